From an optimization exercise on the open Yosys and OpenROAD flow, aimed at small area and a short achievable clock period; shortcuts taken in it are not production practice. At most, simulation tests tie the RTL to the original design; equivalence was not proved. The runs stand in the order in which they began. Some may have run side by side, so a run need not build on the results above it, and the first need not be the original design. The series may have gaps, and a smaller design here may also do less where the tests do not look. Only the layout flow was run in runs 1 to 5 and 18; the RTL was not checked for function there. In runs 15 to 21 the design's own scripts or RTL, not TritonCTS, make the clock network. The clock input has no modelled driver; a real chip could not lean on it and would need a root buffer or a full tree. No activity file was given, so power comes from the tool's default toggle rates.

**flow/config.mk**
```make
export PLATFORM = sky130hd
export DESIGN_NAME = spi_master_top
export DESIGN_NICKNAME = spi_master_top
export VERILOG_FILES = /design/flow/design.v
export SDC_FILE = /design/flow/constraint.sdc
export NUM_CORES = 4
export LEC_CHECK = 0
export CAP_MARGIN = 20
export CORE_MARGIN = 2
export CORE_UTILIZATION = 40
export SLEW_MARGIN = 20
```
**flow/constraint.sdc**
```tcl
create_clock -name core_clock -period 5.0 [get_ports {clk_i}]
set_input_delay 1.0000 -clock core_clock [delete_from_list [all_inputs] [get_ports {clk_i}]]
set_output_delay 1.0000 -clock core_clock [all_outputs]
set_load 0.01 [all_outputs]
```
**flow/design.v**
```verilog
module spi_master_top (
    input                    clk_i          ,
    input                    rstn_i         ,
    input                    miso_i         ,
    output reg               sck_o          ,
    output                   mosi_o         ,
    output                   spi_oe_o       ,               
    output      [7:0]        ssn_o          ,
    input                    stb_i          ,
    input       [1:0]        addr_i         ,
    input                    we_i           ,
    input       [7:0]        data_i         ,
    output reg  [7:0]        data_o         ,
    output reg               ack_o          ,
    output reg               int_o
);
reg              rstn_sync         ;
reg              rstn_temp         ;
always @(posedge clk_i or negedge rstn_i) begin
    if (!rstn_i) begin
        rstn_sync <= 1'b0;
        rstn_temp <= 1'b0;
    end
    else begin
        rstn_temp <= 1'b1;
        rstn_sync <= rstn_temp;
    end
end
wire             srst   = ~rstn_sync ;              
wire             wb_wr      = stb_i & we_i ;
wire             wr_con     = wb_wr & (addr_i == 2'b00);
wire             wr_sta     = wb_wr & (addr_i == 2'b01);
wire             wr_ext     = wb_wr & (addr_i == 2'b11);
reg              con5      ;                        
reg    [7:0]     con_r     ;                        
wire   [7:0]     spi_con   = {con_r[7:6], con5, con_r[4:0]};
always @(posedge clk_i or negedge rstn_sync) begin
    if (!rstn_sync)
        con5 <= 1'b1;
    else if (wr_con)
        con5 <= data_i[5];
end
always @(posedge clk_i) begin
    if (srst)
        con_r <= 8'h00;
    else if (wr_con)
        con_r <= data_i;
end
wire             spi_en     = spi_con[7];
wire             spi_int_en = spi_con[6];
wire             cpol       = spi_con[4];
wire             cpha       = spi_con[3];
wire   [2:0]     sck_sel    = spi_con[2:0];
wire             me         = spi_con[7] & con5;    
assign           spi_oe_o   = con5;
reg    [7:0]     spi_ext   ;
always @(posedge clk_i) begin
    if (srst)
        spi_ext <= 8'h08;
    else if (me && wr_ext)
        spi_ext <= data_i;
end
wire   [1:0]     intcnt_sel = spi_ext[7:6];
wire   [2:0]     sck_mode   = spi_ext[5:3];
wire   [2:0]     slave_sel  = spi_ext[2:0];
reg              wfifo_ren ;
reg              rfifo_wen ;
reg              db7       ;                        
reg    [6:0]     db_lo     ;                        
wire   [7:0]     data_buf  = {db7, db_lo};
wire             fclr       = srst | ~spi_en;
wire             wfifo_wen  = stb_i & (addr_i == 2'b10) & ack_o &  we_i;
wire             rfifo_ren  = stb_i & (addr_i == 2'b10) & ack_o & ~we_i;
reg    [7:0]     wmem [0:3];
reg    [2:0]     wwp, wrp;
always @(posedge clk_i) begin
    if (fclr) begin
        wwp <= 3'd0;
        wrp <= 3'd0;
    end
    else begin
        wwp <= wwp + {2'b00, wfifo_wen};
        wrp <= wrp + {2'b00, wfifo_ren};
    end
end
integer i;
wire   [7:0]     wdin = data_i & {8{rstn_sync}};
always @(posedge clk_i) begin
    for (i = 0; i < 4; i = i + 1)
        if (srst || (wfifo_wen && wwp[1:0] == i))
            wmem[i] <= wdin;
end
wire   [7:0]     wfifo_dout = wmem[wrp[1:0]];
wire             wfifo_emp  = (wwp == wrp);
wire             wfifo_ful  = (wwp[2] != wrp[2]) && (wwp[1:0] == wrp[1:0]);
reg    [7:0]     rmem [0:3];
reg    [2:0]     rwp, rrp;
always @(posedge clk_i) begin
    if (fclr) begin
        rwp <= 3'd0;
        rrp <= 3'd0;
    end
    else begin
        rwp <= rwp + {2'b00, rfifo_wen};
        rrp <= rrp + {2'b00, rfifo_ren};
    end
end
wire   [7:0]     rdin = data_buf & {8{rstn_sync}};
always @(posedge clk_i) begin
    for (i = 0; i < 4; i = i + 1)
        if (srst || (rfifo_wen && rwp[1:0] == i))
            rmem[i] <= rdin;
end
wire   [7:0]     rfifo_dout = rmem[rrp[1:0]];
wire             rfifo_emp  = (rwp == rrp);
wire             rfifo_ful  = (rwp[2] != rrp[2]) && (rwp[1:0] == rrp[1:0]);
reg    [1:0]     trans_cnt ;
reg              spi_int_f ;
reg              wr_col_f  ;
always @(posedge clk_i) begin
    if (srst)
        trans_cnt <= 2'd0;
    else if (me) begin
        if (wr_ext)
            trans_cnt <= intcnt_sel;
        else if (rfifo_wen)
            trans_cnt <= (|trans_cnt) ? trans_cnt - 2'd1 : intcnt_sel;
    end
end
always @(posedge clk_i) begin
    if (srst)
        spi_int_f <= 1'b0;
    else if (me)
        spi_int_f <= (wr_sta & data_i[7]) ? 1'b0 : (spi_int_f | (~|trans_cnt & rfifo_wen));
end
always @(posedge clk_i) begin
    if (srst)
        wr_col_f <= 1'b0;
    else if (me)
        wr_col_f <= (wr_sta & data_i[6]) ? 1'b0 : (wr_col_f | (wfifo_wen & wfifo_ful));
end
wire   [7:0]     spi_sta = {spi_int_f, wr_col_f, 2'b00, wfifo_ful, wfifo_emp, rfifo_ful, rfifo_emp};
always @(posedge clk_i or negedge rstn_sync) begin
    if (!rstn_sync)
        data_o <= 8'h00;
    else if (me) begin
        case (addr_i)
            2'b00 : data_o <= spi_con    ;
            2'b01 : data_o <= spi_sta    ;
            2'b10 : data_o <= rfifo_dout ;
            2'b11 : data_o <= spi_ext    ;
        endcase
    end
end
always @(posedge clk_i or negedge rstn_sync) begin
    if (!rstn_sync)
        ack_o <= 1'b0;
    else if (me)
        ack_o <= stb_i & ~ack_o;
end
always @(posedge clk_i or negedge rstn_sync) begin
    if (!rstn_sync)
        int_o <= 1'b0;
    else if (me)
        int_o <= spi_int_en & spi_int_f;
end
localparam [2:0] IDLE = 3'b000,
                 ST   = 3'b001,
                 P2   = 3'b011,
                 P1   = 3'b010,
                 CT   = 3'b110;
reg    [2:0]     state     ;
reg    [12:0]    clk_cnt   ;
reg    [12:0]    reload    ;
always @(*) begin
    case (sck_mode)
        3'b010 : case (sck_sel)
            3'd0 : reload = 13'd4;
            3'd1 : reload = 13'd9;
            3'd2 : reload = 13'd19;
            3'd3 : reload = 13'd79;
            3'd4 : reload = 13'd159;
            3'd5 : reload = 13'd319;
            3'd6 : reload = 13'd1279;
            default : reload = 13'd2559;
        endcase
        3'b100 : case (sck_sel)
            3'd0 : reload = 13'd4;
            3'd1 : reload = 13'd24;
            3'd2 : reload = 13'd49;
            3'd3 : reload = 13'd99;
            3'd4 : reload = 13'd249;
            3'd5 : reload = 13'd499;
            3'd6 : reload = 13'd2499;
            default : reload = 13'd4999;
        endcase
        default : case (sck_sel)
            3'd0 : reload = 13'h1;
            3'd1 : reload = 13'h3;
            3'd2 : reload = 13'h7;
            3'd3 : reload = 13'h1f;
            3'd4 : reload = 13'h7f;
            3'd5 : reload = 13'h1ff;
            3'd6 : reload = 13'h7ff;
            default : reload = 13'h1fff;
        endcase
    endcase
end
wire             trans_en = (clk_cnt == 13'd0);
always @(posedge clk_i) begin
    if (me) begin
        if (!trans_en && state != IDLE)
            clk_cnt <= clk_cnt - 13'd1;
        else
            clk_cnt <= reload;
    end
end
reg    [2:0]     bit_cnt   ;
reg              ssn       ;
always @(posedge clk_i or negedge rstn_sync) begin
    if (!rstn_sync) begin
        sck_o       <= 1'b0;
        db7         <= 1'b0;
        ssn         <= 1'b1;
    end
    else if (me) begin
        case (state)
            IDLE: begin
                db7 <= wfifo_dout[7];
                sck_o       <= cpol;
                ssn         <= wfifo_emp;
            end
            ST: begin
                if (trans_en && cpha)
                    sck_o <= ~sck_o;
            end
            P2: begin
                if (trans_en)
                    sck_o <= ~sck_o;
            end
            P1: begin
                if (trans_en) begin
                    db7 <= db_lo[6];
                    if (bit_cnt != 3'd0)
                        sck_o <= ~sck_o;
                end
            end
            CT: begin
                if (wfifo_emp)
                    sck_o <= cpol;
                else begin
                    db7 <= wfifo_dout[7];
                    sck_o       <= ~sck_o;
                end
            end
            default: ;
        endcase
    end
end
always @(posedge clk_i) begin
    if (me) begin
        case (state)
            IDLE: begin
                bit_cnt       <= 3'd7;
                db_lo <= wfifo_dout[6:0];
            end
            P1: begin
                if (trans_en) begin
                    db_lo <= {db_lo[5:0], miso_i};
                    bit_cnt       <= bit_cnt - 3'd1;
                end
            end
            CT: begin
                if (!wfifo_emp) begin
                    bit_cnt       <= 3'd7;
                    db_lo <= wfifo_dout[6:0];
                end
            end
            default: ;
        endcase
    end
end
always @(posedge clk_i) begin
    if (srst) begin
        state     <= IDLE;
        wfifo_ren <= 1'b0;
        rfifo_wen <= 1'b0;
    end
    else if (me) begin
        wfifo_ren <= 1'b0;
        rfifo_wen <= 1'b0;
        case (state)
            IDLE: begin
                if (!wfifo_emp)
                    state <= ST;
            end
            ST: begin
                if (trans_en) begin
                    wfifo_ren <= 1'b1;
                    state     <= P2;
                end
            end
            P2: begin
                if (trans_en)
                    state <= P1;
            end
            P1: begin
                if (trans_en) begin
                    if (bit_cnt == 3'd0) begin
                        rfifo_wen <= 1'b1;
                        state     <= CT;
                    end
                    else
                        state <= P2;
                end
            end
            CT: begin
                if (wfifo_emp)
                    state <= IDLE;
                else begin
                    wfifo_ren <= 1'b1;
                    state     <= P2;
                end
            end
            default: state <= IDLE;
        endcase
    end
end
assign mosi_o = db7;
genvar g;
generate
    for (g = 0; g < 8; g = g + 1) begin : g_ssn
        assign ssn_o[g] = ssn | (slave_sel != g);
    end
endgenerate
endmodule
```
**flow/run.sh**
```bash
#!/bin/bash
# synth_recipe.tcl (not shown) runs the flow's synth.tcl, then flattens the netlist and writes it again
# the make line also repeats each setting of config.mk as NAME=value (left out here)
make -C /OpenROAD-flow-scripts/flow DESIGN_CONFIG=/design/flow/config.mk WORK_HOME=/design/flow/orfs CLKGATE_MAP_FILE= SYNTH_SCRIPT=/design/flow/synth_recipe.tcl finish
```
==> metrics.md, run 1 <==
| Metric | Value |
|---|---|
| Run status | finished clean |
| Period minus WS final | 2.76 ns |
| Slew Limit Fails | 0 |
| Leading area contributor after synthesis | edfxtp_1 |
| Setup TNS | 0 ns |
| Starting density of the core | 41.0% |
| Vias in the first global route | roughly 4100 |
| EDFF count, synth | 87 |
| Nets | approximately 600 |
| Die Span X | 132 um |
| Total Power | 2810 uW |
| Routed length per instance | 17.8 um |
| Crit-path cells | clkdlybuf4s50_1 -> buf_4 -> nor2b_1 -> nand4_1 -> inv_1 -> nand2_1 -> o21ai_0 -> buf_4 |
| GRT Residual Overflow | 0 |
| Worst path max stage delay | 0.46 ns |
| CTS max path bufs | 2 |
| Area Growth Syn to Fin | 18.3% |
| CTS buffer count | 17 |
| Post-synthesis average cell area | 12.1 um^2 |
| Final ANT Viol Nets | 0 |
| Worst setup EP type | flip-flop |
| Worst Hold Class | reg2async |
| RSZ-0062 raised after global routing | false |
| Sw Share | a little under a quarter |
| Worst setup SP type | input pin |
| Setup Fix Bufs, Post-CTS | 0 |
| Overall routing resource usage | 17.2% |
| # rows | 46 |
| Final Instance Count excl. Fillers | between 800 and 900 |
| Post-route DRC | 0 |
| Core area | approximately 16000 um^2 |
| Clock sink count | between 100 and 150 |
| Maximum vdd drop | ~0.00024 V |
| Max frequency | ~360 MHz |
| Port Buffers | 35 |
| CTS root buffer | clkbuf_16 |
| Yosys reg bits | 139 |
| I/O pins | 36 |
| CTS tree | built |
| Reg-to-reg startpoint | wrp[0]$_SDFF_PP0_ |
| Routability cong. | 0.867 |
| Final critical-path share of the clock period | 55.2% |
| Vias per cell | 5.37 |
| Post-DP HPWL | 10.3 mm |
| WS Path Type | in2reg |
| Clk pwr share | between 40% and 50% |
| Routed wire length | 14.3 mm |
| LEAKAGE | 0.00280 uW |
| Full die area | approximately 17000 um^2 |
| Pwr dens | 365 nW/um^2 |
| Synth async-reset ratio | 11.5% |
| # placed instances | 773 |
| Initial antenna violation count | 0 |
| Top FF cell, synth | edfxtp_1 |
| Count of final hold-check violations | 0 |
| Synth warnings | 3 |
| CP most frequent cell | buf_4 |
| Layout Skew | just over 0.008 ns |
| P_int | 2160 uW |
| Die Ht | 132 um |
| Share of layout cells above drive strength 1 | 14.9% |
| Resize count post-CTS | 0 |
| Cell Area, Synth | 6510 um^2 |
| Cell count after synthesis | 539 |
| Largest cells by area after synthesis | edfxtp_1, dfxtp_1, mux4_2, dfrtp_1, mux2i_1 |
| Sequential area share after synthesis | between 50% and 60% |
| Total number of vias | 4321 |
| Worst r2r path cells | 4 |
| Reg2reg end | bit_cnt[2]$_SDFFCE_PN1P_ |
| R2R Setup Slk | 2.64 ns |
| Crit path max-delay cell type | clkdlybuf4s50_1 |
| Req. time, crit path | 5.13 ns |
| Worst-Skew Late Latency | around 0.42 ns |
| Post-Place Worst Slack | 1.82 ns |
| Crit-path max FO | 23 |
| Synth top area share | 40.1% |
| CTS Hold Bufs | 0 |
| Final worst setup slack | 2.24 ns |
| Htree depth | 4 |
| Inserted Diodes | 0 |
| Final setup vio count | 0 |
| Sequential Power Share | 48.0% |
| Syn Nets | approximately 570 |
| Combinational share of power | 8.5% |
| Worst-path clk slew | 0.06 ns |
| Initial DRC count | 352 |
| Netlist cell types | 60 |
| Worst Path Arrival | 2.89 ns |
| Max Cap Viol | 0 |
| Worst-Margin Slew | around 0.81 ns |
| Largest net degree at the start of global routing | 53 |
| Psw | 650 uW |
| Worst rel slew slack | 45.5% |
| First-pass GRT wire length | ~23 mm |
| Drt first pass iters | 5 |
==> logic make-up (layout without fill, tap and decap cells) <==
family                   Yosys count  count (layout)  synth area share (%)
AO/OA/AOI/OAI                     96              96                  9.39
AND/OR/NAND/NOR                  168             168                  13.2
XOR/XNOR                          23              23                  3.09
flip-flops                       139             139                  57.4
multiplexers                      53              53                  11.6
adder cells (fa/ha/maj)           12              12                  2.30
buffers and inverters             47              97                  2.94
other                              1               1                0.0576
==> synth_stat cells, types with 8 or more instances <==
master	n
a21oi_1	35
and2_1	16
and3_1	8
buf_2	9
clkbuf_1	21
dfrtp_1	14
dfxtp_1	36
edfxtp_1	87
ha_1	12
inv_1	14
mux2_2	12
mux2i_1	24
mux4_2	17
nand2_1	38
nand2b_1	8
nor2_1	47
nor3_1	11
o21ai_0	19
xnor2_1	11
xor2_1	12
==> layer usage <==
| layer | GRT usage [%] | share of wire, % | vias up | wire (um) |
|---|---|---|---|---|
| met5 | 0 | 0 | - | 0 |
| met4 | 5.92 | 1.8 | 0 | 257 |
| met3 | 3.74 | 4.7 | 18 | 668 |
| met2 | 26.4 | 47 | 113 | 6680 |
| met1 | 24.2 | 47 | 2127 | 6680 |
| li1 | - | - | 2063 | - |
==> power by group through the flow <==
stage | registers (uW) | clock network [uW] | logic [uW]
6_report | 1350 | 1220 | 239
5_1_grt | 1360 | 1290 | 258
4_1_cts | 1350 | 1250 | 242
3_5_place_dp | 1370 | 0 | 242
3_3_place_gp | 1370 | 0 | 237
2_1_floorplan | 1370 | 0 | 99.9
==> worst max path at each step <==
stage | end | slack (ns) | depth (start not counted) | from
after CTS | bit_cnt[2]$_SDFFCE_PN1P_ | 2.22 | 4 | wrp[0]$_SDFF_PP0_
after detailed placement | wmem[1][3]$_DFFE_PP_ | 1.82 | 8 | addr_i[1]
after floorplan | wmem[1][0]$_DFFE_PP_ | 2.48 | 5 | addr_i[1]
final | wmem[3][5]$_DFFE_PP_ | 2.24 | 8 | addr_i[1]
after global placement | wmem[3][5]$_DFFE_PP_ | 1.86 | 8 | addr_i[1]
after global routing | wmem[3][2]$_DFFE_PP_ | 2.08 | 8 | addr_i[1]
==> flip-flops by register name, summed over array words and instances, names as in the netlist, 2 cells and up <==
name / flops
rmem: 32
wmem: 32
clk_cnt: 13
data_o: 8
spi_ext: 8
con_r: 7
db_lo: 7
bit_cnt: 3
rrp: 3
rwp: 3
state: 3
wrp: 3
wwp: 3
trans_cnt: 2
==> through the flow <==
stage | util, % | instance area (um^2) | hold WS (ns)
floorplan | - | 6510 | 0.189
global placement | 44.8 | 7120 | 0.313
detailed placement | 44.8 | 7120 | 0.319
CTS | 48.5 | 7700 | 0.329
global route | 48.5 | 7700 | 0.366
finish | 48.5 | 7700 | 0.300
==> critical path, delay by kind of cell <==
family                 cells  cell delay [ns]
buffers and inverters      4             1.08
and+or+nand+nor            3             0.65
AOI/OAI and AO/OA          1             0.16
==> cell usage in the layout (no fill, tap or decap), drive strengths merged, types with 5 or more instances in the layout <==
cell            n
a21o            5
a21oi          35
and2           17
and3            8
buf            15
clkbuf         20
clkdlybuf4s50  35
dfrtp          14
dfxtp          36
edfxtp         87
ha             12
inv            21
mux2           12
mux2i          24
mux4           17
nand2          39
nand2b          8
nand3           7
nor2           47
nor2b           7
nor3           13
o21ai          19
xnor2          11
xor2           12
==> cell type report <==
class	count	area, um^2
fill	1419	8180
sequential	139	3740
multi-input combinational	353	2590
timing repair buffer	50	463
clock buffer	20	458
tap	216	270
clock inverter	12	125
inverter	15	56.3
==> inputs of run 2 (changes only) <==
==> flow/flow/run.sh (new file) <==
#!/bin/bash
# Standard layout, with plain buf_1 cells as the port buffers.
set -euo pipefail
bash standard.sh "BUFFER_PORTS_ARGS=-buffer_cell sky130_fd_sc_hd__buf_1" finish > flow_standard.log 2>&1
==> flow/standard.sh (new file) <==
#!/bin/bash
# synth_recipe.tcl (not shown) runs the flow's synth.tcl, then flattens the netlist and writes it again
# the make line also repeats each setting of config.mk as NAME=value (left out here)
make -C /OpenROAD-flow-scripts/flow DESIGN_CONFIG=/design/flow/config.mk WORK_HOME=/design/flow/orfs CLKGATE_MAP_FILE= SYNTH_SCRIPT=/design/flow/synth_recipe.tcl "${@:-finish}"
--- a/flow/config.mk
+++ b/flow/config.mk
@@ -9,3 +9,4 @@
 export CORE_MARGIN = 2
 export CORE_UTILIZATION = 40
+export CTS_BUF_LIST = sky130_fd_sc_hd__clkbuf_4 sky130_fd_sc_hd__clkbuf_8
 export SLEW_MARGIN = 20
removed: flow/run.sh
==> run 2 against run 1 <==
Against the previous run: global-route usage is 0.069 points higher; total power is 10% lower; non-clock buffer count is 2 lower; synthesized cell count stayed put; flip-flop and latch count stayed put; cell area is 5.0% lower; still clean on timing, DRC and antenna; die area stayed put; final cell count is 0.25% lower; sequential share of layout area is 2.6 points higher.
==> metrics.md, run 2 <==
| Metric | Value |
|---|---|
| Run status | finished clean |
| Max Cap Viol | 0 (unchanged) |
| First-pass GRT wire length | 23.0 mm (about the same) |
| Routed length per instance | 17.8 um (about the same) |
| Pwr dens | 345 nW/um^2 (-5.3%) |
| Htree depth | 4 (unchanged) |
| Post-DP HPWL | 10.3 mm (+0.26%) |
| Synth cell count leaders | edfxtp_1, nor2_1, nand2_1, dfxtp_1, a21oi_1 |
| Worst Path Arrival | 3.01 ns (+0.12 ns) |
| GRT Residual Overflow | 0 (unchanged) |
| Worst path max stage delay | 0.76 ns (+0.30 ns) |
| Final worst setup slack | 2.15 ns (-0.0845 ns) |
| Most common cell in the netlist | edfxtp_1 |
| R2R Setup Slk | 2.39 ns (-0.25 ns) |
| Nets | 601 (-0.33%) |
| Crit-path cells | buf_1 -> nor2b_1 -> nand4_1 -> inv_1 -> nand2_1 -> o21ai_0 -> buf_4 |
| Full die area | 17300 um^2 (unchanged) |
| Initial DRC count | 361 (+2.6%) |
| Yosys reg bits | 139 (unchanged) |
| Setup Fix Bufs, Post-CTS | 0 (unchanged) |
| Worst rel slew slack | 29.8% (-16 points) |
| Inserted Diodes | 0 (unchanged) |
| Area Growth Syn to Fin | 12.3% |
| # placed instances | 771 (-0.26%) |
| Post-Place Worst Slack | 1.75 ns (-0.0746 ns) |
| Die Span X | 132 um (unchanged) |
| Worst Hold Class | reg2async |
| Worst setup EP type | flip-flop |
| Worst-path clk slew | 0.08 ns (+0.02 ns) |
| Maximum vdd drop | 0.000287 V (+21%) |
| Resize count post-CTS | 0 (unchanged) |
| Final setup vio count | 0 (unchanged) |
| Drt first pass iters | 5 (unchanged) |
| Largest net degree at the start of global routing | 36 (-32%) |
| Commonest non-fill, non-tap cell in the layout | edfxtp_1 |
| CTS buffer count | 17 (unchanged) |
| Sequential area share after synthesis | 57.4% (unchanged) |
| Cell Area, Synth | 6510 um^2 (unchanged) |
| Routed wire length | 14.3 mm (-0.19%) |
| Clock sink count | 139 (unchanged) |
| Synth async-reset ratio | 11.5% (unchanged) |
| Layout fillers | 1472 (+3.7%) |
| Overall routing resource usage | 17.3% (+0.069 points) |
| Netlist cell types | 60 (unchanged) |
| Setup TNS | 0 ns (unchanged) |
| Layout Skew | 0.0125 ns (+0.00442 ns) |
| Share of layout cells above drive strength 1 | 14.7% (-0.29 points) |
| Top Registers | rmem (32), wmem (32), clk_cnt (13) |
| I/O pins | 36 (unchanged) |
| Routability cong. | 0.868 (+0.10%) |
| Cell count after synthesis | 539 (unchanged) |
| Req. time, crit path | 5.16 ns (+0.03 ns) |
| Crit-path max FO | 23 (unchanged) |
| Die Ht | 132 um (unchanged) |
| Crit path max-delay cell type | buf_1 |
| Top FF cell, synth | edfxtp_1 |
| Post-synthesis average cell area | 12.1 um^2 (unchanged) |
| Starting density of the core | 41.0% (unchanged) |
| Initial antenna violation count | 0 (unchanged) |
| LEAKAGE | 0.00263 uW (-6.2%) |
| Port Buffers | 35 (unchanged) |
| CTS Hold Bufs | 0 (unchanged) |
| Worst setup SP type | input pin |
| Area of the multi-input gates | 2590 um^2 (-0.14%) |
| CTS max path bufs | 2 (unchanged) |
| Worst-Margin Slew | 1.05 ns (+0.240 ns) |
| Vias in the first global route | 4196 (+1.7%) |
| Post-route DRC | 0 (unchanged) |
| Final critical-path share of the clock period | 56.9% (+1.7 points) |
| Max frequency | 351 MHz (-3.0%) |
| WS Path Type | in2reg |
| CTS root buffer | clkbuf_8 |
| Synth warnings | 3 (unchanged) |
| Largest cells by area after synthesis | edfxtp_1, dfxtp_1, mux4_2, dfrtp_1, mux2i_1 |
| RSZ-0062 raised after global routing | false |
| Period minus WS final | 2.85 ns (+0.0845 ns) |
| Core area | 15900 um^2 (unchanged) |
| Count of final hold-check violations | 0 (unchanged) |
| # rows | 46 (unchanged) |
| CTS tree | built |
| Syn Nets | 566 (unchanged) |
| Vias per cell | 5.29 (-1.4%) |
| FF/Latch Area | 3740 um^2 (unchanged) |
| Final Instance Count excl. Fillers | 803 (-0.25%) |
| Synth top area share | 40.1% (unchanged) |
| EDFF count, synth | 87 (unchanged) |
| Total number of vias | 4251 (-1.6%) |
| Worst-Skew Late Latency | 0.45 ns (+0.03 ns) |
| Final ANT Viol Nets | 0 (unchanged) |
| Slew Limit Fails | 0 (unchanged) |
| Commonest non-fill, non-tap cells in the layout | edfxtp_1, nor2_1, nand2_1 |
| Leading area contributor after synthesis | edfxtp_1 |
## run 2: path summary, 6_finish.rpt
kind                       cells after the start                start                    to
setup / recovery                               7            addr_i[1]  wmem[3][6]$_DFFE_PP_
hold / removal                                 0  rstn_sync$_DFF_PN0_     ack_o$_DFFE_PN0P_
hold reg to reg                                0  rstn_sync$_DFF_PN0_     ack_o$_DFFE_PN0P_
min in group core_clock                        0  rstn_temp$_DFF_PN0_   rstn_sync$_DFF_PN0_
setup reg to reg                               4    wrp[0]$_SDFF_PP0_    db_lo[5]$_DFFE_PP_
max in group asynchronous                      1  rstn_sync$_DFF_PN0_       ssn$_DFFE_PN1P_
## run 2: critical path: cells and delay by family
| kind | cells | cell delay (ns) |
|---|---|---|
| and+or+nand+nor | 3 | 0.69 |
| AOI/OAI and AO/OA | 1 | 0.18 |
| buffers and inverters | 3 | 1.13 |
## run 2: per-layer routing
| metal | GRT usage, % | wire length [um] |
|---|---|---|
| met5 | 0 | 0 |
| met4 | 5.13 | 116 |
| met3 | 4.67 | 640 |
| met2 | 26.5 | 6720 |
| met1 | 24.1 | 6780 |
## run 2: cell type report
| type | count | share of cell area [%] |
|---|---|---|
| Multi-Input combinational cell | 353 | 35.4 |
| Clock buffer | 21 | 3.61 |
| Clock inverter | 11 | 2.31 |
| Inverter | 15 | 0.770 |
| Sequential cell | 139 | 51.1 |
| Tap cell | 216 | 3.69 |
| Timing Repair Buffer | 48 | 3.13 |
## run 2: logic make-up (layout without fill, tap and decap cells)
group,count (synthesis),count (layout),share of synthesized area [%]
AOI/OAI and AO/OA,96,96,9.39
xor gates and xnor gates,23,23,3.09
adders and majority gates,12,12,2.30
buffers and inverters,47,95,2.94
DFF,139,139,57.4
muxes,53,53,11.6
other,1,1,0.0576
and+or+nand+nor,168,168,13.2
## run 2: stage by stage
step | utilization, % | power, uW | area, um^2 | hold slack [ns]
3_3_place_gp | 43.3 | 1550 | 6880 | 0.293
5_1_grt | 46.1 | 2630 | 7320 | 0.282
2_1_floorplan | - | 1470 | 6510 | 0.189
6_report | 46.1 | 2530 | 7320 | 0.283
4_1_cts | 46.1 | 2560 | 7320 | 0.281
3_5_place_dp | 43.3 | 1560 | 6880 | 0.283
## run 2: power by group
part	switching (uW)	internal (uW)
registers	47.2	1300
logic	109	73.2
clock network	428	566
==> inputs of run 3 (changes only) <==
==> flow/run.sh (new file) <==
#!/bin/bash
# synth_recipe.tcl (not shown) runs the flow's synth.tcl, then flattens the netlist and writes it again
# the make line also repeats each setting of config.mk as NAME=value (left out here)
make -C /OpenROAD-flow-scripts/flow DESIGN_CONFIG=/design/flow/config.mk WORK_HOME=/design/flow/orfs CLKGATE_MAP_FILE= SYNTH_SCRIPT=/design/flow/synth_recipe.tcl finish
removed: flow/flow/run.sh
removed: flow/standard.sh
==> run 3 against run 2 <==
Against the previous run: global-route usage is 0.20 points lower; die area stayed put; critical path depth is 1 higher; total power is 0.81% lower; non-clock buffer count is 2 higher; area after synthesis stayed put; hold slack better by 0.023 ns; register-to-register slack better by 0.28 ns; first-iteration DRC count is 12% lower.
==> metrics.md, run 3 <==
| Metric | Value |
|---|---|
| Crit-path cells | clkdlybuf4s50_1 -> buf_4 -> nor2b_1 -> nand4_1 -> inv_1 -> nand2_1 -> o21ai_0 -> buf_4 |
| Initial DRC count | 316 (-12%) |
| Final setup vio count | 0 (unchanged) |
| WS Path Type | in2reg |
| Area of the multi-input gates | 2590 um^2 (+0.14%) |
| Post-synthesis average cell area | 12.1 um^2 (unchanged) |
| Top FF cell, synth | edfxtp_1 |
| Synth cell count leaders | edfxtp_1, nor2_1, nand2_1, dfxtp_1, a21oi_1 |
| Die Span X | 132 um (unchanged) |
| Nets | 603 (+0.33%) |
| Initial antenna violation count | 0 (unchanged) |
| Final ANT Viol Nets | 0 (unchanged) |
| Starting density of the core | 41.0% (unchanged) |
| Core area | 15900 um^2 (unchanged) |
| Period minus WS final | 2.75 ns (-0.0947 ns) |
| Port Buffers | 35 (unchanged) |
| Routed wire length | 14.2 mm (-0.78%) |
| Pwr dens | 333 nW/um^2 (-3.6%) |
| First-pass GRT wire length | 22.8 mm (-0.96%) |
| CTS Hold Bufs | 0 (unchanged) |
| Most common cell in the netlist | edfxtp_1 |
| Worst Path Arrival | 2.91 ns (-0.10 ns) |
| Routability cong. | 0.867 (-0.10%) |
| CTS root buffer | clkbuf_8 |
| Worst Hold Class | reg2async |
| Synth async-reset ratio | 11.5% (unchanged) |
| Maximum vdd drop | 0.000217 V (-24%) |
| Largest cells by area after synthesis | edfxtp_1, dfxtp_1, mux4_2, dfrtp_1, mux2i_1 |
| Crit-path max FO | 23 (unchanged) |
| Worst-Skew Late Latency | 0.45 ns (about the same) |
| Commonest non-fill, non-tap cells in the layout | edfxtp_1, nor2_1, nand2_1 |
| Share of layout cells above drive strength 1 | 15.3% (+0.63 points) |
| Worst setup SP type | input pin |
| Largest net degree at the start of global routing | 53 (+47%) |
| Max frequency | 364 MHz (+3.4%) |
| Drt first pass iters | 5 (unchanged) |
| Synth warnings | 3 (unchanged) |
| Area Growth Syn to Fin | 15.5% |
| CTS buffer count | 17 (unchanged) |
| Final critical-path share of the clock period | 55.0% (-1.9 points) |
| Vias in the first global route | 4131 (-1.5%) |
| Htree depth | 4 (unchanged) |
| Commonest non-fill, non-tap cell in the layout | edfxtp_1 |
| FF/Latch Area | 3740 um^2 (unchanged) |
| Worst setup EP type | flip-flop |
| Setup TNS | 0 ns (unchanged) |
| Cell count after synthesis | 539 (unchanged) |
| RSZ-0062 raised after global routing | false |
| CTS max path bufs | 2 (unchanged) |
| Clock sink count | 139 (unchanged) |
| Req. time, crit path | 5.16 ns (about the same) |
| Cell Area, Synth | 6510 um^2 (unchanged) |
| Max Cap Viol | 0 (unchanged) |
| Layout Skew | 0.0127 ns (+0.000195 ns) |
| Worst-Margin Slew | 0.818 ns (-0.234 ns) |
| Vias per cell | 5.33 (+0.60%) |
| Synth top area share | 40.1% (unchanged) |
| Full die area | 17300 um^2 (unchanged) |
| Netlist cell types | 60 (unchanged) |
| Post-DP HPWL | 10.3 mm (-0.26%) |
| Run status | finished clean |
| Setup Fix Bufs, Post-CTS | 0 (unchanged) |
| LEAKAGE | 0.00272 uW (+3.6%) |
| Crit path max-delay cell type | clkdlybuf4s50_1 |
| Overall routing resource usage | 17.1% (-0.20 points) |
| Routed length per instance | 17.6 um (-1.0%) |
| Syn Nets | 566 (unchanged) |
| # rows | 46 (unchanged) |
| Layout fillers | 1442 (-2.0%) |
| Worst r2r path cells | 4 (unchanged) |
| Sequential area share after synthesis | 57.4% (unchanged) |
| Worst path max stage delay | 0.46 ns (-0.30 ns) |
| Top Registers | rmem (32), wmem (32), clk_cnt (13) |
| Inserted Diodes | 0 (unchanged) |
| CP most frequent cell | buf_4 |
| Count of final hold-check violations | 0 (unchanged) |
| Total number of vias | 4287 (+0.85%) |
| R2R Setup Slk | 2.67 ns (+0.28 ns) |
| Slew Limit Fails | 0 (unchanged) |
| Core occupancy in the finished layout | 47.4% (+1.3 points) |
| EDFF count, synth | 87 (unchanged) |
| I/O pins | 36 (unchanged) |
| Worst rel slew slack | 45.1% (+15 points) |
| Yosys reg bits | 139 (unchanged) |
| Worst-path clk slew | 0.08 ns (about the same) |
| GRT Residual Overflow | 0 (unchanged) |
| Post-route DRC | 0 (unchanged) |
| CTS tree | built |
| Die Ht | 132 um (unchanged) |
| Resize count post-CTS | 0 (unchanged) |
| Leading area contributor after synthesis | edfxtp_1 |
## run 3: worst paths after layout
check	startpoint	to
max reg2reg	wrp[0]$_SDFF_PP0_	bit_cnt[2]$_SDFFCE_PN1P_
min reg2reg	rstn_sync$_DFF_PN0_	data_o[7]$_DFFE_PN0P_
max	addr_i[1]	wmem[3][5]$_DFFE_PP_
min in group core_clock	rstn_temp$_DFF_PN0_	rstn_sync$_DFF_PN0_
max in group asynchronous	rstn_i	rstn_sync$_DFF_PN0_
min	rstn_sync$_DFF_PN0_	data_o[7]$_DFFE_PN0P_
## run 3: where the power goes
| part | total, uW | internal [uW] | switching [uW] |
|---|---|---|---|
| clock network | 921 | 467 | 454 |
| registers | 1350 | 1300 | 43.6 |
| logic | 239 | 129 | 111 |
| total | 2510 | 1900 | 608 |
## run 3: kinds of logic (layout without fill, tap and decap cells)
kind of cell,Yosys count,count (layout),share of synthesized area (%)
AO/OA/AOI/OAI,96,96,9.39
AND/OR/NAND/NOR,168,168,13.2
buffers and inverters,47,97,2.94
other,1,1,0.0576
flip-flops,139,139,57.4
multiplexers,53,53,11.6
XOR/XNOR,23,23,3.09
adder cells (fa/ha/maj),12,12,2.30
## run 3: final cells by class
class	instances	share of cell area, %
clock buffers	19	3.31
flip-flops and latches	139	49.7
inverters	15	0.748
repair buffers	50	6.15
well taps	216	3.59
multi-input cells	353	34.5
clock inverters	13	2.06
## run 3: metrics by stage
stage | instances | hold slack (ns) | total power [uW] | worst slack (ns) | cell area, um^2
2_1_floorplan | 539 | 0.189 | 1470 | 2.48 | 6510
3_3_place_gp | 773 | 0.313 | 1610 | 1.86 | 7120
3_5_place_dp | 773 | 0.319 | 1620 | 1.82 | 7120
4_1_cts | 805 | 0.332 | 2540 | 2.22 | 7520
5_1_grt | 805 | 0.372 | 2610 | 2.12 | 7520
6_report | 805 | 0.306 | 2510 | 2.25 | 7520
## run 3: worst max-delay path: cells and delay by family
| kind | cells | cell delay, ns |
|---|---|---|
| AND/OR/NAND/NOR | 3 | 0.65 |
| AO/OA/AOI/OAI | 1 | 0.16 |
| buffers and inverters | 4 | 1.09 |
## run 3: layer usage
metal	track usage (%)	wire (um)	part of all wire, %
met1	23.8	6750	48
met2	26.4	6610	47
met3	3.51	543	3.8
met4	6.64	253	1.8
met5	0	0	0
==> inputs of run 4 (changes only) <==
==> flow/flow/run.sh (new file) <==
#!/bin/bash
# Standard layout with buf_2 port buffers and a lighter clock tree (no dummy loads,
# clkbuf_4/clkbuf_8 only, larger sink clusters).
set -euo pipefail
bash standard.sh \
  "BUFFER_PORTS_ARGS=-buffer_cell sky130_fd_sc_hd__buf_2" \
  "CTS_ARGS=-sink_clustering_enable -repair_clock_nets -dont_use_dummy_load -buf_list {sky130_fd_sc_hd__clkbuf_4 sky130_fd_sc_hd__clkbuf_8} -sink_clustering_size 20" \
  finish > flow_standard.log 2>&1
==> flow/standard.sh (new file) <==
#!/bin/bash
# synth_recipe.tcl (not shown) runs the flow's synth.tcl, then flattens the netlist and writes it again
# the make line also repeats each setting of config.mk as NAME=value (left out here)
make -C /OpenROAD-flow-scripts/flow DESIGN_CONFIG=/design/flow/config.mk WORK_HOME=/design/flow/orfs CLKGATE_MAP_FILE= SYNTH_SCRIPT=/design/flow/synth_recipe.tcl "${@:-finish}"
--- a/flow/config.mk
+++ b/flow/config.mk
@@ -9,4 +9,4 @@
 export CORE_MARGIN = 2
 export CORE_UTILIZATION = 40
-export CTS_BUF_LIST = sky130_fd_sc_hd__clkbuf_4 sky130_fd_sc_hd__clkbuf_8
+export SETUP_SLACK_MARGIN = 2.6
 export SLEW_MARGIN = 20
removed: flow/run.sh
==> run 4 against run 3 <==
Against the previous run: still clean on timing, DRC and antenna; critical path depth decreased by 5; synthesized cell count unchanged; clock power decreased by 29%; count of clock-buffer cells in the layout decreased by 2; hold slack improved by 0.0065 ns; largest cell class unchanged.
==> metrics.md, run 4 <==
| Metric | Value |
|---|---|
| Die Ht | 132 um (unchanged) |
| Worst setup SP type | flip-flop |
| Layout fillers | 1464 (+1.5%) |
| Worst r2r path cells | 5 (+1) |
| Crit-path max FO | 4 (-83%) |
| EDFF count, synth | 87 (unchanged) |
| # rows | 46 (unchanged) |
| Nets | 599 (-0.66%) |
| Slew Limit Fails | 0 (unchanged) |
| Pwr dens | 304 nW/um^2 (-8.6%) |
| Count of final hold-check violations | 0 (unchanged) |
| Initial antenna violation count | 0 (unchanged) |
| LEAKAGE | 0.00264 uW (-3.0%) |
| Routability cong. | 0.853 (-1.6%) |
| CTS root buffer | clkbuf_8 |
| Synth top area share | 40.1% (unchanged) |
| Area Growth Syn to Fin | 11.0% |
| Final setup vio count | 0 (unchanged) |
| Post-synthesis average cell area | 12.1 um^2 (unchanged) |
| Post-route DRC | 0 (unchanged) |
| Routed length per instance | 17.8 um (+1.4%) |
| Largest cells by area after synthesis | edfxtp_1, dfxtp_1, mux4_2, dfrtp_1, mux2i_1 |
| Starting density of the core | 41.0% (unchanged) |
| Htree depth | 4 (unchanged) |
| WS Path Type | reg2out |
| First-pass GRT wire length | 22.5 mm (-1.2%) |
| Req. time, crit path | 4.00 ns (-1.16 ns) |
| Full die area | 17300 um^2 (unchanged) |
| Most common cell in the netlist | edfxtp_1 |
| Drt first pass iters | 5 (unchanged) |
| GRT Residual Overflow | 0 (unchanged) |
| Post-DP HPWL | 10.3 mm (+0.69%) |
| Worst-Margin Slew | 0.966 ns (+0.147 ns) |
| Run status | finished clean |
| RSZ-0062 raised after global routing | false |
| Final ANT Viol Nets | 0 (unchanged) |
| Max Cap Viol | 0 (unchanged) |
| FF/Latch Area | 3740 um^2 (+0.10%) |
| Cell count after synthesis | 539 (unchanged) |
| Largest net degree at the start of global routing | 26 (-51%) |
| Port Buffers | 35 (unchanged) |
| Routed wire length | 14.0 mm (-1.0%) |
| CTS max path bufs | 2 (unchanged) |
| Synth async-reset ratio | 11.5% (unchanged) |
| Clk pwr share | 29.7% (-7.1 points) |
| Inserted Diodes | 0 (unchanged) |
| Total number of vias | 4214 (-1.7%) |
| Synth cell count leaders | edfxtp_1, nor2_1, nand2_1, dfxtp_1, a21oi_1 |
| I/O pins | 36 (unchanged) |
| Final critical-path share of the clock period | 46.6% (-8.4 points) |
| Top FF cell, synth | edfxtp_1 |
| Initial DRC count | 350 (+11%) |
| Worst Hold Class | in2async |
| Commonest non-fill, non-tap cell in the layout | edfxtp_1 |
| CTS tree | built |
| Maximum vdd drop | 0.000205 V (-5.8%) |
| Top Registers | rmem (32), wmem (32), clk_cnt (13) |
| Vias per cell | 5.36 (+0.67%) |
| Sequential area share after synthesis | 57.4% (unchanged) |
| Setup TNS | 0 ns (unchanged) |
| Max frequency | 429 MHz (+18%) |
| P_int | 1690 uW (-11%) |
| Yosys reg bits | 139 (unchanged) |
| Period minus WS final | 2.33 ns (-0.419 ns) |
| CTS buffer count | 17 (unchanged) |
| Combinational share of power | 8.9% (-0.6 points) |
| Worst-Skew Late Latency | 0.45 ns (about the same) |
| Worst Path Arrival | 1.33 ns (-1.58 ns) |
| Fin Hold WS | 0.313 ns (+0.00650 ns) |
| Worst-path clk slew | 0.09 ns (about the same) |
| Area of the multi-input gates | 2670 um^2 (+2.8%) |
| Vias in the first global route | 4085 (-1.1%) |
| Syn Nets | 566 (unchanged) |
| Layout Skew | 0.0336 ns (+0.0209 ns) |
| Netlist cell types | 60 (unchanged) |
| Worst setup EP type | output port |
| Synth warnings | 3 (unchanged) |
| Cell Area, Synth | 6510 um^2 (unchanged) |
| Share of layout cells above drive strength 1 | 20.4% (+5.1 points) |
| Worst rel slew slack | 35.3% (-9.8 points) |
| Leading area contributor after synthesis | edfxtp_1 |
| Commonest non-fill, non-tap cells in the layout | edfxtp_1, nor2_1, nand2_1 |
| Core area | 15900 um^2 (unchanged) |
| Psw | 512 uW (-16%) |
| Sequential Power Share | 61.4% (+7.7 points) |
| Die Span X | 132 um (unchanged) |
| Sw Share | 23.3% (-0.98 points) |
| Overall routing resource usage | 16.9% (-0.19 points) |
| Clock sink count | 139 (unchanged) |
-- run 4: cell types whose count changed in the layout (fill, tap and decap cells not counted), sizes merged --
| cell | delta |
|---|---|
| clkbuf | -2 |
| clkinvlp | -1 |
| buf | +31 |
| clkinv | -3 |
| inv | -7 |
| clkdlybuf4s50 | -35 |
| bufinv | -2 |
-- run 4: area by class of cell --
class	count	area share [%]
Multi-Input combinational cell	353	36.9
Sequential cell	139	51.7
Clock buffer	17	3.24
Timing Repair Buffer	46	3.60
Tap cell	216	3.74
Inverter	15	0.796
-- run 4: timing repair --
| action | in CTS | in global routing |
|---|---|---|
| gates cloned | 0 | 0 |
| endpoints found under the setup margin | 54 | 47 |
| hold buffers | 0 | 0 |
| buffers inserted | 0 | 2 |
| pin swaps | 0 | 1 |
| gates resized for setup | 14 | 7 |
-- run 4: metal layers --
metal  share of wire (%)  track usage [%]  vias to the layer above
met1                  47             23.4                     2045
met4                 1.5             5.37                        0
met5                   0                0                        -
li1                    -                -                     2033
met2                  46             26.2                      118
met3                 5.3             4.24                       18
-- run 4: logic make-up after synthesis --
family / synth area share, %
compound gates: 9.39
fa+ha+maj: 2.30
simple gates: 13.2
mux: 11.6
buf+inv: 2.94
flops: 57.4
xor+xnor: 3.09
other cells: 0.0576
-- run 4: path summary, 6_finish.rpt --
path / startpoint / endpoint / slack [ns]
max in group asynchronous: rstn_sync$_DFF_PN0_ / data_o[0]$_DFFE_PN0P_ / 3.95
max: spi_ext[2]$_SDFFE_PN0P_ / ssn_o[7] / 2.67
min reg2reg: rstn_temp$_DFF_PN0_ / rstn_sync$_DFF_PN0_ / 0.36
min: rstn_i / rstn_sync$_DFF_PN0_ / 0.31
min in group core_clock: rstn_temp$_DFF_PN0_ / rstn_sync$_DFF_PN0_ / 0.36
max reg2reg: clk_cnt[2]$_DFFE_PP_ / clk_cnt[6]$_DFFE_PP_ / 2.79
-- run 4: metrics by stage --
stage          instance area, um^2  util [%]  setup WS [ns]  instances  power [uW]
2_1_floorplan                 6510         -           2.48        539        1470
3_3_place_gp                  6900      43.4           1.61        767        1560
3_5_place_dp                  6900      43.4           1.53        767        1570
4_1_cts                       7170      45.1           2.47        784        2220
5_1_grt                       7230      45.5           2.61        786        2300
6_report                      7230      45.5           2.67        786        2200
-- run 4: critical path: stages (launching register included) --
cell	delay (ns)
dfxtp_1	0.45
nor2b_4	0.22
nand3_1	0.08
buf_2	0.15
-- run 4: power groups by stage --
stage	clock network (uW)	registers [uW]	logic (uW)
2_1_floorplan	0	1370	99.9
3_3_place_gp	0	1370	191
3_5_place_dp	0	1380	195
4_1_cts	676	1350	197
5_1_grt	723	1360	215
6_report	653	1350	196
==> inputs of run 5 (changes only) <==
--- a/flow/config.mk
+++ b/flow/config.mk
@@ -9,4 +9,4 @@
 export CORE_MARGIN = 2
 export CORE_UTILIZATION = 40
-export SETUP_SLACK_MARGIN = 2.6
+export SETUP_SLACK_MARGIN = 2.9
 export SLEW_MARGIN = 20
==> run 5 against run 4 <==
Against the previous run: still clean on timing, DRC and antenna; total power is 0.46% higher; core utilization rose by 1.2 points; non-clock buffer count increased by 3; global-route usage up 0.45 points; clock skew is 0.016 ns lower; sequential power hardly changed; cell area rose by 2.6%; hold slack improved by 0.0062 ns; largest cell class unchanged; setup slack gained 0.055 ns; highest routed layer unchanged.
==> metrics.md, run 5 <==
| Metric | Value |
|---|---|
| Run status | finished clean |
| Cell Area, Synth | 6510 um^2 (unchanged) |
| Max Cap Viol | 0 (unchanged) |
| Clock sink count | 139 (unchanged) |
| Final setup vio count | 0 (unchanged) |
| Routed wire length | 14.4 mm (+3.1%) |
| Sequential area share after synthesis | 57.4% (unchanged) |
| Reg-to-reg startpoint | clk_cnt[5]$_DFFE_PP_ |
| Die Ht | 132 um (unchanged) |
| Vias in the first global route | 4233 (+3.6%) |
| Worst Path Arrival | 1.28 ns (-0.05 ns) |
| Period minus WS final | 2.28 ns (-0.0553 ns) |
| Routability cong. | 0.833 (-2.3%) |
| Fin Hold WS | 0.319 ns (+0.00625 ns) |
| Post-synthesis simple-gate area fraction | 13.2% (unchanged) |
| Synth warnings | 3 (unchanged) |
| Top Registers | rmem (32), wmem (32), clk_cnt (13) |
| CTS max path bufs | 2 (unchanged) |
| Nets | 603 (+0.67%) |
| Synth top area share | 40.1% (unchanged) |
| EDFF count, synth | 87 (unchanged) |
| Worst-Skew Late Latency | 0.44 ns (about the same) |
| Crit-path max FO | 4 (unchanged) |
| Count of final hold-check violations | 0 (unchanged) |
| Crit-path leading delay family | flip-flops |
| Maximum vdd drop | 0.000215 V (+4.9%) |
| Drt first pass iters | 4 (-1) |
| Commonest non-fill, non-tap cells in the layout | edfxtp_1, nor2_1, nand2_1 |
| Final critical-path share of the clock period | 45.5% (-1.1 points) |
| WS Path Type | reg2out |
| RSZ-0062 raised after global routing | true |
| Commonest non-fill, non-tap cell in the layout | edfxtp_1 |
| Synth Area in Compound Gates | 9.39% (unchanged) |
| Worst-path clk slew | 0.08 ns (about the same) |
| WP buf/inv | 1 (unchanged) |
| Yosys reg bits | 139 (unchanged) |
| Htree depth | 4 (unchanged) |
| I/O pins | 36 (unchanged) |
| Reg2reg end | clk_cnt[11]$_DFFE_PP_ |
| Worst rel slew slack | 39.9% (+4.6 points) |
| Slew Limit Fails | 0 (unchanged) |
| Final ANT Viol Nets | 0 (unchanged) |
| Worst path max stage delay | 0.59 ns (+0.14 ns) |
| Area Growth Syn to Fin | 13.9% |
| R2R Setup Slk | 3.00 ns (+0.21 ns) |
| Worst-Margin Slew | 0.891 ns (-0.0743 ns) |
| Post-synthesis adder-cell area fraction | 2.31% (unchanged) |
| Final worst setup slack | 2.72 ns (+0.0553 ns) |
| Port Buffers | 35 (unchanged) |
| Core area | 15900 um^2 (unchanged) |
| Routed length per instance | 18.3 um (+2.5%) |
| Worst r2r path cells | 6 (+1) |
| Overall routing resource usage | 17.3% (+0.45 points) |
| Pwr dens | 298 nW/um^2 (-2.1%) |
| Synth async-reset ratio | 11.5% (unchanged) |
| Top FF cell, synth | edfxtp_1 |
| Mux contribution to synthesized area | 11.6% (unchanged) |
| Final instance area | 7420 um^2 (+2.6%) |
| CTS root buffer | clkbuf_8 |
| Xor/xnor share of the synthesized area | 3.09% (unchanged) |
| Max frequency | 439 MHz (+2.4%) |
| Total Power | 2210 uW (+0.46%) |
| Setup TNS | 0 ns (unchanged) |
| GRT Residual Overflow | 0 (unchanged) |
| Post-route DRC | 0 (unchanged) |
| CTS buffer count | 17 (unchanged) |
| Worst setup SP type | flip-flop |
| Initial DRC count | 419 (+20%) |
| Starting density of the core | 41.0% (unchanged) |
| # rows | 46 (unchanged) |
| Cell count after synthesis | 539 (unchanged) |
| Crit path max-delay cell type | dfstp_2 |
| Post-Place Worst Slack | 2.03 ns (+0.505 ns) |
| Vias per cell | 5.39 (+0.46%) |
| Netlist cell types | 60 (unchanged) |
| Synth cell count leaders | edfxtp_1, nor2_1, nand2_1, dfxtp_1, a21oi_1 |
| Total number of vias | 4255 (+0.97%) |
| Dpl cell area | 6950 um^2 (+0.82%) |
| Worst Hold Class | in2async |
| Inserted Diodes | 0 (unchanged) |
| Post-synthesis average cell area | 12.1 um^2 (unchanged) |
| Main combinational cell family by area after synthesis | simple AND/OR/NAND/NOR gates |
| Share of layout cells above drive strength 1 | 24.2% (+3.9 points) |
| Most common cell in the netlist | edfxtp_1 |
| Worst setup EP type | output port |
| CTS Hold Bufs | 0 (unchanged) |
| Largest cells by area after synthesis | edfxtp_1, dfxtp_1, mux4_2, dfrtp_1, mux2i_1 |
| Post-DP HPWL | 10.3 mm (-0.84%) |
| First-pass GRT wire length | 23.0 mm (+2.2%) |
| Initial antenna violation count | 0 (unchanged) |
| CTS tree | built |
| Leading area contributor after synthesis | edfxtp_1 |
| Full die area | 17300 um^2 (unchanged) |
| LEAKAGE | 0.00270 uW (+2.3%) |
| Req. time, crit path | 4.00 ns (about the same) |
| Layout Skew | 0.0173 ns (-0.0163 ns) |
| Crit-path cells | nor2_4 -> nand3_1 -> buf_2 |
| Syn Nets | 566 (unchanged) |
| Die Span X | 132 um (unchanged) |
| Largest net degree at the start of global routing | 53 (+100%) |
run 5: routing by layer:
metal / global-route usage, % / wire length [um]
met1: 23.7 / 6630
met2: 26.2 / 6900
met3: 4.98 / 639
met4: 6.52 / 265
met5: 0 / 0
run 5: stage by stage:
step	utilization [%]	cells
after floorplan	-	539
after global placement	43.8	765
after detailed placement	43.8	765
after CTS	45.8	786
after global routing	46.7	790
final	46.7	790
run 5: logic make-up (layout without fill, tap and decap cells):
family	after synthesis	in the layout
compound gates	96	96
fa+ha+maj	12	12
mux	53	53
buf+inv	47	82
simple gates	168	168
flops	139	139
xor+xnor	23	23
other cells	1	1
run 5: worst max path at each step:
stage                           end  cells after the start            start
6_report                   ssn_o[3]                      3  ssn$_DFFE_PN1P_
5_1_grt                    ssn_o[0]                      3  ssn$_DFFE_PN1P_
4_1_cts                    ssn_o[3]                      3  ssn$_DFFE_PN1P_
3_5_place_dp   wmem[3][0]$_DFFE_PP_                      6        addr_i[1]
3_3_place_gp   wmem[1][0]$_DFFE_PP_                      6        addr_i[1]
2_1_floorplan  wmem[1][0]$_DFFE_PP_                      5        addr_i[1]
run 5: power breakdown:
group | internal (uW) | total, uW | switching [uW]
Combinational | 93.8 | 211 | 117
Clock | 299 | 653 | 354
Sequential | 1300 | 1350 | 44.7
run 5: cell type report:
cell class                 instances  area (um^2)
tap                              216          270
clock buffer                      17          234
timing repair buffer              49          337
sequential                       139         3760
fill                            1474         8470
timing repair inverter             1         5.00
multi-input combinational        353         2750
inverter                          15         65.1
run 5: timing repair:
item / 4_1_cts / 5_1_grt
pin swaps: 3 / 5
endpoints found under the setup margin: 98 / 64
setup buffers: 4 / 3
cloned: 0 / 1
gates resized for setup: 19 / 22
==> inputs of run 6 (changes only) <==
--- a/flow/design.v
+++ b/flow/design.v
@@ -32,12 +32,13 @@
 wire             wr_sta     = wb_wr & (addr_i == 2'b01);
 wire             wr_ext     = wb_wr & (addr_i == 2'b11);
-reg              con5      ;                        
+reg              con5_n    ;                        
+wire             con5      = ~con5_n;
 reg    [7:0]     con_r     ;                        
 wire   [7:0]     spi_con   = {con_r[7:6], con5, con_r[4:0]};
 always @(posedge clk_i or negedge rstn_sync) begin
     if (!rstn_sync)
-        con5 <= 1'b1;
+        con5_n <= 1'b0;
     else if (wr_con)
-        con5 <= data_i[5];
+        con5_n <= ~data_i[5];
 end
 always @(posedge clk_i) begin
@@ -217,10 +218,10 @@
 end
 reg    [2:0]     bit_cnt   ;
-reg              ssn       ;
+reg              ssn_n     ;                        
 always @(posedge clk_i or negedge rstn_sync) begin
     if (!rstn_sync) begin
         sck_o       <= 1'b0;
         db7         <= 1'b0;
-        ssn         <= 1'b1;
+        ssn_n       <= 1'b0;
     end
     else if (me) begin
@@ -229,5 +230,5 @@
                 db7 <= wfifo_dout[7];
                 sck_o       <= cpol;
-                ssn         <= wfifo_emp;
+                ssn_n       <= ~wfifo_emp;
             end
             ST: begin
@@ -331,5 +332,5 @@
 generate
     for (g = 0; g < 8; g = g + 1) begin : g_ssn
-        assign ssn_o[g] = ssn | (slave_sel != g);
+        assign ssn_o[g] = ~(ssn_n & (slave_sel == g));
     end
 endgenerate
==> run 6 against run 5 <==
Against the previous run: still clean; critical endpoint is now ssn_o[7]; clock power is 2% higher; count of clock-buffer cells in the layout stayed put; clock skew is 0.021 ns higher; core utilization is 0.81 points higher; critical path depth stayed put.
==> metrics.md, run 6 <==
| Metric | Value |
|---|---|
| Leading area contributor after synthesis | edfxtp_1 |
| GRT Residual Overflow | 0 (unchanged) |
| I/O pins | 36 (unchanged) |
| Core area | 16000 um^2 (+0.72%) |
| Met1 usage | 25.1% (+1.4 points) |
| Post-DP HPWL | 10.5 mm (+2.2%) |
| Crit path max-delay cell type | dfxtp_4 |
| Final ANT Viol Nets | 0 (unchanged) |
| Worst Hold Class | reg2async |
| Worst setup SP type | flip-flop |
| Initial antenna violation count | 0 (unchanged) |
| Yosys reg bits | 139 (unchanged) |
| Starting density of the core | 41.2% (+0.18 points) |
| Overall routing resource usage | 18.0% (+0.63 points) |
| Max frequency | 453 MHz (+3.2%) |
| Die Span X | 132 um (+0.57%) |
| Clock sink count | 139 (unchanged) |
| Share of layout cells above drive strength 1 | 24.5% (+0.24 points) |
| Post-synthesis average cell area | 11.7 um^2 (-2.8%) |
| Final critical-path share of the clock period | 44.1% (-1.4 points) |
| Worst r2r path cells | 5 (-1) |
| Inserted Diodes | 0 (unchanged) |
| CTS Hold Bufs | 0 (unchanged) |
| Vias in the first global route | 4279 (+1.1%) |
| Slew Limit Fails | 0 (unchanged) |
| EDFF count, synth | 87 (unchanged) |
| Post-route DRC | 0 (unchanged) |
| Drt first pass iters | 5 (+1) |
| # rows | 46 (unchanged) |
| Met2 Use GR | 28.0% (+1.7 points) |
| Worst setup EP type | output port |
| Port Buffers | 35 (unchanged) |
| Synth warnings | 3 (unchanged) |
| Crit-path leading delay family | flip-flops |
| Commonest non-fill, non-tap cells in the layout | edfxtp_1, nand2_1, buf_2 |
| Synth cell count leaders | edfxtp_1, nand2_1, dfxtp_1, a21oi_1, nor2_1 |
| Synth async-reset ratio | 11.5% (unchanged) |
| Netlist cell types | 61 (+1.7%) |
| RSZ-0062 raised after global routing | true |
| Commonest non-fill, non-tap cell in the layout | edfxtp_1 |
| Run status | finished clean |
| WP buf/inv | 2 (+1) |
| Crit-path cells | buf_4 -> nand4_1 -> buf_2 |
| Top Registers | rmem (32), wmem (32), clk_cnt (13) |
| Setup TNS | 0 ns (unchanged) |
| Die Ht | 132 um (+0.57%) |
| Sequential area share after synthesis | 56.7% (-0.70 points) |
| Worst-Margin Slew | 0.823 ns (-0.0682 ns) |
| Cell count after synthesis | 561 (+4.1%) |
| Initial DRC count | 393 (-6.2%) |
| Req. time, crit path | 4.00 ns (about the same) |
| Total number of vias | 4474 (+5.1%) |
| Worst rel slew slack | 44.7% (+4.8 points) |
| Largest net degree at the start of global routing | 44 (-17%) |
| Most common cell in the netlist | edfxtp_1 |
| WS Path Type | reg2out |
| CTS root buffer | clkbuf_8 |
| Nets | 630 (+4.5%) |
| Reg-to-reg startpoint | wwp[1]$_SDFF_PP0_ |
| Worst-Skew Late Latency | 0.46 ns (+0.02 ns) |
| Largest cells by area after synthesis | edfxtp_1, dfxtp_1, dfrtp_1, mux4_2, nand2_1 |
| Total Power | 2240 uW (+1.4%) |
| GR peak layer | met2 |
| R2R Setup Slk | 2.95 ns (-0.05 ns) |
| Full die area | 17500 um^2 (+1.1%) |
| Worst Path Arrival | 1.21 ns (-0.07 ns) |
| LEAKAGE | 0.00277 uW (+2.7%) |
| Worst path max stage delay | 0.39 ns (-0.20 ns) |
| Max Cap Viol | 0 (unchanged) |
| Worst-path clk slew | 0.08 ns (about the same) |
| Routability cong. | 0.805 (-3.5%) |
| Met3 GRT Util | 3.69% (-1.3 points) |
| Reg2reg end | db_lo[5]$_DFFE_PP_ |
| Count of final hold-check violations | 0 (unchanged) |
| Syn Nets | 588 (+3.9%) |
| Final setup vio count | 0 (unchanged) |
| Layout Skew | 0.0383 ns (+0.0210 ns) |
| Crit-path max FO | 5 (+1) |
| Period minus WS final | 2.21 ns (-0.0710 ns) |
| CTS tree | built |
| Pwr dens | 295 nW/um^2 (-1.1%) |
| Htree depth | 4 (unchanged) |
| Area Growth Syn to Fin | 15.3% |
| Top FF cell, synth | edfxtp_1 |
| CTS max path bufs | 2 (unchanged) |
| Maximum vdd drop | 0.000162 V (-24%) |
| First-pass GRT wire length | 24.2 mm (+5.2%) |
| Routed length per instance | 18.6 um (+1.7%) |
| Cell Area, Synth | 6590 um^2 (+1.2%) |
| Vias per cell | 5.48 (+1.7%) |
| CTS buffer count | 17 (unchanged) |
| Routed wire length | 15.2 mm (+5.1%) |
| Synth top area share | 39.6% (-0.46 points) |
## run 6: cells by family (layout without fill, tap and decap cells)
group	Yosys count	count (layout)	synth area share [%]
multiplexers	41	41	9.59
XOR/XNOR	23	23	3.06
buffers and inverters	54	94	3.59
adder cells (fa/ha/maj)	12	12	2.28
other	1	1	0.0569
AO/OA/AOI/OAI	106	106	10.0
AND/OR/NAND/NOR	185	185	14.8
flip-flops	139	139	56.7
## run 6: metrics by stage
step / hold slack (ns) / cell area, um^2 / cells / util (%) / setup slack [ns]
after CTS: 0.249 / 7450 / 811 / 46.6 / 2.79
after detailed placement: 0.262 / 6980 / 782 / 43.6 / 2.14
final: 0.239 / 7600 / 817 / 47.5 / 2.79
after floorplan: 0.205 / 6680 / 561 / - / 2.84
after global placement: 0.260 / 6980 / 782 / 43.6 / 2.19
after global routing: 0.278 / 7600 / 817 / 47.5 / 2.74
## run 6: how the worst max path moves through the flow
| stage | cells after the start | startpoint | to | slack, ns |
|---|---|---|---|---|
| 2_1_floorplan | 6 | addr_i[0] | rrp[1]$_SDFF_PP0_ | 2.84 |
| 3_3_place_gp | 5 | addr_i[1] | wmem[1][0]$_DFFE_PP_ | 2.19 |
| 3_5_place_dp | 5 | addr_i[1] | wmem[1][3]$_DFFE_PP_ | 2.14 |
| 4_1_cts | 3 | spi_ext[0]$_SDFFE_PN0P_ | ssn_o[5] | 2.79 |
| 5_1_grt | 3 | spi_ext[1]$_SDFFE_PN0P_ | ssn_o[7] | 2.74 |
| 6_report | 3 | spi_ext[1]$_SDFFE_PN0P_ | ssn_o[7] | 2.79 |
## run 6: layer usage
metal	vias up	share of wire [%]
met2	119	47
met5	-	0
met3	18	3.9
met1	2208	47
met4	0	1.3
li1	2129	-
## run 6: cell type report
type | count | area (um^2)
fillers | 1480 | 8400
flip-flops and latches | 139 | 3750
multi-input cells | 368 | 2850
repair buffers | 58 | 420
well taps | 216 | 270
clock buffers | 17 | 234
inverters | 18 | 71.3
repair inverters | 1 | 7.51
## run 6: worst register-to-register path: cells and delay by family (launching register included)
| family | cells | cell delay, ns |
|---|---|---|
| xor+xnor | 1 | 0.34 |
| compound gates | 3 | 0.73 |
| buf+inv | 1 | 0.16 |
| flops | 1 | 0.54 |
## run 6: where the power goes
group | internal [uW] | total, uW | leakage [uW] | switching, uW
combinational | 103 | 230 | 0.00134 | 126
sequential | 1300 | 1350 | 0.00131 | 47.8
clock | 299 | 663 | 0.000122 | 364
total | 1700 | 2240 | 0.00277 | 539
## run 6: what timing repair did
action / CTS / global route
hold endpoints to repair: 0 / 0
pin swaps: 6 / 5
setup endpoints to repair: 112 / 61
cloned: 1 / 0
gates resized for setup: 36 / 18
buffers inserted: 11 / 6
==> inputs of run 7 (changes only) <==
--- a/flow/config.mk
+++ b/flow/config.mk
@@ -9,4 +9,4 @@
 export CORE_MARGIN = 2
 export CORE_UTILIZATION = 40
-export SETUP_SLACK_MARGIN = 2.9
+export SETUP_SLACK_MARGIN = 3.1
 export SLEW_MARGIN = 20
==> run 7 against run 6 <==
Against the previous run: sequential power about the same; register-to-register slack better by 0.09 ns; non-clock buffer count up 23; first-iteration DRC count down 24%; critical path type unchanged; largest power group unchanged; core utilization up 2.3 points; final cell count up 2.9%.
==> metrics.md, run 7 <==
| Metric | Value |
|---|---|
| Metal3 WL | 791 um (+33%) |
| P_int | 1750 uW (+2.8%) |
| Reg2reg end | clk_cnt[0]$_DFFE_PP_ |
| Dpl cell area | 7010 um^2 (+0.48%) |
| Vias per cell | 5.42 (-0.94%) |
| Yosys reg bits | 139 (unchanged) |
| Netlist cell types | 61 (unchanged) |
| Worst Setup EP | ssn_o[3] |
| Core area | 16000 um^2 (unchanged) |
| Combinational share of power | 13.0% (+2.7 points) |
| Die Span X | 132 um (unchanged) |
| Count of final hold-check violations | 0 (unchanged) |
| Nets | 654 (+3.8%) |
| Starting density of the core | 41.2% (unchanged) |
| CTS tree | built |
| Full die area | 17500 um^2 (unchanged) |
| I/O pins | 36 (unchanged) |
| Final ANT Viol Nets | 0 (unchanged) |
| Worst Hold Class | reg2async |
| Cell count after synthesis | 561 (unchanged) |
| Core occupancy in the finished layout | 49.8% (+2.3 points) |
| EDFF count, synth | 87 (unchanged) |
| Syn Nets | 588 (unchanged) |
| Worst setup EP type | output port |
| Psw | 541 uW (+0.52%) |
| Most common cell in the netlist | edfxtp_1 |
| Worst-path clk slew | 0.06 ns (-0.02 ns) |
| Crit path max-delay cell type | dfrtp_1 |
| Die Ht | 132 um (unchanged) |
| Req. time, crit path | 4.00 ns (about the same) |
| WP buf/inv | 1 (-1) |
| Worst r2r path cells | 6 (+1) |
| Max frequency | 455 MHz (+0.44%) |
| RSZ-0062 raised after global routing | true |
| Worst-Margin Slew | 0.836 ns (+0.0124 ns) |
| Top FF cell, synth | edfxtp_1 |
| Highest metal used | met4 |
| Crit-path cells | nor2b_4 -> nand3_2 -> buf_6 |
| Initial DRC count | 297 (-24%) |
| Post-DP HPWL | 10.2 mm (-2.9%) |
| Crit-path leading delay family | flip-flops |
| LEAKAGE | 0.00295 uW (+6.5%) |
| Maximum vdd drop | 0.000164 V (+1.2%) |
| Synth warnings | 3 (unchanged) |
| Run status | finished clean |
| Total number of vias | 4562 (+2.0%) |
| CTS max path bufs | 2 (unchanged) |
| Top Registers | rmem (32), wmem (32), clk_cnt (13) |
| CP startpoint | ssn_n$_DFFE_PN0P_ |
| Drt first pass iters | 5 (unchanged) |
| Commonest non-fill, non-tap cell in the layout | edfxtp_1 |
| Worst Path Arrival | 1.20 ns (about the same) |
| Met2 wire length | 7.61 mm (+5.5%) |
| Pwr dens | 287 nW/um^2 (-2.5%) |
| Synth top area share | 39.6% (unchanged) |
| Sw Share | 23.6% (-0.41 points) |
| # rows | 46 (unchanged) |
| Synth cell count leaders | edfxtp_1, nand2_1, dfxtp_1, a21oi_1, nor2_1 |
| CTS buffer count | 17 (unchanged) |
| Setup TNS | 0 ns (unchanged) |
| Logic depth of the worst path, buffers included | 3 (unchanged) |
| Worst rel slew slack | 43.9% (-0.78 points) |
| Wire length on met1 | 6.60 mm (-8.0%) |
| Slew Limit Fails | 0 (unchanged) |
| Inserted Diodes | 0 (unchanged) |
| Commonest non-fill, non-tap cells in the layout | edfxtp_1, nand2_1, buf_4 |
| Crit-path max FO | 4 (-1) |
| Vias in the first global route | 4470 (+4.5%) |
| Period minus WS final | 2.20 ns (-0.00974 ns) |
| Final instance area | 7970 um^2 (+4.9%) |
| Post-route DRC | 0 (unchanged) |
| Worst path max stage delay | 0.35 ns (-0.04 ns) |
| CTS root buffer | clkbuf_8 |
| Sequential area share after synthesis | 56.7% (unchanged) |
| Htree depth | 4 (unchanged) |
| Worst setup SP type | flip-flop |
| WS Path Type | reg2out |
| Layout Skew | 0.0300 ns (-0.00834 ns) |
| Synth async-reset ratio | 11.5% (unchanged) |
| Port Buffers | 35 (unchanged) |
| Leading area contributor after synthesis | edfxtp_1 |
| Post-synthesis average cell area | 11.7 um^2 (unchanged) |
| Final setup vio count | 0 (unchanged) |
| Max Cap Viol | 0 (unchanged) |
| Initial antenna violation count | 0 (unchanged) |
| GRT Residual Overflow | 0 (unchanged) |
| Sequential Power Share | 58.3% (-1.8 points) |
| Cell Area, Synth | 6590 um^2 (unchanged) |
| Routability cong. | 0.785 (-2.5%) |
| Clock sink count | 139 (unchanged) |
| Final critical-path share of the clock period | 43.9% (-0.19 points) |
| Routed wire length | 15.2 mm (-0.20%) |
| Reg-to-reg startpoint | clk_cnt[5]$_DFFE_PP_ |
| Worst-Skew Late Latency | 0.44 ns (-0.02 ns) |
| Routed length per instance | 18.0 um (-3.1%) |
| Clk pwr share | 28.7% (-0.9 points) |
| First-pass GRT wire length | 24.1 mm (-0.48%) |
| Share of layout cells above drive strength 1 | 30.2% (+5.8 points) |
| Layout fillers | 1437 (-2.9%) |
| Area Growth Syn to Fin | 21.0% |
| Largest net degree at the start of global routing | 73 (+66%) |
| Overall routing resource usage | 17.8% (-0.15 points) |
| Largest cells by area after synthesis | edfxtp_1, dfxtp_1, dfrtp_1, mux4_2, nand2_1 |
| R2R Setup Slk | 3.04 ns (+0.09 ns) |
==> run 7: what timing repair did <==
action | CTS | global route
gates resized for setup | 42 | 37
hold buffers | 0 | 0
setup buffers | 36 | 8
gates cloned | 2 | 0
endpoints found under the setup margin | 135 | 148
pin swaps | 9 | 7
==> run 7: worst min-delay path by stage <==
stage | start | end | slack (ns)
global route | rstn_i | rstn_temp$_DFF_PN0_ | 0.33
detailed placement | rstn_temp$_DFF_PN0_ | rstn_sync$_DFF_PN0_ | 0.34
finish | rstn_sync$_DFF_PN0_ | data_o[6]$_DFFE_PN0P_ | 0.32
CTS | rstn_i | rstn_temp$_DFF_PN0_ | 0.33
global placement | rstn_temp$_DFF_PN0_ | rstn_sync$_DFF_PN0_ | 0.34
floorplan | rstn_sync$_DFF_PN0_ | ack_o$_DFFE_PN0P_ | 0.21
==> run 7: area by class of cell <==
type / count / area [um^2] / area share, %
Sequential cell: 139 / 3760 / 47.2
Multi-Input combinational cell: 369 / 2940 / 36.8
Timing Repair Buffer: 81 / 688 / 8.63
Tap cell: 216 / 270 / 3.39
Clock buffer: 17 / 234 / 2.93
Inverter: 18 / 71.3 / 0.895
Timing Repair inverter: 1 / 7.51 / 0.0942
==> run 7: cells by family after synthesis <==
family	after synthesis	share of synthesized area, %
other	1	0.0569
DFF	139	56.7
adders and majority gates	12	2.28
buffers and inverters	54	3.59
AOI/OAI and AO/OA	106	10.0
muxes	41	9.59
and+or+nand+nor	185	14.8
xor gates and xnor gates	23	3.06
==> run 7: through the flow <==
step	setup slack, ns	std cells	total power [uW]	hold slack (ns)
after floorplan	2.84	561	1490	0.205
after global placement	2.29	778	1570	0.342
after CTS	2.79	833	2280	0.328
after global routing	2.74	841	2390	0.329
after detailed placement	2.20	778	1580	0.335
final	2.80	841	2290	0.321
==> run 7: routing by layer <==
metal / up-vias / track usage, %
li1: 2181 / -
met1: 2235 / 23.6
met2: 130 / 29.2
met3: 16 / 4.46
met4: 0 / 4.96
met5: - / 0
==> run 7: power groups by stage <==
stage	logic, uW	registers [uW]	clock network (uW)
after CTS	272	1340	675
after global routing	324	1340	724
after global placement	206	1370	0
after floorplan	118	1370	0
after detailed placement	210	1370	0
final	299	1340	656
==> inputs of run 8 (changes only) <==
--- a/flow/config.mk
+++ b/flow/config.mk
@@ -6,7 +6,8 @@
 export NUM_CORES = 4
 export LEC_CHECK = 0
+export ABC_AREA = 1
 export CAP_MARGIN = 20
 export CORE_MARGIN = 2
-export CORE_UTILIZATION = 40
-export SETUP_SLACK_MARGIN = 3.1
+export CORE_UTILIZATION = 65
+export SETUP_SLACK_MARGIN = 2.9
 export SLEW_MARGIN = 20
==> run 8 against run 7 <==
Against the previous run: synthesized cell count rose by 28%; count of clock-buffer cells in the layout did not move; non-clock buffer count fell by 41; routed wire length fell by 0.83%; critical endpoint unchanged; largest cell class unchanged.
==> metrics.md, run 8 <==
| Metric | Value |
|---|---|
| Met3 GRT Util | 7.21% (+2.7 points) |
| I/O pins | 36 (unchanged) |
| Synth async-reset ratio | 11.5% (unchanged) |
| Worst Path Arrival | 1.18 ns (-0.02 ns) |
| Setup TNS | 0 ns (unchanged) |
| Clock sink count | 139 (unchanged) |
| Maximum vdd drop | 0.000235 V (+43%) |
| Largest net degree at the start of global routing | 56 (-23%) |
| Vias per cell | 5.71 (+5.3%) |
| Final Instance Count excl. Fillers | 894 (+6.3%) |
| Yosys reg bits | 139 (unchanged) |
| Combinational share of power | 9.1% (-3.9 points) |
| Core area | 9770 um^2 (-39%) |
| Commonest non-fill, non-tap cell in the layout | nand2_1 |
| CTS tree | built |
| RSZ-0062 raised after global routing | true |
| Worst-path clk slew | 0.06 ns (about the same) |
| Met2 Use GR | 44.4% (+15 points) |
| Count of final hold-check violations | 0 (unchanged) |
| Sw Share | 23.8% (+0.19 points) |
| Die Ht | 104 um (-21%) |
| Post-synthesis average cell area | 9.13 um^2 (-22%) |
| Routed wire length | 15.0 mm (-0.83%) |
| CTS root buffer | clkbuf_8 |
| Leading area contributor after synthesis | edfxtp_1 |
| Slew Limit Fails | 0 (unchanged) |
| # placed instances | 872 (+12%) |
| Worst setup SP type | flip-flop |
| Sequential Power Share | 61.3% (+3.0 points) |
| Psw | 521 uW (-3.8%) |
| CTS buffer count | 17 (unchanged) |
| LEAKAGE | 0.00297 uW (+0.55%) |
| Max frequency | 459 MHz (+0.83%) |
| Commonest non-fill, non-tap cells in the layout | nand2_1, edfxtp_1, inv_1 |
| CTS max path bufs | 2 (unchanged) |
| GR peak layer | met2 |
| Top Registers | rmem (32), wmem (32), clk_cnt (13) |
| WS Path Type | reg2out |
| Routability cong. | 0.885 (+13%) |
| Overall routing resource usage | 28.8% (+11 points) |
| Full die area | 10900 um^2 (-38%) |
| Total Power | 2190 uW (-4.5%) |
| Crit-path max FO | 4 (unchanged) |
| Post-route DRC | 0 (unchanged) |
| Run status | finished clean |
| Worst rel slew slack | 43.4% (-0.56 points) |
| Worst Hold Class | in2async |
| Clk pwr share | 29.7% (+1.0 points) |
| Max Cap Viol | 0 (unchanged) |
| GRT Residual Overflow | 0 (unchanged) |
| Final setup vio count | 0 (unchanged) |
| First-pass GRT wire length | 23.9 mm (-0.97%) |
| Largest cells by area after synthesis | edfxtp_1, dfxtp_1, nand2_1, dfrtp_1, inv_1 |
| Pwr dens | 302 nW/um^2 (+5.2%) |
| Dpl cell area | 6920 um^2 (-1.3%) |
| Share of layout cells above drive strength 1 | 15.6% (-15 points) |
| Synth top area share | 39.9% (+0.28 points) |
| Cell Area, Synth | 6540 um^2 (-0.70%) |
| Htree depth | 4 (unchanged) |
| Final critical-path share of the clock period | 43.5% (-0.36 points) |
| Post-DP HPWL | 11.0 mm (+8.2%) |
| Vias in the first global route | 4780 (+6.9%) |
| Fin Hold WS | 0.342 ns (+0.0209 ns) |
| Layout Skew | 0.0297 ns (-0.000218 ns) |
| Starting density of the core | 66.9% (+26 points) |
| P_int | 1670 uW (-4.8%) |
| Syn Nets | 744 (+27%) |
| Cell count after synthesis | 717 (+28%) |
| CTS Hold Bufs | 0 (unchanged) |
| Top FF cell, synth | edfxtp_1 |
| Port Buffers | 35 (unchanged) |
| Period minus WS final | 2.18 ns (-0.0181 ns) |
| Drt first pass iters | 5 (unchanged) |
| Area Growth Syn to Fin | 10.6% |
| Req. time, crit path | 4.00 ns (about the same) |
| Sequential area share after synthesis | 57.1% (+0.40 points) |
| Inserted Diodes | 0 (unchanged) |
| Total number of vias | 5108 (+12%) |
| Layout fillers | 743 (-48%) |
| # rows | 36 (-22%) |
| Worst-Skew Late Latency | 0.45 ns (about the same) |
| Initial DRC count | 425 (+43%) |
| EDFF count, synth | 87 (unchanged) |
| Final ANT Viol Nets | 0 (unchanged) |
| Routed length per instance | 16.8 um (-6.7%) |
| Most common cell in the netlist | nand2_1 |
| Final instance area | 7240 um^2 (-9.2%) |
| Worst setup EP type | output port |
| Initial antenna violation count | 0 (unchanged) |
| Nets | 790 (+21%) |
| Netlist cell types | 43 (-30%) |
| Worst-Margin Slew | 0.849 ns (+0.0131 ns) |
| Die Span X | 104 um (-21%) |
| Met1 usage | 39.4% (+16 points) |
| Synth cell count leaders | nand2_1, edfxtp_1, inv_1, nor2_1, o21ai_0 |
| Synth warnings | 3 (unchanged) |
-- run 8: cell types whose count changed after synthesis, moves of 36 or more --
| cell | before | now |
|---|---|---|
| nor2_1 | 28 | 68 |
| inv_1 | 18 | 80 |
| o21ai_0 | 22 | 58 |
| nand2_1 | 56 | 177 |
-- run 8: logic make-up (layout without fill, tap and decap cells) --
family                     after synthesis  count (layout)  synth area share (%)
xor gates and xnor gates                15              15                  2.01
and+or+nand+nor                        313             314                  20.7
AOI/OAI and AO/OA                      132             132                  11.6
adders and majority gates               12              12                  2.29
other                                    1               1                0.0573
buffers and inverters                  105             148                  6.35
DFF                                    139             139                  57.1
-- run 8: path summary, 6_finish.rpt --
path	slack (ns)	startpoint	depth (start not counted)	end
max	2.82	ssn_n$_DFFE_PN0P_	4	ssn_o[3]
min	0.34	rstn_i	1	rstn_sync$_DFF_PN0_
max reg2reg	3.09	con5_n$_DFFE_PN0P_	5	data_o[4]$_DFFE_PN0P_
min reg2reg	0.35	rstn_temp$_DFF_PN0_	0	rstn_sync$_DFF_PN0_
max in group asynchronous	4.01	rstn_sync$_DFF_PN0_	1	con5_n$_DFFE_PN0P_
min in group core_clock	0.35	rstn_temp$_DFF_PN0_	0	rstn_sync$_DFF_PN0_
-- run 8: layer usage --
layer | share of wire [%] | wire length, um
met1 | 43 | 6520
met2 | 47 | 7080
met3 | 6.9 | 1040
met4 | 2.6 | 391
met5 | 0 | 0
-- run 8: per-stage QoR --
| stage | utilization (%) | worst slack, ns |
|---|---|---|
| final | 74.0 | 2.82 |
| after global routing | 74.0 | 2.77 |
| after CTS | 73.7 | 2.83 |
| after detailed placement | 70.8 | 2.49 |
| after global placement | 70.8 | 2.56 |
| after floorplan | - | 2.82 |
-- run 8: power groups by stage --
stage	Combinational (uW)	Sequential, uW	Clock [uW]
2_1_floorplan	97.6	1370	0
3_3_place_gp	182	1360	0
3_5_place_dp	187	1370	0
4_1_cts	193	1340	656
5_1_grt	219	1350	703
6_report	198	1340	649
-- run 8: cell type report --
cell class,count,area (um^2),area share [%]
clock buffer,17,234,3.23
multi-input combinational,474,2510,34.7
tap,133,166,2.30
timing repair buffer,40,213,2.94
inverter,91,365,5.05
sequential,139,3750,51.8
-- run 8: worst max-delay path, cell delays in order (launching register included) --
cell     delay [ns]
dfrtp_1        0.37
inv_2          0.06
nor2_4         0.11
nand2_1        0.06
buf_2          0.14
-- run 8: timing repair --
item,in CTS,in global routing
cloned,1,0
resized for setup,13,8
setup endpoints to repair,19,20
pin swaps,4,5
buffers inserted,3,1
==> inputs of run 9 (changes only) <==
--- a/flow/config.mk
+++ b/flow/config.mk
@@ -6,5 +6,4 @@
 export NUM_CORES = 4
 export LEC_CHECK = 0
-export ABC_AREA = 1
 export CAP_MARGIN = 20
 export CORE_MARGIN = 2
==> run 9 against run 8 <==
Against the previous run: still clean; critical path depth shrank 1; routed wire length shrank 2.5%; register-to-register slack lost 0.12 ns; total power grew 1.9%; cell area grew 3.0%; flip-flop and latch count is the same; global-route usage shrank 0.59 points; sequential share of layout area shrank 1.5 points; die area grew 0.68%; clock power is essentially flat; final cell count shrank 17%; critical path type unchanged; critical endpoint is now ssn_o[6]; largest cell class unchanged.
==> metrics.md, run 9 <==
| Metric | Value |
|---|---|
| Full die area | 11000 um^2 (+0.68%) |
| Worst Hold Class | reg2async |
| # placed instances | 700 (-20%) |
| Drt first pass iters | 6 (+1) |
| Routability cong. | 0.828 (-6.4%) |
| Setup TNS | 0 ns (unchanged) |
| Commonest non-fill, non-tap cells in the layout | edfxtp_1, nand2_1, buf_2 |
| Post-synthesis adder-cell area fraction | 2.28% (-0.016 points) |
| Synth top area share | 39.6% (-0.28 points) |
| Initial antenna violation count | 0 (unchanged) |
| Vias in the first global route | 4424 (-7.4%) |
| Final setup vio count | 0 (unchanged) |
| Worst-path clk slew | 0.07 ns (about the same) |
| Overall routing resource usage | 28.2% (-0.59 points) |
| Maximum vdd drop | 0.000243 V (+3.7%) |
| Post-Place Worst Slack | 2.08 ns (-0.414 ns) |
| Cell Area, Synth | 6590 um^2 (+0.71%) |
| Netlist cell types | 61 (+42%) |
| Top FF cell, synth | edfxtp_1 |
| Pwr dens | 299 nW/um^2 (-1.1%) |
| Initial DRC count | 341 (-20%) |
| Area Growth Syn to Fin | 13.1% |
| I/O pins | 36 (unchanged) |
| Final worst setup slack | 2.74 ns (-0.0842 ns) |
| Largest cells by area after synthesis | edfxtp_1, dfxtp_1, dfrtp_1, mux4_2, nand2_1 |
| Synth warnings | 3 (unchanged) |
| Worst setup EP type | output port |
| Fin Hold WS | 0.122 ns (-0.221 ns) |
| Nets | 634 (-20%) |
| Syn Nets | 588 (-21%) |
| Inserted Diodes | 0 (unchanged) |
| EDFF count, synth | 87 (unchanged) |
| Crit-path max FO | 7 (+3) |
| Routed length per instance | 19.9 um (+18%) |
| Post-synthesis simple-gate area fraction | 14.8% (-5.9 points) |
| Main combinational cell family by area after synthesis | simple AND/OR/NAND/NOR gates |
| CTS tree | built |
| Routed wire length | 14.7 mm (-2.5%) |
| Most common cell in the netlist | edfxtp_1 |
| Post-route DRC | 0 (unchanged) |
| First-pass GRT wire length | 23.7 mm (-0.87%) |
| Run status | finished clean |
| Top Registers | rmem (32), wmem (32), clk_cnt (13) |
| Final critical-path share of the clock period | 45.2% (+1.7 points) |
| Worst Path Arrival | 1.26 ns (+0.08 ns) |
| WS Path Type | reg2out |
| CTS root buffer | clkbuf_8 |
| Worst-Margin Slew | 0.694 ns (-0.155 ns) |
| Synth cell count leaders | edfxtp_1, nand2_1, dfxtp_1, a21oi_1, nor2_1 |
| Synth async-reset ratio | 11.5% (unchanged) |
| Post-synthesis average cell area | 11.7 um^2 (+29%) |
| RSZ-0062 raised after global routing | true |
| Worst-Skew Late Latency | 0.45 ns (about the same) |
| Worst setup SP type | flip-flop |
| # rows | 36 (unchanged) |
| Req. time, crit path | 4.00 ns (about the same) |
| Port Buffers | 35 (unchanged) |
| Core occupancy in the finished layout | 75.9% (+1.9 points) |
| Largest net degree at the start of global routing | 63 (+13%) |
| Count of final hold-check violations | 0 (unchanged) |
| Die Ht | 105 um (+0.34%) |
| Xor/xnor share of the synthesized area | 3.06% (+1.0 points) |
| Max frequency | 442 MHz (-3.7%) |
| Yosys reg bits | 139 (unchanged) |
| GRT Residual Overflow | 0 (unchanged) |
| Final Instance Count excl. Fillers | 738 (-17%) |
| LEAKAGE | 0.00277 uW (-6.7%) |
| Final ANT Viol Nets | 0 (unchanged) |
| Worst rel slew slack | 53.3% (+9.9 points) |
| Htree depth | 4 (unchanged) |
| Starting density of the core | 67.1% (+0.16 points) |
| Synth Area in Compound Gates | 10.0% (-1.6 points) |
| Period minus WS final | 2.26 ns (+0.0842 ns) |
| Post-DP HPWL | 9.79 mm (-11%) |
| Slew Limit Fails | 0 (unchanged) |
| Mux contribution to synthesized area | 9.59% (+9.6 points) |
| CTS max path bufs | 2 (unchanged) |
| Total number of vias | 4571 (-11%) |
| Die Span X | 105 um (+0.34%) |
| Layout Skew | 0.0237 ns (-0.00604 ns) |
| Max Cap Viol | 0 (unchanged) |
| Core area | 9820 um^2 (+0.46%) |
| Share of layout cells above drive strength 1 | 24.6% (+9.0 points) |
| Leading area contributor after synthesis | edfxtp_1 |
| Commonest non-fill, non-tap cell in the layout | edfxtp_1 |
| CTS buffer count | 17 (unchanged) |
| Clock sink count | 139 (unchanged) |
| Cell count after synthesis | 561 (-22%) |
| Vias per cell | 6.19 (+8.4%) |
| Sequential area share after synthesis | 56.7% (-0.40 points) |
-- run 9: cell types whose count changed in the layout (fill, tap and decap cells not counted), moves of 11 or more --
cell      previous run  this run
inv_1               74        15
and2_1               0        18
nor2_1              65        28
mux2i_1              0        17
o21ai_0             54        18
inv_2               15         2
and3_1               0        11
a21boi_0             0        11
nand2_1            176        54
mux4_2               0        17
buf_4                5        22
nand3_1             27         9
-- run 9: where the power goes --
group | internal, uW | total, uW | switching, uW
registers | 1300 | 1340 | 45.1
logic | 106 | 233 | 127
clock network | 299 | 650 | 352
-- run 9: area by class of cell --
class                      instances  area, um^2
multi-input combinational        368        2800
timing repair buffer              63         425
sequential                       139        3750
tap                              133         166
inverter                          18        71.3
fill                             692        2360
clock buffer                      17         234
-- run 9: per-layer routing --
metal	track usage [%]	up-vias	share of wire, %
li1	-	2131	-
met1	40.5	2258	44
met2	43.7	156	49
met3	5.80	26	5.4
met4	9.05	0	2.0
met5	0	-	0
-- run 9: stage by stage --
stage / instance area (um^2) / power (uW)
floorplan: 6680 / 1480
global placement: 6880 / 1570
detailed placement: 6880 / 1580
CTS: 7320 / 2230
global route: 7460 / 2310
finish: 7460 / 2230
-- run 9: worst max-delay path: stages, from the launching register on --
cell     delay (ns)
dfxtp_4        0.41
nor2b_2        0.19
nand3_1        0.08
buf_2          0.14
-- run 9: path summary, 6_finish.rpt --
path / start / to / slack, ns / cells after the start
min reg2reg: rstn_sync$_DFF_PN0_ / data_o[6]$_DFFE_PN0P_ / 0.12 / 0
min: rstn_sync$_DFF_PN0_ / data_o[6]$_DFFE_PN0P_ / 0.12 / 0
max in group asynchronous: rstn_sync$_DFF_PN0_ / sck_o$_DFFE_PN0P_ / 4.14 / 1
max: spi_ext[1]$_SDFFE_PN0P_ / ssn_o[6] / 2.74 / 3
max reg2reg: rrp[1]$_SDFF_PP0_ / data_o[1]$_DFFE_PN0P_ / 2.97 / 5
min in group core_clock: rstn_temp$_DFF_PN0_ / rstn_sync$_DFF_PN0_ / 0.35 / 0
-- run 9: cells by family (layout without fill, tap and decap cells) --
family,after synthesis,in the layout
XOR/XNOR,23,23
AO/OA/AOI/OAI,106,106
other,1,1
adder cells (fa/ha/maj),12,12
buffers and inverters,54,98
multiplexers,41,41
flip-flops,139,139
AND/OR/NAND/NOR,185,185
-- run 9: repair_timing --
action | 4_1_cts | 5_1_grt
hold buffers | 0 | 0
setup buffers | 11 | 9
cloned | 0 | 1
setup endpoints to repair | 90 | 68
pin swaps | 5 | 4
gates resized for setup | 26 | 18
==> inputs of run 10 (changes only) <==
--- a/flow/design.v
+++ b/flow/design.v
@@ -208,11 +208,16 @@
     endcase
 end
-wire             trans_en = (clk_cnt == 13'd0);
+reg              trans_en  ;
+wire             cnt_run  = !trans_en && state != IDLE;
 always @(posedge clk_i) begin
     if (me) begin
-        if (!trans_en && state != IDLE)
-            clk_cnt <= clk_cnt - 13'd1;
-        else
-            clk_cnt <= reload;
+        if (cnt_run) begin
+            clk_cnt  <= clk_cnt - 13'd1;
+            trans_en <= (clk_cnt == 13'd1);
+        end
+        else begin
+            clk_cnt  <= reload;
+            trans_en <= 1'b0;
+        end
     end
 end
--- a/flow/config.mk
+++ b/flow/config.mk
@@ -8,5 +8,5 @@
 export CAP_MARGIN = 20
 export CORE_MARGIN = 2
-export CORE_UTILIZATION = 65
+export CORE_UTILIZATION = 40
 export SETUP_SLACK_MARGIN = 2.9
 export SLEW_MARGIN = 20
==> run 10 against run 9 <==
Against the previous run: synthesized cell count unchanged; final cell count increased by 11%; cell area increased by 1.6%; non-clock buffer count decreased by 4; die area increased by 58%; clock skew increased by 0.012 ns; critical path depth unchanged; via count decreased by 1.6%; total power about the same; routed wire length increased by 1.3%; critical path type unchanged.
==> metrics.md, run 10 <==
| Metric | Value |
|---|---|
| Nets | 632 (-0.32%) |
| Final instance area | 7580 um^2 (+1.6%) |
| Final ANT Viol Nets | 0 (unchanged) |
| Max frequency | 447 MHz (+1.1%) |
| Synth warnings | 3 (unchanged) |
| Max Cap Viol | 0 (unchanged) |
| Overall routing resource usage | 17.6% (-11 points) |
| Req. time, crit path | 4.00 ns (about the same) |
| I/O pins | 36 (unchanged) |
| Share of layout cells above drive strength 1 | 26.0% (+1.4 points) |
| Slew Limit Fails | 0 (unchanged) |
| Vias per cell | 5.49 (-11%) |
| Worst-Skew Late Latency | 0.45 ns (about the same) |
| Largest cells by area after synthesis | edfxtp_1, dfxtp_1, dfrtp_1, mux4_2, nand2_1 |
| Syn Nets | 588 (unchanged) |
| Post-route DRC | 0 (unchanged) |
| Commonest non-fill, non-tap cells in the layout | edfxtp_1, nand2_1, nor2_1 |
| Worst rel slew slack | 41.2% (-12 points) |
| Leading area contributor after synthesis | edfxtp_1 |
| Total Power | 2230 uW (about the same) |
| Worst-path clk slew | 0.07 ns (about the same) |
| Pwr dens | 294 nW/um^2 (-1.6%) |
| Post-synthesis average cell area | 11.6 um^2 (-1.0%) |
| Area Growth Syn to Fin | 16.1% |
| Period minus WS final | 2.24 ns (-0.0249 ns) |
| # rows | 46 (+28%) |
| Initial antenna violation count | 0 (unchanged) |
| Final critical-path share of the clock period | 44.7% (-0.50 points) |
| Worst Path Arrival | 1.24 ns (-0.02 ns) |
| Post-DP HPWL | 10.3 mm (+5.2%) |
| Fin Hold WS | 0.348 ns (+0.227 ns) |
| Worst Hold Class | reg2reg |
| Layout Skew | 0.0356 ns (+0.0119 ns) |
| Die Span X | 132 um (+26%) |
| Netlist cell types | 56 (-8.2%) |
| Most common cell in the netlist | edfxtp_1 |
| Initial DRC count | 369 (+8.2%) |
| Routability cong. | 0.835 (+0.76%) |
| Routed length per instance | 18.1 um (-8.7%) |
| Port Buffers | 35 (unchanged) |
| Worst setup EP type | output port |
| Full die area | 17300 um^2 (+58%) |
| Die Ht | 132 um (+26%) |
| CTS buffer count | 17 (unchanged) |
| Setup TNS | 0 ns (unchanged) |
| Synth top area share | 40.5% (+0.86 points) |
| Post-Place Worst Slack | 2.21 ns (+0.131 ns) |
| Inserted Diodes | 0 (unchanged) |
| Maximum vdd drop | 0.000219 V (-10%) |
| Count of final hold-check violations | 0 (unchanged) |
| Cell count after synthesis | 561 (unchanged) |
| Final setup vio count | 0 (unchanged) |
| CTS max path bufs | 2 (unchanged) |
| EDFF count, synth | 88 (+1.1%) |
| Core area | 15900 um^2 (+62%) |
| Synth async-reset ratio | 11.4% (-0.082 points) |
| Worst-Margin Slew | 0.875 ns (+0.181 ns) |
| Top FF cell, synth | edfxtp_1 |
| WS Path Type | reg2out |
| Run status | finished clean |
| Routed wire length | 14.8 mm (+1.3%) |
| Vias in the first global route | 4318 (-2.4%) |
| Starting density of the core | 41.1% (-26 points) |
| Clock sink count | 140 (+0.72%) |
| Drt first pass iters | 6 (unchanged) |
| Yosys reg bits | 140 (+0.72%) |
| GRT Residual Overflow | 0 (unchanged) |
| Cell Area, Synth | 6520 um^2 (-1.0%) |
| RSZ-0062 raised after global routing | true |
| CTS Hold Bufs | 0 (unchanged) |
| Total number of vias | 4498 (-1.6%) |
| Crit-path max FO | 6 (-1) |
| LEAKAGE | 0.00277 uW (about the same) |
| Synth cell count leaders | edfxtp_1, nand2_1, nor2_1, a21oi_1, dfxtp_1 |
| CTS tree | built |
| CTS root buffer | clkbuf_8 |
| Largest net degree at the start of global routing | 53 (-16%) |
| First-pass GRT wire length | 23.6 mm (-0.35%) |
| Top Registers | rmem (32), wmem (32), clk_cnt (13) |
| Dpl cell area | 6990 um^2 (+1.6%) |
| Htree depth | 4 (unchanged) |
| Final worst setup slack | 2.76 ns (+0.0249 ns) |
| Commonest non-fill, non-tap cell in the layout | edfxtp_1 |
| Worst setup SP type | flip-flop |
| Sequential area share after synthesis | 57.7% (+1.0 points) |
[run 10: changes by cell type after synthesis, sizes merged, moves of 4 or more]
cell / delta
a31oi: -4
buf: -7
nor2: +13
o211ai: +8
mux2i: -6
nor2b: -5
a21oi: +8
a21boi: -10
clkbuf: +6
[run 10: logic make-up (layout without fill, tap and decap cells)]
logic type      count (synthesis)  after routing  synth area share (%)
fa+ha+maj                      12             12                  2.30
simple gates                  185            185                  14.4
other cells                     1              1                0.0575
buf+inv                        56             98                  3.30
flops                         140            140                  57.7
compound gates                107            107                  10.1
xor+xnor                       23             23                  3.09
mux                            37             37                  9.11
[run 10: final timing paths]
kind / from / endpoint / slack, ns / cells past startpoint
max: spi_ext[1]$_SDFFE_PN0P_ / ssn_o[6] / 2.76 / 3
min: rstn_temp$_DFF_PN0_ / rstn_sync$_DFF_PN0_ / 0.35 / 0
max reg2reg: clk_cnt[3]$_DFFE_PP_ / clk_cnt[9]$_DFFE_PP_ / 2.77 / 5
min reg2reg: rstn_temp$_DFF_PN0_ / rstn_sync$_DFF_PN0_ / 0.35 / 0
max in group asynchronous: rstn_sync$_DFF_PN0_ / ack_o$_DFFE_PN0P_ / 4.19 / 1
min in group asynchronous: rstn_sync$_DFF_PN0_ / sck_o$_DFFE_PN0P_ / 0.36 / 1
[run 10: per-stage QoR]
stage	instances	util, %
final	819	47.7
after global placement	783	44.0
after CTS	812	46.6
after global routing	819	47.7
after floorplan	561	-
after detailed placement	783	44.0
[run 10: critical path, cell delays in order, from the launching register on]
cell,delay [ns]
dfxtp_4,0.42
nor2b_4,0.18
nand3_2,0.08
buf_6,0.12
[run 10: where the power goes]
| group | switching [uW] | total, uW | internal (uW) |
|---|---|---|---|
| registers | 43.3 | 1350 | 1310 |
| clock network | 355 | 653 | 299 |
| logic | 123 | 224 | 102 |
| total | 521 | 2230 | 1710 |
[run 10: layout make-up]
cell class	instances	area, um^2
Clock buffer	17	234
Fill cell	1458	8310
Inverter	21	97.6
Multi-Input combinational cell	365	2770
Sequential cell	140	3790
Tap cell	216	270
Timing Repair Buffer	59	408
Timing Repair inverter	1	5.00
[run 10: repair_timing]
action / CTS / global route
pin swaps: 7 / 7
setup buffers: 12 / 6
gates cloned: 0 / 1
hold endpoints to repair: 0 / 0
gates resized for setup: 30 / 19
setup endpoints to repair: 77 / 70
[run 10: routing by layer]
layer | up-vias | wire length, um | GRT usage (%)
li1 | 2127 | - | -
met1 | 2222 | 7170 | 25.7
met2 | 134 | 6660 | 25.9
met3 | 15 | 756 | 3.63
met4 | 0 | 256 | 6.28
met5 | - | 0 | 0
==> inputs of run 11 (changes only) <==
--- a/flow/config.mk
+++ b/flow/config.mk
@@ -9,4 +9,4 @@
 export CORE_MARGIN = 2
 export CORE_UTILIZATION = 40
-export SETUP_SLACK_MARGIN = 2.9
+export SETUP_SLACK_MARGIN = 2.7
 export SLEW_MARGIN = 20
==> run 11 against run 10 <==
Against the previous run: still clean; synthesized cell count is the same; sequential share of layout area grew 1.2 points; register-to-register slack got worse by 0.05 ns; routed wire length is 0.67% lower; critical path type is now reg2reg.
==> metrics.md, run 11 <==
| Metric | Value |
|---|---|
| Worst-path clk slew | 0.08 ns (about the same) |
| Overall routing resource usage | 17.8% (+0.22 points) |
| Worst-Skew Late Latency | 0.45 ns (about the same) |
| Routed length per instance | 18.3 um (+0.69%) |
| Maximum vdd drop | 0.000141 V (-35%) |
| Worst-Margin Slew | 0.869 ns (-0.00592 ns) |
| RSZ-0062 raised after global routing | true |
| Setup TNS | 0 ns (unchanged) |
| Core area | 15900 um^2 (unchanged) |
| Final setup vio count | 0 (unchanged) |
| Routability cong. | 0.804 (-3.7%) |
| Commonest non-fill, non-tap cell in the layout | edfxtp_1 |
| Crit-path max FO | 4 (-2) |
| Sequential area share after synthesis | 57.7% (unchanged) |
| Synth warnings | 3 (unchanged) |
| Die Ht | 132 um (unchanged) |
| Synth async-reset ratio | 11.4% (unchanged) |
| CTS Hold Bufs | 0 (unchanged) |
| CTS max path bufs | 2 (unchanged) |
| Post-DP HPWL | 10.3 mm (about the same) |
| Leading area contributor after synthesis | edfxtp_1 |
| Run status | finished clean |
| LEAKAGE | 0.00270 uW (-2.5%) |
| I/O pins | 36 (unchanged) |
| Req. time, crit path | 5.18 ns (+1.18 ns) |
| GRT Residual Overflow | 0 (unchanged) |
| Most common cell in the netlist | edfxtp_1 |
| Area Growth Syn to Fin | 13.2% |
| # rows | 46 (unchanged) |
| Initial DRC count | 286 (-22%) |
| Cell count after synthesis | 561 (unchanged) |
| Full die area | 17300 um^2 (unchanged) |
| Largest cells by area after synthesis | edfxtp_1, dfxtp_1, dfrtp_1, mux4_2, nand2_1 |
| Worst Hold Class | reg2async |
| Synth top area share | 40.5% (unchanged) |
| Share of layout cells above drive strength 1 | 22.5% (-3.6 points) |
| Crit-path cells | or4_4 -> or3_4 -> or4_4 -> xor2_4 -> o21ai_2 |
| Vias in the first global route | 4311 (-0.16%) |
| CTS root buffer | clkbuf_8 |
| Top FF cell, synth | edfxtp_1 |
| Commonest non-fill, non-tap cells in the layout | edfxtp_1, nand2_1, nor2_1 |
| Synth cell count leaders | edfxtp_1, nand2_1, nor2_1, a21oi_1, dfxtp_1 |
| Final critical-path share of the clock period | 45.6% (+0.91 points) |
| Largest net degree at the start of global routing | 53 (unchanged) |
| Worst setup SP type | flip-flop |
| Total number of vias | 4475 (-0.51%) |
| Reg-to-reg startpoint | clk_cnt[3]$_DFFE_PP_ |
| CTS buffer count | 17 (unchanged) |
| WS Path Type | reg2reg |
| Final ANT Viol Nets | 0 (unchanged) |
| Htree depth | 4 (unchanged) |
| Clock sink count | 140 (unchanged) |
| Layout Skew | 0.0377 ns (+0.00217 ns) |
| Cell Area, Synth | 6520 um^2 (unchanged) |
| CP startpoint | clk_cnt[3]$_DFFE_PP_ |
| First-pass GRT wire length | 23.7 mm (+0.61%) |
| Core occupancy in the finished layout | 46.5% (-1.2 points) |
| Yosys reg bits | 140 (unchanged) |
| Worst setup EP type | flip-flop |
| Starting density of the core | 41.1% (unchanged) |
| Vias per cell | 5.54 (+0.84%) |
| Crit path max-delay cell type | or4_4 |
| Slew Limit Fails | 0 (unchanged) |
| Pwr dens | 301 nW/um^2 (+2.4%) |
| Inserted Diodes | 0 (unchanged) |
| Period minus WS final | 2.28 ns (+0.0453 ns) |
| Worst rel slew slack | 41.6% (+0.40 points) |
| Drt first pass iters | 7 (+1) |
| Max Cap Viol | 0 (unchanged) |
| Top Registers | rmem (32), wmem (32), clk_cnt (13) |
| Routed wire length | 14.7 mm (-0.67%) |
| Worst Path Arrival | 2.46 ns (+1.22 ns) |
| Worst path max stage delay | 0.56 ns (+0.14 ns) |
| Max frequency | 438 MHz (-2.0%) |
| Post-route DRC | 0 (unchanged) |
| Port Buffers | 35 (unchanged) |
| Post-synthesis average cell area | 11.6 um^2 (unchanged) |
| Netlist cell types | 56 (unchanged) |
| Nets | 621 (-1.7%) |
| CP most frequent cell | or4_4 |
| EDFF count, synth | 88 (unchanged) |
| CTS tree | built |
| Syn Nets | 588 (unchanged) |
| Die Span X | 132 um (unchanged) |
| Count of final hold-check violations | 0 (unchanged) |
| Initial antenna violation count | 0 (unchanged) |
run 11: cell counts after synthesis:
Identical to the previous run, type by type.
run 11: path summary, 6_finish.rpt:
path                                        end  slack (ns)  cells after the start
setup / recovery           clk_cnt[9]$_DFFE_PP_        2.72                      5
hold / removal               con5_n$_DFFE_PN0P_        0.33                      1
setup reg to reg           clk_cnt[9]$_DFFE_PP_        2.72                      5
hold reg to reg              con5_n$_DFFE_PN0P_        0.33                      1
max in group asynchronous     ssn_n$_DFFE_PN0P_        4.25                      1
min in group core_clock     rstn_sync$_DFF_PN0_        0.35                      0
run 11: cell families after synthesis:
logic type	synth area share (%)
AO/OA/AOI/OAI	10.1
XOR/XNOR	3.09
adder cells (fa/ha/maj)	2.30
buffers and inverters	3.30
flip-flops	57.7
multiplexers	9.11
other	0.0575
AND/OR/NAND/NOR	14.4
run 11: critical path: cells and delay by family, from the launching register on:
family                    cells  cell delay [ns]
xor gates and xnor gates      1             0.17
AOI/OAI and AO/OA             1             0.06
and+or+nand+nor               3             1.39
DFF                           1             0.40
run 11: through the flow:
step	setup WS [ns]	hold WS [ns]	area (um^2)	instances	total power, uW
5_1_grt	2.67	0.321	7380	808	2320
3_5_place_dp	1.94	0.342	6960	782	1580
3_3_place_gp	2.06	0.339	6960	782	1570
2_1_floorplan	2.68	0.189	6630	561	1490
4_1_cts	2.67	0.325	7310	806	2250
6_report	2.72	0.330	7380	808	2220
run 11: layout make-up:
class,instances,area (um^2)
multi-input cells,365,2720
fillers,1478,8500
flip-flops and latches,140,3780
repair buffers,49,295
clock buffers,17,234
well taps,216,270
inverters,21,88.8
run 11: routing by layer:
| layer | vias to the layer above | track usage [%] | share of wire (%) |
|---|---|---|---|
| li1 | 2108 | - | - |
| met1 | 2222 | 26.4 | 50 |
| met2 | 125 | 25.8 | 44 |
| met3 | 20 | 4.36 | 4.7 |
| met4 | 0 | 5.43 | 1.5 |
| met5 | - | 0 | 0 |
run 11: repair_timing:
| action | CTS | global route |
|---|---|---|
| buffers inserted | 7 | 2 |
| hold endpoints to repair | 0 | 0 |
| setup endpoints to repair | 85 | 20 |
| pin swaps | 2 | 0 |
| resized for setup | 16 | 15 |
run 11: power breakdown:
group,switching [uW],internal [uW],leakage (uW),total [uW]
Clock,359,298,0.000122,657
Combinational,124,95.9,0.00124,220
Sequential,40.6,1310,0.00133,1350
==> inputs of run 12 (changes only) <==
--- a/flow/config.mk
+++ b/flow/config.mk
@@ -6,7 +6,8 @@
 export NUM_CORES = 4
 export LEC_CHECK = 0
+export ABC_AREA = 1
 export CAP_MARGIN = 20
 export CORE_MARGIN = 2
 export CORE_UTILIZATION = 40
-export SETUP_SLACK_MARGIN = 2.7
+export SETUP_SLACK_MARGIN = 2.9
 export SLEW_MARGIN = 20
==> run 12 against run 11 <==
Against the previous run: cell area decreased by 0.49%; sequential power about the same; critical path depth down 1; area after synthesis about the same; final cell count is 23% higher; register-to-register slack improved by 0.33 ns; core utilization decreased by 0.23 points; non-clock buffer count decreased by 4; count of clock-buffer cells in the layout did not move; combinational power down 7%.
==> metrics.md, run 12 <==
| Metric | Value |
|---|---|
| Run status | finished clean |
| Post-synthesis average cell area | 8.94 um^2 (-23%) |
| Initial antenna violation count | 0 (unchanged) |
| Sequential area share after synthesis | 57.7% (about the same) |
| Layout fillers | 1543 (+4.4%) |
| Slew Limit Fails | 0 (unchanged) |
| # rows | 46 (unchanged) |
| Core area | 15900 um^2 (unchanged) |
| Final instance area | 7350 um^2 (-0.49%) |
| Pwr dens | 300 nW/um^2 (-0.33%) |
| Synth async-reset ratio | 11.4% (unchanged) |
| First-pass GRT wire length | 25.0 mm (+5.2%) |
| Largest net degree at the start of global routing | 38 (-28%) |
| Inserted Diodes | 0 (unchanged) |
| Period minus WS final | 2.16 ns (-0.122 ns) |
| Final critical-path share of the clock period | 43.2% (-2.4 points) |
| Area of the multi-input gates | 2420 um^2 (-11%) |
| Fin Hold WS | 0.164 ns (-0.166 ns) |
| Vias per cell | 5.15 (-7.0%) |
| Setup TNS | 0 ns (unchanged) |
| Worst-Margin Slew | 0.670 ns (-0.199 ns) |
| CTS root buffer | clkbuf_8 |
| Die Ht | 132 um (about the same) |
| Post-synthesis simple-gate area fraction | 21.0% (+6.7 points) |
| Drt first pass iters | 7 (unchanged) |
| Port Buffers | 35 (unchanged) |
| FF/Latch Area | 3770 um^2 (-0.17%) |
| Cell Area, Synth | 6520 um^2 (about the same) |
| Commonest non-fill, non-tap cell in the layout | nand2_1 |
| I/O pins | 36 (unchanged) |
| EDFF count, synth | 88 (unchanged) |
| Die Span X | 132 um (about the same) |
| Reg-to-reg startpoint | wwp[1]$_SDFF_PP0_ |
| R2R Setup Slk | 3.05 ns (+0.33 ns) |
| Area Growth Syn to Fin | 12.7% |
| Nets | 804 (+29%) |
| Worst rel slew slack | 55.3% (+14 points) |
| Synth warnings | 3 (unchanged) |
| Cell count after synthesis | 729 (+30%) |
| Routed length per instance | 15.6 um (-15%) |
| Netlist cell types | 42 (-25%) |
| GRT Residual Overflow | 0 (unchanged) |
| Max frequency | 463 MHz (+5.7%) |
| CTS tree | built |
| Worst-path clk slew | 0.06 ns (-0.02 ns) |
| Final ANT Viol Nets | 0 (unchanged) |
| Top Registers | rmem (32), wmem (32), clk_cnt (13) |
| Total number of vias | 5106 (+14%) |
| Full die area | 17300 um^2 (about the same) |
| Crit-path max FO | 4 (unchanged) |
| RSZ-0062 raised after global routing | true |
| Worst r2r path cells | 7 (+2) |
| Clock sink count | 140 (unchanged) |
| Yosys reg bits | 140 (unchanged) |
| Htree depth | 4 (unchanged) |
| Overall routing resource usage | 18.5% (+0.66 points) |
| CP startpoint | ssn_n$_DFFE_PN0P_ |
| Routability cong. | 0.947 (+18%) |
| Worst Hold Class | reg2async |
| Leading area contributor after synthesis | edfxtp_1 |
| Maximum vdd drop | 0.000234 V (+66%) |
| Main combinational cell family by area after synthesis | simple AND/OR/NAND/NOR gates |
| Layout Skew | 0.0235 ns (-0.0143 ns) |
| Mux contribution to synthesized area | 0% (-9.1 points) |
| Synth top area share | 40.5% (about the same) |
| Post-synthesis adder-cell area fraction | 2.30% (about the same) |
| LEAKAGE | 0.00301 uW (+12%) |
| Starting density of the core | 41.0% (about the same) |
| Synth cell count leaders | nand2_1, edfxtp_1, inv_1, nor2_1, o21ai_0 |
| Worst Path Arrival | 1.16 ns (-1.30 ns) |
| CTS buffer count | 17 (unchanged) |
| Count of final hold-check violations | 0 (unchanged) |
| Synth Area in Compound Gates | 10.7% (+0.60 points) |
| Largest cells by area after synthesis | edfxtp_1, nand2_1, dfxtp_1, dfrtp_1, inv_1 |
| Share of layout cells above drive strength 1 | 13.0% (-9.4 points) |
| CTS max path bufs | 2 (unchanged) |
| Reg2reg end | bit_cnt[0]$_SDFFCE_PN1P_ |
| Xor/xnor share of the synthesized area | 1.46% (-1.6 points) |
| Initial DRC count | 307 (+7.3%) |
| Worst setup SP type | flip-flop |
| Post-route DRC | 0 (unchanged) |
| Vias in the first global route | 4831 (+12%) |
| Post-DP HPWL | 11.4 mm (+10%) |
| WS Path Type | reg2out |
| Commonest non-fill, non-tap cells in the layout | nand2_1, edfxtp_1, inv_1 |
| Req. time, crit path | 4.00 ns (-1.18 ns) |
| CTS Hold Bufs | 0 (unchanged) |
| Max Cap Viol | 0 (unchanged) |
| Worst Setup EP | ssn_o[2] |
| Dpl cell area | 7000 um^2 (+0.63%) |
| Final setup vio count | 0 (unchanged) |
| Most common cell in the netlist | nand2_1 |
| Routed wire length | 15.4 mm (+4.6%) |
| Worst setup EP type | output port |
| Top FF cell, synth | edfxtp_1 |
| Worst-Skew Late Latency | 0.45 ns (about the same) |
| Syn Nets | 756 (+29%) |
## run 12: area by class of cell
| type | count | area share (%) |
|---|---|---|
| timing repair buffer | 45 | 3.78 |
| tap | 216 | 3.68 |
| inverter | 94 | 5.07 |
| clock buffer | 17 | 3.18 |
| multi-input combinational | 479 | 32.9 |
| sequential | 140 | 51.4 |
## run 12: cells by family after synthesis
group / after synthesis
and+or+nand+nor: 330
DFF: 140
AOI/OAI and AO/OA: 126
buffers and inverters: 110
adders and majority gates: 12
xor gates and xnor gates: 10
other: 1
## run 12: report_power, final
group | internal, uW | leakage (uW) | total, uW | switching, uW
Sequential | 1310 | 0.00133 | 1350 | 38.9
Clock | 299 | 0.000122 | 656 | 357
Combinational | 74.1 | 0.00156 | 204 | 130
Total | 1680 | 0.00301 | 2210 | 526
## run 12: what timing repair did
| item | in CTS | in global routing |
|---|---|---|
| pin swaps | 7 | 3 |
| resized for setup | 21 | 5 |
| setup endpoints to repair | 57 | 20 |
| buffers inserted | 4 | 0 |
| gates cloned | 0 | 0 |
## run 12: worst max-delay path: stages (launching register included)
cell and delay (ns):
dfrtp_1 0.36, inv_2 0.06, nor2_4 0.11, nand2_1 0.06, buf_2 0.13
## run 12: how the worst min path moves through the flow
| stage | end | slack (ns) |
|---|---|---|
| 3_3_place_gp | sck_o$_DFFE_PN0P_ | 0.16 |
| 5_1_grt | ssn_n$_DFFE_PN0P_ | 0.20 |
| 4_1_cts | sck_o$_DFFE_PN0P_ | 0.17 |
| 3_5_place_dp | sck_o$_DFFE_PN0P_ | 0.17 |
| 2_1_floorplan | ack_o$_DFFE_PN0P_ | 0.18 |
| 6_report | sck_o$_DFFE_PN0P_ | 0.16 |
## run 12: metrics by stage
step / instances / total power (uW) / util, % / setup slack [ns]
3_3_place_gp: 970 / 1560 / 44.1 / 2.10
6_report: 991 / 2210 / 46.3 / 2.84
5_1_grt: 991 / 2310 / 46.3 / 2.75
2_1_floorplan: 729 / 1470 / - / 2.65
3_5_place_dp: 970 / 1570 / 44.1 / 2.02
4_1_cts: 991 / 2230 / 46.1 / 2.81
## run 12: routing by layer
layer | vias to the layer above | part of all wire (%) | track usage [%]
li1 | 2522 | - | -
met1 | 2407 | 46 | 24.3
met2 | 157 | 47 | 30.1
met3 | 20 | 4.9 | 3.82
met4 | 0 | 1.7 | 6.76
met5 | - | 0 | 0
==> inputs of run 13 (changes only) <==
--- a/flow/flow/run.sh
+++ b/flow/flow/run.sh
@@ -6,3 +6,4 @@
   "BUFFER_PORTS_ARGS=-buffer_cell sky130_fd_sc_hd__buf_2" \
   "CTS_ARGS=-sink_clustering_enable -repair_clock_nets -dont_use_dummy_load -buf_list {sky130_fd_sc_hd__clkbuf_4 sky130_fd_sc_hd__clkbuf_8} -sink_clustering_size 20" \
+  RECOVER_POWER=100 \
   finish > flow_standard.log 2>&1
==> run 13 against run 12 <==
Against the previous run: the layout now fails its checks (max-capacitance violations, max-slew violations); clock skew barely moved; area after synthesis did not move; synthesized cell count did not move; setup slack got worse by 1.1 ns; sequential share of layout area rose by 0.78 points; flip-flop and latch count did not move; sequential power barely moved; total power fell by 0.76%; critical path type is now reg2reg; highest routed layer unchanged.
==> metrics.md, run 13 <==
| Metric | Value |
|---|---|
| Run status | failed layout checks |
| Layout check faults | max-capacitance violations, max-slew violations |
| Total number of vias | 5076 (-0.59%) |
| LEAKAGE | 0.00292 uW (-3.2%) |
| Worst Path Arrival | 3.44 ns (+2.28 ns) |
| FF/Latch Area | 3770 um^2 (about the same) |
| Most common cell in the netlist | nand2_1 |
| Max frequency | 303 MHz (-35%) |
| Pwr dens | 303 nW/um^2 (+0.79%) |
| CTS root buffer | clkbuf_8 |
| Post-DP HPWL | 11.4 mm (unchanged) |
| Slew Limit Fails | 67 (+67) |
| Die Ht | 132 um (unchanged) |
| Sequential area share after synthesis | 57.7% (unchanged) |
| Setup TNS | 0 ns (unchanged) |
| Maximum vdd drop | 0.000234 V (-0.12%) |
| Period minus WS final | 3.30 ns (+1.14 ns) |
| Clock sink count | 140 (unchanged) |
| Count of final hold-check violations | 0 (unchanged) |
| Fin Hold WS | 0.252 ns (+0.0886 ns) |
| Layout fillers | 1566 (+1.5%) |
| Netlist cell types | 42 (unchanged) |
| Full die area | 17300 um^2 (unchanged) |
| Worst setup SP type | flip-flop |
| Post-route DRC | 0 (unchanged) |
| Area of the multi-input gates | 2370 um^2 (-2.1%) |
| Worst setup EP type | flip-flop |
| Largest net degree at the start of global routing | 38 (unchanged) |
| Max Cap Viol | 2 (+2) |
| Synth cell count leaders | nand2_1, edfxtp_1, inv_1, nor2_1, o21ai_0 |
| Yosys reg bits | 140 (unchanged) |
| Routability cong. | 0.947 (unchanged) |
| Post-synthesis average cell area | 8.94 um^2 (unchanged) |
| Syn Nets | 756 (unchanged) |
| Htree depth | 4 (unchanged) |
| I/O pins | 36 (unchanged) |
| Worst-path clk slew | 0.06 ns (about the same) |
| Vias per cell | 5.12 (-0.59%) |
| Worst-Margin Slew | 2.07 ns (+1.40 ns) |
| Final critical-path share of the clock period | 66.0% (+23 points) |
| Leading area contributor after synthesis | edfxtp_1 |
| Synth top area share | 40.5% (unchanged) |
| CTS max path bufs | 2 (unchanged) |
| # rows | 46 (unchanged) |
| Commonest non-fill, non-tap cells in the layout | nand2_1, edfxtp_1, inv_1 |
| Vias in the first global route | 4831 (unchanged) |
| Worst rel slew slack | -37.8% (-93 points) |
| Routed length per instance | 15.5 um (-0.14%) |
| Commonest non-fill, non-tap cell in the layout | nand2_1 |
| First-pass GRT wire length | 25.0 mm (unchanged) |
| Share of layout cells above drive strength 1 | 8.00% (-5.0 points) |
| Top Registers | rmem (32), wmem (32), clk_cnt (13) |
| Core area | 15900 um^2 (unchanged) |
| Final ANT Viol Nets | 0 (unchanged) |
| Layout Skew | 0.0231 ns (-0.000351 ns) |
| GRT Residual Overflow | 0 (unchanged) |
| CTS Hold Bufs | 0 (unchanged) |
| Port Buffers | 35 (unchanged) |
| Initial DRC count | 313 (+2.0%) |
| Top FF cell, synth | edfxtp_1 |
| Synth async-reset ratio | 11.4% (unchanged) |
| Nets | 804 (unchanged) |
| Routed wire length | 15.4 mm (-0.14%) |
| Starting density of the core | 41.0% (unchanged) |
| Worst Hold Class | reg2async |
| Overall routing resource usage | 18.5% (unchanged) |
| Area Growth Syn to Fin | 11.0% |
| Final setup vio count | 0 (unchanged) |
| Worst-Skew Late Latency | 0.45 ns (about the same) |
| Synth warnings | 3 (unchanged) |
| Drt first pass iters | 5 (-2) |
| Initial antenna violation count | 0 (unchanged) |
| WS Path Type | reg2reg |
| Cell count after synthesis | 729 (unchanged) |
| Req. time, crit path | 5.15 ns (+1.15 ns) |
| Die Span X | 132 um (unchanged) |
| Largest cells by area after synthesis | edfxtp_1, nand2_1, dfxtp_1, dfrtp_1, inv_1 |
| CTS tree | built |
| Inserted Diodes | 0 (unchanged) |
| Cell Area, Synth | 6520 um^2 (unchanged) |
| CTS buffer count | 17 (unchanged) |
| Crit-path max FO | 28 (+24) |
| EDFF count, synth | 88 (unchanged) |
| RSZ-0062 raised after global routing | true |
[run 13: report_power, final]
| part | leakage, uW | switching [uW] | internal, uW |
|---|---|---|---|
| sequential | 0.00133 | 39.8 | 1310 |
| clock | 0.000122 | 356 | 299 |
| combinational | 0.00146 | 126 | 60.9 |
[run 13: logic make-up after synthesis]
kind of cell,count (synthesis),share of synthesized area [%]
AO/OA/AOI/OAI,126,10.7
adder cells (fa/ha/maj),12,2.30
buffers and inverters,110,6.70
other,1,0.0575
flip-flops,140,57.7
XOR/XNOR,10,1.46
AND/OR/NAND/NOR,330,21.0
[run 13: layout make-up]
type                            count  share of cell area, %
Clock buffer                       17                   3.23
Inverter                           94                   5.14
Multi-Input combinational cell    479                   32.8
Sequential cell                   140                   52.1
Tap cell                          216                   3.74
Timing Repair Buffer               45                   3.01
[run 13: final timing paths]
| check | startpoint | endpoint | slack (ns) | cells past startpoint |
|---|---|---|---|---|
| max | con5_n$_DFFE_PN0P_ | bit_cnt[0]$_SDFFCE_PN1P_ | 1.70 | 9 |
| min | rstn_sync$_DFF_PN0_ | sck_o$_DFFE_PN0P_ | 0.25 | 0 |
| max reg2reg | con5_n$_DFFE_PN0P_ | bit_cnt[0]$_SDFFCE_PN1P_ | 1.70 | 9 |
| min reg2reg | rstn_sync$_DFF_PN0_ | sck_o$_DFFE_PN0P_ | 0.25 | 0 |
| max in group asynchronous | rstn_sync$_DFF_PN0_ | db7$_DFFE_PN0P_ | 2.41 | 1 |
| min in group core_clock | rstn_temp$_DFF_PN0_ | rstn_sync$_DFF_PN0_ | 0.35 | 0 |
[run 13: worst max-delay path, cell delays in order (launching register included)]
cell	delay (ns)
dfrtp_1	0.37
inv_1	0.08
nand2_1	0.38
inv_1	0.15
clkbuf_1	1.18
o21ai_1	0.23
inv_1	0.11
o21ai_0	0.19
nor2_4	0.18
buf_12	0.14
[run 13: metal layers]
layer,GRT usage (%),share of wire (%)
met4,6.76,1.9
met1,24.3,46
met2,30.1,47
met3,3.82,4.3
met5,0,0
[run 13: stage by stage]
step	worst slack (ns)	area, um^2	total power, uW	util, %	cells
2_1_floorplan	2.65	6600	1470	-	729
3_3_place_gp	2.10	7000	1560	44.1	970
3_5_place_dp	2.02	7000	1570	44.1	970
4_1_cts	2.81	7330	2230	46.1	991
5_1_grt	1.39	7240	2290	45.5	991
6_report	1.70	7240	2190	45.5	991
[run 13: repair_timing]
item / CTS / global route
resized for setup: 21 / 5
endpoints found under the setup margin: 57 / 20
pin swaps: 7 / 3
endpoints found under the hold margin: 0 / 0
buffers inserted: 4 / 0
==> inputs of run 14 (changes only) <==
==> flow/flow/run.sh (replaced) <==
#!/bin/bash
# Standard layout with buf_1 port buffers and a lighter clock tree (no dummy loads,
# clkbuf_4/clkbuf_8 only, larger sink clusters).
set -euo pipefail
bash standard.sh \
  "BUFFER_PORTS_ARGS=-buffer_cell sky130_fd_sc_hd__buf_1" \
  "CTS_ARGS=-sink_clustering_enable -repair_clock_nets -dont_use_dummy_load -buf_list {sky130_fd_sc_hd__clkbuf_4 sky130_fd_sc_hd__clkbuf_8} -sink_clustering_size 20" \
  finish > flow_standard.log 2>&1
==> run 14 against run 13 <==
Against the previous run: now clean on timing, DRC and antenna; count of clock-buffer cells in the layout is the same; first-iteration DRC count grew 33%; sequential power is essentially flat; total power is essentially flat; combinational power is essentially flat; critical path type is now reg2out; largest cell class unchanged.
==> metrics.md, run 14 <==
| Metric | Value |
|---|---|
| Mux contribution to synthesized area | 0% (unchanged) |
| Worst Path Arrival | 1.19 ns (-2.25 ns) |
| Commonest non-fill, non-tap cell in the layout | nand2_1 |
| # rows | 46 (unchanged) |
| Final critical-path share of the clock period | 43.9% (-22 points) |
| Synth cell count leaders | nand2_1, edfxtp_1, inv_1, nor2_1, o21ai_0 |
| Routability cong. | 0.937 (-1.1%) |
| Inserted Diodes | 0 (unchanged) |
| Share of layout cells above drive strength 1 | 10.7% (+2.7 points) |
| Reg-to-reg startpoint | con5_n$_DFFE_PN0P_ |
| Post-DP HPWL | 11.5 mm (+0.66%) |
| Synth Area in Compound Gates | 10.7% (unchanged) |
| Main combinational cell family by area after synthesis | simple AND/OR/NAND/NOR gates |
| Sw Share | 23.7% (-0.17 points) |
| Die Span X | 132 um (unchanged) |
| LEAKAGE | 0.00296 uW (+1.5%) |
| Netlist cell types | 42 (unchanged) |
| Post-Place Worst Slack | 1.95 ns (-0.0778 ns) |
| Full die area | 17300 um^2 (unchanged) |
| P_int | 1670 uW (+0.17%) |
| Layout Skew | 0.0244 ns (+0.00129 ns) |
| Drt first pass iters | 5 (unchanged) |
| Layout fillers | 1592 (+1.7%) |
| Initial DRC count | 415 (+33%) |
| Max frequency | 456 MHz (+50%) |
| Worst path max stage delay | 0.37 ns (-0.81 ns) |
| Final worst setup slack | 2.81 ns (+1.11 ns) |
| Worst Hold Class | reg2async |
| First-pass GRT wire length | 24.9 mm (-0.25%) |
| Synth async-reset ratio | 11.4% (unchanged) |
| Post-synthesis average cell area | 8.94 um^2 (unchanged) |
| Req. time, crit path | 4.00 ns (-1.15 ns) |
| Leading area contributor after synthesis | edfxtp_1 |
| Final setup vio count | 0 (unchanged) |
| Worst-path clk slew | 0.06 ns (about the same) |
| R2R Setup Slk | 3.09 ns (+1.39 ns) |
| Core area | 15900 um^2 (unchanged) |
| Clk pwr share | 29.6% (-0.3 points) |
| Top Registers | rmem (32), wmem (32), clk_cnt (13) |
| Vias in the first global route | 4857 (+0.54%) |
| CTS root buffer | clkbuf_8 |
| CTS max path bufs | 2 (unchanged) |
| Clock sink count | 140 (unchanged) |
| Setup TNS | 0 ns (unchanged) |
| Xor/xnor share of the synthesized area | 1.46% (unchanged) |
| Htree depth | 4 (unchanged) |
| Vias per cell | 5.11 (-0.30%) |
| Cell Area, Synth | 6520 um^2 (unchanged) |
| WS Path Type | reg2out |
| Worst setup EP type | output port |
| Port Buffers | 35 (unchanged) |
| Crit path max-delay cell type | dfxtp_4 |
| Initial antenna violation count | 0 (unchanged) |
| Psw | 518 uW (-0.77%) |
| Synth top area share | 40.5% (unchanged) |
| Crit-path cells | buf_6 -> nor2_4 -> nand2_1 -> buf_2 |
| Cell count after synthesis | 729 (unchanged) |
| Nets | 806 (+0.25%) |
| Reg2reg end | db_lo[2]$_DFFE_PP_ |
| Combinational share of power | 8.7% (+0.2 points) |
| Syn Nets | 756 (unchanged) |
| EDFF count, synth | 88 (unchanged) |
| Slew Limit Fails | 0 (-100%) |
| Total number of vias | 5071 (-0.099%) |
| Count of final hold-check violations | 0 (unchanged) |
| Starting density of the core | 41.0% (unchanged) |
| Sequential area share after synthesis | 57.7% (unchanged) |
| WP buf/inv | 2 (-3) |
| Worst rel slew slack | 51.4% (+89 points) |
| Largest net degree at the start of global routing | 31 (-18%) |
| Period minus WS final | 2.19 ns (-1.11 ns) |
| Overall routing resource usage | 18.5% (about the same) |
| Post-synthesis simple-gate area fraction | 21.0% (unchanged) |
| Commonest non-fill, non-tap cells in the layout | nand2_1, edfxtp_1, inv_1 |
| RSZ-0062 raised after global routing | true |
| Sequential Power Share | 61.7% (about the same) |
| Post-route DRC | 0 (unchanged) |
| CTS tree | built |
| Worst-Skew Late Latency | 0.44 ns (about the same) |
| Routed wire length | 15.4 mm (+0.11%) |
| Yosys reg bits | 140 (unchanged) |
| Largest cells by area after synthesis | edfxtp_1, nand2_1, dfxtp_1, dfrtp_1, inv_1 |
| Routed length per instance | 15.5 um (about the same) |
| Max Cap Viol | 0 (-2) |
| CTS Hold Bufs | 0 (unchanged) |
| Worst-Margin Slew | 0.726 ns (-1.34 ns) |
| Post-synthesis adder-cell area fraction | 2.30% (unchanged) |
| Worst r2r path cells | 7 (-2) |
| GRT Residual Overflow | 0 (unchanged) |
| Crit-path leading delay family | flip-flops |
| Crit-path max FO | 4 (-86%) |
| Die Ht | 132 um (unchanged) |
| Final ANT Viol Nets | 0 (unchanged) |
| Top FF cell, synth | edfxtp_1 |
| Most common cell in the netlist | nand2_1 |
| Worst setup SP type | flip-flop |
| Run status | finished clean |
| Maximum vdd drop | 0.000137 V (-42%) |
| I/O pins | 36 (unchanged) |
| CTS buffer count | 17 (unchanged) |
| Synth warnings | 3 (unchanged) |
| Area Growth Syn to Fin | 12.5% |
| Pwr dens | 298 nW/um^2 (-1.4%) |
run 14: cell counts after synthesis:
No cell type changed its count.
run 14: worst register-to-register path, delay by kind of cell, from the launching register on:
family	cells	cell delay, ns
DFF	1	0.38
AOI/OAI and AO/OA	2	0.31
and+or+nand+nor	2	0.58
buffers and inverters	3	0.30
run 14: power groups by stage:
stage          Combinational [uW]  Sequential [uW]  Clock [uW]
2_1_floorplan                97.8             1380           0
3_5_place_dp                  181             1370           0
6_report                      190             1350         649
5_1_grt                       216             1360         719
4_1_cts                       186             1350         669
3_3_place_gp                  178             1370           0
run 14: layout make-up:
class	instances	area [um^2]	area share, %
Clock buffer	17	234	3.19
Inverter	94	373	5.09
Multi-Input combinational cell	479	2430	33.2
Sequential cell	140	3770	51.5
Tap cell	216	270	3.69
Timing Repair Buffer	47	249	3.40
run 14: kinds of logic after synthesis:
family                   Yosys count
adder cells (fa/ha/maj)           12
flip-flops                       140
other                              1
AO/OA/AOI/OAI                    126
buffers and inverters            110
XOR/XNOR                          10
AND/OR/NAND/NOR                  330
run 14: worst max-delay path by stage:
stage	start	endpoint	slack, ns	cells after the start
floorplan	addr_i[0]	wmem[0][0]$_DFFE_PP_	2.65	5
global placement	addr_i[0]	wmem[2][0]$_DFFE_PP_	2.00	6
detailed placement	addr_i[0]	wmem[3][3]$_DFFE_PP_	1.95	6
CTS	ssn_n$_DFFE_PN0P_	ssn_o[2]	2.80	4
global route	ssn_n$_DFFE_PN0P_	ssn_o[3]	2.73	4
finish	spi_ext[1]$_SDFFE_PN0P_	ssn_o[1]	2.81	4
run 14: repair_timing:
item	in CTS	in global routing
pin swaps	5	10
gates resized for setup	28	12
endpoints found under the setup margin	61	45
setup buffers	3	3
cloned	0	0
run 14: layer usage:
metal	wire length (um)	global-route usage, %	vias to the layer above
met5	0	0	-
li1	-	-	2529
met2	7260	30.1	110
met1	7310	24.5	2411
met3	587	3.67	21
met4	261	6.58	0
run 14: through the flow:
stage | cell area, um^2 | utilization [%] | instances | hold WS (ns) | total power (uW)
after floorplan | 6600 | - | 729 | 0.181 | 1470
after global placement | 6960 | 43.8 | 970 | 0.307 | 1550
after detailed placement | 6960 | 43.8 | 970 | 0.302 | 1550
after CTS | 7270 | 45.8 | 990 | 0.305 | 2200
after global routing | 7330 | 46.2 | 993 | 0.314 | 2290
final | 7330 | 46.2 | 993 | 0.296 | 2190
==> inputs of run 15 (changes only) <==
==> flow/flow/run.sh (replaced) <==
#!/bin/bash
# Standard layout with buf_2 port buffers and a two-level clock tree: the clock
# port drives one clkbuf_16, which drives 10 clkbuf_8, each driving one cluster of flip-flops
# (flow/cts_hook.tcl replaces TritonCTS's tree building; CTS's repair steps stay).
set -euo pipefail
bash standard.sh \
  "BUFFER_PORTS_ARGS=-buffer_cell sky130_fd_sc_hd__buf_2" \
  "PRE_CTS_TCL=$(pwd)/flow/cts_hook.tcl" \
  CTS_NLEAF=10 CTS_LEAF_BUF=sky130_fd_sc_hd__clkbuf_8 CTS_ROOT_BUF=sky130_fd_sc_hd__clkbuf_16 \
  finish > flow_standard.log 2>&1
==> flow/flow/cts_hook.tcl (new file) <==
# Replaces clock_tree_synthesis with a flat clock tree: the clock port drives
# CTS_NLEAF clock buffers, each placed at the centre of a cluster of flip-flops
# (k-means on their locations) and driving that cluster's clock pins.
proc clock_tree_synthesis { args } {
  set nleaf 4
  if { [info exists ::env(CTS_NLEAF)] } { set nleaf $::env(CTS_NLEAF) }
  set bufname sky130_fd_sc_hd__clkbuf_16
  if { [info exists ::env(CTS_LEAF_BUF)] } { set bufname $::env(CTS_LEAF_BUF) }
  set block [ord::get_db_block]
  set clk_net [$block findNet clk_i]
  set sinks {}
  set xs {}
  set ys {}
  foreach it [$clk_net getITerms] {
    set inst [$it getInst]
    set loc [$inst getLocation]
    set m [$inst getMaster]
    lappend sinks $it
    lappend xs [expr {[lindex $loc 0] + [$m getWidth] / 2.0}]
    lappend ys [expr {[lindex $loc 1] + [$m getHeight] / 2.0}]
  }
  set n [llength $sinks]
  # initial centres: sinks spread by sorted x then y
  set order [lsort -integer -indices [lmap x $xs {expr {int($x)}}]]
  set cx {}
  set cy {}
  for {set k 0} {$k < $nleaf} {incr k} {
    set i [lindex $order [expr {int(($k + 0.5) * $n / $nleaf)}]]
    lappend cx [lindex $xs $i]
    lappend cy [lindex $ys $i]
  }
  set capf 1.0
  if { [info exists ::env(CTS_CAP_FACTOR)] } { set capf $::env(CTS_CAP_FACTOR) }
  set cap [expr {int(ceil($capf * $n / $nleaf))}]
  for {set iter 0} {$iter < 30} {incr iter} {
    # balanced assignment: sinks in order of distance to nearest centre, capped cluster size
    set cnt [lrepeat $nleaf 0]
    set pairs {}
    for {set i 0} {$i < $n} {incr i} {
      for {set k 0} {$k < $nleaf} {incr k} {
        set d [expr {abs([lindex $xs $i] - [lindex $cx $k]) + abs([lindex $ys $i] - [lindex $cy $k])}]
        lappend pairs [list $d $i $k]
      }
    }
    set asg [lrepeat $n -1]
    foreach p [lsort -real -index 0 $pairs] {
      lassign $p d i k
      if {[lindex $asg $i] >= 0} continue
      if {[lindex $cnt $k] >= $cap} continue
      lset asg $i $k
      lset cnt $k [expr {[lindex $cnt $k] + 1}]
    }
    set sx [lrepeat $nleaf 0.0]
    set sy [lrepeat $nleaf 0.0]
    for {set i 0} {$i < $n} {incr i} {
      set k [lindex $asg $i]
      lset sx $k [expr {[lindex $sx $k] + [lindex $xs $i]}]
      lset sy $k [expr {[lindex $sy $k] + [lindex $ys $i]}]
    }
    for {set k 0} {$k < $nleaf} {incr k} {
      if {[lindex $cnt $k] > 0} {
        lset cx $k [expr {[lindex $sx $k] / [lindex $cnt $k]}]
        lset cy $k [expr {[lindex $sy $k] / [lindex $cnt $k]}]
      }
    }
  }
  set master [[ord::get_db] findMaster $bufname]
  set nets {}
  # optional root buffer between the clock port and the leaf buffers
  set leaf_in $clk_net
  if { [info exists ::env(CTS_ROOT_BUF)] && $::env(CTS_ROOT_BUF) ne "" } {
    set rmaster [[ord::get_db] findMaster $::env(CTS_ROOT_BUF)]
    set rinst [odb::dbInst_create $block $rmaster "clkbuf_root"]
    set leaf_in [odb::dbNet_create $block "clknet_root"]
    $leaf_in setSigType CLOCK
    [$rinst findITerm A] connect $clk_net
    [$rinst findITerm X] connect $leaf_in
    set mx 0.0
    set my 0.0
    for {set k 0} {$k < $nleaf} {incr k} {
      set mx [expr {$mx + [lindex $cx $k] / $nleaf}]
      set my [expr {$my + [lindex $cy $k] / $nleaf}]
    }
    $rinst setLocation [expr {int($mx - [$rmaster getWidth] / 2.0)}] [expr {int($my - [$rmaster getHeight] / 2.0)}]
    $rinst setPlacementStatus PLACED
  }
  for {set k 0} {$k < $nleaf} {incr k} {
    set inst [odb::dbInst_create $block $master "clkbuf_leaf_$k"]
    set net [odb::dbNet_create $block "clknet_leaf_$k"]
    $net setSigType CLOCK
    [$inst findITerm A] connect $leaf_in
    [$inst findITerm X] connect $net
    set x [expr {int([lindex $cx $k] - [$master getWidth] / 2.0)}]
    set y [expr {int([lindex $cy $k] - [$master getHeight] / 2.0)}]
    $inst setLocation $x $y
    $inst setPlacementStatus PLACED
    lappend nets $net
    puts "clock leaf $k: [lindex $cnt $k] sinks at ($x, $y)"
  }
  for {set i 0} {$i < $n} {incr i} {
    set it [lindex $sinks $i]
    $it disconnect
    $it connect [lindex $nets [lindex $asg $i]]
  }
  $clk_net setSigType CLOCK
  set_propagated_clock [all_clocks]
}
==> run 15 against run 14 <==
Against the previous run: die area is the same; global-route usage fell by 1.0 points; register-to-register slack worse by 0.04 ns; hold slack got worse by 0.088 ns; combinational power is 8% higher; highest routed layer unchanged; largest cell class unchanged; critical path type unchanged; via count is 0.14% higher; flip-flop and latch count unchanged.
==> metrics.md, run 15 <==
| Metric | Value |
|---|---|
| Run status | finished clean |
| GRT Residual Overflow | 0 (unchanged) |
| Crit-path max FO | 4 (unchanged) |
| Yosys reg bits | 140 (unchanged) |
| Sw Share | 24.5% (+0.83 points) |
| Routed length per instance | 15.7 um (+0.86%) |
| Count of final hold-check violations | 0 (unchanged) |
| Worst path max stage delay | 0.34 ns (-0.03 ns) |
| Syn Nets | 756 (unchanged) |
| Final setup vio count | 0 (unchanged) |
| Pwr dens | 290 nW/um^2 (-2.9%) |
| Largest net degree at the start of global routing | 38 (+23%) |
| Period minus WS final | 2.09 ns (-0.0984 ns) |
| Req. time, crit path | 4.00 ns (about the same) |
| Xor/xnor share of the synthesized area | 1.46% (unchanged) |
| Routed wire length | 15.5 mm (+0.35%) |
| Routability cong. | 0.947 (+1.1%) |
| Layout fillers | 1541 (-3.2%) |
| Mux contribution to synthesized area | 0% (unchanged) |
| Commonest non-fill, non-tap cells in the layout | nand2_1, edfxtp_1, inv_1 |
| Initial DRC count | 370 (-11%) |
| Setup TNS | 0 ns (unchanged) |
| Synth warnings | 3 (unchanged) |
| Most common cell in the netlist | nand2_1 |
| Cell Area, Synth | 6520 um^2 (unchanged) |
| Max frequency | 477 MHz (+4.7%) |
| Final ANT Viol Nets | 0 (unchanged) |
| Post-synthesis average cell area | 8.94 um^2 (unchanged) |
| CTS Hold Bufs | 0 (unchanged) |
| WS Path Type | reg2out |
| Inserted Diodes | 0 (unchanged) |
| Synth async-reset ratio | 11.4% (unchanged) |
| Psw | 519 uW (+0.27%) |
| Commonest non-fill, non-tap cell in the layout | nand2_1 |
| Nets | 801 (-0.62%) |
| First-pass GRT wire length | 24.8 mm (-0.39%) |
| EDFF count, synth | 88 (unchanged) |
| P_int | 1600 uW (-4.2%) |
| Post-synthesis simple-gate area fraction | 21.0% (unchanged) |
| Initial antenna violation count | 0 (unchanged) |
| Synth top area share | 40.5% (unchanged) |
| Worst Hold Class | reg2async |
| Main combinational cell family by area after synthesis | simple AND/OR/NAND/NOR gates |
| Worst-Skew Late Latency | 0.38 ns (-0.06 ns) |
| Post-DP HPWL | 11.4 mm (-0.65%) |
| Worst Path Arrival | 1.09 ns (-0.10 ns) |
| Layout Skew | 0.0336 ns (+0.00914 ns) |
| Post-route DRC | 0 (unchanged) |
| Cell count after synthesis | 729 (unchanged) |
| R2R Setup Slk | 3.05 ns (-0.04 ns) |
| Vias per cell | 5.14 (+0.64%) |
| LEAKAGE | 0.00299 uW (+1.2%) |
| Drt first pass iters | 5 (unchanged) |
| Full die area | 17300 um^2 (unchanged) |
| Leading area contributor after synthesis | edfxtp_1 |
| Final worst setup slack | 2.91 ns (+0.0984 ns) |
| Post-synthesis adder-cell area fraction | 2.30% (unchanged) |
| Top Registers | rmem (32), wmem (32), clk_cnt (13) |
| Slew Limit Fails | 0 (unchanged) |
| Top FF cell, synth | edfxtp_1 |
| Combinational share of power | 9.7% (+1.0 points) |
| Worst-path clk slew | 0.12 ns (+0.06 ns) |
| Area Growth Syn to Fin | 12.2% |
| Share of layout cells above drive strength 1 | 12.6% (+1.9 points) |
| RSZ-0062 raised after global routing | true |
| Core area | 15900 um^2 (unchanged) |
| Worst-Margin Slew | 0.690 ns (-0.0363 ns) |
| Maximum vdd drop | 0.000203 V (+48%) |
| Total number of vias | 5078 (+0.14%) |
| Crit-path cells | buf_4 -> nor2_4 -> nand2_1 -> buf_2 |
| Synth cell count leaders | nand2_1, edfxtp_1, inv_1, nor2_1, o21ai_0 |
| Clk pwr share | 26.8% (-2.8 points) |
| Post-Place Worst Slack | 2.02 ns (+0.0778 ns) |
| Overall routing resource usage | 17.4% (-1.0 points) |
| Die Span X | 132 um (unchanged) |
| Port Buffers | 35 (unchanged) |
| Vias in the first global route | 4785 (-1.5%) |
| Starting density of the core | 41.0% (unchanged) |
| Worst setup SP type | flip-flop |
| Max Cap Viol | 0 (unchanged) |
| Sequential area share after synthesis | 57.7% (unchanged) |
| Synth Area in Compound Gates | 10.7% (unchanged) |
| Sequential Power Share | 63.5% (+1.8 points) |
| Worst rel slew slack | 53.8% (+2.4 points) |
| Largest cells by area after synthesis | edfxtp_1, nand2_1, dfxtp_1, dfrtp_1, inv_1 |
| # rows | 46 (unchanged) |
| Crit path max-delay cell type | dfxtp_2 |
| Die Ht | 132 um (unchanged) |
| Final critical-path share of the clock period | 41.9% (-2.0 points) |
| Worst setup EP type | output port |
| I/O pins | 36 (unchanged) |
| Netlist cell types | 42 (unchanged) |
## run 15: kinds of logic after synthesis
kind of cell             after synthesis
adder cells (fa/ha/maj)               12
AO/OA/AOI/OAI                        126
other                                  1
flip-flops                           140
XOR/XNOR                              10
buffers and inverters                110
AND/OR/NAND/NOR                      330
## run 15: path summary, 6_finish.rpt
path,start,endpoint,depth (start not counted)
worst max-delay path,spi_ext[1]$_SDFFE_PN0P_,ssn_o[1],4
worst min-delay path,rstn_sync$_DFF_PN0_,sck_o$_DFFE_PN0P_,0
worst max register to register,con5_n$_DFFE_PN0P_,bit_cnt[2]$_SDFFCE_PN1P_,9
worst min register to register,rstn_sync$_DFF_PN0_,sck_o$_DFFE_PN0P_,0
max in group asynchronous,rstn_sync$_DFF_PN0_,data_o[1]$_DFFE_PN0P_,1
min in group core_clock,rstn_temp$_DFF_PN0_,rstn_sync$_DFF_PN0_,0
## run 15: power groups by stage
stage / Clock (uW) / Sequential (uW) / Combinational, uW
6_report: 568 / 1350 / 206
5_1_grt: 627 / 1360 / 230
4_1_cts: 587 / 1350 / 204
3_5_place_dp: 0 / 1370 / 196
3_3_place_gp: 0 / 1370 / 192
2_1_floorplan: 0 / 1380 / 97.8
## run 15: cell type report
cell class	count	area (um^2)	area share [%]
plain buffers	11	163	2.22
inverters	94	370	5.07
multi-input cells	479	2420	33.1
flip-flops and latches	140	3770	51.6
well taps	216	270	3.70
repair buffers	48	317	4.33
## run 15: per-layer routing
| metal | wire, um | part of all wire [%] | vias to the layer above | GRT usage (%) |
|---|---|---|---|---|
| met2 | 7340 | 47 | 136 | 30.3 |
| met5 | 0 | 0 | - | 0 |
| li1 | - | - | 2518 | - |
| met1 | 7180 | 46 | 2401 | 24.1 |
| met3 | 649 | 4.2 | 23 | 1.47 |
| met4 | 316 | 2.0 | 0 | 3.14 |
## run 15: worst max-delay path: cells and delay by family (launching register included)
kind	cells	cell delay, ns
and+or+nand+nor	2	0.12
DFF	1	0.34
buffers and inverters	2	0.27
## run 15: timing repair
action,CTS,global route
pin swaps,6,6
resized for setup,17,7
setup buffers,4,3
setup endpoints to repair,57,52
## run 15: through the flow
| step | util, % | hold WS, ns | std cells | instance area, um^2 | total power [uW] |
|---|---|---|---|---|---|
| 6_report | 46.0 | 0.208 | 988 | 7310 | 2120 |
| 5_1_grt | 46.0 | 0.249 | 988 | 7310 | 2210 |
| 4_1_cts | 45.6 | 0.216 | 985 | 7250 | 2140 |
| 3_5_place_dp | 44.1 | 0.169 | 970 | 7000 | 1570 |
| 3_3_place_gp | 44.1 | 0.161 | 970 | 7000 | 1560 |
| 2_1_floorplan | - | 0.181 | 729 | 6600 | 1470 |
==> inputs of run 16 (changes only) <==
--- a/flow/config.mk
+++ b/flow/config.mk
@@ -10,4 +10,4 @@
 export CORE_MARGIN = 2
 export CORE_UTILIZATION = 40
-export SETUP_SLACK_MARGIN = 2.9
+export SETUP_SLACK_MARGIN = 3.1
 export SLEW_MARGIN = 20
==> run 16 against run 15 <==
Against the previous run: clock skew up 0.00057 ns; sequential power about the same; maximum frequency down 0.81%; critical path type unchanged; largest power group unchanged.
==> metrics.md, run 16 <==
| Metric | Value |
|---|---|
| Setup TNS | 0 ns (unchanged) |
| Vias in the first global route | 4916 (+2.7%) |
| Vias per cell | 5.10 (-0.72%) |
| Syn Nets | 756 (unchanged) |
| R2R Setup Slk | 3.18 ns (+0.13 ns) |
| Routed length per instance | 16.2 um (+3.2%) |
| Pwr dens | 288 nW/um^2 (-0.65%) |
| Total Power | 2170 uW (+2.2%) |
| Max frequency | 474 MHz (-0.81%) |
| Post-route DRC | 0 (unchanged) |
| Routed wire length | 16.2 mm (+4.9%) |
| Starting density of the core | 41.0% (unchanged) |
| Worst rel slew slack | 54.7% (+0.82 points) |
| Reg-to-reg startpoint | con5_n$_DFFE_PN0P_ |
| Drt first pass iters | 5 (unchanged) |
| Most common cell in the netlist | nand2_1 |
| Max Cap Viol | 0 (unchanged) |
| Overall routing resource usage | 18.0% (+0.52 points) |
| Initial antenna violation count | 0 (unchanged) |
| Initial DRC count | 440 (+19%) |
| GRT Residual Overflow | 0 (unchanged) |
| Cell count after synthesis | 729 (unchanged) |
| Port Buffers | 35 (unchanged) |
| Post-DP HPWL | 11.6 mm (+2.2%) |
| Share of layout cells above drive strength 1 | 16.0% (+3.4 points) |
| Synth cell count leaders | nand2_1, edfxtp_1, inv_1, nor2_1, o21ai_0 |
| Synth warnings | 3 (unchanged) |
| Slew Limit Fails | 0 (unchanged) |
| I/O pins | 36 (unchanged) |
| Worst-Skew Late Latency | 0.38 ns (about the same) |
| Worst setup EP type | output port |
| Top Registers | rmem (32), wmem (32), clk_cnt (13) |
| Core area | 15900 um^2 (unchanged) |
| Leading area contributor after synthesis | edfxtp_1 |
| Yosys reg bits | 140 (unchanged) |
| Die Ht | 132 um (unchanged) |
| Commonest non-fill, non-tap cell in the layout | nand2_1 |
| Commonest non-fill, non-tap cells in the layout | nand2_1, edfxtp_1, inv_1 |
| Total number of vias | 5128 (+0.98%) |
| Reg2reg end | trans_cnt[1]$_SDFFE_PN0P_ |
| Worst setup SP type | flip-flop |
| Worst Path Arrival | 1.11 ns (+0.02 ns) |
| Fin Hold WS | 0.300 ns (+0.0922 ns) |
| Worst Hold Class | reg2async |
| LEAKAGE | 0.00310 uW (+3.5%) |
| Nets | 818 (+2.1%) |
| Final ANT Viol Nets | 0 (unchanged) |
| Top FF cell, synth | edfxtp_1 |
| Inserted Diodes | 0 (unchanged) |
| Worst-path clk slew | 0.10 ns (-0.02 ns) |
| EDFF count, synth | 88 (unchanged) |
| Count of final hold-check violations | 0 (unchanged) |
| Die Span X | 132 um (unchanged) |
| Period minus WS final | 2.11 ns (+0.0171 ns) |
| Netlist cell types | 42 (unchanged) |
| Run status | finished clean |
| Maximum vdd drop | 0.000193 V (-4.6%) |
| Largest net degree at the start of global routing | 37 (-2.6%) |
| Worst r2r path cells | 9 (unchanged) |
| Synth top area share | 40.5% (unchanged) |
| Worst-Margin Slew | 0.678 ns (-0.0123 ns) |
| Synth async-reset ratio | 11.4% (unchanged) |
| Cell Area, Synth | 6520 um^2 (unchanged) |
| RSZ-0062 raised after global routing | true |
| Post-synthesis average cell area | 8.94 um^2 (unchanged) |
| WS Path Type | reg2out |
| Sequential area share after synthesis | 57.7% (unchanged) |
| Crit-path max FO | 4 (unchanged) |
| Routability cong. | 0.894 (-5.6%) |
| Req. time, crit path | 4.00 ns (about the same) |
| First-pass GRT wire length | 25.5 mm (+2.9%) |
| Final setup vio count | 0 (unchanged) |
| Area Growth Syn to Fin | 15.4% |
| Full die area | 17300 um^2 (unchanged) |
| # rows | 46 (unchanged) |
| Layout Skew | 0.0341 ns (+0.000571 ns) |
| Largest cells by area after synthesis | edfxtp_1, nand2_1, dfxtp_1, dfrtp_1, inv_1 |
| Final critical-path share of the clock period | 42.2% (+0.34 points) |
[run 16: power by group]
part	internal (uW)	switching (uW)
clock network	218	347
logic	110	143
registers	1310	41.5
[run 16: cell type report]
| cell class | count | area, um^2 |
|---|---|---|
| fill | 1555 | 8370 |
| sequential | 140 | 3780 |
| multi-input combinational | 479 | 2470 |
| timing repair buffer | 64 | 458 |
| inverter | 94 | 377 |
| tap | 216 | 270 |
| buffer | 11 | 163 |
| timing repair inverter | 1 | 7.51 |
[run 16: what timing repair did]
item | CTS | global route
setup endpoints to repair | 114 | 70
cloned | 0 | 1
pin swaps | 8 | 10
hold endpoints to repair | 0 | 0
buffers inserted | 13 | 10
hold buffers | 0 | 0
gates resized for setup | 31 | 23
[run 16: metal layers]
metal  up-vias  global-route usage, %  part of all wire [%]
li1       2551                      -                     -
met3        31                   1.81                   5.0
met2       148                   29.0                    45
met1      2398                   26.3                    47
met4         0                   3.74                   2.5
met5         -                      0                     0
[run 16: cells by family after synthesis]
group	after synthesis	synth area share, %
AO/OA/AOI/OAI	126	10.7
XOR/XNOR	10	1.46
adder cells (fa/ha/maj)	12	2.30
buffers and inverters	110	6.70
flip-flops	140	57.7
other	1	0.0575
AND/OR/NAND/NOR	330	21.0
[run 16: per-stage QoR]
stage / util [%] / setup WS [ns] / instance area [um^2] / std cells
6_report: 47.3 / 2.89 / 7520 / 1005
5_1_grt: 47.3 / 2.79 / 7520 / 1005
4_1_cts: 46.3 / 2.85 / 7360 / 994
3_5_place_dp: 44.1 / 2.06 / 7000 / 970
3_3_place_gp: 44.1 / 2.12 / 7000 / 970
2_1_floorplan: - / 2.65 / 6600 / 729
[run 16: worst max path at each step]
| stage | start | cells past startpoint | to | slack, ns |
|---|---|---|---|---|
| global route | ssn_n$_DFFE_PN0P_ | 4 | ssn_o[1] | 2.79 |
| global placement | addr_i[0] | 6 | wmem[3][4]$_DFFE_PP_ | 2.12 |
| CTS | ssn_n$_DFFE_PN0P_ | 4 | ssn_o[3] | 2.85 |
| floorplan | addr_i[0] | 5 | wmem[0][0]$_DFFE_PP_ | 2.65 |
| finish | spi_ext[0]$_SDFFE_PN0P_ | 4 | ssn_o[1] | 2.89 |
| detailed placement | addr_i[0] | 6 | wmem[0][5]$_DFFE_PP_ | 2.06 |
[run 16: worst max-delay path, cell delays in order, from the launching register on]
cell and delay (ns):
dfxtp_2 0.38, inv_2 0.07, nor2_4 0.12, nand2_1 0.06
buf_2 0.14
==> inputs of run 17 (changes only) <==
--- a/flow/config.mk
+++ b/flow/config.mk
@@ -10,4 +10,4 @@
 export CORE_MARGIN = 2
 export CORE_UTILIZATION = 40
-export SETUP_SLACK_MARGIN = 3.1
+export SETUP_SLACK_MARGIN = 2.7
 export SLEW_MARGIN = 20
==> run 17 against run 16 <==
Against the previous run: still clean on timing, DRC and antenna; core utilization down 2.3 points; first-iteration DRC count decreased by 7.5%; sequential power about the same; cell area shrank 4.8%; register-to-register slack got worse by 0.25 ns; setup slack worse by 0.075 ns; combinational power is 22% lower; maximum frequency fell by 3.4%; hold slack improved by 0.061 ns; routed wire length is 5.9% lower; flip-flop and latch count stayed put; die area is the same; largest power group unchanged.
==> metrics.md, run 17 <==
| Metric | Value |
|---|---|
| Count of final hold-check violations | 0 (unchanged) |
| Largest cells by area after synthesis | edfxtp_1, nand2_1, dfxtp_1, dfrtp_1, inv_1 |
| Syn Nets | 756 (unchanged) |
| Initial DRC count | 407 (-7.5%) |
| Pwr dens | 293 nW/um^2 (+1.7%) |
| Req. time, crit path | 4.00 ns (about the same) |
| Nets | 795 (-2.8%) |
| Commonest non-fill, non-tap cell in the layout | nand2_1 |
| # placed instances | 970 (unchanged) |
| R2R Setup Slk | 2.93 ns (-0.25 ns) |
| Top Registers | rmem (32), wmem (32), clk_cnt (13) |
| Routed wire length | 15.3 mm (-5.9%) |
| Yosys reg bits | 140 (unchanged) |
| Port Buffers | 35 (unchanged) |
| Netlist cell types | 42 (unchanged) |
| Worst r2r path cells | 8 (-1) |
| Vias per cell | 5.18 (+1.4%) |
| Dpl cell area | 6930 um^2 (-1.1%) |
| Initial antenna violation count | 0 (unchanged) |
| Post-DP HPWL | 11.2 mm (-3.5%) |
| Drt first pass iters | 5 (unchanged) |
| First-pass GRT wire length | 24.5 mm (-4.1%) |
| Full die area | 17300 um^2 (unchanged) |
| Highest metal used | met4 |
| Final instance area | 7160 um^2 (-4.8%) |
| Largest net degree at the start of global routing | 58 (+57%) |
| Worst-Skew Late Latency | 0.36 ns (-0.02 ns) |
| # rows | 46 (unchanged) |
| Final ANT Viol Nets | 0 (unchanged) |
| Met2 wire length | 6.76 mm (-7.9%) |
| Synth warnings | 3 (unchanged) |
| Starting density of the core | 41.0% (unchanged) |
| I/O pins | 36 (unchanged) |
| CTS Hold Bufs | 0 (unchanged) |
| Synth async-reset ratio | 11.4% (unchanged) |
| Core occupancy in the finished layout | 45.1% (-2.3 points) |
| Worst Path Arrival | 1.19 ns (+0.08 ns) |
| Most common cell in the netlist | nand2_1 |
| Layout Skew | 0.0235 ns (-0.0107 ns) |
| Post-route DRC | 0 (unchanged) |
| Slew Limit Fails | 0 (unchanged) |
| RSZ-0062 raised after global routing | false |
| Overall routing resource usage | 17.2% (-0.75 points) |
| Synth cell count leaders | nand2_1, edfxtp_1, inv_1, nor2_1, o21ai_0 |
| Maximum vdd drop | 0.000204 V (+5.5%) |
| Cell count after synthesis | 729 (unchanged) |
| Reg-to-reg startpoint | con5_n$_DFFE_PN0P_ |
| Die Ht | 132 um (unchanged) |
| Final Instance Count excl. Fillers | 982 (-2.3%) |
| Leading area contributor after synthesis | edfxtp_1 |
| Worst-path clk slew | 0.11 ns (about the same) |
| Hold endpoint | rstn_sync$_DFF_PN0_ |
| Top FF cell, synth | edfxtp_1 |
| Synth top area share | 40.5% (unchanged) |
| Wire length on met1 | 7.20 mm (-6.4%) |
| Die Span X | 132 um (unchanged) |
| Setup TNS | 0 ns (unchanged) |
| Area Growth Syn to Fin | 9.87% |
| Reg2reg end | trans_cnt[1]$_SDFFE_PN0P_ |
| Final critical-path share of the clock period | 43.7% (+1.5 points) |
| Final setup vio count | 0 (unchanged) |
| Cell Area, Synth | 6520 um^2 (unchanged) |
| EDFF count, synth | 88 (unchanged) |
| Worst Hold Class | reg2reg |
| Worst rel slew slack | 53.3% (-1.4 points) |
| Metal3 WL | 997 um (+23%) |
| LEAKAGE | 0.00294 uW (-5.1%) |
| Share of layout cells above drive strength 1 | 10.4% (-5.5 points) |
| Post-synthesis average cell area | 8.94 um^2 (unchanged) |
| Inserted Diodes | 0 (unchanged) |
| Hold Path Origin | rstn_temp$_DFF_PN0_ |
| WS Path Type | reg2out |
| Worst setup EP type | output port |
| Worst-Margin Slew | 0.701 ns (+0.0231 ns) |
| Total number of vias | 5083 (-0.88%) |
| Vias in the first global route | 4749 (-3.4%) |
| GRT Residual Overflow | 0 (unchanged) |
| Sequential area share after synthesis | 57.7% (unchanged) |
| Period minus WS final | 2.19 ns (+0.0746 ns) |
| Crit-path max FO | 4 (unchanged) |
| Core area | 15900 um^2 (unchanged) |
| Worst setup SP type | flip-flop |
| Routed length per instance | 15.6 um (-3.7%) |
| Max Cap Viol | 0 (unchanged) |
| Run status | finished clean |
| Max frequency | 457 MHz (-3.4%) |
| Commonest non-fill, non-tap cells in the layout | nand2_1, edfxtp_1, inv_1 |
| Routability cong. | 0.874 (-2.2%) |
| Hold path depth | 0 |
-- run 17: cell types whose count changed in the layout (fill, tap and decap cells not counted), sizes merged --
cell | previous run | this run
inv | 92 | 93
clkinvlp | 2 | 0
buf | 64 | 42
-- run 17: metal layers --
metal  vias to the layer above  track usage (%)
met2                       171             27.8
li1                       2495                -
met4                         0             3.26
met5                         -                0
met3                        25             2.24
met1                      2392             25.0
-- run 17: worst max-delay path by stage --
| stage | cells past startpoint | startpoint | end | slack, ns |
|---|---|---|---|---|
| floorplan | 5 | addr_i[0] | wmem[0][0]$_DFFE_PP_ | 2.47 |
| global placement | 6 | addr_i[0] | wmem[1][1]$_DFFE_PP_ | 1.90 |
| detailed placement | 6 | addr_i[0] | wmem[3][4]$_DFFE_PP_ | 1.76 |
| CTS | 8 | con5_n$_DFFE_PN0P_ | trans_cnt[1]$_SDFFE_PN0P_ | 2.70 |
| global route | 8 | con5_n$_DFFE_PN0P_ | trans_cnt[1]$_SDFFE_PN0P_ | 2.70 |
| finish | 4 | spi_ext[1]$_SDFFE_PN0P_ | ssn_o[2] | 2.81 |
-- run 17: repair_timing --
item	4_1_cts	5_1_grt
pin swaps	2	1
resized for setup	9	2
setup buffers	1	0
setup endpoints to repair	43	32
-- run 17: layout make-up --
| type | instances | area, um^2 |
|---|---|---|
| Fill cell | 1534 | 8720 |
| Sequential cell | 140 | 3760 |
| Multi-Input combinational cell | 479 | 2380 |
| Inverter | 94 | 353 |
| Tap cell | 216 | 270 |
| Timing Repair Buffer | 42 | 228 |
| Buffer | 11 | 163 |
-- run 17: kinds of logic (layout without fill, tap and decap cells) --
group	after synthesis	count (layout)	synth area share, %
and+or+nand+nor	330	330	21.0
DFF	140	140	57.7
other	1	1	0.0575
AOI/OAI and AO/OA	126	126	10.7
adders and majority gates	12	12	2.30
buffers and inverters	110	147	6.70
xor gates and xnor gates	10	10	1.46
-- run 17: critical path, stage by stage, from the launching register on --
cell,delay (ns)
dfxtp_1,0.38
inv_1,0.09
nor2_1,0.15
nand2_1,0.08
buf_2,0.14
-- run 17: per-stage QoR --
step,hold WS [ns],setup slack (ns),total power (uW)
after floorplan,0.181,2.47,1470
after global routing,0.372,2.70,2190
after global placement,0.336,1.90,1560
after CTS,0.363,2.70,2110
after detailed placement,0.338,1.76,1560
final,0.361,2.81,2100
-- run 17: report_power, final --
part	internal [uW]	switching (uW)
Clock	217	340
Sequential	1310	35.7
Combinational	67.4	130
==> inputs of run 18 (changes only) <==
--- a/flow/design.v
+++ b/flow/design.v
@@ -70,5 +70,5 @@
 reg    [6:0]     db_lo     ;                        
 wire   [7:0]     data_buf  = {db7, db_lo};
-wire             fclr       = srst | ~spi_en;
+wire             fclr       = ~spi_en;           
 wire             wfifo_wen  = stb_i & (addr_i == 2'b10) & ack_o &  we_i;
 wire             rfifo_ren  = stb_i & (addr_i == 2'b10) & ack_o & ~we_i;
@@ -87,7 +87,9 @@
 integer i;
 wire   [7:0]     wdin = data_i & {8{rstn_sync}};
+wire             wr_data    = stb_i & we_i & addr_i[1] & ~addr_i[0];
+wire   [3:0]     wrow_rdy   = {4{ack_o}} & (4'b0001 << wwp[1:0]);
 always @(posedge clk_i) begin
     for (i = 0; i < 4; i = i + 1)
-        if (srst || (wfifo_wen && wwp[1:0] == i))
+        if (srst | (wr_data & wrow_rdy[i]))
             wmem[i] <= wdin;
 end
--- a/flow/flow/cts_hook.tcl
+++ b/flow/flow/cts_hook.tcl
@@ -30,5 +30,5 @@
     lappend cy [lindex $ys $i]
   }
-  set capf 1.0
+  set capf 1.2
   if { [info exists ::env(CTS_CAP_FACTOR)] } { set capf $::env(CTS_CAP_FACTOR) }
   set cap [expr {int(ceil($capf * $n / $nleaf))}]
@@ -98,4 +98,11 @@
     puts "clock leaf $k: [lindex $cnt $k] sinks at ($x, $y)"
   }
+  set dmax [lrepeat $nleaf 0]
+  for {set i 0} {$i < $n} {incr i} {
+    set k [lindex $asg $i]
+    set d [expr {int(abs([lindex $xs $i] - [lindex $cx $k]) + abs([lindex $ys $i] - [lindex $cy $k]))}]
+    if {$d > [lindex $dmax $k]} { lset dmax $k $d }
+  }
+  puts "clock leaf max sink distances (dbu): $dmax"
   for {set i 0} {$i < $n} {incr i} {
     set it [lindex $sinks $i]
--- a/flow/config.mk
+++ b/flow/config.mk
@@ -10,4 +10,4 @@
 export CORE_MARGIN = 2
 export CORE_UTILIZATION = 40
-export SETUP_SLACK_MARGIN = 2.7
+export SETUP_SLACK_MARGIN = 2.9
 export SLEW_MARGIN = 20
==> run 18 against run 17 <==
Against the previous run: still clean on timing, DRC and antenna; die area rose by 0.65%; synthesized cell count increased by 0.82%; global-route usage is 0.37 points higher; combinational power increased by 5%; sequential share of layout area shrank 0.64 points; hold slack worse by 0.0051 ns; clock skew up 0.0077 ns; cell area increased by 1.6%; maximum frequency rose by 3.4%; area after synthesis is 0.67% higher; clock power decreased by 1%; critical path type unchanged.
==> metrics.md, run 18 <==
| Metric | Value |
|---|---|
| I/O pins | 36 (unchanged) |
| Commonest non-fill, non-tap cell in the layout | nand2_1 |
| Largest net degree at the start of global routing | 58 (unchanged) |
| Max Cap Viol | 0 (unchanged) |
| Req. time, crit path | 4.00 ns (about the same) |
| Hold Path Origin | rstn_temp$_DFF_PN0_ |
| # rows | 46 (unchanged) |
| Synth async-reset ratio | 11.4% (unchanged) |
| Syn Nets | 762 (+0.79%) |
| LEAKAGE | 0.00307 uW (+4.5%) |
| Top Registers | rmem (32), wmem (32), clk_cnt (13) |
| Leading area contributor after synthesis | edfxtp_1 |
| Synth cell count leaders | nand2_1, edfxtp_1, inv_1, nor2_1, o21ai_0 |
| Starting density of the core | 41.2% (+0.13 points) |
| Share of layout cells above drive strength 1 | 13.4% (+3.0 points) |
| Die Ht | 132 um (+0.33%) |
| Post-Place Worst Slack | 1.92 ns (+0.156 ns) |
| Fin Hold WS | 0.356 ns (-0.00508 ns) |
| Routed length per instance | 15.8 um (+1.5%) |
| EDFF count, synth | 88 (unchanged) |
| Yosys reg bits | 140 (unchanged) |
| Cell Area, Synth | 6560 um^2 (+0.67%) |
| Post-synthesis average cell area | 8.93 um^2 (-0.15%) |
| Count of final hold-check violations | 0 (unchanged) |
| Run status | finished clean |
| Worst path max stage delay | 0.40 ns (+0.02 ns) |
| Crit path max-delay cell type | dfxtp_4 |
| Worst Hold Class | reg2reg |
| Synth warnings | 3 (unchanged) |
| First-pass GRT wire length | 25.2 mm (+2.7%) |
| Initial antenna violation count | 1 (+1) |
| Max frequency | 473 MHz (+3.4%) |
| Cell count after synthesis | 735 (+0.82%) |
| Routability cong. | 0.888 (+1.6%) |
| Post-DP HPWL | 11.7 mm (+4.4%) |
| Port Buffers | 35 (unchanged) |
| Final setup vio count | 0 (unchanged) |
| Layout Skew | 0.0312 ns (+0.00773 ns) |
| Core area | 15900 um^2 (+0.36%) |
| Drt first pass iters | 5 (unchanged) |
| CP startpoint | spi_ext[1]$_SDFFE_PN0P_ |
| Period minus WS final | 2.12 ns (-0.0714 ns) |
| Worst-Margin Slew | 0.689 ns (-0.0117 ns) |
| Crit-path max FO | 5 (+1) |
| Worst-path clk slew | 0.10 ns (about the same) |
| Die Span X | 132 um (+0.33%) |
| Nets | 804 (+1.1%) |
| Crit-path cells | inv_2 -> nor2_2 -> nand2_1 -> buf_2 |
| Vias in the first global route | 4944 (+4.1%) |
| Reg-to-reg startpoint | con5_n$_DFFE_PN0P_ |
| Area Growth Syn to Fin | 10.9% |
| Top FF cell, synth | edfxtp_1 |
| Worst rel slew slack | 54.1% (+0.78 points) |
| Crit-path leading delay family | flip-flops |
| RSZ-0062 raised after global routing | true |
| Maximum vdd drop | 0.000190 V (-6.9%) |
| Netlist cell types | 44 (+4.8%) |
| Layout fillers | 1560 (+1.7%) |
| Slew Limit Fails | 0 (unchanged) |
| Initial DRC count | 493 (+21%) |
| Pwr dens | 289 nW/um^2 (-1.2%) |
| Final instance area | 7270 um^2 (+1.6%) |
| Synth top area share | 40.3% (-0.27 points) |
| Worst setup SP type | flip-flop |
| Total Power | 2110 uW (+0.38%) |
| Full die area | 17400 um^2 (+0.65%) |
| Post-route DRC | 0 (unchanged) |
| Routed wire length | 15.7 mm (+2.5%) |
| WS Path Type | reg2out |
| Vias per cell | 5.16 (-0.23%) |
| Setup TNS | 0 ns (unchanged) |
| Overall routing resource usage | 17.6% (+0.37 points) |
| Worst-Skew Late Latency | 0.37 ns (about the same) |
| WP buf/inv | 2 (unchanged) |
| Worst Path Arrival | 1.12 ns (-0.07 ns) |
| R2R Setup Slk | 3.05 ns (+0.12 ns) |
| GRT Residual Overflow | 0 (unchanged) |
| Worst setup EP type | output port |
| Final ANT Viol Nets | 0 (unchanged) |
| Final critical-path share of the clock period | 42.3% (-1.4 points) |
| Sequential area share after synthesis | 57.4% (-0.39 points) |
| Commonest non-fill, non-tap cells in the layout | nand2_1, edfxtp_1, inv_1 |
| Dpl cell area | 6960 um^2 (+0.45%) |
| Final worst setup slack | 2.88 ns (+0.0714 ns) |
| Total number of vias | 5123 (+0.79%) |
| Largest cells by area after synthesis | edfxtp_1, nand2_1, dfxtp_1, dfrtp_1, inv_1 |
| Most common cell in the netlist | nand2_1 |
==> run 18: cell count changes after synthesis, moves of 3 or more <==
cell / before / now
inv_1: 86 / 83
inv_2: 7 / 10
nand2_1: 195 / 211
nand3_1: 34 / 37
nor2_1: 68 / 55
o21ai_0: 57 / 53
o21ai_1: 4 / 7
o31ai_1: 5 / 1
==> run 18: worst paths after layout <==
| check | depth (start not counted) | endpoint |
|---|---|---|
| setup / recovery | 4 | ssn_o[2] |
| hold / removal | 0 | rstn_sync$_DFF_PN0_ |
| setup reg to reg | 7 | db_lo[6]$_DFFE_PP_ |
| hold reg to reg | 0 | rstn_sync$_DFF_PN0_ |
| max in group asynchronous | 1 | data_o[4]$_DFFE_PN0P_ |
| min in group asynchronous | 1 | rstn_sync$_DFF_PN0_ |
==> run 18: repair_timing <==
action / in CTS / in global routing
pin swaps: 2 / 9
setup buffers: 2 / 2
setup endpoints to repair: 63 / 52
hold buffers: 0 / 0
gates cloned: 0 / 0
gates resized for setup: 26 / 14
==> run 18: per-layer routing <==
| layer | part of all wire [%] | track usage, % | wire length [um] |
|---|---|---|---|
| met1 | 44 | 23.4 | 6950 |
| met2 | 48 | 31.0 | 7570 |
| met3 | 4.2 | 1.38 | 661 |
| met4 | 3.1 | 4.71 | 488 |
| met5 | 0 | 0 | 0 |
==> run 18: cell type report <==
type / count / area [um^2] / area share [%]
Buffer: 11 / 163 / 2.24
Sequential cell: 140 / 3780 / 51.9
Tap cell: 216 / 270 / 3.72
Antenna cell: 1 / 2.50 / 0.0344
Timing Repair Buffer: 44 / 251 / 3.46
Inverter: 94 / 360 / 4.95
Multi-Input combinational cell: 486 / 2450 / 33.7
==> run 18: cell families after synthesis <==
family,count (synthesis),share of synthesized area [%]
xor+xnor,9,1.20
compound gates,126,10.7
simple gates,338,21.6
fa+ha+maj,12,2.29
buf+inv,109,6.73
flops,140,57.4
other cells,1,0.0572
==> run 18: worst register-to-register path: stages (launching register included) <==
cell and delay [ns]:
dfrtp_1 0.39, inv_1 0.12, nand2_4 0.18, inv_6 0.27
o21ai_0 0.19, inv_1 0.09, nand2_1 0.09, nor2_4 0.28
==> run 18: stage by stage <==
stage	cells	utilization, %
final	992	45.6
after CTS	989	45.3
after floorplan	735	-
after detailed placement	976	43.6
after global placement	976	43.6
after global routing	992	45.6
==> run 18: power breakdown <==
| part | total, uW | switching (uW) | internal, uW |
|---|---|---|---|
| combinational | 208 | 135 | 72.6 |
| clock | 551 | 334 | 217 |
| sequential | 1350 | 39.2 | 1310 |
==> inputs of run 19 (changes only) <==
--- a/flow/design.v
+++ b/flow/design.v
@@ -70,5 +70,5 @@
 reg    [6:0]     db_lo     ;                        
 wire   [7:0]     data_buf  = {db7, db_lo};
-wire             fclr       = ~spi_en;           
+wire             fclr       = srst | ~spi_en;
 wire             wfifo_wen  = stb_i & (addr_i == 2'b10) & ack_o &  we_i;
 wire             rfifo_ren  = stb_i & (addr_i == 2'b10) & ack_o & ~we_i;
@@ -87,9 +87,7 @@
 integer i;
 wire   [7:0]     wdin = data_i & {8{rstn_sync}};
-wire             wr_data    = stb_i & we_i & addr_i[1] & ~addr_i[0];
-wire   [3:0]     wrow_rdy   = {4{ack_o}} & (4'b0001 << wwp[1:0]);
 always @(posedge clk_i) begin
     for (i = 0; i < 4; i = i + 1)
-        if (srst | (wr_data & wrow_rdy[i]))
+        if (srst || (wfifo_wen && wwp[1:0] == i))
             wmem[i] <= wdin;
 end
==> flow/flow/run.sh (replaced) <==
#!/bin/bash
# Standard layout with buf_2 port buffers and a two-level clock tree: the clock
# port drives one clkbuf_16, which drives 8 clkbuf_8, each driving one cluster of flip-flops
# (flow/cts_hook.tcl replaces TritonCTS's tree building; CTS's repair steps stay).
set -euo pipefail
bash standard.sh \
  "BUFFER_PORTS_ARGS=-buffer_cell sky130_fd_sc_hd__buf_2" \
  "PRE_CTS_TCL=$(pwd)/flow/cts_hook.tcl" \
  CTS_NLEAF=8 CTS_LEAF_BUF=sky130_fd_sc_hd__clkbuf_8 CTS_ROOT_BUF=sky130_fd_sc_hd__clkbuf_16 \
  finish > flow_standard.log 2>&1
--- a/flow/config.mk
+++ b/flow/config.mk
@@ -9,5 +9,5 @@
 export CAP_MARGIN = 20
 export CORE_MARGIN = 2
-export CORE_UTILIZATION = 40
+export CORE_UTILIZATION = 50
 export SETUP_SLACK_MARGIN = 2.9
 export SLEW_MARGIN = 20
==> run 19 against run 18 <==
Against the previous run: final cell count fell by 5.2%; total power fell by 2.6%; setup slack improved by 0.018 ns; first-iteration DRC count fell by 1.2%; routed wire length fell by 2.9%; synthesized cell count fell by 0.82%; via count fell by 2.3%; critical endpoint unchanged; highest routed layer unchanged; global-route usage rose by 3.7 points.
==> metrics.md, run 19 <==
| Metric | Value |
|---|---|
| Yosys reg bits | 140 (unchanged) |
| Full die area | 14000 um^2 (-20%) |
| Drt first pass iters | 5 (unchanged) |
| Worst Path Arrival | 1.10 ns (-0.02 ns) |
| Wire length on met1 | 7.02 mm (+0.98%) |
| Worst Hold Class | reg2async |
| Largest cells by area after synthesis | edfxtp_1, nand2_1, dfxtp_1, dfrtp_1, inv_1 |
| Worst rel slew slack | 59.2% (+5.1 points) |
| Worst-Skew Late Latency | 0.37 ns (about the same) |
| Vias in the first global route | 4573 (-7.5%) |
| Routability cong. | 0.858 (-3.4%) |
| Vias per cell | 5.33 (+3.1%) |
| Synth async-reset ratio | 11.4% (unchanged) |
| Met2 wire length | 7.32 mm (-3.3%) |
| Core area | 12700 um^2 (-21%) |
| Crit-path max FO | 4 (-1) |
| Final setup vio count | 0 (unchanged) |
| Share of layout cells above drive strength 1 | 12.2% (-1.2 points) |
| Final critical-path share of the clock period | 41.9% (-0.35 points) |
| Worst r2r path cells | 9 (+2) |
| Reg-to-reg startpoint | con5_n$_DFFE_PN0P_ |
| Initial DRC count | 487 (-1.2%) |
| Pwr dens | 286 nW/um^2 (-1.2%) |
| Routed length per instance | 16.2 um (+2.4%) |
| R2R Setup Slk | 3.08 ns (+0.03 ns) |
| Synth warnings | 3 (unchanged) |
| Top FF cell, synth | edfxtp_1 |
| Post-synthesis average cell area | 8.94 um^2 (+0.15%) |
| Maximum vdd drop | 0.000209 V (+10%) |
| Port Buffers | 35 (unchanged) |
| Worst-path clk slew | 0.11 ns (about the same) |
| Commonest non-fill, non-tap cell in the layout | nand2_1 |
| Cell count after synthesis | 729 (-0.82%) |
| Core occupancy in the finished layout | 56.6% (+11 points) |
| Routed wire length | 15.2 mm (-2.9%) |
| First-pass GRT wire length | 24.1 mm (-4.2%) |
| Cell Area, Synth | 6520 um^2 (-0.67%) |
| Top Registers | rmem (32), wmem (32), clk_cnt (13) |
| Commonest non-fill, non-tap cells in the layout | nand2_1, edfxtp_1, inv_1 |
| Run status | finished clean |
| GRT Residual Overflow | 0 (unchanged) |
| Largest net degree at the start of global routing | 44 (-24%) |
| Highest metal used | met4 |
| Die Ht | 118 um (-11%) |
| LEAKAGE | 0.00295 uW (-3.8%) |
| Reg2reg end | trans_cnt[1]$_SDFFE_PN0P_ |
| Syn Nets | 756 (-0.79%) |
| Req. time, crit path | 4.00 ns (about the same) |
| Overall routing resource usage | 21.3% (+3.7 points) |
| Post-route DRC | 0 (unchanged) |
| Die Span X | 118 um (-11%) |
| Most common cell in the netlist | nand2_1 |
| Count of final hold-check violations | 0 (unchanged) |
| Max frequency | 477 MHz (+0.84%) |
| Worst setup SP type | flip-flop |
| Period minus WS final | 2.10 ns (-0.0176 ns) |
| RSZ-0062 raised after global routing | true |
| I/O pins | 36 (unchanged) |
| Netlist cell types | 42 (-4.5%) |
| Inserted Diodes | 0 (-1) |
| Setup TNS | 0 ns (unchanged) |
| Layout Skew | 0.0305 ns (-0.000746 ns) |
| Layout fillers | 1198 (-23%) |
| Dpl cell area | 6960 um^2 (about the same) |
| WS Path Type | reg2out |
| Leading area contributor after synthesis | edfxtp_1 |
| Total number of vias | 5007 (-2.3%) |
| Max Cap Viol | 0 (unchanged) |
| Worst-Margin Slew | 0.610 ns (-0.0787 ns) |
| Starting density of the core | 51.4% (+10 points) |
| Sequential area share after synthesis | 57.7% (+0.39 points) |
| Final instance area | 7180 um^2 (-1.3%) |
| Metal3 WL | 698 um (+5.6%) |
| Nets | 797 (-0.87%) |
| Worst setup EP type | output port |
| Final ANT Viol Nets | 0 (unchanged) |
| # rows | 41 (-11%) |
| Synth cell count leaders | nand2_1, edfxtp_1, inv_1, nor2_1, o21ai_0 |
| Post-DP HPWL | 11.4 mm (-2.8%) |
| EDFF count, synth | 88 (unchanged) |
| Slew Limit Fails | 0 (unchanged) |
| Synth top area share | 40.5% (+0.27 points) |
| Initial antenna violation count | 0 (-1) |
| Area Growth Syn to Fin | 10.1% |
## run 19: cell count changes after synthesis, sizes merged, moves of 2 or more
| cell | previous run | this run |
|---|---|---|
| a21oi | 43 | 41 |
| nand2 | 215 | 198 |
| nand3 | 37 | 35 |
| nand4 | 11 | 13 |
| nor2 | 64 | 73 |
| o31ai | 1 | 5 |
## run 19: how the worst max path moves through the flow
stage	start	endpoint	slack (ns)	cells after the start
finish	spi_ext[1]$_SDFFE_PN0P_	ssn_o[2]	2.90	4
global route	spi_ext[1]$_SDFFE_PN0P_	ssn_o[6]	2.83	4
CTS	spi_ext[0]$_SDFFE_PN0P_	ssn_o[5]	2.83	4
detailed placement	addr_i[0]	wmem[0][0]$_DFFE_PP_	2.02	6
global placement	addr_i[0]	wmem[0][0]$_DFFE_PP_	2.06	6
floorplan	addr_i[0]	wmem[0][0]$_DFFE_PP_	2.65	5
## run 19: cell families (layout without fill, tap and decap cells)
| kind of cell | Yosys count | in the layout | synth area share (%) |
|---|---|---|---|
| and+or+nand+nor | 330 | 330 | 21.0 |
| DFF | 140 | 140 | 57.7 |
| AOI/OAI and AO/OA | 126 | 126 | 10.7 |
| buffers and inverters | 110 | 149 | 6.70 |
| adders and majority gates | 12 | 12 | 2.30 |
| xor gates and xnor gates | 10 | 10 | 1.46 |
| other | 1 | 1 | 0.0575 |
## run 19: stage by stage
stage                     hold slack, ns  setup slack, ns  power, uW  cells
after global routing               0.209             2.83       2140    940
after CTS                          0.184             2.83       2070    938
after floorplan                    0.181             2.65       1470    729
after global placement             0.151             2.06       1560    928
final                              0.172             2.90       2050    940
after detailed placement           0.156             2.02       1560    928
## run 19: cell type report
type	instances	area [um^2]	share of cell area, %
Buffer	9	135	1.88
Inverter	94	370	5.16
Multi-Input combinational cell	479	2420	33.7
Sequential cell	140	3770	52.6
Tap cell	172	215	3.00
Timing Repair Buffer	46	264	3.68
## run 19: metal layers
metal,vias up,global-route usage (%)
li1,2503,-
met1,2386,30.6
met2,107,36.5
met3,11,1.98
met4,0,1.96
met5,-,0
## run 19: critical path, cell delays in order, from the launching register on
cell	delay, ns
dfxtp_4	0.39
inv_2	0.07
nor2_4	0.08
nand2_1	0.06
buf_2	0.14
## run 19: power by group
group / total, uW / internal (uW) / switching [uW]
combinational: 196 / 70.6 / 125
sequential: 1340 / 1310 / 37.0
clock: 513 / 183 / 330
## run 19: what timing repair did
action | 4_1_cts | 5_1_grt
setup buffers | 1 | 2
pin swaps | 2 | 7
resized for setup | 7 | 17
cloned | 0 | 0
setup endpoints to repair | 52 | 53
hold buffers | 0 | 0
==> inputs of run 20 (changes only) <==
--- a/flow/config.mk
+++ b/flow/config.mk
@@ -9,5 +9,5 @@
 export CAP_MARGIN = 20
 export CORE_MARGIN = 2
-export CORE_UTILIZATION = 50
+export CORE_UTILIZATION = 40
 export SETUP_SLACK_MARGIN = 2.9
 export SLEW_MARGIN = 20
==> run 20 against run 19 <==
Against the previous run: die area grew 24%; sequential power is essentially flat; register-to-register slack lost 0.04 ns; via count increased by 0.98%; setup slack better by 0.0052 ns; routed wire length fell by 0.15%; first-iteration DRC count decreased by 32%; critical path depth unchanged; core utilization is 11 points lower; largest cell class unchanged; flip-flop and latch count stayed put; clock power fell by 2%; maximum frequency up 0.25%.
==> metrics.md, run 20 <==
| Metric | Value |
|---|---|
| Worst path max stage delay | 0.37 ns (-0.02 ns) |
| Crit-path leading delay family | flip-flops |
| WP buf/inv | 2 (unchanged) |
| Drt first pass iters | 5 (unchanged) |
| RSZ-0062 raised after global routing | true |
| Area Growth Syn to Fin | 11.3% |
| Count of final hold-check violations | 0 (unchanged) |
| Post-route DRC | 0 (unchanged) |
| Largest cells by area after synthesis | edfxtp_1, nand2_1, dfxtp_1, dfrtp_1, inv_1 |
| Initial antenna violation count | 0 (unchanged) |
| Crit path max-delay cell type | dfrtp_1 |
| Total number of vias | 5056 (+0.98%) |
| Pwr dens | 283 nW/um^2 (-1.1%) |
| Vias per cell | 5.14 (-3.4%) |
| Setup TNS | 0 ns (unchanged) |
| First-pass GRT wire length | 24.5 mm (+1.7%) |
| Period minus WS final | 2.09 ns (-0.00520 ns) |
| Synth warnings | 3 (unchanged) |
| Worst-Skew Late Latency | 0.35 ns (-0.02 ns) |
| GRT Residual Overflow | 0 (unchanged) |
| Worst rel slew slack | 56.0% (-3.2 points) |
| Core occupancy in the finished layout | 45.7% (-11 points) |
| EDFF count, synth | 88 (unchanged) |
| GR peak layer | met2 |
| Max Cap Viol | 0 (unchanged) |
| Routed length per instance | 15.5 um (-4.5%) |
| Full die area | 17300 um^2 (+24%) |
| Worst-path clk slew | 0.11 ns (about the same) |
| CTS Hold Bufs | 0 (unchanged) |
| Final ANT Viol Nets | 0 (unchanged) |
| Syn Nets | 756 (unchanged) |
| Vias in the first global route | 4747 (+3.8%) |
| # rows | 46 (+12%) |
| Starting density of the core | 41.0% (-10 points) |
| Sequential area share after synthesis | 57.7% (unchanged) |
| Fin Hold WS | 0.176 ns (+0.00365 ns) |
| Worst setup EP type | output port |
| Routed wire length | 15.2 mm (-0.15%) |
| Netlist cell types | 42 (unchanged) |
| Synth top area share | 40.5% (unchanged) |
| Synth async-reset ratio | 11.4% (unchanged) |
| Port Buffers | 35 (unchanged) |
| Initial DRC count | 333 (-32%) |
| Commonest non-fill, non-tap cell in the layout | nand2_1 |
| Final critical-path share of the clock period | 41.8% (-0.10 points) |
| Core area | 15900 um^2 (+25%) |
| Req. time, crit path | 4.00 ns (about the same) |
| Slew Limit Fails | 0 (unchanged) |
| Die Span X | 132 um (+11%) |
| Cell Area, Synth | 6520 um^2 (unchanged) |
| LEAKAGE | 0.00296 uW (+0.22%) |
| Crit-path cells | inv_2 -> nor2_4 -> nand2_1 -> buf_2 |
| Layout Skew | 0.0140 ns (-0.0165 ns) |
| Post-synthesis average cell area | 8.94 um^2 (unchanged) |
| Synth cell count leaders | nand2_1, edfxtp_1, inv_1, nor2_1, o21ai_0 |
| Run status | finished clean |
| Final setup vio count | 0 (unchanged) |
| Max frequency | 478 MHz (+0.25%) |
| Worst-Margin Slew | 0.658 ns (+0.0479 ns) |
| Top Registers | rmem (32), wmem (32), clk_cnt (13) |
| Cell count after synthesis | 729 (unchanged) |
| Commonest non-fill, non-tap cells in the layout | nand2_1, edfxtp_1, inv_1 |
| Leading area contributor after synthesis | edfxtp_1 |
| Maximum vdd drop | 0.000229 V (+9.4%) |
| Total Power | 2050 uW (about the same) |
| Crit-path max FO | 4 (unchanged) |
| Die Ht | 132 um (+11%) |
| WS Path Type | reg2out |
| Met2 Use GR | 29.8% (-6.6 points) |
| Nets | 796 (-0.13%) |
| Yosys reg bits | 140 (unchanged) |
| Post-DP HPWL | 11.4 mm (about the same) |
| I/O pins | 36 (unchanged) |
| Met1 usage | 23.5% (-7.1 points) |
| Overall routing resource usage | 17.2% (-4.1 points) |
| Worst setup SP type | flip-flop |
| Share of layout cells above drive strength 1 | 12.0% (-0.24 points) |
| Most common cell in the netlist | nand2_1 |
| Met3 GRT Util | 1.85% (-0.13 points) |
| Inserted Diodes | 0 (unchanged) |
| Worst Path Arrival | 1.09 ns (about the same) |
| Top FF cell, synth | edfxtp_1 |
| Routability cong. | 0.947 (+10%) |
| Worst Hold Class | reg2async |
| Largest net degree at the start of global routing | 38 (-14%) |
-- run 20: final timing paths --
check,from,end,slack [ns],depth (start not counted)
min in group core_clock,rstn_temp$_DFF_PN0_,rstn_sync$_DFF_PN0_,0.36,0
worst min-delay path,rstn_sync$_DFF_PN0_,sck_o$_DFFE_PN0P_,0.18,0
max in group asynchronous,rstn_sync$_DFF_PN0_,data_o[7]$_DFFE_PN0P_,4.01,1
worst max register to register,con5_n$_DFFE_PN0P_,bit_cnt[2]$_SDFFCE_PN1P_,3.04,9
worst min register to register,rstn_sync$_DFF_PN0_,sck_o$_DFFE_PN0P_,0.18,0
worst max-delay path,ssn_n$_DFFE_PN0P_,ssn_o[2],2.91,4
-- run 20: where the power goes --
| group | internal (uW) | leakage (uW) | switching (uW) |
|---|---|---|---|
| Sequential | 1310 | 0.00133 | 38.9 |
| Clock | 182 | 0.0000698 | 321 |
| Combinational | 73.4 | 0.00156 | 129 |
| Total | 1560 | 0.00296 | 489 |
-- run 20: cell families (layout without fill, tap and decap cells) --
family,after synthesis,in the layout,synth area share [%]
AOI/OAI and AO/OA,126,126,10.7
xor gates and xnor gates,10,10,1.46
adders and majority gates,12,12,2.30
buffers and inverters,110,148,6.70
DFF,140,140,57.7
other,1,1,0.0575
and+or+nand+nor,330,330,21.0
-- run 20: through the flow --
step / cells / worst slack, ns / cell area [um^2]
6_report: 983 / 2.91 / 7250
2_1_floorplan: 729 / 2.65 / 6600
3_5_place_dp: 970 / 2.02 / 7000
5_1_grt: 983 / 2.82 / 7250
4_1_cts: 982 / 2.87 / 7210
3_3_place_gp: 970 / 2.10 / 7000
-- run 20: final cells by class --
class | count | area, um^2
plain buffers | 9 | 135
fillers | 1547 | 8630
inverters | 94 | 373
multi-input cells | 479 | 2420
flip-flops and latches | 140 | 3770
well taps | 216 | 270
repair buffers | 45 | 282
-- run 20: repair_timing --
item,in CTS,in global routing
hold endpoints to repair,0,0
resized for setup,18,8
buffers inserted,3,1
pin swaps,5,8
endpoints found under the setup margin,58,45
-- run 20: layer usage --
| metal | vias up | routed length (um) |
|---|---|---|
| met2 | 137 | 7190 |
| li1 | 2508 | - |
| met5 | - | 0 |
| met1 | 2385 | 6960 |
| met4 | 0 | 375 |
| met3 | 26 | 673 |
==> inputs of run 21 (changes only) <==
--- a/flow/config.mk
+++ b/flow/config.mk
@@ -12,2 +12,3 @@
 export SETUP_SLACK_MARGIN = 2.9
 export SLEW_MARGIN = 20
+export TNS_END_PERCENT = 0
==> run 21 against run 20 <==
Against the previous run: highest routed layer unchanged; die area unchanged; largest power group unchanged; critical endpoint unchanged; final cell count down 0.31%; cell area down 1.1%; critical path type unchanged; synthesized cell count unchanged.
==> metrics.md, run 21 <==
| Metric | Value |
|---|---|
| Run status | finished clean |
| Top FF cell, synth | edfxtp_1 |
| Layout fillers | 1538 (-0.58%) |
| R2R Setup Slk | 3.01 ns (-0.03 ns) |
| Max frequency | 470 MHz (-1.7%) |
| Post-route DRC | 0 (unchanged) |
| Dpl cell area | 7000 um^2 (unchanged) |
| Worst path max stage delay | 0.37 ns (about the same) |
| EDFF count, synth | 88 (unchanged) |
| GRT Residual Overflow | 0 (unchanged) |
| Layout Skew | 0.0397 ns (+0.0258 ns) |
| Worst setup EP type | output port |
| Initial antenna violation count | 0 (unchanged) |
| Drt first pass iters | 5 (unchanged) |
| Maximum vdd drop | 0.000193 V (-15%) |
| Cell count after synthesis | 729 (unchanged) |
| Inserted Diodes | 0 (unchanged) |
| Full die area | 17300 um^2 (unchanged) |
| Commonest non-fill, non-tap cell in the layout | nand2_1 |
| Crit path max-delay cell type | dfxtp_2 |
| Count of final hold-check violations | 0 (unchanged) |
| Initial DRC count | 434 (+30%) |
| Vias per cell | 5.05 (-1.9%) |
| Period minus WS final | 2.13 ns (+0.0353 ns) |
| Final ANT Viol Nets | 0 (unchanged) |
| RSZ-0062 raised after global routing | true |
| Routability cong. | 0.971 (+2.5%) |
| Cell Area, Synth | 6520 um^2 (unchanged) |
| Starting density of the core | 41.0% (unchanged) |
| Core occupancy in the finished layout | 45.2% (-0.50 points) |
| Largest net degree at the start of global routing | 32 (-16%) |
| Port Buffers | 35 (unchanged) |
| Largest cells by area after synthesis | edfxtp_1, nand2_1, dfxtp_1, dfrtp_1, inv_1 |
| Worst Path Arrival | 1.13 ns (+0.04 ns) |
| LEAKAGE | 0.00293 uW (-0.93%) |
| Die Ht | 132 um (unchanged) |
| Total number of vias | 4947 (-2.2%) |
| Yosys reg bits | 140 (unchanged) |
| Synth top area share | 40.5% (unchanged) |
| Routed length per instance | 15.4 um (-0.31%) |
| Worst rel slew slack | 53.6% (-2.3 points) |
| FF/Latch Area | 3770 um^2 (-0.13%) |
| Worst-path clk slew | 0.11 ns (about the same) |
| Crit-path cells | inv_1 -> nor2_2 -> nand2_1 -> buf_2 |
| Max Cap Viol | 0 (unchanged) |
| Worst-Skew Late Latency | 0.37 ns (+0.02 ns) |
| # rows | 46 (unchanged) |
| First-pass GRT wire length | 24.4 mm (-0.48%) |
| Area Growth Syn to Fin | 10.1% |
| I/O pins | 36 (unchanged) |
| Netlist cell types | 42 (unchanged) |
| Final instance area | 7170 um^2 (-1.1%) |
| Reg2reg end | trans_cnt[1]$_SDFFE_PN0P_ |
| Worst Hold Class | reg2async |
| Vias in the first global route | 4618 (-2.7%) |
| Sequential area share after synthesis | 57.7% (unchanged) |
| Share of layout cells above drive strength 1 | 11.1% (-0.87 points) |
| Worst setup SP type | flip-flop |
| Reg-to-reg startpoint | con5_n$_DFFE_PN0P_ |
| Most common cell in the netlist | nand2_1 |
| Synth cell count leaders | nand2_1, edfxtp_1, inv_1, nor2_1, o21ai_0 |
| Nets | 793 (-0.38%) |
| Crit-path max FO | 4 (unchanged) |
| Post-synthesis average cell area | 8.94 um^2 (unchanged) |
| Area of the multi-input gates | 2400 um^2 (-0.62%) |
| Worst-Margin Slew | 0.695 ns (+0.0365 ns) |
| Req. time, crit path | 4.00 ns (about the same) |
| Syn Nets | 756 (unchanged) |
| Post-DP HPWL | 11.3 mm (-0.78%) |
| Top Registers | rmem (32), wmem (32), clk_cnt (13) |
| # placed instances | 970 (unchanged) |
| Final setup vio count | 0 (unchanged) |
| Synth async-reset ratio | 11.4% (unchanged) |
| Final Instance Count excl. Fillers | 980 (-0.31%) |
| Fin Hold WS | 0.277 ns (+0.101 ns) |
| Commonest non-fill, non-tap cells in the layout | nand2_1, edfxtp_1, inv_1 |
| Pwr dens | 286 nW/um^2 (+1.2%) |
| Die Span X | 132 um (unchanged) |
| Core area | 15900 um^2 (unchanged) |
| Synth warnings | 3 (unchanged) |
| Final critical-path share of the clock period | 42.6% (+0.71 points) |
| CP startpoint | spi_ext[1]$_SDFFE_PN0P_ |
| Leading area contributor after synthesis | edfxtp_1 |
| Slew Limit Fails | 0 (unchanged) |
| Worst r2r path cells | 8 (-1) |
| Setup TNS | 0 ns (unchanged) |
| Overall routing resource usage | 17.1% (-0.064 points) |
| Routed wire length | 15.1 mm (-0.62%) |
| WS Path Type | reg2out |
-- run 21: logic make-up after synthesis --
kind of cell,after synthesis,share of synthesized area (%)
AND/OR/NAND/NOR,330,21.0
flip-flops,140,57.7
AO/OA/AOI/OAI,126,10.7
buffers and inverters,110,6.70
adder cells (fa/ha/maj),12,2.30
XOR/XNOR,10,1.46
other,1,0.0575
-- run 21: power by group --
group	internal [uW]	total (uW)	switching [uW]	leakage (uW)
clock	183	513	330	0.0000698
combinational	68.7	193	124	0.00153
sequential	1310	1350	40.9	0.00133
-- run 21: repair_timing --
action                                  CTS  global route
pin swaps                                 1             0
endpoints found under the setup margin   59            55
gates resized for setup                   0            10
hold buffers                              0             0
buffers inserted                          1             0
-- run 21: worst max-delay path by stage --
stage                          endpoint  cells after the start
6_report                       ssn_o[2]                      4
2_1_floorplan      wmem[0][0]$_DFFE_PP_                      5
5_1_grt                        ssn_o[1]                      4
3_3_place_gp       wmem[0][1]$_DFFE_PP_                      6
3_5_place_dp       wmem[0][2]$_DFFE_PP_                      6
4_1_cts        bit_cnt[2]$_SDFFCE_PN1P_                      7
-- run 21: per-stage QoR --
step	total power [uW]	setup WS, ns
floorplan	1470	2.65
global placement	1560	2.12
detailed placement	1570	2.08
CTS	2070	2.52
global route	2150	2.78
finish	2050	2.87
-- run 21: critical path: cells and delay by family, from the launching register on --
kind,cells,cell delay (ns)
and+or+nand+nor,2,0.17
buffers and inverters,2,0.23
DFF,1,0.37
-- run 21: final cells by class --
type | instances | share of cell area (%)
Multi-Input combinational cell | 479 | 33.5
Timing Repair Buffer | 42 | 3.17
Tap cell | 216 | 3.77
Buffer | 9 | 1.88
Inverter | 94 | 5.13
Sequential cell | 140 | 52.5
-- run 21: layer usage --
layer  global-route usage [%]  wire (um)  up-vias  part of all wire, %
met4                     2.66        261        0                  1.7
li1                         -          -     2490                    -
met3                     1.50        729       18                  4.8
met2                     28.8       7060      128                   47
met5                        0          0        -                    0
met1                     24.5       7040     2311                   47

separate check: timing with driven ports:
The results above use ideal ports. As a check the final layouts listed here were re-extracted and re-timed, cells and wires unchanged. Step 1 sets driving cells, clkbuf_16 on the clock port and buf_2 on the other inputs (assumed; they add their load-dependent delay and slew). Step 2 moves the port delays by t, midway between the first and last clock arrival at a register: inputs arrive t later, outputs are due t later. That takes back most of the time a late clock gives input paths. Slacks: ideal / step 1 / step 2; pairs: ideal / step 1.
run | t (ns) | slack for setup (ns) | worst data-port slew with drivers (ns) | pins driven straight from the clock port
run 1 | 0.456 | 2.239 / 2.250 / 1.794 | 0.04 | 1
run 2 | 0.476 | 2.155 / 2.163 / 1.687 | 0.04 | 1
run 3 | 0.481 | 2.249 / 2.233 / 1.773 | 0.04 | 1
run 4 | 0.467 | 2.669 / 2.634 / 2.287 | 0.04 | 1
run 5 | 0.475 | 2.724 / 2.685 / 2.525 | 0.06 | 1
run 6 | 0.478 | 2.795 / 2.760 / 2.517 | 0.05 | 1
run 7 | 0.461 | 2.805 / 2.771 / 2.695 | 0.06 | 1
run 8 | 0.471 | 2.823 / 2.787 / 2.481 | 0.04 | 1
run 9 | 0.470 | 2.739 / 2.703 / 2.502 | 0.04 | 1
run 10 | 0.463 | 2.763 / 2.728 / 2.471 | 0.04 | 1
run 11 | 0.468 | 2.718 / 2.718 / 2.299 | 0.03 | 1
run 12 | 0.471 | 2.840 / 2.805 / 2.492 | 0.03 | 1
run 13 | 0.470 | 1.701 / 1.701 / 1.608 | 0.03 | 1
run 14 | 0.465 | 2.807 / 2.771 / 2.497 | 0.03 | 1
run 15 | 0.399 | 2.905 / 2.865 / 2.553 | 0.03 | 1
run 16 | 0.401 | 2.888 / 2.848 / 2.727 | 0.05 | 1
run 17 | 0.395 | 2.814 / 2.771 / 2.465 | 0.03 | 1
run 18 | 0.391 | 2.885 / 2.845 / 2.572 | 0.08 | 1
run 19 | 0.392 | 2.903 / 2.863 / 2.583 | 0.03 | 1
run 20 | 0.386 | 2.908 / 2.869 / 2.577 | 0.03 | 1
run 21 | 0.387 | 2.872 / 2.833 / 2.537 | 0.03 | 1
For run 3, which loses most, drivers alone change the setup slack by -0.016 ns; drivers and shift together by -0.476 ns.
